What follows belongs to an exercise in optimizing a design on an open flow for small area, a short achievable clock period and few clock cycles; a production flow would make more cautious choices.
RTL that was checked went through simulation tests only; none was proved equivalent to the original.
Order is by start time. A run may have started before the one above it ended, and the first run may already hold edits.
Some runs may be left out. An edit can pass the tests and still lose a function that they never use.
No functional check of the RTL was part of run 8.
Power figures rest on the tool's default switching activity, not on a simulated workload.

<file path="flow/design.v">
module LASER (
input CLK,
input RST,
input [3:0] X,
input [3:0] Y,
output reg [3:0] C1X,
output reg [3:0] C1Y,
output reg [3:0] C2X,
output reg [3:0] C2Y,
output reg DONE);
reg [3:0]current_state;
reg [3:0]next_state;
reg [2:0] interval;
parameter  INIT = 0;
parameter READ = 1;
parameter CAL_CIRCLE2_LOCATION = 2;
parameter CAL_COVER_RATE = 3;
parameter CAL_UP = 4;
parameter CAL_DOWN = 5;
parameter CAL_LEFT = 6;
parameter CAL_RIGHT = 7;
parameter OPTIMIZE = 8;
parameter OUTPUT = 9;
reg change;
reg circle;
reg [5:0] tmp_max_cover;
reg [5:0] max_cover;
reg [5:0] counter;
reg [3:0] bufferX [39:0];
reg [3:0] bufferY [39:0];
wire [10:0] add_1;
wire [10:0] add_2;
reg [10:0] temp_1;
reg [10:0] temp_2;
reg [10:0] temp_3;
reg [10:0] temp_4;
reg [3:0] dir1, dir2;
assign add_1 = (temp_1 + temp_2);
assign add_2 = (temp_3 + temp_4);
integer i;
reg [3:0] tmpx1, tmpx2, tmpy1, tmpy2;
wire [8:0] mul1, mul2;
assign mul1 =(tmpx1 - bufferX[counter])*(tmpx1 - bufferX[counter]) + (tmpy1 - bufferY[counter])*(tmpy1 - bufferY[counter]);
assign mul2 =(tmpx2 - bufferX[counter])*(tmpx2 - bufferX[counter]) + (tmpy2 - bufferY[counter])*(tmpy2 - bufferY[counter]);
always @(posedge CLK or posedge RST) begin
    if(RST)
        current_state <= INIT;
    else 
        current_state <= next_state;
end
always @(*) begin
case (current_state)
    INIT:
        next_state =(RST)?INIT:READ;
    READ:
        next_state =  (counter == 6'd39)?CAL_CIRCLE2_LOCATION:READ;
    CAL_CIRCLE2_LOCATION:
        next_state = CAL_COVER_RATE;
    CAL_COVER_RATE:
        next_state = (counter == 6'd40)?CAL_DOWN:CAL_COVER_RATE;
    CAL_DOWN:
        next_state =(counter == 6'd40)?CAL_UP:CAL_DOWN;
    CAL_UP:
        next_state =(counter == 6'd40)?CAL_RIGHT:CAL_UP;
    CAL_RIGHT:
        next_state =(counter == 6'd40)?CAL_LEFT:CAL_RIGHT;
    CAL_LEFT:
        next_state =(counter == 6'd40)?OPTIMIZE:CAL_LEFT;
    OPTIMIZE:
        next_state =(dir1 == 0 && dir2 == 0 && change ==0 && interval == 3'd7)?OUTPUT:CAL_DOWN;
    OUTPUT:
        next_state = READ;
    default: 
        next_state = INIT;
endcase
end
always @(posedge CLK)
begin
    if(RST)
    begin
        for(i=0;i<40;i=i+1)
        begin
            bufferX[i] <= 4'b0;
            bufferY[i] <= 4'b0;
        end
        temp_1 <= 0;
        temp_2 <= 0;
        temp_3 <= 0;
        temp_4 <= 0;
    end
    else if(next_state == READ || current_state == READ)
    begin
        if(counter == 0)
        begin
            bufferX[counter] <= X;
            bufferY[counter] <= Y;
            temp_1 <= X;
            temp_3 <= Y;
        end
        else if(counter == 1)
        begin
            bufferX[counter] <= X;
            bufferY[counter] <= Y;
            temp_2 <= X;
            temp_4 <= Y;
        end
        else
        begin
            bufferX[counter] <= X;
            bufferY[counter] <= Y;
            temp_1 <= add_1;
            temp_3 <= add_2;
            temp_2 <= X;
            temp_4 <= Y;
        end
    end
end
always @(posedge CLK) begin
if(RST)
    tmp_max_cover <= 6'd0;
else if(current_state == CAL_COVER_RATE)
begin
    if(counter >0)
    begin
        if(mul1 <=16)
            tmp_max_cover <= tmp_max_cover + 1;
    end
end
else if(current_state == CAL_UP || current_state == CAL_DOWN || current_state == CAL_LEFT ||current_state == CAL_RIGHT)
begin
    if(counter >0)
    begin
        if(mul1 <=16 || mul2 <= 16)
            tmp_max_cover <= tmp_max_cover + 1;
    end
    else
        tmp_max_cover <= 0;
end
else if(current_state == OUTPUT)
    tmp_max_cover <= 0;
end
always @(posedge CLK) begin
if(RST)
    max_cover <= 6'd0;
else if(current_state == CAL_COVER_RATE || current_state == CAL_UP || current_state == CAL_DOWN || current_state == CAL_LEFT || current_state == CAL_RIGHT)
begin
    if(counter == 6'd40)
    begin
        if(tmp_max_cover >max_cover)
            max_cover <= tmp_max_cover;
    end
end
else if(current_state == OUTPUT)
    max_cover <= 0;
end
always @(posedge CLK)
begin
if(RST)
begin
    dir1 <= 0;
    dir2 <= 0;
    change <= 0;
end
else if(current_state == OPTIMIZE && next_state == CAL_DOWN)
begin
    if(!circle && dir2!=0)
        change <= 1;
    else if(circle && dir1!=0)
        change <= 1;
    else
        change <=0;
    dir1 <= 0;
    dir2 <= 0;
end
else if(counter == 6'd40 && tmp_max_cover >max_cover)
begin
    if(circle)
    begin
        change <= 1;
        case(current_state)
            CAL_UP:
                dir2 <= 1;
            CAL_DOWN:
                dir2 <= 2;
            CAL_LEFT:
                dir2 <= 3;
            CAL_RIGHT:
                dir2 <= 4;
        endcase
    end
    else
    begin
        change <= 1;
        case(current_state)
            CAL_UP:
                dir1 <= 1;
            CAL_DOWN:
                dir1 <= 2;
            CAL_LEFT:
                dir1 <= 3;
            CAL_RIGHT:
                dir1 <= 4;
        endcase
    end
end
else if(current_state == OUTPUT)
begin
    dir1 <= 0;
    dir2 <= 0;
end
end
always @(posedge CLK) begin
if(RST)
    circle <= 0;
else if(current_state == CAL_LEFT)
begin
    if(counter == 6'd40)
        if((!circle && dir2==0) || (circle && dir1 == 0))
            circle <= ~circle;
end
else if(current_state == OUTPUT)
    circle <= 0;
end
always @(posedge CLK) begin
if(RST)
begin
    tmpx1 <= 0;
    tmpx2 <= 0;
    tmpy1 <= 0;
    tmpy2 <= 0;
end
else if(next_state == CAL_COVER_RATE)
begin
    tmpx1 <= C1X;
    tmpy1 <= C1Y;
end
else if(current_state == CAL_UP)
begin
    if(circle) 
    begin
        tmpx1 <= C1X-interval;
        tmpy1 <= C1Y;
        tmpx2 <= C2X;
        tmpy2 <= C2Y;
    end
    else  
    begin
        tmpx1 <= C1X;
        tmpy1 <= C1Y;
        tmpx2 <= C2X-interval;
        tmpy2 <= C2Y;
    end
end
else if(current_state == CAL_DOWN)
begin
    if(circle) 
    begin
        tmpx1 <= C1X+interval;
        tmpy1 <= C1Y;
        tmpx2 <= C2X;
        tmpy2 <= C2Y;
    end
    else  
    begin
        tmpx1 <= C1X;
        tmpy1 <= C1Y;
        tmpx2 <= C2X+interval;
        tmpy2 <= C2Y;
    end
end
else if(current_state == CAL_RIGHT)
begin
    if(circle) 
    begin
        tmpx1 <= C1X;
        tmpy1 <= C1Y-interval;
        tmpx2 <= C2X;
        tmpy2 <= C2Y;
    end
    else  
    begin
        tmpx1 <= C1X;
        tmpy1 <= C1Y;
        tmpx2 <= C2X;
        tmpy2 <= C2Y+interval;
    end
end
else if(current_state == CAL_LEFT)
begin
    if(circle) 
    begin
        tmpx1 <= C1X;
        tmpy1 <= C1Y+interval;
        tmpx2 <= C2X;
        tmpy2 <= C2Y;
    end
    else  
    begin
        tmpx1 <= C1X;
        tmpy1 <= C1Y;
        tmpx2 <= C2X;
        tmpy2 <= C2Y-interval;
    end
end
end
always @(posedge CLK) begin
if(RST)
    counter <= 0;
else if(current_state == OUTPUT)
    counter <= 0;
else if(next_state == READ)
    counter <= counter + 1;
else if(current_state == CAL_CIRCLE2_LOCATION)
    counter <= 0;
else if(current_state == CAL_COVER_RATE)
begin
    if(counter == 40)
        counter <= 0;
    else
        counter <= counter + 1;
end
else if(current_state == CAL_UP || current_state == CAL_DOWN || current_state == CAL_LEFT|| current_state == CAL_RIGHT )
begin
    if(counter ==6'd40)
        counter <= 0;
    else 
        counter <= counter +1;
end
else 
    counter <= 0;
end
always @(posedge CLK) begin
if(RST)
begin
    C1X <= 0;
    C1Y <= 0;
    C2X <= 0;
    C2Y <= 0;
    DONE <= 0;
end
else if(current_state == CAL_CIRCLE2_LOCATION)
begin
    C1X <= add_1/40;
    C1Y <= add_2/40;
    C2X <= add_1/40;
    C2Y <= add_2/40;
end
else if(current_state == CAL_UP || current_state == CAL_DOWN || current_state == CAL_LEFT || current_state == CAL_RIGHT)
begin
    if(counter == 6'd40)
    begin
        if(tmp_max_cover > max_cover)
        begin
            C1X <= tmpx1;
            C1Y <= tmpy1;
            C2X <= tmpx2;
            C2Y <= tmpy2;
        end
    end
end
if(next_state == OUTPUT)
begin
    DONE <= 1;
end
else 
    DONE <= 0;
end
always @(posedge CLK) begin
if(RST)
    interval <=1;
else if(change)
    interval <= 1;
else if(current_state == OPTIMIZE && change == 0 && dir1 == 0 && dir2 ==0)
    interval <= interval +1;
else if(current_state == READ)
    interval <= 1;
end
endmodule
</file>
<file path="flow/run.sh">
#!/bin/bash
# synth_recipe.tcl (not shown) runs the flow's synth.tcl, then flattens the netlist and writes it again
# the make line also repeats each setting of config.mk as NAME=value (left out here)
make -C /OpenROAD-flow-scripts/flow DESIGN_CONFIG=/design/flow/config.mk WORK_HOME=/design/flow/orfs CLKGATE_MAP_FILE= SYNTH_SCRIPT=/design/flow/synth_recipe.tcl finish
</file>
<file path="flow/config.mk">
export PLATFORM = sky130hd
export DESIGN_NAME = LASER
export DESIGN_NICKNAME = LASER
export VERILOG_FILES = /design/flow/design.v
export SDC_FILE = /design/flow/constraint.sdc
export NUM_CORES = 4
export LEC_CHECK = 0
export CAP_MARGIN = 20
export CORE_MARGIN = 2
export CORE_UTILIZATION = 40
export SLEW_MARGIN = 20
</file>
<file path="flow/constraint.sdc">
create_clock -name core_clock -period 12.0 [get_ports {CLK}]
set_input_delay 2.4000 -clock core_clock [delete_from_list [all_inputs] [get_ports {CLK}]]
set_output_delay 2.4000 -clock core_clock [all_outputs]
set_load 0.01 [all_outputs]
</file>
==> flow_summary.ini, run 1 <==
[status]
outcome = timing/DRC/antenna clean

[layout]
utilization = 0.4461
nets = 2952
stdcell_count = 3880
layout-drive-gt1-share = 0.08121
fillerInstances = 7409
multi_input_area_um2 = 13740
seq_area_um2 = 17320
antenna_cells = 0
syn_to_final_growth_pct = 10.74

[floorplan]
fp-row-count = 104
die_h_um = 288.1
core-area_um2 = 80160
die_x_um = 288.1
io_pins = 27
die_area_um2 = 83010
start_util = 0.4028

[logic_synthesis]
synthMostInstantiatedCell = edfxtp_1
yosys-top-cells-area = edfxtp_1 (48%), and2_1 (6.5%), dfxtp_1 (5.7%)
synthCells = 2801
yosys_most_used_dff = edfxtp_1
syn_area_um2 = 32290
yosys.area.top_type_share = 0.4762
ys_seq_area_frac = 0.5363
yosysTopAreaCell = edfxtp_1
syn_area_per_cell_um2 = 11.53
yosys_warnings = 1
synth_nets = 2989
ys_top_cells_by_count = edfxtp_1 (512), and2_1 (335), a22oi_1 (221)
synthArstFlopShare = 0.006579
synth.distinct_cells = 112
ys_ff_latch = 608
synth_edf_count = 512

[critical_path]
path_max_fanout = 34
worstPathRequired_ps = 12490
setup.reg_to_reg.worst_slack_ps = 2220
critPathCaptureType = flop
start_kind = flop
crit_arrival_ps = 10270
critPathSlowestCell = and3_2
critPathMostFrequentCell = fa_1
critical_path_class = reg2reg
cp_slowest_stage_delay_ps = 950

[clock_tree]
cts_resized = 0
cts_tree = built
cts_max_path_buffers = 3
numCtsBuffers = 70
cts_root_buffer = clkbuf_16
clk_pin_slew_ps = 70
clkLatencyLatePin_ps = 620
ctsHoldBuffers = 0
cts_setup_buffers = 0
h-tree-depth = 3
cts.sinks = 608

[sta]
finalSetupTns_ps = 0
fmaxAchievable_ghz = 0.1022
hold_violations = 0
rsz0062_at_grt = false
relSlewSlack = 0.2900
worst_slew_pin_slew_ps = 1054
worst_slack_ps = 2216
fin_crit_ps = 9784
clock_skew_ps = 38.89
period_share = 0.8154
setup_viol = 0
slew_violations = 0

[drt]
viasPerCell = 5.866
ant_nets = 0
wl_per_cell_um = 23.32
drt-initial-drc-count = 2581
drt-pass1-iter-count = 6
vias = 22760
drc = 0
totalWireLength_mm = 90.49

[pwr]
p_leak_nw = 12.79
worst_ir_drop_vdd_v = 0.0005135
power.total_mw = 8.534
power.density_nw_per_um2 = 238.7

[placed_design]
place.port_buffers = 26
preCtsSetupSlack_ps = 2355
placed_cells = 3751
gp_congestion = 0.8808
hpwl_mm = 58.84

[grt]
use_met1 = 0.2973
busiest_layer = met2
grt_pass1_wl_mm = 139.4
grt_use_met2 = 0.3611
use_met3 = 0.03835
grt-ovfl-total = 0
grt_pass1_vias = 22630
grt.total_usage = 0.2194
antenna_found_initial = 0
grt_max_degree = 67

[min_path]
hold_class = reg2reg

[flow_run]
maxCapViolCount = 0
-- final timing paths --
path	depth (start not counted)	endpoint	startpoint
setup / recovery	33	tmp_max_cover[4]	counter[2]
hold / removal	2	tmpy2[0]	tmpy2[0]
setup reg to reg	33	tmp_max_cover[4]	counter[2]
hold reg to reg	2	tmpy2[0]	tmpy2[0]
max in group asynchronous	2	current_state[3]	RST
min in group asynchronous	2	current_state[0]	RST
-- final cells by class --
cell class,instances,share of cell area
Clock buffer,89,0.05536
Inverter,127,0.01333
Timing Repair Buffer,71,0.01596
Clock inverter,39,0.009798
Tap cell,1060,0.03709
Multi-Input combinational cell,1886,0.3841
Sequential cell,608,0.4843
-- layout by cell type, fill, tap and decap left out, types with 75 or more instances in the layout --
master and n:
a22oi_1 221, nor2_1 211, edfxtp_1 512, ha_1 100, dfxtp_1 91, and2_1 335, clkbuf_16 75, nand2_1 135
fa_1 78, inv_1 124
-- kinds of logic after synthesis --
family,share of synthesized area
XOR/XNOR,0.02224
buffers and inverters,0.03960
AO/OA/AOI/OAI,0.1483
adder cells (fa/ha/maj),0.08773
AND/OR/NAND/NOR,0.1578
flip-flops,0.5363
multiplexers,0.008021
-- power breakdown --
part           switching, mW  internal (mW)  total (mW)
Clock                  0.882           1.26        2.14
Combinational           2.18           1.85        4.03
Sequential            0.0260           2.34        2.36
-- per-stage QoR --
step	hold WS [ps]	instance area, um2
after floorplan	431.9	32290
after global placement	442.4	33410
after detailed placement	447.0	33420
after CTS	459.2	35750
after global routing	483.5	35760
final	455.6	35760
-- critical path: cells and delay by family (launching register included) --
kind,cells,cell delay (ps)
adders and majority gates,8,3410
buffers and inverters,5,730
and+or+nand+nor,7,1640
DFF,1,760
xor gates and xnor gates,3,440
AOI/OAI and AO/OA,10,2650
-- flip-flops by register name, summed over array words and instances (netlist names), 6 cells and up --
signal,count
tmp_max_cover,6
max_cover,6
bufferY,256
temp_1,11
bufferX,256
temp_3,11
counter,6
-- routing by layer --
metal / up-vias / part of all wire / wire, um
met5: - / 0 / 0
met4: 0 / 0.027 / 2412
met3: 149 / 0.069 / 6254
met1: 11400 / 0.42 / 38270
li1: 10290 / - / -
met2: 929 / 0.48 / 43560
Testbench counts, summed over its fixed seeds: cycles 992,140.
==> inputs of run 2 (changes only) <==
==> flow/design.v (replaced) <==
module LASER (
input CLK,
input RST,
input [3:0] X,
input [3:0] Y,
output reg [3:0] C1X,
output reg [3:0] C1Y,
output reg [3:0] C2X,
output reg [3:0] C2Y,
output reg DONE);
localparam NR = 38;            
localparam OP_NONE = 2'd0, OP_CAND = 2'd1, OP_REF = 2'd2, OP_INIT = 2'd3;
function cov;
    input [3:0] cx, cy, px, py;
    reg [4:0] dx, dy;
    reg [3:0] ax, ay;
    begin
        dx = {1'b0, cx} - {1'b0, px};
        dy = {1'b0, cy} - {1'b0, py};
        ax = dx[4] ? (~dx[3:0] + 4'd1) : dx[3:0];
        ay = dy[4] ? (~dy[3:0] + 4'd1) : dy[3:0];
        cov = (ax == 4'd0 && ay <= 4'd4) ||
              (ax >= 4'd1 && ax <= 4'd2 && ay <= 4'd3) ||
              (ax == 4'd3 && ay <= 4'd2) ||
              (ax == 4'd4 && ay == 4'd0);
    end
endfunction
function [7:0] mv;
    input [3:0] x, y;
    input circ;
    input [1:0] d;
    input [2:0] s;
    begin
        case (d)
            2'd0: mv = {x + {1'b0, s}, y};
            2'd1: mv = {x - {1'b0, s}, y};
            2'd2: mv = {x, circ ? y - {1'b0, s} : y + {1'b0, s}};
            default: mv = {x, circ ? y + {1'b0, s} : y - {1'b0, s}};
        endcase
    end
endfunction
reg inph;
reg [5:0] cnt;
reg [3:0] xr, yr;
reg ldr, p0r, p1r, lastr, cent;
reg [9:0] sumx, sumy;
reg [3:0] p1x, p1y;
reg [7:0] ring [0:NR-1];
integer j;
always @(posedge CLK or posedge RST) begin
    if (RST) begin
        inph <= 1'b1; cnt <= 6'd0;
        ldr <= 1'b0; p0r <= 1'b0; p1r <= 1'b0; lastr <= 1'b0; cent <= 1'b0;
    end else begin
        if (DONE) begin
            inph <= 1'b1; cnt <= 6'd0;
        end else if (inph) begin
            cnt <= cnt + 6'd1;
            if (cnt == 6'd39) inph <= 1'b0;
        end
        ldr <= inph;
        p0r <= inph && cnt == 6'd0;
        p1r <= inph && cnt == 6'd1;
        lastr <= inph && cnt == 6'd39;
        cent <= lastr;
    end
end
always @(posedge CLK) begin
    xr <= X; yr <= Y;
    if (ldr) begin
        sumx <= (p0r ? 10'd0 : sumx) + {6'd0, xr};
        sumy <= (p0r ? 10'd0 : sumy) + {6'd0, yr};
    end
    if (p1r) begin p1x <= xr; p1y <= yr; end
    ring[0] <= ldr ? {xr, yr} : ring[NR-1];
    for (j = 1; j < NR; j = j + 1) ring[j] <= ring[j-1];
end
wire [9:0] qx10 = sumx / 10'd40;
wire [9:0] qy10 = sumy / 10'd40;
wire [3:0] qx = qx10[3:0];
wire [3:0] qy = qy10[3:0];
reg srch, stopped;
reg circle, ch, acc;
reg [1:0] d;
reg [2:0] I;
reg [5:0] maxc;
reg [1:0] op0, op1, op2;
reg [3:0] cx0, cy0, qx0, qy0;
reg [6:0] mt0, mt1, mt2;      
reg [NR-1:0] cov1;
reg covp1;
reg [3:0] pa2, pb2, pc2;
reg [NR-1:0] m1, m2;          
reg m1p, m2p;                 
wire [2:0] s_main = ch ? 3'd1 : I;
wire [3:0] movx = circle ? C1X : C2X;
wire [3:0] movy = circle ? C1Y : C2Y;
wire [7:0] ic = mv(movx, movy, circle, d, s_main);
wire [7:0] ip = mv(movx, movy, circle, d, I);
wire [5:0] count = {2'b0, pa2} + {2'b0, pb2} + {2'b0, pc2};
wire gt = count > maxc;
wire accept = (op2 == OP_CAND) && gt;
wire kc = mt2[6];
wire [1:0] kd = mt2[5:4];
wire [2:0] kI = mt2[3:1];
wire kch = mt2[0];
wire [3:0] kmx = kc ? C1X : C2X;
wire [3:0] kmy = kc ? C1Y : C2Y;
wire [7:0] kcand = mv(kmx, kmy, kc, kd, kch ? 3'd1 : kI);
wire done_n = srch && stopped && op0 == OP_NONE && op1 == OP_NONE && op2 == OP_NONE;
always @(posedge CLK or posedge RST) begin
    if (RST) begin
        srch <= 1'b0; op0 <= OP_NONE; op1 <= OP_NONE; op2 <= OP_NONE; DONE <= 1'b0;
    end else begin
        DONE <= done_n;
        if (done_n) srch <= 1'b0;
        else if (cent) srch <= 1'b1;
        op2 <= accept ? OP_NONE : op1;
        op1 <= accept ? OP_NONE : op0;
        if (accept) op0 <= OP_REF;
        else if (cent) op0 <= OP_INIT;
        else if (srch && !stopped) op0 <= OP_CAND;
        else op0 <= OP_NONE;
    end
end
always @(posedge CLK) begin
    if (accept) begin
        cx0 <= kcand[7:4]; cy0 <= kcand[3:0];
        qx0 <= kcand[7:4]; qy0 <= kcand[3:0];
        mt0 <= {kc, 6'd0};
        if (kc) begin C1X <= kcand[7:4]; C1Y <= kcand[3:0]; end
        else    begin C2X <= kcand[7:4]; C2Y <= kcand[3:0]; end
        maxc <= count;
        stopped <= 1'b0;
        ch <= 1'b1;
        if (kd == 2'd3) begin
            circle <= ~kc; d <= 2'd0; I <= 3'd1; acc <= 1'b0;
        end else begin
            circle <= kc; d <= kd + 2'd1; I <= kch ? 3'd1 : kI; acc <= 1'b1;
        end
    end else if (cent) begin
        C1X <= qx; C1Y <= qy; C2X <= qx; C2Y <= qy;
        cx0 <= qx; cy0 <= qy; qx0 <= qx; qy0 <= qy;
        mt0 <= 7'd0;
        stopped <= 1'b0; circle <= 1'b0; d <= 2'd0; I <= 3'd1; ch <= 1'b0; acc <= 1'b0;
    end else begin
        if (op2 == OP_INIT) begin
            maxc <= count;
            ch <= count != 6'd0;
        end
        if (srch && !stopped) begin
            cx0 <= ic[7:4]; cy0 <= ic[3:0];
            qx0 <= ip[7:4]; qy0 <= ip[3:0];
            mt0 <= {circle, d, I, ch};
            if (d == 2'd3) begin
                circle <= ~circle; d <= 2'd0;
                if (!ch && I == 3'd7) stopped <= 1'b1;
                I <= ch ? 3'd1 : I + 3'd1;
                ch <= acc; acc <= 1'b0;
            end else begin
                d <= d + 2'd1;
                if (ch) I <= 3'd1;
            end
        end
    end
    for (j = 0; j < NR; j = j + 1)
        cov1[j] <= cov(cx0, cy0, ring[j][7:4], ring[j][3:0]);
    covp1 <= cov(qx0, qy0, p1x, p1y);
    mt1 <= mt0;
    pa2 <= cnt13(uall[12:0]);
    pb2 <= cnt13(uall[25:13]);
    pc2 <= cnt13(uall[38:26]);
    mt2 <= mt1;
    for (j = 0; j < NR; j = j + 1) begin
        m1[j] <= ((op1 == OP_REF && mt1[6]) || op1 == OP_INIT) ? cov1[(j+NR-2)%NR] : m1[(j+NR-1)%NR];
        m2[j] <= ((op1 == OP_REF && !mt1[6]) || op1 == OP_INIT) ? cov1[(j+NR-2)%NR] : m2[(j+NR-1)%NR];
    end
    if ((op1 == OP_REF && mt1[6]) || op1 == OP_INIT) m1p <= covp1;
    if ((op1 == OP_REF && !mt1[6]) || op1 == OP_INIT) m2p <= covp1;
end
wire [NR-1:0] fm = mt1[6] ? m2 : m1;
wire fmp = mt1[6] ? m2p : m1p;
wire nofix = (op1 == OP_INIT);
wire [NR:0] uall;
genvar g;
generate
    for (g = 0; g < NR; g = g + 1) begin : U
        assign uall[g] = cov1[g] | (fm[(g+1)%NR] & ~nofix);
    end
endgenerate
assign uall[NR] = covp1 | (fmp & ~nofix);
function [3:0] cnt13;
    input [12:0] b;
    integer k;
    begin
        cnt13 = 4'd0;
        for (k = 0; k < 13; k = k + 1) cnt13 = cnt13 + {3'd0, b[k]};
    end
endfunction
endmodule
==> flow_summary.ini, run 2 <==
[floorplan]
fp-row-count = 108
io_pins = 27
die_area_um2 = 90140
start_util = 0.4040
core-area_um2 = 86890
die_h_um = 300.2
die_x_um = 300.2

[layout]
utilization = 0.4477
final_common_cell = inv_1
fin_area_um2 = 38900
layout-drive-gt1-share = 0.07224
antenna_cells = 0
syn_to_final_growth_pct = 10.80
top_register = ring
nets = 4152
layout_common_cells = inv_1 (494), dfxtp_1 (460), ha_1 (459)
largest_reg_flops = 304

[clock_tree]
cts_setup_buffers = 0
clkLatencyLatePin_ps = 590
h-tree-depth = 3
cts_resized = 0
cts_max_path_buffers = 3
ctsHoldBuffers = 0
cts.sinks = 557
numCtsBuffers = 66
cts_tree = built
cts_root_buffer = clkbuf_16
clk_pin_slew_ps = 60

[logic_synthesis]
yosys.area.top_type_share = 0.2629
syn_area_per_cell_um2 = 10.00
synthCells = 3510
yosys_most_used_dff = dfxtp_1
synthArstFlopShare = 0.03591
yosys-top-cells-area = dfxtp_1 (26%), ha_1 (16%), fa_1 (6.7%)
yosys_warnings = 2
synth_edf_count = 76
ys_top_cells_by_count = inv_1 (496), dfxtp_1 (461), ha_1 (459)
synthMostInstantiatedCell = inv_1
syn_area_um2 = 35100
yosysTopAreaCell = dfxtp_1
synth_nets = 4097
ys_seq_area_frac = 0.3422
ys_ff_latch = 557
synth.distinct_cells = 78

[sta]
fin_crit_ps = 4697
slew_violations = 0
period_share = 0.3914
setup_viol = 0
fmaxAchievable_ghz = 0.2129
worst_slew_pin_slew_ps = 935.3
clock_skew_ps = 27.29
rsz0062_at_grt = false
relSlewSlack = 0.3750
hold_violations = 0
holdWs_ps = 324.7
finalSetupTns_ps = 0

[placed_design]
place.port_buffers = 26
place_area_um2 = 36730
hpwl_mm = 52.27
gp_congestion = 0.8381

[drt]
vias = 23290
viasPerCell = 4.885
ant_nets = 0
drt-initial-drc-count = 1043
wl_per_cell_um = 14.93
drt-pass1-iter-count = 5
totalWireLength_mm = 71.21
drc = 0

[grt]
grt-ovfl-total = 0
antenna_found_initial = 0
grt.total_usage = 0.1617
grt_pass1_vias = 23400
grt_pass1_wl_mm = 119.2
grt_max_degree = 40

[status]
outcome = timing/DRC/antenna clean

[critical_path]
crit_arrival_ps = 5180
worstPathRequired_ps = 12480
critical_path_class = reg2reg
critPathCaptureType = flop
path_max_fanout = 33
cp_slowest_stage_delay_ps = 550
crit_family = adder cells
start_kind = flop
crit_chain = buf_4 > mux2i_1 > o21bai_1 > fa_1 > fa_1 > fa_1 > fa_1 > fa_1 > fa_1 > xor2_1
crit_buf_inv = 1
critPathMostFrequentCell = fa_1
critPathSlowestCell = fa_1

[flow_run]
maxCapViolCount = 0

[min_path]
hold_class = reg2reg
run 2: path summary, 6_finish.rpt:
check	slack, ps	start	to	cells past startpoint
max	7300	mt1[6]	pb2[2]	10
min	320	mt1[5]	mt2[5]	0
max reg2reg	7300	mt1[6]	pb2[2]	10
min reg2reg	320	mt1[5]	mt2[5]	0
max in group asynchronous	9120	RST	ldr	2
min in group asynchronous	2390	RST	op2[1]	2
run 2: cell type report:
| class | instances | area, um2 |
|---|---|---|
| timing repair buffer | 46 | 410.4 |
| clock buffer | 94 | 1929 |
| multi-input combinational | 2398 | 21000 |
| fill | 8188 | 47990 |
| sequential | 557 | 12010 |
| inverter | 496 | 1862 |
| clock inverter | 22 | 235.2 |
| tap | 1155 | 1445 |
run 2: logic make-up (layout without fill, tap and decap cells):
family	after synthesis	in the layout	synth area share
compound gates	725	725	0.1443
flops	557	557	0.3422
fa+ha+maj	596	596	0.2363
mux	144	144	0.04299
buf+inv	555	658	0.06020
simple gates	596	596	0.08169
xor+xnor	337	337	0.09232
run 2: worst register-to-register path: stages, from the launching register on:
cell,delay [ps]
dfxtp_2,520
buf_4,530
mux2i_1,300
o21bai_1,100
fa_1,550
fa_1,520
fa_1,510
fa_1,520
fa_1,470
fa_1,390
xor2_1,160
run 2: metal layers:
| metal | part of all wire | global-route usage | vias up | wire length, um |
|---|---|---|---|---|
| met5 | 0 | 0 | - | 0 |
| met3 | 0.028 | 0.01973 | 90 | 2013 |
| met4 | 0.018 | 0.04214 | 0 | 1315 |
| li1 | - | - | 12130 | - |
| met1 | 0.49 | 0.2158 | 10860 | 34600 |
| met2 | 0.47 | 0.2763 | 213 | 33280 |
run 2: through the flow:
step	instances	setup WS, ps
after floorplan	3510	7383
after global placement	4652	7313
after detailed placement	4652	7286
after CTS	4768	7267
after global routing	4768	7112
final	4768	7303
Testbench counts for the RTL of run 2, summed over its fixed seeds: cycles 45,102.
Power of run 2 is not shown: the default activity estimate is doubtful for this run.
==> inputs of run 3 (changes only) <==
--- a/flow/config.mk
+++ b/flow/config.mk
@@ -6,6 +6,8 @@
 export NUM_CORES = 4
 export LEC_CHECK = 0
+export ABC_CLOCK_PERIOD_IN_PS = 3000
 export CAP_MARGIN = 20
 export CORE_MARGIN = 2
 export CORE_UTILIZATION = 40
+export SETUP_SLACK_MARGIN = 5
 export SLEW_MARGIN = 20
==> flow_summary.ini, run 3 <==
[sta]
worst_slew_pin_slew_ps = 935.3
relSlewSlack = 0.3750
finalSetupTns_ps = 0
slew_violations = 0
worst_slack_ps = 7303
holdWs_ps = 324.7
hold_violations = 0
rsz0062_at_grt = false
fin_crit_ps = 4697
period_share = 0.3914
clock_skew_ps = 27.29
setup_viol = 0
fmaxAchievable_ghz = 0.2129

[placed_design]
place.port_buffers = 26
hpwl_mm = 52.27
preCtsSetupSlack_ps = 7286
gp_congestion = 0.8381

[grt]
grt_max_degree = 40
antenna_found_initial = 0
grt-ovfl-total = 0
grt.total_usage = 0.1617
grt_pass1_wl_mm = 119.2
grt_pass1_vias = 23400

[drt]
drc = 0
totalWireLength_mm = 71.21
wl_met3_mm = 2.013
viasPerCell = 4.885
vias = 23290
drt-initial-drc-count = 1043
wl_met1_mm = 34.60
drt-pass1-iter-count = 5
dr.max_layer_used = met4
wl_per_cell_um = 14.93
wl_met2_mm = 33.28
ant_nets = 0

[clock_tree]
cts_root_buffer = clkbuf_16
clk_pin_slew_ps = 60
numCtsBuffers = 66
cts_resized = 0
cts_setup_buffers = 0
cts.sinks = 557
h-tree-depth = 3
clkLatencyLatePin_ps = 590
cts_max_path_buffers = 3
ctsHoldBuffers = 0
cts_tree = built

[critical_path]
worstPathRequired_ps = 12480
critPathCaptureType = flop
crit_arrival_ps = 5180
r2r_start = mt1[6]
critPathMostFrequentCell = fa_1
crit_cells = 10
critPathSlowestCell = fa_1
path_max_fanout = 33
reg2reg_depth = 10
critical_path_class = reg2reg
crit-reg2reg-capture = pb2[2]
endpoint = pb2[2]
crit_buf_inv = 1
start_kind = flop
setup.reg_to_reg.worst_slack_ps = 7300
startpoint = mt1[6]
crit_chain = buf_4 > mux2i_1 > o21bai_1 > fa_1 > fa_1 > fa_1 > fa_1 > fa_1 > fa_1 > xor2_1
cp_slowest_stage_delay_ps = 550
crit_family = adder cells

[layout]
antenna_cells = 0
nets = 4152
final_common_cell = inv_1
top_register = ring
layout-drive-gt1-share = 0.07224
layout_common_cells = inv_1 (494), dfxtp_1 (460), ha_1 (459)
largest_reg_flops = 304
syn_to_final_growth_pct = 10.80

[logic_synthesis]
synth.distinct_cells = 78
ys_seq_area_frac = 0.3422
syn_area_um2 = 35100
synthCells = 3510
ys_top_cells_by_count = inv_1 (496), dfxtp_1 (461), ha_1 (459)
yosys.area.top_type_share = 0.2629
syn_area_per_cell_um2 = 10.00
synth_edf_count = 76
yosys_most_used_dff = dfxtp_1
yosys_warnings = 2
ys_ff_latch = 557
synthMostInstantiatedCell = inv_1
yosysTopAreaCell = dfxtp_1
synth_nets = 4097
yosys-top-cells-area = dfxtp_1 (26%), ha_1 (16%), fa_1 (6.7%)
synthArstFlopShare = 0.03591

[min_path]
hp-start = mt1[5]
hold_class = reg2reg

[flow_run]
maxCapViolCount = 0

[status]
outcome = timing/DRC/antenna clean

[floorplan]
fp-row-count = 108
die_h_um = 300.2
core-area_um2 = 86890
start_util = 0.4040
io_pins = 27
die_area_um2 = 90140
die_x_um = 300.2
[run 3: cell counts in the layout (fill, tap and decap cells not counted)]
No cell type changed its count.
[run 3: metal layers]
metal | vias up | track usage
li1 | 12130 | -
met1 | 10860 | 0.2158
met2 | 213 | 0.2763
met3 | 90 | 0.01973
met4 | 0 | 0.04214
met5 | - | 0
[run 3: worst min path at each step]
stage	depth (start not counted)	end
after floorplan	0	mt2[0]
after global placement	0	mt2[2]
after detailed placement	0	mt2[5]
after CTS	0	mt2[5]
after global routing	0	mt2[4]
final	0	mt2[5]
[run 3: cell type report]
cell class | count | area [um2]
tap | 1155 | 1445
multi-input combinational | 2398 | 21000
fill | 8188 | 47990
sequential | 557 | 12010
clock inverter | 22 | 235.2
clock buffer | 94 | 1929
timing repair buffer | 46 | 410.4
inverter | 496 | 1862
[run 3: cell families (layout without fill, tap and decap cells)]
group / Yosys count / in the layout / share of synthesized area
XOR/XNOR: 337 / 337 / 0.09232
buffers and inverters: 555 / 658 / 0.06020
flip-flops: 557 / 557 / 0.3422
adder cells (fa/ha/maj): 596 / 596 / 0.2363
AO/OA/AOI/OAI: 725 / 725 / 0.1443
multiplexers: 144 / 144 / 0.04299
AND/OR/NAND/NOR: 596 / 596 / 0.08169
[run 3: per-stage QoR]
stage	std cells	utilization	area, um2
after floorplan	3510	-	35100
after detailed placement	4652	0.4227	36730
after global routing	4768	0.4477	38900
final	4768	0.4477	38900
after CTS	4768	0.4477	38900
after global placement	4652	0.4227	36730
Power of run 3 is not shown: the default activity estimate is doubtful for this run.
==> inputs of run 4 (changes only) <==
--- a/flow/design.v
+++ b/flow/design.v
@@ -11,17 +11,45 @@
 localparam NR = 38;            
 localparam OP_NONE = 2'd0, OP_CAND = 2'd1, OP_REF = 2'd2, OP_INIT = 2'd3;
+function [3:0] dm;
+    input [3:0] a;
+    input [3:0] q;
+    reg k1, k2, k3;
+    begin
+        dm[0] = a[0] ^ q[0];
+        k1 = a[0] & q[0];
+        dm[1] = a[1] ^ q[1] ^ k1;
+        k2 = (a[1] & q[1]) | (k1 & (a[1] ^ q[1]));
+        dm[2] = a[2] ^ q[2] ^ k2;
+        k3 = (a[2] & q[2]) | (k2 & (a[2] ^ q[2]));
+        dm[3] = a[3] ^ q[3] ^ k3;
+    end
+endfunction
+function [5:0] cside;
+    input [3:0] c;
+    cside = {c + 4'd1, c[3] & c[2], ~c[3] & ~c[2]};
+endfunction
 function cov;
-    input [3:0] cx, cy, px, py;
-    reg [4:0] dx, dy;
-    reg [3:0] ax, ay;
-    begin
-        dx = {1'b0, cx} - {1'b0, px};
-        dy = {1'b0, cy} - {1'b0, py};
-        ax = dx[4] ? (~dx[3:0] + 4'd1) : dx[3:0];
-        ay = dy[4] ? (~dy[3:0] + 4'd1) : dy[3:0];
-        cov = (ax == 4'd0 && ay <= 4'd4) ||
-              (ax >= 4'd1 && ax <= 4'd2 && ay <= 4'd3) ||
-              (ax == 4'd3 && ay <= 4'd2) ||
-              (ax == 4'd4 && ay == 4'd0);
+    input [5:0] sx, sy;
+    input [7:0] q;
+    reg [3:0] dx, dy;
+    reg fx, fy, t;
+    begin
+        fx = (sx[1] & q[7] & q[6]) | (sx[0] & ~q[7] & ~q[6]);
+        fy = (sy[1] & q[3] & q[2]) | (sy[0] & ~q[3] & ~q[2]);
+        dx = dm(sx[5:2], q[7:4]);
+        dy = dm(sy[5:2], q[3:0]);
+        case ({dx, dy})
+            8'h00, 8'h01, 8'h02, 8'h03, 8'h04, 8'h0c, 8'h0d, 8'h0e, 8'h0f,
+            8'h10, 8'h11, 8'h12, 8'h13, 8'h1d, 8'h1e, 8'h1f,
+            8'h20, 8'h21, 8'h22, 8'h23, 8'h2d, 8'h2e, 8'h2f,
+            8'h30, 8'h31, 8'h32, 8'h3e, 8'h3f,
+            8'h40,
+            8'hc0,
+            8'hd0, 8'hd1, 8'hd2, 8'hde, 8'hdf,
+            8'he0, 8'he1, 8'he2, 8'he3, 8'hed, 8'hee, 8'hef,
+            8'hf0, 8'hf1, 8'hf2, 8'hf3, 8'hfd, 8'hfe, 8'hff: t = 1'b1;
+            default: t = 1'b0;
+        endcase
+        cov = t & ~fx & ~fy;
     end
 endfunction
@@ -40,4 +68,19 @@
     end
 endfunction
+function [1:0] fa;
+    input a, b, c;
+    fa = {(a & b) | (a & c) | (b & c), a ^ b ^ c};
+endfunction
+function [2:0] pc7;
+    input [6:0] b;
+    reg [1:0] s1, s2, s3, s4;
+    begin
+        s1 = fa(b[0], b[1], b[2]);
+        s2 = fa(b[3], b[4], b[5]);
+        s3 = fa(s1[0], s2[0], b[6]);
+        s4 = fa(s1[1], s2[1], s3[1]);
+        pc7 = {s4[1], s4[0], s3[0]};
+    end
+endfunction
 reg inph;
 reg [5:0] cnt;
@@ -45,5 +88,5 @@
 reg ldr, p0r, p1r, lastr, cent;
 reg [9:0] sumx, sumy;
-reg [3:0] p1x, p1y;
+reg [7:0] p1q;
 reg [7:0] ring [0:NR-1];
 integer j;
@@ -72,6 +115,6 @@
         sumy <= (p0r ? 10'd0 : sumy) + {6'd0, yr};
     end
-    if (p1r) begin p1x <= xr; p1y <= yr; end
-    ring[0] <= ldr ? {xr, yr} : ring[NR-1];
+    if (p1r) p1q <= ~{xr, yr};
+    ring[0] <= ldr ? ~{xr, yr} : ring[NR-1];
     for (j = 1; j < NR; j = j + 1) ring[j] <= ring[j-1];
 end
@@ -86,11 +129,10 @@
 reg [5:0] maxc;
 reg [1:0] op0, op1, op2;
-reg [3:0] cx0, cy0, qx0, qy0;
-reg [6:0] mt0, mt1, mt2;      
-reg [NR-1:0] cov1;
-reg covp1;
-reg [3:0] pa2, pb2, pc2;
-reg [NR-1:0] m1, m2;          
-reg m1p, m2p;                 
+reg [5:0] sx0, sy0, tx0, ty0;    
+reg [6:0] mt0, mt1, mt2;         
+reg [NR:0] u1;                   
+reg [2:0] g2 [0:5];              
+reg [NR-1:0] m1, m2;             
+reg m1p, m2p;                    
 wire [2:0] s_main = ch ? 3'd1 : I;
 wire [3:0] movx = circle ? C1X : C2X;
@@ -98,7 +140,10 @@
 wire [7:0] ic = mv(movx, movy, circle, d, s_main);
 wire [7:0] ip = mv(movx, movy, circle, d, I);
-wire [5:0] count = {2'b0, pa2} + {2'b0, pb2} + {2'b0, pc2};
-wire gt = count > maxc;
-wire accept = (op2 == OP_CAND) && gt;
+wire [5:0] nmax = ~maxc;
+wire [6:0] tot = {4'd0, g2[0]} + {4'd0, g2[1]} + {4'd0, g2[2]} + {4'd0, g2[3]} +
+                 {4'd0, g2[4]} + {4'd0, g2[5]} + {1'b0, nmax};
+wire [5:0] count = {3'd0, g2[0]} + {3'd0, g2[1]} + {3'd0, g2[2]} + {3'd0, g2[3]} +
+                   {3'd0, g2[4]} + {3'd0, g2[5]};
+wire accept = (op2 == OP_CAND) && tot[6];
 wire kc = mt2[6];
 wire [1:0] kd = mt2[5:4];
@@ -117,5 +162,5 @@
         else if (cent) srch <= 1'b1;
         op2 <= accept ? OP_NONE : op1;
-        op1 <= accept ? OP_NONE : op0;
+        op1 <= (accept || op0 == OP_REF) ? OP_NONE : op0;
         if (accept) op0 <= OP_REF;
         else if (cent) op0 <= OP_INIT;
@@ -124,8 +169,21 @@
     end
 end
+wire [NR-1:0] fm = mt0[6] ? m2 : m1;
+wire fmp = mt0[6] ? m2p : m1p;
+wire init0 = (op0 == OP_INIT);
+wire wr1 = (op0 == OP_REF && mt0[6]) || init0;
+wire wr2 = (op0 == OP_REF && !mt0[6]) || init0;
+wire [NR-1:0] chk;
+wire chkp = cov(tx0, ty0, p1q);
+genvar g;
+generate
+    for (g = 0; g < NR; g = g + 1) begin : CK
+        assign chk[g] = cov(sx0, sy0, ring[g]);
+    end
+endgenerate
 always @(posedge CLK) begin
     if (accept) begin
-        cx0 <= kcand[7:4]; cy0 <= kcand[3:0];
-        qx0 <= kcand[7:4]; qy0 <= kcand[3:0];
+        sx0 <= cside(kcand[7:4]); sy0 <= cside(kcand[3:0]);
+        tx0 <= cside(kcand[7:4]); ty0 <= cside(kcand[3:0]);
         mt0 <= {kc, 6'd0};
         if (kc) begin C1X <= kcand[7:4]; C1Y <= kcand[3:0]; end
@@ -141,5 +199,5 @@
     end else if (cent) begin
         C1X <= qx; C1Y <= qy; C2X <= qx; C2Y <= qy;
-        cx0 <= qx; cy0 <= qy; qx0 <= qx; qy0 <= qy;
+        sx0 <= cside(qx); sy0 <= cside(qy); tx0 <= cside(qx); ty0 <= cside(qy);
         mt0 <= 7'd0;
         stopped <= 1'b0; circle <= 1'b0; d <= 2'd0; I <= 3'd1; ch <= 1'b0; acc <= 1'b0;
@@ -150,6 +208,6 @@
         end
         if (srch && !stopped) begin
-            cx0 <= ic[7:4]; cy0 <= ic[3:0];
-            qx0 <= ip[7:4]; qy0 <= ip[3:0];
+            sx0 <= cside(ic[7:4]); sy0 <= cside(ic[3:0]);
+            tx0 <= cside(ip[7:4]); ty0 <= cside(ip[3:0]);
             mt0 <= {circle, d, I, ch};
             if (d == 2'd3) begin
@@ -165,36 +223,20 @@
     end
     for (j = 0; j < NR; j = j + 1)
-        cov1[j] <= cov(cx0, cy0, ring[j][7:4], ring[j][3:0]);
-    covp1 <= cov(qx0, qy0, p1x, p1y);
+        u1[j] <= chk[j] | (fm[j] & ~init0);
+    u1[NR] <= chkp | (fmp & ~init0);
     mt1 <= mt0;
-    pa2 <= cnt13(uall[12:0]);
-    pb2 <= cnt13(uall[25:13]);
-    pc2 <= cnt13(uall[38:26]);
+    for (j = 0; j < NR; j = j + 1) begin
+        m1[j] <= wr1 ? chk[(j+NR-1)%NR] : m1[(j+NR-1)%NR];
+        m2[j] <= wr2 ? chk[(j+NR-1)%NR] : m2[(j+NR-1)%NR];
+    end
+    if (wr1) m1p <= chkp;
+    if (wr2) m2p <= chkp;
+    g2[0] <= pc7(u1[6:0]);
+    g2[1] <= pc7(u1[13:7]);
+    g2[2] <= pc7(u1[20:14]);
+    g2[3] <= pc7(u1[27:21]);
+    g2[4] <= pc7(u1[34:28]);
+    g2[5] <= pc7({3'b000, u1[38:35]});
     mt2 <= mt1;
-    for (j = 0; j < NR; j = j + 1) begin
-        m1[j] <= ((op1 == OP_REF && mt1[6]) || op1 == OP_INIT) ? cov1[(j+NR-2)%NR] : m1[(j+NR-1)%NR];
-        m2[j] <= ((op1 == OP_REF && !mt1[6]) || op1 == OP_INIT) ? cov1[(j+NR-2)%NR] : m2[(j+NR-1)%NR];
-    end
-    if ((op1 == OP_REF && mt1[6]) || op1 == OP_INIT) m1p <= covp1;
-    if ((op1 == OP_REF && !mt1[6]) || op1 == OP_INIT) m2p <= covp1;
-end
-wire [NR-1:0] fm = mt1[6] ? m2 : m1;
-wire fmp = mt1[6] ? m2p : m1p;
-wire nofix = (op1 == OP_INIT);
-wire [NR:0] uall;
-genvar g;
-generate
-    for (g = 0; g < NR; g = g + 1) begin : U
-        assign uall[g] = cov1[g] | (fm[(g+1)%NR] & ~nofix);
-    end
-endgenerate
-assign uall[NR] = covp1 | (fmp & ~nofix);
-function [3:0] cnt13;
-    input [12:0] b;
-    integer k;
-    begin
-        cnt13 = 4'd0;
-        for (k = 0; k < 13; k = k + 1) cnt13 = cnt13 + {3'd0, b[k]};
-    end
-endfunction
+end
 endmodule
--- a/flow/config.mk
+++ b/flow/config.mk
@@ -6,8 +6,6 @@
 export NUM_CORES = 4
 export LEC_CHECK = 0
-export ABC_CLOCK_PERIOD_IN_PS = 3000
 export CAP_MARGIN = 20
 export CORE_MARGIN = 2
 export CORE_UTILIZATION = 40
-export SETUP_SLACK_MARGIN = 5
 export SLEW_MARGIN = 20
==> flow_summary.ini, run 4 <==
[layout]
antenna_cells = 0
largest_reg_flops = 304
nets = 3473
fillerInstances = 7395
top_register = ring
layout-drive-gt1-share = 0.06254
multi_input_area_um2 = 17360
largestRegisters = ring (304), u1 (39)
layout_common_cells = dfxtp_1 (467), inv_1 (308), o21ai_0 (237)
syn_to_final_growth_pct = 11.96
final_common_cell = dfxtp_1
seq_area_um2 = 12370

[flow_run]
maxCapViolCount = 0

[drt]
viasPerCell = 5.370
wl_met2_mm = 35.70
drt-initial-drc-count = 1340
dr.max_layer_used = met4
drc = 0
totalWireLength_mm = 76.08
vias = 22500
ant_nets = 0
drt-pass1-iter-count = 5
wl_per_cell_um = 18.16
wl_met3_mm = 3.328
wl_met1_mm = 35.55

[logic_synthesis]
synth_nets = 3449
synth_top_family_by_area = adder cells
synth_mux_area_frac = 0.03390
yosysTopAreaCell = dfxtp_1
synth_xor_area_frac = 0.06267
ys_ff_latch = 571
ys_seq_area_frac = 0.3958
yosys.area.top_type_share = 0.2990
syn_area_per_cell_um2 = 10.17
yosys_most_used_dff = dfxtp_1
synth_edf_count = 84
synth.distinct_cells = 89
synthMostInstantiatedCell = dfxtp_1
syn_area_um2 = 31260
yosys_warnings = 3
synth-simple-area-share = 0.1188
yosys-top-cells-area = dfxtp_1 (30%), fa_1 (14%), edfxtp_1 (8.1%)
synthArstFlopShare = 0.03503
synthAdderAreaFrac = 0.1976
synth_compound_area_frac = 0.1412
ys_top_cells_by_count = dfxtp_1 (467), inv_1 (310), o21ai_0 (241)
synthCells = 3074

[critical_path]
startpoint = maxc[2]
crit-reg2reg-capture = C1Y[1]
critical_path_class = reg2reg
start_kind = flop
r2r_start = maxc[2]
endpoint = C1Y[1]
setup.reg_to_reg.worst_slack_ps = 6750
crit_arrival_ps = 5510
worstPathRequired_ps = 12260
critPathCaptureType = flop
path_max_fanout = 41
reg2reg_depth = 13

[floorplan]
die_area_um2 = 80410
io_pins = 27
fp-row-count = 102
start_util = 0.4036
die_x_um = 283.6
die_h_um = 283.6
core-area_um2 = 77470

[grt]
grt_pass1_vias = 21970
antenna_found_initial = 0
grt.total_usage = 0.1886
grt_max_degree = 58
grt_pass1_wl_mm = 122.1
grt-ovfl-total = 0

[status]
outcome = timing/DRC/antenna clean

[clock_tree]
cts_setup_buffers = 0
clkLatencyLatePin_ps = 630
cts_max_path_buffers = 3
ctsHoldBuffers = 0
cts_root_buffer = clkbuf_16
cts.sinks = 571
cts_tree = built
numCtsBuffers = 61
clk_pin_slew_ps = 60
h-tree-depth = 2
cts_resized = 0

[placed_design]
hpwl_mm = 51.96
place.port_buffers = 26
gp_congestion = 0.8416

[sta]
fin_crit_ps = 5255
fmaxAchievable_ghz = 0.1903
worst_slew_pin_slew_ps = 1087
rsz0062_at_grt = false
finalSetupTns_ps = 0
clock_skew_ps = 28.17
slew_violations = 0
hold_violations = 0
period_share = 0.4379
setup_viol = 0
relSlewSlack = 0.2753

[min_path]
hold_class = reg2reg
## run 4: worst min-delay path by stage
stage	from	end	slack [ps]	depth (start not counted)
2_1_floorplan	mt1[0]	mt2[0]	310	0
3_3_place_gp	mt1[1]	mt2[1]	310	0
3_5_place_dp	mt1[1]	mt2[1]	310	0
4_1_cts	mt1[1]	mt2[1]	330	0
5_1_grt	mt1[5]	mt2[5]	340	0
6_report	mt1[1]	mt2[1]	330	0
## run 4: critical path: stages (launching register included)
cell and delay [ps]:
edfxtp_1 390, fa_1 540, inv_1 50, fa_1 500
fa_1 570, fa_1 420, ha_1 300, nand4_1 90
a21oi_1 60, a211oi_1 620, mux2i_4 330, buf_4 400
nand2_1 150, o21ai_1 430
## run 4: logic make-up (layout without fill, tap and decap cells)
family | Yosys count | count (layout)
compound gates | 676 | 676
flops | 571 | 571
xor+xnor | 194 | 194
fa+ha+maj | 367 | 367
mux | 101 | 101
simple gates | 763 | 763
buf+inv | 402 | 478
## run 4: stage by stage
step                      hold WS [ps]  utilization  cell area [um2]  setup slack, ps  cells
final                            328.5       0.4519            35000             6745   4190
after global routing             343.7       0.4519            35000             6405   4190
after CTS                        327.7       0.4519            35000             6653   4190
after detailed placement         313.5       0.4216            32660             6665   4075
after global placement           310.3       0.4216            32660             6710   4075
after floorplan                  309.6            -            31260             7196   3074
## run 4: final cells by class
type,instances,share of cell area
multi-input combinational,2101,0.4960
sequential,571,0.3535
clock buffer,80,0.05119
tap,1040,0.03717
inverter,311,0.03342
clock inverter,35,0.01573
timing repair buffer,52,0.01301
## run 4: layer usage
layer | vias up | global-route usage
met2 | 484 | 0.3114
li1 | 10860 | -
met4 | 0 | 0.04590
met5 | - | 0
met1 | 11050 | 0.2627
met3 | 108 | 0.02387
Testbench counts for the RTL of run 4, summed over its fixed seeds: cycles 45,102.
Power of run 4 is not shown: the default activity estimate is doubtful for this run.
==> inputs of run 5 (changes only) <==
--- a/flow/design.v
+++ b/flow/design.v
@@ -9,4 +9,6 @@
 output reg [3:0] C2Y,
 output reg DONE);
+reg [3:0] c1x, c1y, c2x, c2y;
+reg done_i;
 localparam NR = 38;            
 localparam OP_NONE = 2'd0, OP_CAND = 2'd1, OP_REF = 2'd2, OP_INIT = 2'd3;
@@ -72,4 +74,21 @@
     fa = {(a & b) | (a & c) | (b & c), a ^ b ^ c};
 endfunction
+function [3:0] pc13;
+    input [12:0] b;
+    reg [1:0] a1, a2, a3, a4, b1, b2, c1, c2, d1, e1;
+    begin
+        a1 = fa(b[0], b[1], b[2]);
+        a2 = fa(b[3], b[4], b[5]);
+        a3 = fa(b[6], b[7], b[8]);
+        a4 = fa(b[9], b[10], b[11]);
+        b1 = fa(a1[0], a2[0], a3[0]);
+        b2 = fa(a4[0], b[12], b1[0]);           
+        c1 = fa(a1[1], a2[1], a3[1]);
+        c2 = fa(a4[1], b1[1], b2[1]);
+        d1 = fa(c1[0], c2[0], 1'b0);             
+        e1 = fa(c1[1], c2[1], d1[1]);            
+        pc13 = {e1[1], e1[0], d1[0], b2[0]};
+    end
+endfunction
 function [2:0] pc7;
     input [6:0] b;
@@ -86,6 +105,7 @@
 reg [5:0] cnt;
 reg [3:0] xr, yr;
-reg ldr, p0r, p1r, lastr, cent;
-reg [9:0] sumx, sumy;
+reg ldr, p0r, p1r, lastr;
+reg [3:0] qxr, qyr;           
+reg [5:0] rxr, ryr;           
 reg [7:0] p1q;
 reg [7:0] ring [0:NR-1];
@@ -94,7 +114,7 @@
     if (RST) begin
         inph <= 1'b1; cnt <= 6'd0;
-        ldr <= 1'b0; p0r <= 1'b0; p1r <= 1'b0; lastr <= 1'b0; cent <= 1'b0;
+        ldr <= 1'b0; p0r <= 1'b0; p1r <= 1'b0; lastr <= 1'b0;
     end else begin
-        if (DONE) begin
+        if (done_i) begin
             inph <= 1'b1; cnt <= 6'd0;
         end else if (inph) begin
@@ -106,12 +126,12 @@
         p1r <= inph && cnt == 6'd1;
         lastr <= inph && cnt == 6'd39;
-        cent <= lastr;
     end
 end
 always @(posedge CLK) begin
+    C1X <= c1x; C1Y <= c1y; C2X <= c2x; C2Y <= c2y;
     xr <= X; yr <= Y;
     if (ldr) begin
-        sumx <= (p0r ? 10'd0 : sumx) + {6'd0, xr};
-        sumy <= (p0r ? 10'd0 : sumy) + {6'd0, yr};
+        qxr <= qxn; rxr <= rxn;
+        qyr <= qyn; ryr <= ryn;
     end
     if (p1r) p1q <= ~{xr, yr};
@@ -119,8 +139,14 @@
     for (j = 1; j < NR; j = j + 1) ring[j] <= ring[j-1];
 end
-wire [9:0] qx10 = sumx / 10'd40;
-wire [9:0] qy10 = sumy / 10'd40;
-wire [3:0] qx = qx10[3:0];
-wire [3:0] qy = qy10[3:0];
+wire [5:0] tx_ = (p0r ? 6'd0 : rxr) + {2'd0, xr};
+wire [5:0] ty_ = (p0r ? 6'd0 : ryr) + {2'd0, yr};
+wire ovx = tx_ >= 6'd40;
+wire ovy = ty_ >= 6'd40;
+wire [3:0] qxn = (p0r ? 4'd0 : qxr) + {3'd0, ovx};
+wire [3:0] qyn = (p0r ? 4'd0 : qyr) + {3'd0, ovy};
+wire [5:0] rxn = ovx ? tx_ - 6'd40 : tx_;
+wire [5:0] ryn = ovy ? ty_ - 6'd40 : ty_;
+wire [3:0] qx = qxn;
+wire [3:0] qy = qyn;
 reg srch, stopped;
 reg circle, ch, acc;
@@ -132,31 +158,52 @@
 reg [6:0] mt0, mt1, mt2;         
 reg [NR:0] u1;                   
-reg [2:0] g2 [0:5];              
+reg [3:0] g2 [0:2];              
 reg [NR-1:0] m1, m2;             
 reg m1p, m2p;                    
 wire [2:0] s_main = ch ? 3'd1 : I;
-wire [3:0] movx = circle ? C1X : C2X;
-wire [3:0] movy = circle ? C1Y : C2Y;
+wire [3:0] movx = circle ? c1x : c2x;
+wire [3:0] movy = circle ? c1y : c2y;
 wire [7:0] ic = mv(movx, movy, circle, d, s_main);
 wire [7:0] ip = mv(movx, movy, circle, d, I);
 wire [5:0] nmax = ~maxc;
-wire [6:0] tot = {4'd0, g2[0]} + {4'd0, g2[1]} + {4'd0, g2[2]} + {4'd0, g2[3]} +
-                 {4'd0, g2[4]} + {4'd0, g2[5]} + {1'b0, nmax};
-wire [5:0] count = {3'd0, g2[0]} + {3'd0, g2[1]} + {3'd0, g2[2]} + {3'd0, g2[3]} +
-                   {3'd0, g2[4]} + {3'd0, g2[5]};
-wire accept = (op2 == OP_CAND) && tot[6];
+wire [5:0] count = {2'd0, g2[0]} + {2'd0, g2[1]} + {2'd0, g2[2]};
+wire [3:0] cs_s, cs_c;
+wire [5:0] ct_s, ct_c;
+genvar h;
+generate
+    for (h = 0; h < 4; h = h + 1) begin : CSA1
+        assign {cs_c[h], cs_s[h]} = fa(g2[0][h], g2[1][h], g2[2][h]);
+    end
+    for (h = 0; h < 6; h = h + 1) begin : CSA2
+        wire a_ = (h < 4) ? cs_s[h] : 1'b0;
+        wire b_ = (h >= 1 && h <= 4) ? cs_c[h-1] : 1'b0;
+        assign {ct_c[h], ct_s[h]} = fa(a_, b_, nmax[h]);
+    end
+endgenerate
+wire [6:0] cg, cp;
+assign cg[0] = 1'b0; assign cp[0] = ct_s[0];
+generate
+    for (h = 1; h < 6; h = h + 1) begin : GP
+        assign cg[h] = ct_s[h] & ct_c[h-1];
+        assign cp[h] = ct_s[h] | ct_c[h-1];
+    end
+endgenerate
+wire c6 = cg[5] | (cp[5] & (cg[4] | (cp[4] & (cg[3] | (cp[3] & (cg[2] | (cp[2] & cg[1])))))));
+wire accept = (op2 == OP_CAND) && (ct_c[5] ^ c6);
 wire kc = mt2[6];
 wire [1:0] kd = mt2[5:4];
 wire [2:0] kI = mt2[3:1];
 wire kch = mt2[0];
-wire [3:0] kmx = kc ? C1X : C2X;
-wire [3:0] kmy = kc ? C1Y : C2Y;
+wire [3:0] kmx = kc ? c1x : c2x;
+wire [3:0] kmy = kc ? c1y : c2y;
 wire [7:0] kcand = mv(kmx, kmy, kc, kd, kch ? 3'd1 : kI);
+wire cent = lastr;
 wire done_n = srch && stopped && op0 == OP_NONE && op1 == OP_NONE && op2 == OP_NONE;
 always @(posedge CLK or posedge RST) begin
     if (RST) begin
-        srch <= 1'b0; op0 <= OP_NONE; op1 <= OP_NONE; op2 <= OP_NONE; DONE <= 1'b0;
+        srch <= 1'b0; op0 <= OP_NONE; op1 <= OP_NONE; op2 <= OP_NONE; DONE <= 1'b0; done_i <= 1'b0;
     end else begin
         DONE <= done_n;
+        done_i <= done_n;
         if (done_n) srch <= 1'b0;
         else if (cent) srch <= 1'b1;
@@ -187,6 +234,6 @@
         tx0 <= cside(kcand[7:4]); ty0 <= cside(kcand[3:0]);
         mt0 <= {kc, 6'd0};
-        if (kc) begin C1X <= kcand[7:4]; C1Y <= kcand[3:0]; end
-        else    begin C2X <= kcand[7:4]; C2Y <= kcand[3:0]; end
+        if (kc) begin c1x <= kcand[7:4]; c1y <= kcand[3:0]; end
+        else    begin c2x <= kcand[7:4]; c2y <= kcand[3:0]; end
         maxc <= count;
         stopped <= 1'b0;
@@ -198,5 +245,5 @@
         end
     end else if (cent) begin
-        C1X <= qx; C1Y <= qy; C2X <= qx; C2Y <= qy;
+        c1x <= qx; c1y <= qy; c2x <= qx; c2y <= qy;
         sx0 <= cside(qx); sy0 <= cside(qy); tx0 <= cside(qx); ty0 <= cside(qy);
         mt0 <= 7'd0;
@@ -232,10 +279,7 @@
     if (wr1) m1p <= chkp;
     if (wr2) m2p <= chkp;
-    g2[0] <= pc7(u1[6:0]);
-    g2[1] <= pc7(u1[13:7]);
-    g2[2] <= pc7(u1[20:14]);
-    g2[3] <= pc7(u1[27:21]);
-    g2[4] <= pc7(u1[34:28]);
-    g2[5] <= pc7({3'b000, u1[38:35]});
+    g2[0] <= pc13(u1[12:0]);
+    g2[1] <= pc13(u1[25:13]);
+    g2[2] <= pc13(u1[38:26]);
     mt2 <= mt1;
 end
==> flow_summary.ini, run 5 <==
[floorplan]
die_area_um2 = 81340
fp-row-count = 103
core-area_um2 = 78610
die_h_um = 285.2
start_util = 0.4023
die_x_um = 285.2
io_pins = 27

[drt]
drt-initial-drc-count = 1303
viasPerCell = 5.167
vias = 21940
totalWireLength_mm = 72.29
ant_nets = 0
drt-pass1-iter-count = 5
drc = 0
wl_per_cell_um = 17.03

[placed_design]
gp_congestion = 0.8416
hpwl_mm = 49.38
place.port_buffers = 26

[logic_synthesis]
yosys_most_used_dff = dfxtp_1
synthArstFlopShare = 0.03276
synthMostInstantiatedCell = dfxtp_1
yosys-top-cells-area = dfxtp_1 (30%), fa_1 (13%), edfxtp_1 (8.0%)
synth_nets = 3465
synth.distinct_cells = 91
yosys.area.top_type_share = 0.3019
yosysTopAreaCell = dfxtp_1
syn_area_um2 = 31630
yosys_warnings = 3
synth_edf_count = 84
ys_top_cells_by_count = dfxtp_1 (477), inv_1 (407), fa_1 (202)
ys_seq_area_frac = 0.3967
syn_area_per_cell_um2 = 10.19
ys_ff_latch = 580
synthCells = 3103

[layout]
fillerInstances = 7452
syn_to_final_growth_pct = 11.63
layout-drive-gt1-share = 0.06008
largest_reg_flops = 304
final_common_cell = dfxtp_1
nets = 3510
layout_common_cells = dfxtp_1 (477), inv_1 (403), fa_1 (202)
antenna_cells = 0
top_register = ring
largestRegisters = ring (304), u1 (39)

[critical_path]
path_max_fanout = 20
critPathCaptureType = flop
critPathMostFrequentCell = ha_1
start_kind = flop
cp_slowest_stage_delay_ps = 750
crit_family = adder cells
critPathSlowestCell = dfrtp_1
crit_chain = nor2b_1 > ha_1 > fa_1 > a21o_1 > a21oi_1 > xor2_1 > nor2_1 > nor2b_1 > ha_1 > ha_1 > ha_1 > a21oi_1 > a21oi_1
crit_arrival_ps = 4440
worstPathRequired_ps = 12310
crit_buf_inv = 0
critical_path_class = reg2reg
setup.reg_to_reg.worst_slack_ps = 7870

[grt]
use_met3 = 0.02728
use_met1 = 0.2457
antenna_found_initial = 1
grt_pass1_vias = 21530
grt-ovfl-total = 0
busiest_layer = met2
grt_max_degree = 74
grt_pass1_wl_mm = 117.0
grt.total_usage = 0.1789
grt_use_met2 = 0.2904

[sta]
setup_viol = 0
rsz0062_at_grt = false
hold_violations = 0
period_share = 0.3445
finalSetupTns_ps = 0
clock_skew_ps = 40.68
worst_slew_pin_slew_ps = 1020
fin_crit_ps = 4134
relSlewSlack = 0.3139
slew_violations = 0
fmaxAchievable_ghz = 0.2419

[clock_tree]
cts_root_buffer = clkbuf_16
h-tree-depth = 3
cts.sinks = 580
ctsHoldBuffers = 0
clk_pin_slew_ps = 60
cts_resized = 0
numCtsBuffers = 68
cts_setup_buffers = 0
clkLatencyLatePin_ps = 620
cts_tree = built
cts_max_path_buffers = 3

[status]
outcome = timing/DRC/antenna clean

[min_path]
hold_class = reg2reg

[flow_run]
maxCapViolCount = 0
run 5: changes by cell type in the layout (fill, tap and decap cells not counted), moves of 13 or more:
cell,change
nor2_1,-22
a221oi_1,-20
mux2i_1,+24
nand3_1,-57
o32ai_1,-48
xor3_1,+13
o22ai_1,+14
nand2b_1,+54
o21ai_1,-14
inv_1,+95
o21ai_0,-46
nor3_1,+13
xor2_1,-22
nor3b_1,+21
run 5: cells by family (layout without fill, tap and decap cells):
kind of cell,Yosys count,count (layout),synth area share
simple gates,779,779,0.1266
compound gates,618,618,0.1291
flops,580,580,0.3967
buf+inv,482,575,0.05894
fa+ha+maj,357,357,0.1888
xor+xnor,177,177,0.06416
mux,110,110,0.03572
run 5: layer usage:
layer	part of all wire	wire (um)
met5	0	0
met3	0.038	2733
met1	0.47	34190
met2	0.46	33240
met4	0.029	2124
run 5: through the flow:
step,hold slack (ps),utilization,instances,setup WS [ps],instance area [um2]
6_report,295.7,0.4491,4246,7866,35310
5_1_grt,313.2,0.4491,4246,7563,35310
4_1_cts,293.4,0.4491,4246,7797,35310
3_5_place_dp,314.3,0.4209,4128,7834,33080
3_3_place_gp,311.5,0.4209,4128,7882,33080
2_1_floorplan,309.6,-,3103,7987,31630
run 5: path summary, 6_finish.rpt:
path                       startpoint      to  cells past startpoint
setup / recovery                  p0r  sx0[3]                     13
hold / removal                 mt1[6]  mt2[6]                      0
setup reg to reg                  p0r  sx0[3]                     13
hold reg to reg                mt1[6]  mt2[6]                      0
max in group asynchronous         RST  op1[0]                      2
min in group asynchronous         RST  cnt[3]                      2
run 5: cell type report:
cell class / instances / area, um2 / area share
clock buffers: 85 / 1847 / 0.05231
flip-flops and latches: 580 / 12550 / 0.3554
multi-input cells: 2041 / 17250 / 0.4885
well taps: 1050 / 1314 / 0.03721
repair buffers: 50 / 440.4 / 0.01247
clock inverters: 33 / 376.6 / 0.01067
inverters: 407 / 1533 / 0.04341
Testbench counts for the RTL of run 5, summed over its fixed seeds: cycles 44,782.
Power of run 5 is not shown: the default activity estimate is doubtful for this run.
==> inputs of run 6 (changes only) <==
==> flow/flow/run.sh (new file) <==
#!/bin/bash
set -euo pipefail
bash standard.sh finish "BUFFER_PORTS_ARGS=-buffer_cell sky130_fd_sc_hd__buf_4" > standard_flow.log 2>&1
==> flow/standard.sh (new file) <==
#!/bin/bash
# synth_recipe.tcl (not shown) runs the flow's synth.tcl, then flattens the netlist and writes it again
# the make line also repeats each setting of config.mk as NAME=value (left out here)
make -C /OpenROAD-flow-scripts/flow DESIGN_CONFIG=/design/flow/config.mk WORK_HOME=/design/flow/orfs CLKGATE_MAP_FILE= SYNTH_SCRIPT=/design/flow/synth_recipe.tcl "${@:-finish}"
removed: flow/run.sh
==> flow_summary.ini, run 6 <==
[placed_design]
hpwl_mm = 49.42
placed_cells = 4128
preCtsSetupSlack_ps = 7981
place.port_buffers = 26
gp_congestion = 0.8376

[layout]
seq_area_um2 = 12550
layout-drive-gt1-share = 0.06996
largestRegisters = ring (304), u1 (39)
top_register = ring
largest_reg_flops = 304
antenna_cells = 0
syn_to_final_growth_pct = 12.13
nets = 3509
fillerInstances = 7453
stdcell_count = 4252
final_common_cell = dfxtp_1
layout_common_cells = dfxtp_1 (477), inv_1 (403), fa_1 (202)
multi_input_area_um2 = 17250

[min_path]
hold_depth = 0
whs_endpoint = mt2[3]
hp-start = mt1[3]
hold_class = reg2reg

[floorplan]
die_x_um = 285.2
io_pins = 27
fp-row-count = 103
die_h_um = 285.2
die_area_um2 = 81340
start_util = 0.4023
core-area_um2 = 78610

[logic_synthesis]
synthArstFlopShare = 0.03276
synth_nets = 3465
yosys_warnings = 3
ys_top_cells_by_count = dfxtp_1 (477), inv_1 (407), fa_1 (202)
yosys-top-cells-area = dfxtp_1 (30%), fa_1 (13%), edfxtp_1 (8.0%)
ys_seq_area_frac = 0.3967
yosys.area.top_type_share = 0.3019
syn_area_per_cell_um2 = 10.19
synth.distinct_cells = 91
yosysTopAreaCell = dfxtp_1
yosys_most_used_dff = dfxtp_1
ys_ff_latch = 580
synthCells = 3103
synthMostInstantiatedCell = dfxtp_1
syn_area_um2 = 31630
synth_edf_count = 84

[clock_tree]
cts.sinks = 580
numCtsBuffers = 67
cts_setup_buffers = 0
cts_max_path_buffers = 3
clkLatencyLatePin_ps = 610
h-tree-depth = 3
clk_pin_slew_ps = 60
ctsHoldBuffers = 0
cts_resized = 0
cts_tree = built
cts_root_buffer = clkbuf_16

[grt]
use_met1 = 0.2494
busiest_layer = met2
grt-ovfl-total = 0
use_met3 = 0.02904
grt_use_met2 = 0.2998
antenna_found_initial = 2
grt.total_usage = 0.1826
grt_pass1_wl_mm = 119.2
grt_max_degree = 74
grt_pass1_vias = 22180

[sta]
period_share = 0.3327
fmaxAchievable_ghz = 0.2505
fin_crit_ps = 3993
worst_slew_pin_slew_ps = 983.5
worst_slack_ps = 8007
finalSetupTns_ps = 0
relSlewSlack = 0.3435
rsz0062_at_grt = false
hold_violations = 0
clock_skew_ps = 27.00
setup_viol = 0
slew_violations = 0

[drt]
drt-initial-drc-count = 1400
drc = 0
wl_per_cell_um = 17.16
ant_nets = 0
drt-pass1-iter-count = 5
viasPerCell = 5.169
vias = 21980
totalWireLength_mm = 72.96

[critical_path]
cp_slowest_stage_delay_ps = 720
crit_buf_inv = 0
crit_arrival_ps = 4310
crit_family = adder cells
crit-reg2reg-capture = ty0[5]
start_kind = flop
critPathCaptureType = flop
reg2reg_depth = 15
setup.reg_to_reg.worst_slack_ps = 8010
r2r_start = p0r
critPathMostFrequentCell = ha_1
critPathSlowestCell = dfrtp_1
path_max_fanout = 20
critical_path_class = reg2reg
worstPathRequired_ps = 12310
crit_chain = nor2b_1 > ha_1 > fa_1 > a21o_1 > a21oi_1 > xor2_1 > nor2_1 > nor2b_1 > ha_1 > ha_1 > xnor2_1 > nand3_1 > xnor2_1 > nand3_1 > o221ai_1

[status]
outcome = timing/DRC/antenna clean

[flow_run]
maxCapViolCount = 0
run 6: per-stage QoR:
stage / hold WS [ps] / utilization / cell area [um2]
6_report: 331.2 / 0.4512 / 35470
5_1_grt: 338.0 / 0.4512 / 35470
4_1_cts: 332.8 / 0.4512 / 35470
3_5_place_dp: 314.3 / 0.4200 / 33020
3_3_place_gp: 311.0 / 0.4200 / 33020
2_1_floorplan: 309.6 / - / 31630
run 6: worst max path at each step:
stage / startpoint / endpoint / slack [ps] / depth (start not counted)
after floorplan: sy0[3] / m1[1] / 7990 / 9
after global routing: p0r / sx0[5] / 7580 / 16
after CTS: p0r / ty0[5] / 7980 / 15
after detailed placement: p0r / ty0[5] / 7980 / 15
final: p0r / ty0[5] / 8010 / 15
after global placement: p0r / ty0[5] / 8040 / 15
run 6: cells by family (layout without fill, tap and decap cells):
kind of cell	Yosys count	after routing	synth area share
adder cells (fa/ha/maj)	357	357	0.1888
multiplexers	110	110	0.03572
XOR/XNOR	177	177	0.06416
buffers and inverters	482	581	0.05894
AO/OA/AOI/OAI	618	618	0.1291
flip-flops	580	580	0.3967
AND/OR/NAND/NOR	779	779	0.1266
run 6: area by class of cell:
type                    count  share of cell area
clock buffers              97             0.05867
clock inverters            27             0.01034
inverters                 407             0.04322
multi-input cells        2041              0.4863
flip-flops and latches    580              0.3538
well taps                1050             0.03704
repair buffers             50             0.01058
run 6: per-layer routing:
layer | part of all wire | wire, um
met4 | 0.026 | 1885
met5 | 0 | 0
met1 | 0.46 | 33800
met2 | 0.46 | 33820
met3 | 0.047 | 3454
Power of run 6 is not shown: the default activity estimate is doubtful for this run.
==> inputs of run 7 (changes only) <==
==> flow/flow/run.sh (replaced) <==
#!/bin/bash
set -euo pipefail
bash standard.sh finish "BUFFER_PORTS_ARGS=-buffer_cell sky130_fd_sc_hd__buf_4" SETUP_SLACK_MARGIN=8.4 > standard_flow.log 2>&1
==> flow_summary.ini, run 7 <==
[drt]
wl_per_cell_um = 17.43
vias = 22070
wl_met1_mm = 35.04
drt-pass1-iter-count = 5
wl_met3_mm = 3.181
ant_nets = 0
dr.max_layer_used = met5
viasPerCell = 5.158
totalWireLength_mm = 74.57
drc = 0
wl_met2_mm = 34.32
drt-initial-drc-count = 1665

[critical_path]
critPathCaptureType = output port
crit_arrival_ps = 1130
worstPathRequired_ps = 9600
critPathSlowestCell = dfrtp_2
path_max_fanout = 2
crit_family = flip-flops
crit_chain = buf_4
critical_path_class = reg2out
crit_buf_inv = 1
reg2reg_depth = 14
cp_slowest_stage_delay_ps = 390
crit_cells = 1
start_kind = flop

[logic_synthesis]
syn_area_per_cell_um2 = 10.19
yosys_warnings = 3
synthArstFlopShare = 0.03276
ys_top_cells_by_count = dfxtp_1 (477), inv_1 (407), fa_1 (202)
yosys-top-cells-area = dfxtp_1 (30%), fa_1 (13%), edfxtp_1 (8.0%)
synth.distinct_cells = 91
ys_seq_area_frac = 0.3967
synthCells = 3103
synth_edf_count = 84
synthMostInstantiatedCell = dfxtp_1
synth_nets = 3465
syn_area_um2 = 31630
yosysTopAreaCell = dfxtp_1
ys_ff_latch = 580
yosys_most_used_dff = dfxtp_1
yosys.area.top_type_share = 0.3019

[min_path]
hold_depth = 0
hold_class = reg2reg

[grt]
grt_pass1_vias = 21920
grt-ovfl-total = 0
grt_max_degree = 74
antenna_found_initial = 3
grt_pass1_wl_mm = 119.6
grt.total_usage = 0.1838

[sta]
finalSetupTns_ps = 0
period_share = 0.2945
hold_violations = 0
worst_slew_pin_slew_ps = 897.1
fmaxAchievable_ghz = 0.2830
slew_violations = 0
setup_viol = 0
fin_crit_ps = 3534
clock_skew_ps = 30.34
rsz0062_at_grt = true
relSlewSlack = 0.4013

[clock_tree]
cts_max_path_buffers = 3
h-tree-depth = 3
cts_tree = built
cts_root_buffer = clkbuf_16
ctsHoldBuffers = 0
cts.sinks = 580
clkLatencyLatePin_ps = 610
clk_pin_slew_ps = 50
numCtsBuffers = 69

[layout]
largestRegisters = ring (304), u1 (39)
layout-drive-gt1-share = 0.1025
fin_area_um2 = 35940
top_register = ring
final_common_cell = dfxtp_1
antenna_cells = 0
layout_common_cells = dfxtp_1 (476), inv_1 (402), nand2_1 (200)
nets = 3541
largest_reg_flops = 304
syn_to_final_growth_pct = 13.62

[status]
outcome = timing/DRC/antenna clean

[floorplan]
fp-row-count = 103
core-area_um2 = 78610
io_pins = 27
die_area_um2 = 81340
start_util = 0.4023
die_h_um = 285.2
die_x_um = 285.2

[flow_run]
maxCapViolCount = 0

[placed_design]
hpwl_mm = 49.06
place_area_um2 = 33190
place.port_buffers = 26
gp_congestion = 0.8325
-- run 7: cell counts after synthesis --
Identical to the previous run, type by type.
-- run 7: logic make-up (layout without fill, tap and decap cells) --
logic type / Yosys count / after routing / synth area share
simple gates: 779 / 779 / 0.1266
compound gates: 618 / 618 / 0.1291
flops: 580 / 580 / 0.3967
buf+inv: 482 / 608 / 0.05894
fa+ha+maj: 357 / 357 / 0.1888
xor+xnor: 177 / 177 / 0.06416
mux: 110 / 110 / 0.03572
-- run 7: final cells by class --
type	instances	area, um2
sequential	580	12560
tap	1050	1314
clock inverter	31	330.3
multi-input combinational	2041	17600
inverter	407	1546
timing repair inverter	1	7.507
timing repair buffer	79	669.4
fill	7374	42670
clock buffer	90	1917
-- run 7: path summary, 6_finish.rpt --
check                       start     end  slack, ps
min in group asynchronous     RST  cnt[3]       2000
hold reg to reg            mt1[1]  mt2[1]        320
hold / removal             mt1[1]  mt2[1]        320
setup / recovery             DONE    DONE       8470
max in group asynchronous     RST     p0r       9350
setup reg to reg              p0r  sy0[4]       8520
-- run 7: repair_timing --
| action | in CTS | in global routing |
|---|---|---|
| setup buffers | 12 | 15 |
| pin swaps | 1 | 12 |
| cloned | 1 | 2 |
| setup endpoints to repair | 158 | 82 |
| gates resized for setup | 20 | 45 |
-- run 7: through the flow --
stage	std cells	utilization	setup WS, ps	hold WS [ps]
floorplan	3103	-	8234	309.6
CTS	4262	0.4528	8368	324.7
global route	4279	0.4572	8354	324.2
finish	4279	0.4572	8466	324.1
detailed placement	4128	0.4222	7768	313.8
global placement	4128	0.4222	7796	309.7
-- run 7: layer usage --
| layer | vias to the layer above | global-route usage |
|---|---|---|
| met2 | 489 | 0.2976 |
| met4 | 2 | 0.05432 |
| met1 | 10620 | 0.2541 |
| li1 | 10840 | - |
| met3 | 126 | 0.02848 |
| met5 | - | 0 |
Power of run 7 is not shown: the default activity estimate is doubtful for this run.
==> inputs of run 8 (changes only) <==
--- a/flow/design.v
+++ b/flow/design.v
@@ -107,4 +107,5 @@
 reg ldr, p0r, p1r, lastr;
 reg [3:0] qxr, qyr;           
+reg [3:0] qx1r, qy1r;         
 reg [5:0] rxr, ryr;           
 reg [7:0] p1q;
@@ -132,6 +133,9 @@
     xr <= X; yr <= Y;
     if (ldr) begin
-        qxr <= qxn; rxr <= rxn;
-        qyr <= qyn; ryr <= ryn;
+        qxr <= qxn; rxr <= rxn; qx1r <= qx1n;
+        qyr <= qyn; ryr <= ryn; qy1r <= qy1n;
+    end else begin
+        qxr <= 4'd0; rxr <= 6'd0; qx1r <= 4'd1;
+        qyr <= 4'd0; ryr <= 6'd0; qy1r <= 4'd1;
     end
     if (p1r) p1q <= ~{xr, yr};
@@ -139,10 +143,12 @@
     for (j = 1; j < NR; j = j + 1) ring[j] <= ring[j-1];
 end
-wire [5:0] tx_ = (p0r ? 6'd0 : rxr) + {2'd0, xr};
-wire [5:0] ty_ = (p0r ? 6'd0 : ryr) + {2'd0, yr};
+wire [5:0] tx_ = rxr + {2'd0, xr};
+wire [5:0] ty_ = ryr + {2'd0, yr};
 wire ovx = tx_ >= 6'd40;
 wire ovy = ty_ >= 6'd40;
-wire [3:0] qxn = (p0r ? 4'd0 : qxr) + {3'd0, ovx};
-wire [3:0] qyn = (p0r ? 4'd0 : qyr) + {3'd0, ovy};
+wire [3:0] qxn = ovx ? qx1r : qxr;
+wire [3:0] qyn = ovy ? qy1r : qyr;
+wire [3:0] qx1n = ovx ? qx1r + 4'd1 : qx1r;
+wire [3:0] qy1n = ovy ? qy1r + 4'd1 : qy1r;
 wire [5:0] rxn = ovx ? tx_ - 6'd40 : tx_;
 wire [5:0] ryn = ovy ? ty_ - 6'd40 : ty_;
@@ -216,6 +222,15 @@
     end
 end
-wire [NR-1:0] fm = mt0[6] ? m2 : m1;
-wire fmp = mt0[6] ? m2p : m1p;
+genvar g;
+wire [NR-1:0] fm = mt1[6] ? m2 : m1;
+wire fmp = mt1[6] ? m2p : m1p;
+wire nofix = (op1 == OP_INIT);
+wire [NR:0] uu;
+generate
+    for (g = 0; g < NR; g = g + 1) begin : UU
+        assign uu[g] = u1[g] | (fm[(g+1)%NR] & ~nofix);
+    end
+endgenerate
+assign uu[NR] = u1[NR] | (fmp & ~nofix);
 wire init0 = (op0 == OP_INIT);
 wire wr1 = (op0 == OP_REF && mt0[6]) || init0;
@@ -223,5 +238,4 @@
 wire [NR-1:0] chk;
 wire chkp = cov(tx0, ty0, p1q);
-genvar g;
 generate
     for (g = 0; g < NR; g = g + 1) begin : CK
@@ -246,5 +260,8 @@
     end else if (cent) begin
         c1x <= qx; c1y <= qy; c2x <= qx; c2y <= qy;
-        sx0 <= cside(qx); sy0 <= cside(qy); tx0 <= cside(qx); ty0 <= cside(qy);
+        sx0 <= {qx1n, qx[3] & qx[2], ~qx[3] & ~qx[2]};
+        sy0 <= {qy1n, qy[3] & qy[2], ~qy[3] & ~qy[2]};
+        tx0 <= {qx1n, qx[3] & qx[2], ~qx[3] & ~qx[2]};
+        ty0 <= {qy1n, qy[3] & qy[2], ~qy[3] & ~qy[2]};
         mt0 <= 7'd0;
         stopped <= 1'b0; circle <= 1'b0; d <= 2'd0; I <= 3'd1; ch <= 1'b0; acc <= 1'b0;
@@ -269,7 +286,5 @@
         end
     end
-    for (j = 0; j < NR; j = j + 1)
-        u1[j] <= chk[j] | (fm[j] & ~init0);
-    u1[NR] <= chkp | (fmp & ~init0);
+    u1 <= {chkp, chk};
     mt1 <= mt0;
     for (j = 0; j < NR; j = j + 1) begin
@@ -279,7 +294,7 @@
     if (wr1) m1p <= chkp;
     if (wr2) m2p <= chkp;
-    g2[0] <= pc13(u1[12:0]);
-    g2[1] <= pc13(u1[25:13]);
-    g2[2] <= pc13(u1[38:26]);
+    g2[0] <= pc13(uu[12:0]);
+    g2[1] <= pc13(uu[25:13]);
+    g2[2] <= pc13(uu[38:26]);
     mt2 <= mt1;
 end
==> flow/flow/run.sh (replaced) <==
#!/bin/bash
# The standard layout, with two changes to how it is made:
#  - port buffers of a regular buffer cell (buf_4) instead of the delay cell
#    that buffer_ports picks by default;
#  - repair_timing asked for more setup margin than the 12 ns clock needs,
#    so that it also works on paths that already meet 12 ns.
set -euo pipefail
bash standard.sh finish "BUFFER_PORTS_ARGS=-buffer_cell sky130_fd_sc_hd__buf_4" SETUP_SLACK_MARGIN=8.6 > standard_flow.log 2>&1
==> flow_summary.ini, run 8 <==
[clock_tree]
cts_max_path_buffers = 3
cts_root_buffer = clkbuf_16
numCtsBuffers = 68
cts_tree = built
cts.sinks = 587
ctsHoldBuffers = 0
clk_pin_slew_ps = 70
h-tree-depth = 3
clkLatencyLatePin_ps = 620

[layout]
nets = 3640
layout_common_cells = dfxtp_1 (487), inv_1 (370), nor2_1 (224)
top_register = ring
layout-drive-gt1-share = 0.1742
largest_reg_flops = 304
syn_to_final_growth_pct = 18.48
final_common_cell = dfxtp_1
antenna_cells = 0
fillerInstances = 7326
largestRegisters = ring (304), u1 (39)

[logic_synthesis]
synth_xor_area_frac = 0.06026
synthArstFlopShare = 0.03066
synthMostInstantiatedCell = dfxtp_1
synth-simple-area-share = 0.1219
yosys_warnings = 3
synthCells = 3159
synth_edf_count = 64
yosys.area.top_type_share = 0.3157
synthAdderAreaFrac = 0.1833
yosys_most_used_dff = dfxtp_1
synth_mux_area_frac = 0.05854
ys_ff_latch = 587
ys_seq_area_frac = 0.3899
ys_top_cells_by_count = dfxtp_1 (505), inv_1 (382), nor2_1 (226)
yosys-top-cells-area = dfxtp_1 (32%), fa_1 (13%), edfxtp_1 (6.0%)
syn_area_per_cell_um2 = 10.14
yosysTopAreaCell = dfxtp_1
synth_nets = 3516
synth.distinct_cells = 91
syn_area_um2 = 32020
synth_compound_area_frac = 0.1294
synth_top_family_by_area = adder cells

[floorplan]
die_h_um = 286.9
die_x_um = 286.9
io_pins = 27
start_util = 0.4047
core-area_um2 = 79130
fp-row-count = 103
die_area_um2 = 82330

[critical_path]
crit_arrival_ps = 4260
start_kind = flop
critPathCaptureType = flop
critical_path_class = reg2reg
crit-reg2reg-capture = g2[2][2]
setup.reg_to_reg.worst_slack_ps = 8300
r2r_start = mt1[6]
worstPathRequired_ps = 12550
path_max_fanout = 5
reg2reg_depth = 12

[grt]
grt_pass1_vias = 22600
grt_pass1_wl_mm = 125.7
grt-ovfl-total = 0
antenna_found_initial = 1
grt.total_usage = 0.1933
grt_max_degree = 39

[sta]
fin_crit_ps = 3704
rsz0062_at_grt = true
setup_viol = 0
relSlewSlack = 0.2693
slew_violations = 0
hold_violations = 0
finalSetupTns_ps = 0
clock_skew_ps = 29.61
fmaxAchievable_ghz = 0.2700
worst_slew_pin_slew_ps = 1096
period_share = 0.3086

[drt]
vias = 23280
wl_per_cell_um = 18.41
drt-pass1-iter-count = 6
ant_nets = 0
drc = 0
viasPerCell = 5.309
drt-initial-drc-count = 1574
totalWireLength_mm = 80.71

[status]
outcome = timing/DRC/antenna clean

[min_path]
hold_depth = 0
whs_endpoint = mt2[5]
hold_class = reg2reg
hp-start = mt1[5]

[placed_design]
hpwl_mm = 51.31
place.port_buffers = 26
gp_congestion = 0.8330

[flow_run]
maxCapViolCount = 0
## run 8: changes by cell type in the layout (fill, tap and decap cells not counted), sizes merged, moves of 21 or more
cell / previous run / this run
dfxtp: 477 / 505
nand3: 81 / 50
mux2: 23 / 82
xnor2: 99 / 120
a21oi: 94 / 124
buf: 76 / 120
nand2b: 86 / 61
nor2: 167 / 226
o21ai: 202 / 104
## run 8: cell type report
| cell class | count | area, um2 | area share |
|---|---|---|---|
| clock inverters | 27 | 312.8 | 0.008245 |
| well taps | 1050 | 1314 | 0.03463 |
| flip-flops and latches | 587 | 12510 | 0.3297 |
| inverters | 386 | 1468 | 0.03869 |
| clock buffers | 95 | 1987 | 0.05237 |
| repair buffers | 128 | 1535 | 0.04047 |
| multi-input cells | 2111 | 18800 | 0.4957 |
| repair inverters | 1 | 7.507 | 0.0001979 |
## run 8: worst max-delay path by stage
| stage | cells past startpoint | slack, ps | end | start |
|---|---|---|---|---|
| floorplan | 10 | 8210 | m1[15] | sy0[3] |
| detailed placement | 12 | 7850 | m1[15] | sy0[2] |
| global route | 12 | 8180 | g2[2][2] | mt1[6] |
| finish | 12 | 8300 | g2[2][2] | mt1[6] |
| global placement | 10 | 7920 | g2[1][2] | mt1[6] |
| CTS | 12 | 8300 | g2[1][2] | mt1[6] |
## run 8: cells by family after synthesis
| logic type | count (synthesis) |
|---|---|
| multiplexers | 177 |
| AO/OA/AOI/OAI | 597 |
| flip-flops | 587 |
| buffers and inverters | 462 |
| adder cells (fa/ha/maj) | 348 |
| AND/OR/NAND/NOR | 794 |
| XOR/XNOR | 194 |
## run 8: critical path, cell delays in order, from the launching register on
cell	delay, ps
dfxtp_4	370
buf_12	140
buf_16	150
mux2i_2	230
o21bai_2	90
fa_1	570
inv_2	50
fa_1	490
fa_2	350
inv_2	60
fa_1	420
ha_2	190
fa_2	510
## run 8: layer usage
layer / global-route usage / wire length (um)
met2: 0.3165 / 37920
met1: 0.2665 / 37330
met3: 0.03016 / 3972
met5: 0 / 0
met4: 0.05013 / 1485
## run 8: metrics by stage
stage / hold WS, ps / util / setup slack [ps] / instance area (um2) / instances
2_1_floorplan: 309.6 / - / 8214 / 32450 / 3159
3_3_place_gp: 311.1 / 0.4261 / 7920 / 33710 / 4181
3_5_place_dp: 317.5 / 0.4261 / 7854 / 33710 / 4181
5_1_grt: 346.7 / 0.4794 / 8182 / 37940 / 4385
6_report: 326.0 / 0.4794 / 8296 / 37940 / 4385
4_1_cts: 328.2 / 0.4656 / 8303 / 36840 / 4338
## run 8: timing repair
item,in CTS,in global routing
resized for setup,92,128
setup endpoints to repair,240,171
gates cloned,9,4
buffers inserted,26,43
pin swaps,6,39
Power of run 8 is not shown: the default activity estimate is doubtful for this run.
==> inputs of run 9 (changes only) <==
--- a/flow/design.v
+++ b/flow/design.v
@@ -105,5 +105,5 @@
 reg [5:0] cnt;
 reg [3:0] xr, yr;
-reg ldr, p0r, p1r, lastr;
+reg ldr, p1r, lastr;
 reg [3:0] qxr, qyr;           
 reg [3:0] qx1r, qy1r;         
@@ -115,5 +115,5 @@
     if (RST) begin
         inph <= 1'b1; cnt <= 6'd0;
-        ldr <= 1'b0; p0r <= 1'b0; p1r <= 1'b0; lastr <= 1'b0;
+        ldr <= 1'b0; p1r <= 1'b0; lastr <= 1'b0;
     end else begin
         if (done_i) begin
@@ -124,5 +124,4 @@
         end
         ldr <= inph;
-        p0r <= inph && cnt == 6'd0;
         p1r <= inph && cnt == 6'd1;
         lastr <= inph && cnt == 6'd39;
@@ -205,5 +204,6 @@
 wire [7:0] kcand = mv(kmx, kmy, kc, kd, kch ? 3'd1 : kI);
 wire cent = lastr;
-wire done_n = srch && stopped && op0 == OP_NONE && op1 == OP_NONE && op2 == OP_NONE;
+wire done_n = srch && stopped && op0 == OP_NONE && op1 == OP_NONE &&
+              (op2 == OP_NONE || (op2 == OP_CAND && !accept));
 always @(posedge CLK or posedge RST) begin
     if (RST) begin
@@ -222,15 +222,6 @@
     end
 end
-genvar g;
-wire [NR-1:0] fm = mt1[6] ? m2 : m1;
-wire fmp = mt1[6] ? m2p : m1p;
-wire nofix = (op1 == OP_INIT);
-wire [NR:0] uu;
-generate
-    for (g = 0; g < NR; g = g + 1) begin : UU
-        assign uu[g] = u1[g] | (fm[(g+1)%NR] & ~nofix);
-    end
-endgenerate
-assign uu[NR] = u1[NR] | (fmp & ~nofix);
+wire [NR-1:0] fm = mt0[6] ? m2 : m1;
+wire fmp = mt0[6] ? m2p : m1p;
 wire init0 = (op0 == OP_INIT);
 wire wr1 = (op0 == OP_REF && mt0[6]) || init0;
@@ -238,4 +229,5 @@
 wire [NR-1:0] chk;
 wire chkp = cov(tx0, ty0, p1q);
+genvar g;
 generate
     for (g = 0; g < NR; g = g + 1) begin : CK
@@ -286,5 +278,7 @@
         end
     end
-    u1 <= {chkp, chk};
+    for (j = 0; j < NR; j = j + 1)
+        u1[j] <= chk[j] | (fm[j] & ~init0);
+    u1[NR] <= chkp | (fmp & ~init0);
     mt1 <= mt0;
     for (j = 0; j < NR; j = j + 1) begin
@@ -294,7 +288,7 @@
     if (wr1) m1p <= chkp;
     if (wr2) m2p <= chkp;
-    g2[0] <= pc13(uu[12:0]);
-    g2[1] <= pc13(uu[25:13]);
-    g2[2] <= pc13(uu[38:26]);
+    g2[0] <= pc13(u1[12:0]);
+    g2[1] <= pc13(u1[25:13]);
+    g2[2] <= pc13(u1[38:26]);
     mt2 <= mt1;
 end
--- a/flow/flow/run.sh
+++ b/flow/flow/run.sh
@@ -6,3 +6,3 @@
 #    so that it also works on paths that already meet 12 ns.
 set -euo pipefail
-bash standard.sh finish "BUFFER_PORTS_ARGS=-buffer_cell sky130_fd_sc_hd__buf_4" SETUP_SLACK_MARGIN=8.6 > standard_flow.log 2>&1
+bash standard.sh finish "BUFFER_PORTS_ARGS=-buffer_cell sky130_fd_sc_hd__buf_4" SETUP_SLACK_MARGIN=8.5 > standard_flow.log 2>&1
==> flow_summary.ini, run 9 <==
[critical_path]
crit_buf_inv = 1
crit_chain = buf_6
crit_family = flip-flops
critical_path_class = reg2out
critPathSlowestCell = dfrtp_2
reg2reg_depth = 12
critPathCaptureType = output port
r2r_start = sx0[2]
worstPathRequired_ps = 9600
cp_slowest_stage_delay_ps = 410
path_max_fanout = 2
start_kind = flop
startpoint = DONE
crit_cells = 1
crit_arrival_ps = 1140

[drt]
ant_nets = 0
drt-initial-drc-count = 1623
drc = 0
viasPerCell = 5.241
drt-pass1-iter-count = 6
vias = 23230
wl_per_cell_um = 17.85
totalWireLength_mm = 79.12

[sta]
slew_violations = 0
finalSetupTns_ps = 0
hold_violations = 0
fin_crit_ps = 3538
relSlewSlack = 0.3672
rsz0062_at_grt = true
setup_viol = 0
worst_slew_pin_slew_ps = 949.1
clock_skew_ps = 21.89
period_share = 0.2948
fmaxAchievable_ghz = 0.2827

[logic_synthesis]
synth_nets = 3609
ys_ff_latch = 587
ys_top_cells_by_count = dfxtp_1 (505), inv_1 (403), nand2_1 (253)
yosys_most_used_dff = dfxtp_1
synth_edf_count = 64
yosys.area.top_type_share = 0.3129
yosysTopAreaCell = dfxtp_1
synthCells = 3252
ys_seq_area_frac = 0.3864
syn_area_um2 = 32310
synthArstFlopShare = 0.03066
yosys-top-cells-area = dfxtp_1 (31%), fa_1 (13%), edfxtp_1 (5.9%)
synth.distinct_cells = 89
synthMostInstantiatedCell = dfxtp_1
syn_area_per_cell_um2 = 9.935
yosys_warnings = 3

[floorplan]
io_pins = 27
start_util = 0.4024
core-area_um2 = 80290
die_x_um = 288.2
die_area_um2 = 83070
die_h_um = 288.2
fp-row-count = 104

[min_path]
hp-start = mt1[0]
hold_class = reg2reg
hold_depth = 0

[layout]
syn_to_final_growth_pct = 14.41
nets = 3671
final_common_cell = dfxtp_1
largest_reg_flops = 304
top_register = ring
layout-drive-gt1-share = 0.1166
largestRegisters = ring (304), u1 (39)
layout_common_cells = dfxtp_1 (502), inv_1 (398), nand2_1 (251)
fillerInstances = 7395
utilization = 0.4604

[clock_tree]
numCtsBuffers = 69
cts_tree = built
cts_root_buffer = clkbuf_16
cts_max_path_buffers = 3
cts.sinks = 587
h-tree-depth = 3
clk_pin_slew_ps = 60
clkLatencyLatePin_ps = 610
ctsHoldBuffers = 0

[grt]
grt_max_degree = 62
grt_pass1_wl_mm = 123.9
grt-ovfl-total = 0
grt.total_usage = 0.1879
grt_pass1_vias = 22810
antenna_found_initial = 2

[placed_design]
place.port_buffers = 26
gp_congestion = 0.8656
hpwl_mm = 52.18

[status]
outcome = timing/DRC/antenna clean

[flow_run]
maxCapViolCount = 0
[run 9: changes by cell type in the layout (fill, tap and decap cells not counted), sizes merged, moves of 25 or more]
cell and change:
o21ai +69, nor2 -60, buf -48, mux2 -40, nand3 +39, nand2 +32
a31oi +28, a21oi -26, a32oi -25
[run 9: cell type report]
class	instances	area [um2]	area share
Sequential cell	587	12490	0.3378
Inverter	405	1539	0.04163
Antenna cell	1	2.502	0.00006770
Timing Repair Buffer	76	755.7	0.02044
Clock inverter	33	354.1	0.009579
Multi-Input combinational cell	2175	18470	0.4996
Clock buffer	95	2031	0.05494
Tap cell	1060	1326	0.03588
[run 9: timing repair]
| item | in CTS | in global routing |
|---|---|---|
| cloned | 0 | 6 |
| pin swaps | 2 | 5 |
| setup buffers | 10 | 7 |
| resized for setup | 27 | 64 |
| endpoints found under the setup margin | 191 | 87 |
[run 9: worst paths after layout]
path                          end  slack (ps)
setup / recovery             DONE        8460
hold / removal             mt2[0]         320
setup reg to reg           m2[26]        8570
hold reg to reg            mt2[0]         320
max in group asynchronous    DONE        9520
min in group asynchronous    DONE        1940
[run 9: through the flow]
step                      cells  worst slack [ps]  area [um2]  hold WS (ps)
after CTS                  4418              8418       36500         326.1
after global routing       4431              8431       36960         329.4
after global placement     4280              7662       33950         310.9
after floorplan            3252              8224       32580         309.6
final                      4432              8462       36960         323.7
after detailed placement   4280              7696       33950         315.7
[run 9: kinds of logic (layout without fill, tap and decap cells)]
logic type	after synthesis	count (layout)	synth area share
adder cells (fa/ha/maj)	348	348	0.1816
XOR/XNOR	182	182	0.06115
AO/OA/AOI/OAI	617	617	0.1258
buffers and inverters	490	609	0.05882
other	0	1	0
AND/OR/NAND/NOR	889	889	0.1415
flip-flops	587	587	0.3864
multiplexers	139	139	0.04469
[run 9: metal layers]
metal	part of all wire	routed length (um)	vias up	GRT usage
met4	0.030	2407	0	0.06075
met1	0.47	37110	11230	0.2609
met2	0.45	35740	536	0.3018
li1	-	-	11310	-
met3	0.049	3869	156	0.02765
met5	0	0	-	0
Testbench counts for the RTL of run 9, summed over its fixed seeds: cycles 44,462.
Power of run 9 is not shown: the default activity estimate is doubtful for this run.
==> inputs of run 10 (changes only) <==
--- a/flow/design.v
+++ b/flow/design.v
@@ -105,7 +105,6 @@
 reg [5:0] cnt;
 reg [3:0] xr, yr;
-reg ldr, p1r, lastr;
+reg ldr, p0r, p1r, lastr;
 reg [3:0] qxr, qyr;           
-reg [3:0] qx1r, qy1r;         
 reg [5:0] rxr, ryr;           
 reg [7:0] p1q;
@@ -115,5 +114,5 @@
     if (RST) begin
         inph <= 1'b1; cnt <= 6'd0;
-        ldr <= 1'b0; p1r <= 1'b0; lastr <= 1'b0;
+        ldr <= 1'b0; p0r <= 1'b0; p1r <= 1'b0; lastr <= 1'b0;
     end else begin
         if (done_i) begin
@@ -124,4 +123,5 @@
         end
         ldr <= inph;
+        p0r <= inph && cnt == 6'd0;
         p1r <= inph && cnt == 6'd1;
         lastr <= inph && cnt == 6'd39;
@@ -132,9 +132,6 @@
     xr <= X; yr <= Y;
     if (ldr) begin
-        qxr <= qxn; rxr <= rxn; qx1r <= qx1n;
-        qyr <= qyn; ryr <= ryn; qy1r <= qy1n;
-    end else begin
-        qxr <= 4'd0; rxr <= 6'd0; qx1r <= 4'd1;
-        qyr <= 4'd0; ryr <= 6'd0; qy1r <= 4'd1;
+        qxr <= qxn; rxr <= rxn;
+        qyr <= qyn; ryr <= ryn;
     end
     if (p1r) p1q <= ~{xr, yr};
@@ -142,12 +139,10 @@
     for (j = 1; j < NR; j = j + 1) ring[j] <= ring[j-1];
 end
-wire [5:0] tx_ = rxr + {2'd0, xr};
-wire [5:0] ty_ = ryr + {2'd0, yr};
+wire [5:0] tx_ = (p0r ? 6'd0 : rxr) + {2'd0, xr};
+wire [5:0] ty_ = (p0r ? 6'd0 : ryr) + {2'd0, yr};
 wire ovx = tx_ >= 6'd40;
 wire ovy = ty_ >= 6'd40;
-wire [3:0] qxn = ovx ? qx1r : qxr;
-wire [3:0] qyn = ovy ? qy1r : qyr;
-wire [3:0] qx1n = ovx ? qx1r + 4'd1 : qx1r;
-wire [3:0] qy1n = ovy ? qy1r + 4'd1 : qy1r;
+wire [3:0] qxn = (p0r ? 4'd0 : qxr) + {3'd0, ovx};
+wire [3:0] qyn = (p0r ? 4'd0 : qyr) + {3'd0, ovy};
 wire [5:0] rxn = ovx ? tx_ - 6'd40 : tx_;
 wire [5:0] ryn = ovy ? ty_ - 6'd40 : ty_;
@@ -252,8 +247,5 @@
     end else if (cent) begin
         c1x <= qx; c1y <= qy; c2x <= qx; c2y <= qy;
-        sx0 <= {qx1n, qx[3] & qx[2], ~qx[3] & ~qx[2]};
-        sy0 <= {qy1n, qy[3] & qy[2], ~qy[3] & ~qy[2]};
-        tx0 <= {qx1n, qx[3] & qx[2], ~qx[3] & ~qx[2]};
-        ty0 <= {qy1n, qy[3] & qy[2], ~qy[3] & ~qy[2]};
+        sx0 <= cside(qx); sy0 <= cside(qy); tx0 <= cside(qx); ty0 <= cside(qy);
         mt0 <= 7'd0;
         stopped <= 1'b0; circle <= 1'b0; d <= 2'd0; I <= 3'd1; ch <= 1'b0; acc <= 1'b0;
==> flow_summary.ini, run 10 <==
[floorplan]
die_area_um2 = 80730
io_pins = 27
fp-row-count = 102
die_h_um = 284.1
start_util = 0.4045
die_x_um = 284.1
core-area_um2 = 77590

[critical_path]
setup.reg_to_reg.worst_slack_ps = 8590
critical_path_class = reg2out
path_max_fanout = 2
critPathCaptureType = output port
crit_arrival_ps = 1160
reg2reg_depth = 13
crit_family = flip-flops
worstPathRequired_ps = 9600
crit-reg2reg-capture = sy0[4]
r2r_start = circle
crit_chain = buf_6
cp_slowest_stage_delay_ps = 420
start_kind = flop
critPathSlowestCell = dfrtp_2
crit_buf_inv = 1

[clock_tree]
ctsHoldBuffers = 0
cts.sinks = 580
cts_tree = built
clk_pin_slew_ps = 60
h-tree-depth = 3
clkLatencyLatePin_ps = 620
numCtsBuffers = 67
cts_max_path_buffers = 3
cts_root_buffer = clkbuf_16

[drt]
totalWireLength_mm = 75.69
vias = 22090
viasPerCell = 5.128
drc = 0
wl_per_cell_um = 17.57
drt-initial-drc-count = 1564
ant_nets = 0
drt-pass1-iter-count = 6

[min_path]
hp-start = mt1[2]
hold_depth = 0
hold_class = reg2reg
whs_endpoint = mt2[2]

[logic_synthesis]
yosys_warnings = 3
syn_area_per_cell_um2 = 10.08
yosysTopAreaCell = dfxtp_1
synth_edf_count = 84
yosys_most_used_dff = dfxtp_1
synth.distinct_cells = 82
synthArstFlopShare = 0.03276
ys_seq_area_frac = 0.3998
yosys-top-cells-area = dfxtp_1 (30%), fa_1 (13%), edfxtp_1 (8.0%)
synth_nets = 3476
syn_area_um2 = 31390
synthCells = 3114
ys_top_cells_by_count = dfxtp_1 (477), inv_1 (415), nand2_1 (220)
yosys.area.top_type_share = 0.3042
synthMostInstantiatedCell = dfxtp_1
ys_ff_latch = 580

[sta]
rsz0062_at_grt = true
finalSetupTns_ps = 0
holdWs_ps = 325.4
relSlewSlack = 0.3682
fmaxAchievable_ghz = 0.2810
fin_crit_ps = 3559
clock_skew_ps = 18.50
hold_violations = 0
period_share = 0.2966
slew_violations = 0
worst_slew_pin_slew_ps = 947.7
setup_viol = 0
worst_slack_ps = 8441

[layout]
fin_area_um2 = 36190
layout_common_cells = dfxtp_1 (475), inv_1 (409), nand2_1 (218)
largestRegisters = ring (304), u1 (39)
largest_reg_flops = 304
top_register = ring
layout-drive-gt1-share = 0.1141
syn_to_final_growth_pct = 15.30
final_common_cell = dfxtp_1
nets = 3577
antenna_cells = 0

[placed_design]
gp_congestion = 0.8208
hpwl_mm = 49.31
place.port_buffers = 26
preCtsSetupSlack_ps = 7980
place_area_um2 = 32960

[grt]
grt_max_degree = 76
busiest_layer = met2
grt_use_met2 = 0.2959
use_met3 = 0.02777
use_met1 = 0.2540
grt-ovfl-total = 0
grt_pass1_wl_mm = 118.2
grt_pass1_vias = 21630
antenna_found_initial = 1
grt.total_usage = 0.1831

[flow_run]
maxCapViolCount = 0

[status]
outcome = timing/DRC/antenna clean
==> run 10: cell type report <==
class | instances | area, um2
Tap cell | 1040 | 1301
Clock buffer | 95 | 1933
Sequential cell | 580 | 12560
Timing Repair inverter | 1 | 7.507
Multi-Input combinational cell | 2045 | 17460
Fill cell | 7310 | 41400
Clock inverter | 27 | 372.9
Timing Repair Buffer | 105 | 988.4
Inverter | 415 | 1577
==> run 10: layer usage <==
layer / vias up / part of all wire / wire length (um)
met5: - / 0 / 0
met4: 0 / 0.024 / 1826
met3: 107 / 0.046 / 3462
met2: 484 / 0.46 / 34650
met1: 10690 / 0.47 / 35750
li1: 10810 / - / -
==> run 10: cell families (layout without fill, tap and decap cells) <==
group,count (synthesis),after routing,synth area share
flip-flops,580,580,0.3998
adder cells (fa/ha/maj),360,360,0.1912
XOR/XNOR,188,188,0.06226
AO/OA/AOI/OAI,602,602,0.1242
multiplexers,114,114,0.03711
AND/OR/NAND/NOR,780,781,0.1248
buffers and inverters,490,643,0.06071
==> run 10: what timing repair did <==
item,4_1_cts,5_1_grt
setup endpoints to repair,161,108
pin swaps,4,26
gates resized for setup,29,79
gates cloned,1,6
setup buffers,10,41
==> run 10: through the flow <==
step,util,instances
floorplan,-,3114
global placement,0.4248,4128
detailed placement,0.4248,4128
CTS,0.4570,4261
global route,0.4664,4308
finish,0.4664,4308
==> run 10: worst max-delay path by stage <==
| stage | from | depth (start not counted) | end | slack (ps) |
|---|---|---|---|---|
| 6_report | DONE | 1 | DONE | 8440 |
| 3_3_place_gp | p0r | 16 | sx0[5] | 8100 |
| 2_1_floorplan | sy0[3] | 10 | m2[34] | 8230 |
| 3_5_place_dp | p0r | 16 | sx0[5] | 7980 |
| 5_1_grt | g2[1][2] | 12 | sy0[2] | 8400 |
| 4_1_cts | DONE | 1 | DONE | 8400 |
Testbench counts for the RTL of run 10, summed over its fixed seeds: cycles 44,462.
Power of run 10 is not shown: the default activity estimate is doubtful for this run.
==> inputs of run 11 (changes only) <==
--- a/flow/design.v
+++ b/flow/design.v
@@ -129,4 +129,6 @@
 end
 always @(posedge CLK) begin
+    DONE <= done_n;
+    done_i <= done_n;
     C1X <= c1x; C1Y <= c1y; C2X <= c2x; C2Y <= c2y;
     xr <= X; yr <= Y;
@@ -203,8 +205,6 @@
 always @(posedge CLK or posedge RST) begin
     if (RST) begin
-        srch <= 1'b0; op0 <= OP_NONE; op1 <= OP_NONE; op2 <= OP_NONE; DONE <= 1'b0; done_i <= 1'b0;
+        srch <= 1'b0; op0 <= OP_NONE; op1 <= OP_NONE; op2 <= OP_NONE;
     end else begin
-        DONE <= done_n;
-        done_i <= done_n;
         if (done_n) srch <= 1'b0;
         else if (cent) srch <= 1'b1;
--- a/flow/flow/run.sh
+++ b/flow/flow/run.sh
@@ -6,3 +6,3 @@
 #    so that it also works on paths that already meet 12 ns.
 set -euo pipefail
-bash standard.sh finish "BUFFER_PORTS_ARGS=-buffer_cell sky130_fd_sc_hd__buf_4" SETUP_SLACK_MARGIN=8.5 > standard_flow.log 2>&1
+bash standard.sh finish "BUFFER_PORTS_ARGS=-buffer_cell sky130_fd_sc_hd__buf_4" SETUP_SLACK_MARGIN=8.7 > standard_flow.log 2>&1
==> flow_summary.ini, run 11 <==
[layout]
nets = 3624
largestRegisters = ring (304), u1 (39)
final_common_cell = dfxtp_1
top_register = ring
layout-drive-gt1-share = 0.1685
largest_reg_flops = 304
layout_common_cells = dfxtp_1 (462), inv_1 (401), nand2_1 (218)
syn_to_final_growth_pct = 19.50

[drt]
wl_met3_mm = 3.053
drc = 0
wl_per_cell_um = 17.81
wl_met1_mm = 37.05
vias = 22340
wl_met2_mm = 35.79
ant_nets = 0
totalWireLength_mm = 77.54
dr.max_layer_used = met4
drt-pass1-iter-count = 5
drt-initial-drc-count = 1712
viasPerCell = 5.131

[status]
outcome = timing/DRC/antenna clean

[sta]
hold_violations = 0
fmaxAchievable_ghz = 0.2893
finalSetupTns_ps = 0
slew_violations = 0
setup_viol = 0
period_share = 0.2880
worst_slew_pin_slew_ps = 1110
rsz0062_at_grt = true
clock_skew_ps = 35.37
relSlewSlack = 0.2530
fin_crit_ps = 3456

[flow_run]
maxCapViolCount = 0

[logic_synthesis]
yosys_most_used_dff = dfxtp_1
synth_edf_count = 84
synthArstFlopShare = 0.03103
ys_ff_latch = 580
synthMostInstantiatedCell = dfxtp_1
yosys-top-cells-area = dfxtp_1 (30%), fa_1 (13%), edfxtp_1 (8.0%)
ys_top_cells_by_count = dfxtp_1 (478), inv_1 (415), nand2_1 (220)
synth.distinct_cells = 82
yosys_warnings = 3
synth_nets = 3476
yosysTopAreaCell = dfxtp_1
syn_area_per_cell_um2 = 10.08
synthCells = 3114
yosys.area.top_type_share = 0.3049
syn_area_um2 = 31380
ys_seq_area_frac = 0.3997

[floorplan]
fp-row-count = 102
io_pins = 27
start_util = 0.4045
die_x_um = 284.1
die_h_um = 284.1
die_area_um2 = 80720
core-area_um2 = 77590

[critical_path]
critPathSlowestCell = dfxtp_4
crit_arrival_ps = 1060
worstPathRequired_ps = 9600
path_max_fanout = 2
crit_chain = buf_6
crit_buf_inv = 1
critPathCaptureType = output port
crit_family = flip-flops
cp_slowest_stage_delay_ps = 360
start_kind = flop
critical_path_class = reg2out

[grt]
grt_max_degree = 76
antenna_found_initial = 1
grt_pass1_vias = 21600
grt_pass1_wl_mm = 119.5
grt.total_usage = 0.1855
grt-ovfl-total = 0

[clock_tree]
clkLatencyLatePin_ps = 610
numCtsBuffers = 66
clk_pin_slew_ps = 60
ctsHoldBuffers = 0
cts_max_path_buffers = 3
cts.sinks = 580
cts_root_buffer = clkbuf_16
cts_tree = built
h-tree-depth = 3

[placed_design]
hpwl_mm = 49.29
place.port_buffers = 26
gp_congestion = 0.8374

[min_path]
hold_class = reg2reg
## run 11: cell count changes in the layout (fill, tap and decap cells not counted), moves of 13 or more
cell,previous run,this run
dfxtp_1,475,462
xnor2_2,6,21
xnor2_1,98,82
buf_4,81,104
fa_1,157,126
dfxtp_2,1,15
o21ai_0,152,116
fa_2,45,76
o21ai_1,42,70
buf_6,10,27
## run 11: final timing paths
kind	startpoint	end	slack, ps	cells after the start
hold reg to reg	mt1[1]	mt2[1]	330	0
setup reg to reg	sy0[2]	u1[33]	8660	14
setup / recovery	DONE	DONE	8540	1
hold / removal	mt1[1]	mt2[1]	330	0
max in group asynchronous	RST	p0r	9450	2
min in group asynchronous	RST	p0r	1970	2
## run 11: area by class of cell
| class | instances | area, um2 |
|---|---|---|
| clock buffers | 87 | 1917 |
| clock inverters | 31 | 451.7 |
| well taps | 1040 | 1301 |
| multi-input cells | 2045 | 18130 |
| inverters | 415 | 1577 |
| repair buffers | 153 | 1549 |
| fillers | 7136 | 40090 |
| flip-flops and latches | 580 | 12570 |
| repair inverters | 1 | 7.507 |
| diodes | 1 | 2.502 |
## run 11: repair_timing
item	in CTS	in global routing
cloned	4	8
endpoints found under the setup margin	225	163
gates resized for setup	85	202
setup buffers	46	48
pin swaps	14	95
## run 11: layer usage
metal / global-route usage / vias to the layer above
met5: 0 / -
met3: 0.02496 / 115
met2: 0.2991 / 482
met4: 0.05276 / 0
li1: - / 10900
met1: 0.2606 / 10840
## run 11: cell families after synthesis
kind of cell / count (synthesis) / synth area share
compound gates: 602 / 0.1242
xor+xnor: 188 / 0.06227
fa+ha+maj: 360 / 0.1912
buf+inv: 490 / 0.06072
flops: 580 / 0.3997
mux: 114 / 0.03712
simple gates: 780 / 0.1248
## run 11: metrics by stage
stage | std cells | worst slack (ps) | hold WS, ps | area (um2) | utilization
6_report | 4353 | 8544 | 325.2 | 37500 | 0.4833
3_5_place_dp | 4128 | 7969 | 312.1 | 33030 | 0.4256
4_1_cts | 4296 | 8513 | 324.8 | 36130 | 0.4656
3_3_place_gp | 4128 | 7998 | 309.8 | 33030 | 0.4256
5_1_grt | 4352 | 8514 | 332.6 | 37500 | 0.4833
2_1_floorplan | 3114 | 8287 | 309.6 | 31700 | -
## run 11: worst reg2reg max path: cells and delay by family (launching register included)
| family | cells | cell delay [ps] |
|---|---|---|
| AOI/OAI and AO/OA | 4 | 530 |
| and+or+nand+nor | 2 | 460 |
| DFF | 1 | 470 |
| buffers and inverters | 4 | 490 |
| adders and majority gates | 4 | 1260 |
Testbench counts for the RTL of run 11, summed over its fixed seeds: cycles 44,462.
Power of run 11 is not shown: the default activity estimate is doubtful for this run.
==> inputs of run 12 (changes only) <==
--- a/flow/flow/run.sh
+++ b/flow/flow/run.sh
@@ -6,3 +6,3 @@
 #    so that it also works on paths that already meet 12 ns.
 set -euo pipefail
-bash standard.sh finish "BUFFER_PORTS_ARGS=-buffer_cell sky130_fd_sc_hd__buf_4" SETUP_SLACK_MARGIN=8.7 > standard_flow.log 2>&1
+bash standard.sh finish "BUFFER_PORTS_ARGS=-buffer_cell sky130_fd_sc_hd__buf_4" SETUP_SLACK_MARGIN=8.7 CTS_CLUSTER_SIZE=28 CTS_CLUSTER_DIAMETER=70 > standard_flow.log 2>&1
--- a/flow/config.mk
+++ b/flow/config.mk
@@ -8,4 +8,4 @@
 export CAP_MARGIN = 20
 export CORE_MARGIN = 2
-export CORE_UTILIZATION = 40
+export CORE_UTILIZATION = 65
 export SLEW_MARGIN = 20
==> flow_summary.ini, run 12 <==
[clock_tree]
cts_max_path_buffers = 3
cts.sinks = 580
clk_pin_slew_ps = 90
numCtsBuffers = 37
cts_tree = built
h-tree-depth = 2
cts_root_buffer = clkbuf_16
clkLatencyLatePin_ps = 590

[logic_synthesis]
yosysTopAreaCell = dfxtp_1
yosys.area.top_type_share = 0.3049
ys_top_cells_by_count = dfxtp_1 (478), inv_1 (415), nand2_1 (220)
yosys_warnings = 3
synthCells = 3114
ys_ff_latch = 580
synth_nets = 3476
synthMostInstantiatedCell = dfxtp_1
synth.distinct_cells = 82
yosys-top-cells-area = dfxtp_1 (30%), fa_1 (13%), edfxtp_1 (8.0%)
syn_area_um2 = 31380
syn_area_per_cell_um2 = 10.08
yosys_most_used_dff = dfxtp_1
ys_seq_area_frac = 0.3997
synth_edf_count = 84
synthArstFlopShare = 0.03103

[layout]
fin_area_um2 = 36160
stdcell_count = 3890
nets = 3612
layout-drive-gt1-share = 0.1643
largest_reg_flops = 304
largestRegisters = ring (304), u1 (39)
layout_common_cells = dfxtp_1 (458), inv_1 (401), nand2_1 (218)
final_common_cell = dfxtp_1
syn_to_final_growth_pct = 15.23
top_register = ring
fillerInstances = 3268
antenna_cells = 0

[drt]
drt-initial-drc-count = 1705
totalWireLength_mm = 79.86
ant_nets = 0
vias = 23380
wl_per_cell_um = 20.53
drc = 0
viasPerCell = 6.011
drt-pass1-iter-count = 5

[sta]
worst_slack_ps = 8483
finalSetupTns_ps = 0
clock_skew_ps = 27.74
fin_crit_ps = 3517
worst_slew_pin_slew_ps = 920.7
period_share = 0.2931
fmaxAchievable_ghz = 0.2844
rsz0062_at_grt = true
slew_violations = 0
setup_viol = 0
hold_violations = 0
relSlewSlack = 0.3805

[min_path]
hold_class = reg2reg
hp-start = mt1[6]

[critical_path]
r2r_start = p0r
path_max_fanout = 6
cp_slowest_stage_delay_ps = 510
worstPathRequired_ps = 12320
critPathSlowestCell = dfrtp_4
crit_family = adder cells
critical_path_class = reg2reg
critPathCaptureType = flop
startpoint = p0r
crit_chain = buf_12 > nor2b_4 > buf_4 > fa_2 > a21o_1 > a21oi_2 > xor2_2 > nor2_2 > nor2b_4 > ha_4 > ha_4 > ha_1 > xor2_1 > a21oi_1 > a21oi_1
start_kind = flop
crit_arrival_ps = 3830
setup.reg_to_reg.worst_slack_ps = 8480
crit_buf_inv = 2

[floorplan]
core-area_um2 = 47750
fp-row-count = 80
die_h_um = 223.7
io_pins = 27
start_util = 0.6573
die_x_um = 223.7
die_area_um2 = 50060

[grt]
grt_max_degree = 56
grt.total_usage = 0.3088
antenna_found_initial = 0
grt_pass1_vias = 23150
grt_pass1_wl_mm = 121.6
grt-ovfl-total = 0

[flow_run]
maxCapViolCount = 0

[placed_design]
placed_cells = 3704
place_area_um2 = 32500
preCtsSetupSlack_ps = 7828
gp_congestion = 0.8944
hpwl_mm = 51.05
place.port_buffers = 26

[status]
outcome = timing/DRC/antenna clean
[run 12: metal layers]
metal	global-route usage	up-vias	wire length, um
li1	-	10850	-
met1	0.4039	11460	32860
met2	0.5312	886	38990
met3	0.03673	188	5186
met4	0.1123	0	2836
met5	0	-	0
[run 12: path summary, 6_finish.rpt]
check,to,cells past startpoint
setup / recovery,sx0[4],15
hold / removal,mt2[6],0
setup reg to reg,sx0[4],15
hold reg to reg,mt2[6],0
max in group asynchronous,p0r,2
min in group asynchronous,cnt[3],2
[run 12: timing repair]
action                                  in CTS  in global routing
hold buffers                                 0                  0
setup buffers                               45                 64
resized for setup                          113                200
endpoints found under the setup margin     234                180
pin swaps                                   34                101
gates cloned                                 5                  8
[run 12: metrics by stage]
stage / util / hold slack (ps)
2_1_floorplan: - / 309.6
3_3_place_gp: 0.6807 / 311.1
3_5_place_dp: 0.6808 / 315.0
4_1_cts: 0.7259 / 317.3
5_1_grt: 0.7574 / 320.2
6_report: 0.7574 / 323.3
[run 12: cells by family (layout without fill, tap and decap cells)]
kind of cell | count (synthesis) | in the layout | share of synthesized area
AO/OA/AOI/OAI | 602 | 602 | 0.1242
XOR/XNOR | 188 | 188 | 0.06227
adder cells (fa/ha/maj) | 360 | 360 | 0.1912
buffers and inverters | 490 | 650 | 0.06072
flip-flops | 580 | 580 | 0.3997
multiplexers | 114 | 114 | 0.03712
AND/OR/NAND/NOR | 780 | 781 | 0.1248
[run 12: cell type report]
cell class	instances	area, um2	area share
flip-flops and latches	580	12580	0.3478
clock inverters	21	310.3	0.008580
repair inverters	3	20.02	0.0005536
clock buffers	43	968.4	0.02678
repair buffers	168	1717	0.04747
well taps	615	769.5	0.02128
inverters	415	1577	0.04359
multi-input cells	2045	18230	0.5040
[run 12: worst reg2reg max path, cell delays in order (launching register included)]
cell,delay (ps)
dfrtp_4,510
buf_12,130
nor2b_4,40
buf_4,130
fa_2,370
a21o_1,210
a21oi_2,180
xor2_2,290
nor2_2,100
nor2b_4,150
ha_4,180
ha_4,220
ha_1,190
xor2_1,150
a21oi_1,260
a21oi_1,140
Power of run 12 is not shown: the default activity estimate is doubtful for this run.
==> inputs of run 13 (changes only) <==
--- a/flow/flow/run.sh
+++ b/flow/flow/run.sh
@@ -6,3 +6,3 @@
 #    so that it also works on paths that already meet 12 ns.
 set -euo pipefail
-bash standard.sh finish "BUFFER_PORTS_ARGS=-buffer_cell sky130_fd_sc_hd__buf_4" SETUP_SLACK_MARGIN=8.7 CTS_CLUSTER_SIZE=28 CTS_CLUSTER_DIAMETER=70 > standard_flow.log 2>&1
+bash standard.sh finish "BUFFER_PORTS_ARGS=-buffer_cell sky130_fd_sc_hd__buf_4" SETUP_SLACK_MARGIN=8.7 ABC_AREA=1 CTS_CLUSTER_SIZE=28 CTS_CLUSTER_DIAMETER=70 > standard_flow.log 2>&1
--- a/flow/config.mk
+++ b/flow/config.mk
@@ -8,4 +8,4 @@
 export CAP_MARGIN = 20
 export CORE_MARGIN = 2
-export CORE_UTILIZATION = 65
+export CORE_UTILIZATION = 40
 export SLEW_MARGIN = 20
==> flow_summary.ini, run 13 <==
[layout]
layout-drive-gt1-share = 0.07263
syn_to_final_growth_pct = 10.87
stdcell_count = 5283
layout_common_cells = nand2_1 (957), inv_1 (698), dfxtp_1 (461)
fillerInstances = 8052
utilization = 0.4494
largest_reg_flops = 304
nets = 4543
largestRegisters = ring (304), u1 (39)
final_common_cell = nand2_1
antenna_cells = 0
top_register = ring

[status]
outcome = timing/DRC/antenna clean

[logic_synthesis]
yosys_warnings = 3
yosys.area.top_type_share = 0.2871
yosysTopAreaCell = dfxtp_1
ys_top_cells_by_count = nand2_1 (963), inv_1 (710), dfxtp_1 (478)
synth.distinct_cells = 54
syn_area_per_cell_um2 = 8.067
synth_edf_count = 84
yosys-top-cells-area = dfxtp_1 (29%), fa_1 (12%), nand2_1 (11%)
synthMostInstantiatedCell = nand2_1
ys_ff_latch = 580
yosys_most_used_dff = dfxtp_1
synthArstFlopShare = 0.03103
syn_area_um2 = 33330
synth_nets = 4494
synthCells = 4132
ys_seq_area_frac = 0.3763

[drt]
drc = 0
viasPerCell = 4.892
drt-pass1-iter-count = 7
totalWireLength_mm = 83.03
wl_per_cell_um = 15.72
drt-initial-drc-count = 1718
vias = 25850
ant_nets = 0

[sta]
fmaxAchievable_ghz = 0.2913
finalSetupTns_ps = 0
hold_violations = 0
slew_violations = 0
fin_crit_ps = 3433
holdWs_ps = 330.3
period_share = 0.2861
setup_viol = 0
clock_skew_ps = 53.79
rsz0062_at_grt = true
worst_slew_pin_slew_ps = 1146
relSlewSlack = 0.2362

[clock_tree]
clkLatencyLatePin_ps = 620
numCtsBuffers = 40
ctsHoldBuffers = 0
cts_root_buffer = clkbuf_16
cts_max_path_buffers = 3
cts_tree = built
clk_pin_slew_ps = 90
h-tree-depth = 2
cts.sinks = 580

[critical_path]
path_max_fanout = 2
crit_buf_inv = 1
cp_slowest_stage_delay_ps = 340
crit-reg2reg-capture = g2[2][2]
critical_path_class = reg2out
start_kind = flop
reg2reg_depth = 8
crit_chain = buf_6
worstPathRequired_ps = 9600
crit_family = flip-flops
r2r_start = u1[32]
critPathCaptureType = output port
setup.reg_to_reg.worst_slack_ps = 8830
crit_arrival_ps = 1030
critPathSlowestCell = dfxtp_2

[floorplan]
die_area_um2 = 85660
io_pins = 27
die_h_um = 292.7
start_util = 0.4053
die_x_um = 292.7
core-area_um2 = 82240
fp-row-count = 105

[placed_design]
gp_congestion = 0.8824
placed_cells = 5178
place.port_buffers = 26
hpwl_mm = 57.39

[min_path]
hold_class = reg2reg
whs_endpoint = mt2[3]
hp-start = mt1[3]
hold_depth = 0

[grt]
grt_max_degree = 46
antenna_found_initial = 1
grt_pass1_vias = 24830
grt-ovfl-total = 0
grt.total_usage = 0.1940
grt_pass1_wl_mm = 133.1

[flow_run]
maxCapViolCount = 0
[run 13: cell types whose count changed in the layout (fill, tap and decap cells not counted), sizes merged, moves of 80 or more]
cell | previous run | this run
inv | 420 | 722
nor2 | 174 | 309
nand3 | 75 | 355
mux2i | 95 | 0
nand2b | 83 | 1
buf | 160 | 80
nand2 | 220 | 965
[run 13: cell families after synthesis]
| logic type | Yosys count | share of synthesized area |
|---|---|---|
| buffers and inverters | 792 | 0.09316 |
| AO/OA/AOI/OAI | 442 | 0.07800 |
| XOR/XNOR | 159 | 0.04414 |
| flip-flops | 580 | 0.3763 |
| adder cells (fa/ha/maj) | 352 | 0.1776 |
| AND/OR/NAND/NOR | 1807 | 0.2308 |
[run 13: worst register-to-register path: cells and delay by family (launching register included)]
kind	cells	cell delay, ps
buffers and inverters	2	160
adders and majority gates	6	2530
DFF	1	340
[run 13: area by class of cell]
| cell class | instances | area [um2] | share of cell area |
|---|---|---|---|
| inverter | 714 | 2709 | 0.07329 |
| sequential | 580 | 12570 | 0.3400 |
| tap | 1070 | 1339 | 0.03622 |
| clock inverter | 28 | 414.1 | 0.01121 |
| clock buffer | 46 | 1086 | 0.02938 |
| multi-input combinational | 2760 | 17990 | 0.4867 |
| timing repair inverter | 1 | 7.507 | 0.0002031 |
| timing repair buffer | 84 | 849.6 | 0.02299 |
[run 13: repair_timing]
| action | 4_1_cts | 5_1_grt |
|---|---|---|
| setup buffers | 8 | 18 |
| endpoints found under the setup margin | 213 | 174 |
| pin swaps | 2 | 19 |
| gates cloned | 1 | 4 |
| resized for setup | 56 | 66 |
[run 13: how the worst max path moves through the flow]
stage / start / to / slack, ps / depth (start not counted)
2_1_floorplan: sx0[3] / u1[13] / 8660 / 10
3_3_place_gp: p0r / sx0[4] / 8220 / 16
3_5_place_dp: p0r / ty0[5] / 8160 / 18
4_1_cts: DONE / DONE / 8530 / 1
5_1_grt: DONE / DONE / 8530 / 1
6_report: DONE / DONE / 8570 / 1
[run 13: metrics by stage]
stage          instance area [um2]  setup slack [ps]
3_5_place_dp                 34740              8159
2_1_floorplan                33390              8663
5_1_grt                      36960              8526
4_1_cts                      36490              8532
3_3_place_gp                 34740              8218
6_report                     36960              8567
[run 13: metal layers]
metal	share of wire	up-vias	wire length, um	global-route usage
met4	0.022	0	1802	0.04828
li1	-	13190	-	-
met5	0	-	0	0
met2	0.46	470	37980	0.3189
met1	0.48	12080	40010	0.2735
met3	0.039	107	3238	0.02011
Power of run 13 is not shown: the default activity estimate is doubtful for this run.
==> inputs of run 14 (changes only) <==
--- a/flow/flow/run.sh
+++ b/flow/flow/run.sh
@@ -6,3 +6,3 @@
 #    so that it also works on paths that already meet 12 ns.
 set -euo pipefail
-bash standard.sh finish "BUFFER_PORTS_ARGS=-buffer_cell sky130_fd_sc_hd__buf_4" SETUP_SLACK_MARGIN=8.7 ABC_AREA=1 CTS_CLUSTER_SIZE=28 CTS_CLUSTER_DIAMETER=70 > standard_flow.log 2>&1
+bash standard.sh finish "BUFFER_PORTS_ARGS=-buffer_cell sky130_fd_sc_hd__buf_4" SETUP_SLACK_MARGIN=8.7 CTS_CLUSTER_SIZE=32 CTS_CLUSTER_DIAMETER=90 CTS_BUF_DISTANCE=300 > standard_flow.log 2>&1
==> flow_summary.ini, run 14 <==
[status]
outcome = timing/DRC/antenna clean

[flow_run]
maxCapViolCount = 0

[floorplan]
io_pins = 27
die_x_um = 284.1
fp-row-count = 102
start_util = 0.4045
die_area_um2 = 80720
core-area_um2 = 77590
die_h_um = 284.1

[placed_design]
hpwl_mm = 49.29
placed_cells = 4128
place.port_buffers = 26
gp_congestion = 0.8374

[clock_tree]
numCtsBuffers = 29
cts_root_buffer = clkbuf_16
cts.sinks = 580
cts_tree = built
clk_pin_slew_ps = 120
ctsHoldBuffers = 0
clkLatencyLatePin_ps = 630
cts_max_path_buffers = 3
h-tree-depth = 1

[sta]
rsz0062_at_grt = true
clock_skew_ps = 42.16
finalSetupTns_ps = 0
fmaxAchievable_ghz = 0.2830
setup_viol = 0
holdWs_ps = 337.0
fin_crit_ps = 3534
period_share = 0.2945
worst_slew_pin_slew_ps = 1053
relSlewSlack = 0.2914
slew_violations = 0
hold_violations = 0

[critical_path]
crit_buf_inv = 1
start_kind = flop
path_max_fanout = 2
critPathSlowestCell = dfxtp_4
critPathCaptureType = output port
critical_path_class = reg2out
crit_chain = buf_6
crit_arrival_ps = 1130
cp_slowest_stage_delay_ps = 380
crit_family = flip-flops
worstPathRequired_ps = 9600

[logic_synthesis]
synth_nets = 3476
yosys_warnings = 3
ys_seq_area_frac = 0.3997
synth.distinct_cells = 82
synthMostInstantiatedCell = dfxtp_1
yosys-top-cells-area = dfxtp_1 (30%), fa_1 (13%), edfxtp_1 (8.0%)
synth_compound_area_frac = 0.1242
synth_top_family_by_area = adder cells
syn_area_per_cell_um2 = 10.08
synth_xor_area_frac = 0.06227
synth_mux_area_frac = 0.03712
ys_top_cells_by_count = dfxtp_1 (478), inv_1 (415), nand2_1 (220)
synth-simple-area-share = 0.1248
ys_ff_latch = 580
synth_edf_count = 84
synthArstFlopShare = 0.03103
synthAdderAreaFrac = 0.1912
syn_area_um2 = 31380
yosys_most_used_dff = dfxtp_1
synthCells = 3114
yosys.area.top_type_share = 0.3049
yosysTopAreaCell = dfxtp_1

[layout]
final_common_cell = dfxtp_1
top_register = ring
layout_common_cells = dfxtp_1 (461), inv_1 (394), nand2_1 (218)
syn_to_final_growth_pct = 18.12
stdcell_count = 4334
largest_reg_flops = 304
nets = 3634
layout-drive-gt1-share = 0.1870
utilization = 0.4777
largestRegisters = ring (304), u1 (39)
antenna_cells = 0

[drt]
drt-pass1-iter-count = 5
vias = 22270
totalWireLength_mm = 77.34
drc = 0
ant_nets = 0
wl_per_cell_um = 17.84
drt-initial-drc-count = 1564
viasPerCell = 5.139

[grt]
grt_max_degree = 76
grt.total_usage = 0.1799
grt_pass1_wl_mm = 116.7
antenna_found_initial = 1
grt-ovfl-total = 0
grt_pass1_vias = 21070

[min_path]
hold_class = reg2reg
run 14: changes by cell type after synthesis, moves of 30 or more:
cell,before,now
nor3b_1,2,32
nor2_1,306,172
mux2i_1,0,95
nand3_1,343,75
a21oi_1,68,99
inv_1,710,415
nand2b_1,1,83
nor3_1,77,23
nor2b_1,0,53
nand2_1,963,220
a32oi_1,0,55
run 14: worst paths after layout:
kind | start | endpoint | slack, ps | cells past startpoint
worst min register to register | mt1[2] | mt2[2] | 340 | 0
worst max register to register | sy0[2] | m1[7] | 8560 | 14
max in group asynchronous | RST | p0r | 9500 | 2
min in group asynchronous | RST | srch | 1910 | 2
worst max-delay path | DONE | DONE | 8470 | 1
worst min-delay path | mt1[2] | mt2[2] | 340 | 0
run 14: logic make-up (layout without fill, tap and decap cells):
family / count (synthesis) / count (layout)
adder cells (fa/ha/maj): 360 / 360
XOR/XNOR: 188 / 188
multiplexers: 114 / 114
flip-flops: 580 / 580
AND/OR/NAND/NOR: 780 / 781
buffers and inverters: 490 / 669
AO/OA/AOI/OAI: 602 / 602
run 14: layout make-up:
| type | count | area (um2) |
|---|---|---|
| inverter | 415 | 1577 |
| tap | 1040 | 1301 |
| timing repair buffer | 198 | 2042 |
| clock buffer | 33 | 793.3 |
| fill | 7195 | 40520 |
| sequential | 580 | 12570 |
| clock inverter | 20 | 305.3 |
| timing repair inverter | 3 | 22.52 |
| multi-input combinational | 2045 | 18460 |
run 14: metrics by stage:
stage | area [um2] | setup WS [ps]
2_1_floorplan | 31700 | 8287
3_3_place_gp | 33030 | 7998
3_5_place_dp | 33030 | 7969
4_1_cts | 34870 | 8422
5_1_grt | 37070 | 8420
6_report | 37070 | 8466
run 14: layer usage:
layer,vias to the layer above,routed length (um),track usage
li1,10890,-,-
met1,10820,36060,0.2567
met2,492,36150,0.2894
met3,77,3639,0.02247
met4,0,1489,0.04500
met5,-,0,0
run 14: what timing repair did:
item / in CTS / in global routing
pin swaps: 26 / 142
buffers inserted: 41 / 96
cloned: 4 / 12
endpoints found under the setup margin: 226 / 171
resized for setup: 92 / 317
Power of run 14 is not shown: the default activity estimate is doubtful for this run.
==> inputs of run 15 (changes only) <==
--- a/flow/flow/run.sh
+++ b/flow/flow/run.sh
@@ -6,3 +6,3 @@
 #    so that it also works on paths that already meet 12 ns.
 set -euo pipefail
-bash standard.sh finish "BUFFER_PORTS_ARGS=-buffer_cell sky130_fd_sc_hd__buf_4" SETUP_SLACK_MARGIN=8.7 CTS_CLUSTER_SIZE=32 CTS_CLUSTER_DIAMETER=90 CTS_BUF_DISTANCE=300 > standard_flow.log 2>&1
+bash standard.sh finish "BUFFER_PORTS_ARGS=-buffer_cell sky130_fd_sc_hd__buf_4" SETUP_SLACK_MARGIN=8.7 CTS_CLUSTER_SIZE=22 CTS_CLUSTER_DIAMETER=60 > standard_flow.log 2>&1
==> flow_summary.ini, run 15 <==
[logic_synthesis]
ys_ff_latch = 580
yosys-top-cells-area = dfxtp_1 (30%), fa_1 (13%), edfxtp_1 (8.0%)
synth.distinct_cells = 82
syn_area_per_cell_um2 = 10.08
synthCells = 3114
ys_seq_area_frac = 0.3997
synth_edf_count = 84
syn_area_um2 = 31380
yosys_most_used_dff = dfxtp_1
yosys_warnings = 3
yosys.area.top_type_share = 0.3049
synthMostInstantiatedCell = dfxtp_1
ys_top_cells_by_count = dfxtp_1 (478), inv_1 (415), nand2_1 (220)
synthArstFlopShare = 0.03103
yosysTopAreaCell = dfxtp_1
synth_nets = 3476

[floorplan]
start_util = 0.4045
fp-row-count = 102
die_x_um = 284.1
io_pins = 27
die_area_um2 = 80720
core-area_um2 = 77590
die_h_um = 284.1

[clock_tree]
clk_pin_slew_ps = 80
cts_tree = built
h-tree-depth = 2
cts.sinks = 580
cts_root_buffer = clkbuf_16
ctsHoldBuffers = 0
clkLatencyLatePin_ps = 630
cts_max_path_buffers = 3
numCtsBuffers = 49

[critical_path]
r2r_start = p0r
crit_buf_inv = 1
crit-reg2reg-capture = tx0[5]
cp_slowest_stage_delay_ps = 370
critPathCaptureType = output port
setup.reg_to_reg.worst_slack_ps = 8670
critical_path_class = reg2out
crit_arrival_ps = 1110
crit_chain = buf_6
reg2reg_depth = 17
crit_family = flip-flops
worstPathRequired_ps = 9600
path_max_fanout = 2
critPathSlowestCell = dfxtp_4
start_kind = flop

[layout]
syn_to_final_growth_pct = 18.71
top_register = ring
layout_common_cells = dfxtp_1 (462), inv_1 (399), nand2_1 (218)
largestRegisters = ring (304), u1 (39)
nets = 3629
antenna_cells = 0
fillerInstances = 7178
final_common_cell = dfxtp_1
largest_reg_flops = 304
layout-drive-gt1-share = 0.1733

[grt]
use_met3 = 0.02496
use_met1 = 0.2587
grt_pass1_wl_mm = 118.5
antenna_found_initial = 1
busiest_layer = met2
grt_max_degree = 76
grt.total_usage = 0.1837
grt_use_met2 = 0.2937
grt-ovfl-total = 0
grt_pass1_vias = 21450

[sta]
clock_skew_ps = 38.61
holdWs_ps = 330.2
setup_viol = 0
slew_violations = 0
rsz0062_at_grt = true
fmaxAchievable_ghz = 0.2848
finalSetupTns_ps = 0
relSlewSlack = 0.2749
fin_crit_ps = 3511
period_share = 0.2926
worst_slew_pin_slew_ps = 1078
hold_violations = 0

[min_path]
whs_endpoint = mt2[2]
hp-start = mt1[2]
hold_class = reg2reg
hold_depth = 0

[drt]
viasPerCell = 5.137
drt-pass1-iter-count = 5
vias = 22330
drt-initial-drc-count = 1578
wl_per_cell_um = 17.79
drc = 0
ant_nets = 0
totalWireLength_mm = 77.30

[placed_design]
gp_congestion = 0.8374
place.port_buffers = 26
hpwl_mm = 49.29

[flow_run]
maxCapViolCount = 0

[status]
outcome = timing/DRC/antenna clean
-- run 15: cell counts after synthesis --
No cell type changed its count.
-- run 15: metal layers --
| layer | up-vias | wire [um] |
|---|---|---|
| li1 | 10920 | - |
| met1 | 10810 | 36320 |
| met2 | 496 | 35520 |
| met3 | 103 | 3663 |
| met4 | 0 | 1795 |
| met5 | - | 0 |
-- run 15: worst max path at each step --
stage               cells past startpoint  startpoint      to  slack, ps
CTS                                     1        DONE    DONE       8450
detailed placement                     16         p0r  sx0[5]       7970
global placement                       16         p0r  tx0[5]       8000
floorplan                              10      sy0[3]  m2[34]       8290
finish                                  1        DONE    DONE       8490
global route                            1        DONE    DONE       8450
-- run 15: area by class of cell --
class / count / area [um2] / area share
clock inverter: 35 / 554.3 / 0.01488
sequential: 580 / 12570 / 0.3375
timing repair inverter: 2 / 15.01 / 0.0004030
multi-input combinational: 2045 / 18180 / 0.4880
clock buffer: 55 / 1301 / 0.03493
timing repair buffer: 174 / 1754 / 0.04709
tap: 1040 / 1301 / 0.03493
inverter: 415 / 1577 / 0.04232
-- run 15: timing repair --
action,4_1_cts,5_1_grt
gates cloned,3,7
gates resized for setup,89,230
pin swaps,13,125
endpoints found under the hold margin,0,0
endpoints found under the setup margin,225,173
buffers inserted,47,71
-- run 15: stage by stage --
step / instance area [um2] / utilization / instances / worst slack, ps
6_report: 37250 / 0.4801 / 4346 / 8489
5_1_grt: 37250 / 0.4801 / 4346 / 8455
4_1_cts: 35650 / 0.4594 / 4268 / 8449
3_5_place_dp: 33030 / 0.4256 / 4128 / 7969
3_3_place_gp: 33030 / 0.4256 / 4128 / 7998
2_1_floorplan: 31700 / - / 3114 / 8287
-- run 15: logic make-up after synthesis --
family	after synthesis	share of synthesized area
AO/OA/AOI/OAI	602	0.1242
AND/OR/NAND/NOR	780	0.1248
multiplexers	114	0.03712
XOR/XNOR	188	0.06227
buffers and inverters	490	0.06072
flip-flops	580	0.3997
adder cells (fa/ha/maj)	360	0.1912
Power of run 15 is not shown: the default activity estimate is doubtful for this run.
==> inputs of run 16 (changes only) <==
--- a/flow/flow/run.sh
+++ b/flow/flow/run.sh
@@ -6,3 +6,3 @@
 #    so that it also works on paths that already meet 12 ns.
 set -euo pipefail
-bash standard.sh finish "BUFFER_PORTS_ARGS=-buffer_cell sky130_fd_sc_hd__buf_4" SETUP_SLACK_MARGIN=8.7 CTS_CLUSTER_SIZE=22 CTS_CLUSTER_DIAMETER=60 > standard_flow.log 2>&1
+bash standard.sh finish "BUFFER_PORTS_ARGS=-buffer_cell sky130_fd_sc_hd__buf_4" SETUP_SLACK_MARGIN=8.7 CTS_CLUSTER_SIZE=28 CTS_CLUSTER_DIAMETER=70 > standard_flow.log 2>&1
==> flow_summary.ini, run 16 <==
[drt]
drt-initial-drc-count = 1643
drt-pass1-iter-count = 6
vias = 22290
drc = 0
viasPerCell = 5.150
wl_per_cell_um = 17.73
ant_nets = 0
totalWireLength_mm = 76.75

[grt]
grt_max_degree = 76
grt-ovfl-total = 0
grt_pass1_vias = 21180
grt_pass1_wl_mm = 117.3
antenna_found_initial = 1
grt.total_usage = 0.1819

[floorplan]
die_area_um2 = 80720
die_h_um = 284.1
io_pins = 27
fp-row-count = 102
core-area_um2 = 77590
start_util = 0.4045
die_x_um = 284.1

[clock_tree]
cts_max_path_buffers = 3
clk_pin_slew_ps = 80
h-tree-depth = 2
cts_root_buffer = clkbuf_16
cts_tree = built
clkLatencyLatePin_ps = 600
cts.sinks = 580
numCtsBuffers = 38

[logic_synthesis]
ys_seq_area_frac = 0.3997
synthMostInstantiatedCell = dfxtp_1
synth_xor_area_frac = 0.06227
synth-simple-area-share = 0.1248
synthArstFlopShare = 0.03103
synth_mux_area_frac = 0.03712
synth_compound_area_frac = 0.1242
synthAdderAreaFrac = 0.1912
yosys_most_used_dff = dfxtp_1
yosys-top-cells-area = dfxtp_1 (30%), fa_1 (13%), edfxtp_1 (8.0%)
syn_area_um2 = 31380
synth_nets = 3476
synth_edf_count = 84
synth_top_family_by_area = adder cells
yosys_warnings = 3
yosysTopAreaCell = dfxtp_1
yosys.area.top_type_share = 0.3049
synthCells = 3114
syn_area_per_cell_um2 = 10.08
ys_top_cells_by_count = dfxtp_1 (478), inv_1 (415), nand2_1 (220)
ys_ff_latch = 580
synth.distinct_cells = 82

[flow_run]
maxCapViolCount = 0

[sta]
finalSetupTns_ps = 0
fin_crit_ps = 3476
period_share = 0.2897
setup_viol = 0
rsz0062_at_grt = true
worst_slack_ps = 8524
worst_slew_pin_slew_ps = 1085
fmaxAchievable_ghz = 0.2877
slew_violations = 0
clock_skew_ps = 23.21
relSlewSlack = 0.2698
hold_violations = 0

[critical_path]
r2r_start = sy0[2]
critical_path_class = reg2out
reg2reg_depth = 14
worstPathRequired_ps = 9600
start_kind = flop
critPathCaptureType = output port
crit_family = flip-flops
cp_slowest_stage_delay_ps = 370
crit-reg2reg-capture = m1[24]
critPathSlowestCell = dfxtp_4
crit_arrival_ps = 1080
setup.reg_to_reg.worst_slack_ps = 8630
crit_chain = buf_6
path_max_fanout = 2
crit_buf_inv = 1

[layout]
final_common_cell = dfxtp_1
layout-drive-gt1-share = 0.1630
top_register = ring
antenna_cells = 0
nets = 3621
seq_area_um2 = 12570
fillerInstances = 7220
utilization = 0.4729
syn_to_final_growth_pct = 16.92
largestRegisters = ring (304), u1 (39)
layout_common_cells = dfxtp_1 (461), inv_1 (404), nand2_1 (217)
largest_reg_flops = 304
multi_input_area_um2 = 18080

[status]
outcome = timing/DRC/antenna clean

[placed_design]
gp_congestion = 0.8374
preCtsSetupSlack_ps = 7969
place.port_buffers = 26
hpwl_mm = 49.29

[min_path]
whs_endpoint = mt2[2]
hold_depth = 0
hold_class = reg2reg
hp-start = mt1[2]
-- run 16: per-stage QoR --
stage | area [um2] | hold slack, ps | cells
finish | 36690 | 331.6 | 4328
CTS | 35080 | 331.9 | 4243
detailed placement | 33030 | 312.1 | 4128
global route | 36690 | 340.9 | 4328
global placement | 33030 | 309.8 | 4128
floorplan | 31700 | 309.6 | 3114
-- run 16: kinds of logic after synthesis --
family / Yosys count
compound gates: 602
xor+xnor: 188
fa+ha+maj: 360
buf+inv: 490
flops: 580
mux: 114
simple gates: 780
-- run 16: worst max-delay path by stage --
stage / startpoint / to / slack [ps] / cells past startpoint
3_3_place_gp: p0r / tx0[5] / 8000 / 16
3_5_place_dp: p0r / sx0[5] / 7970 / 16
5_1_grt: sy0[2] / m2[24] / 8460 / 14
4_1_cts: DONE / DONE / 8490 / 1
6_report: DONE / DONE / 8520 / 1
2_1_floorplan: sy0[3] / m2[34] / 8290 / 10
-- run 16: final cells by class --
class,count,share of cell area
multi-input combinational,2045,0.4927
sequential,580,0.3427
timing repair buffer,178,0.04866
inverter,415,0.04296
tap,1040,0.03546
clock buffer,43,0.02755
clock inverter,26,0.009820
timing repair inverter,1,0.0002046
-- run 16: metal layers --
metal | vias to the layer above | wire length, um | global-route usage
met2 | 523 | 35450 | 0.2902
met4 | 0 | 1420 | 0.05237
met1 | 10790 | 36090 | 0.2559
met5 | - | 0 | 0
met3 | 86 | 3794 | 0.02753
li1 | 10890 | - | -
-- run 16: repair_timing --
item                       4_1_cts  5_1_grt
pin swaps                       11       97
setup endpoints to repair      226      169
setup buffers                   42       82
cloned                           4        3
gates resized for setup         79      213
hold buffers                     0        0
Power of run 16 is not shown: the default activity estimate is doubtful for this run.
==> inputs of run 17 (changes only) <==
--- a/flow/design.v
+++ b/flow/design.v
@@ -255,8 +255,8 @@
             ch <= count != 6'd0;
         end
+        sx0 <= cside(ic[7:4]); sy0 <= cside(ic[3:0]);
+        tx0 <= cside(ip[7:4]); ty0 <= cside(ip[3:0]);
+        mt0 <= {circle, d, I, ch};
         if (srch && !stopped) begin
-            sx0 <= cside(ic[7:4]); sy0 <= cside(ic[3:0]);
-            tx0 <= cside(ip[7:4]); ty0 <= cside(ip[3:0]);
-            mt0 <= {circle, d, I, ch};
             if (d == 2'd3) begin
                 circle <= ~circle; d <= 2'd0;
==> flow_summary.ini, run 17 <==
[status]
outcome = timing/DRC/antenna clean

[logic_synthesis]
synthCells = 3077
ys_top_cells_by_count = dfxtp_1 (503), inv_1 (407), nand2_1 (211)
yosysTopAreaCell = dfxtp_1
ys_ff_latch = 580
yosys.area.top_type_share = 0.3258
ys_seq_area_frac = 0.3977
synthMostInstantiatedCell = dfxtp_1
synth_nets = 3439
syn_area_um2 = 30910
yosys_most_used_dff = dfxtp_1
yosys-top-cells-area = dfxtp_1 (33%), fa_1 (13%), ha_1 (6.1%)
yosys_warnings = 3
synth.distinct_cells = 79
syn_area_per_cell_um2 = 10.04
synth_edf_count = 59
synthArstFlopShare = 0.03103

[placed_design]
place.port_buffers = 26
hpwl_mm = 47.30
gp_congestion = 0.8373

[grt]
grt_use_met2 = 0.2914
antenna_found_initial = 0
grt_max_degree = 74
grt_pass1_vias = 20820
busiest_layer = met2
grt_pass1_wl_mm = 112.6
use_met3 = 0.02130
grt.total_usage = 0.1776
use_met1 = 0.2522
grt-ovfl-total = 0

[sta]
hold_violations = 0
slew_violations = 0
clock_skew_ps = 31.52
setup_viol = 0
worst_slew_pin_slew_ps = 981.5
rsz0062_at_grt = true
fmaxAchievable_ghz = 0.2890
relSlewSlack = 0.3457
period_share = 0.2883
fin_crit_ps = 3460
finalSetupTns_ps = 0

[clock_tree]
cts_root_buffer = clkbuf_16
cts_max_path_buffers = 3
ctsHoldBuffers = 0
cts_tree = built
cts.sinks = 580
clk_pin_slew_ps = 80
h-tree-depth = 2
clkLatencyLatePin_ps = 590
numCtsBuffers = 38

[critical_path]
r2r_start = sx0[2]
path_max_fanout = 2
worstPathRequired_ps = 9600
crit-reg2reg-capture = m1[23]
cp_slowest_stage_delay_ps = 360
start_kind = flop
crit_arrival_ps = 1060
reg2reg_depth = 13
critical_path_class = reg2out
setup.reg_to_reg.worst_slack_ps = 8770
critPathCaptureType = output port
crit_chain = buf_6
critPathSlowestCell = dfxtp_4
crit_buf_inv = 1
crit_family = flip-flops

[drt]
vias = 21630
drc = 0
drt-initial-drc-count = 1378
ant_nets = 0
totalWireLength_mm = 71.99
drt-pass1-iter-count = 5
wl_per_cell_um = 17.05
viasPerCell = 5.125

[layout]
nets = 3523
syn_to_final_growth_pct = 13.20
final_common_cell = dfxtp_1
layout-drive-gt1-share = 0.1254
layout_common_cells = dfxtp_1 (476), inv_1 (399), nand2_1 (211)
largest_reg_flops = 304
fillerInstances = 7144
top_register = ring
largestRegisters = ring (304), u1 (39)

[floorplan]
start_util = 0.4056
core-area_um2 = 76200
die_x_um = 282.0
die_h_um = 282.0
io_pins = 27
fp-row-count = 101
die_area_um2 = 79510

[min_path]
whs_endpoint = mt2[4]
hp-start = mt1[4]
hold_depth = 0
hold_class = reg2reg

[flow_run]
maxCapViolCount = 0
-- run 17: logic make-up after synthesis --
| group | after synthesis | synth area share |
|---|---|---|
| simple gates | 782 | 0.1273 |
| compound gates | 588 | 0.1214 |
| flops | 580 | 0.3977 |
| buf+inv | 481 | 0.06036 |
| fa+ha+maj | 357 | 0.1932 |
| xor+xnor | 178 | 0.06295 |
| mux | 111 | 0.03708 |
-- run 17: how the worst max path moves through the flow --
stage                       from  slack, ps      to  depth (start not counted)
after floorplan           sy0[3]       8330  m2[27]                         10
after global placement    sy0[2]       8120  m2[27]                         12
after detailed placement  sy0[2]       8120  m2[27]                         12
after CTS                   DONE       8500    DONE                          1
after global routing        DONE       8510    DONE                          1
final                       DONE       8540    DONE                          1
-- run 17: metrics by stage --
stage                     cells  hold slack, ps  cell area, um2    util  setup slack [ps]
final                      4221           327.8           34990  0.4592              8540
after global routing       4220           336.0           34990  0.4591              8511
after CTS                  4170           334.0           34190  0.4487              8504
after detailed placement   4080           314.4           32510  0.4267              8119
after global placement     4080           311.0           32510  0.4267              8116
after floorplan            3077           309.6           31180       -              8332
-- run 17: per-layer routing --
layer	vias up	wire length, um
li1	10630	-
met1	10500	34810
met2	409	32650
met3	91	2921
met4	0	1602
met5	-	0
-- run 17: area by class of cell --
cell class	count	area (um2)	share of cell area
clock inverter	24	244.0	0.006973
inverter	408	1550	0.04431
tap	1030	1289	0.03683
timing repair buffer	114	1131	0.03233
sequential	580	12340	0.3526
antenna	1	2.502	0.00007152
timing repair inverter	2	12.51	0.0003576
multi-input combinational	2017	17390	0.4971
clock buffer	45	1028	0.02940
-- run 17: timing repair --
item                                    in CTS  in global routing
gates cloned                                 2                  8
endpoints found under the setup margin     206                 92
gates resized for setup                     75                 73
pin swaps                                   10                 32
endpoints found under the hold margin        0                  0
buffers inserted                            19                 42
Testbench counts for the RTL of run 17, summed over its fixed seeds: cycles 44,462.
Power of run 17 is not shown: the default activity estimate is doubtful for this run.
==> inputs of run 18 (changes only) <==
--- a/flow/design.v
+++ b/flow/design.v
@@ -10,5 +10,4 @@
 output reg DONE);
 reg [3:0] c1x, c1y, c2x, c2y;
-reg done_i;
 localparam NR = 38;            
 localparam OP_NONE = 2'd0, OP_CAND = 2'd1, OP_REF = 2'd2, OP_INIT = 2'd3;
@@ -116,5 +115,5 @@
         ldr <= 1'b0; p0r <= 1'b0; p1r <= 1'b0; lastr <= 1'b0;
     end else begin
-        if (done_i) begin
+        if (!inph && !srch && !lastr) begin    
             inph <= 1'b1; cnt <= 6'd0;
         end else if (inph) begin
@@ -130,5 +129,4 @@
 always @(posedge CLK) begin
     DONE <= done_n;
-    done_i <= done_n;
     C1X <= c1x; C1Y <= c1y; C2X <= c2x; C2Y <= c2y;
     xr <= X; yr <= Y;
==> flow_summary.ini, run 18 <==
[logic_synthesis]
synth_nets = 3508
yosys.area.top_type_share = 0.3190
synth_edf_count = 59
ys_seq_area_frac = 0.3894
yosys-top-cells-area = dfxtp_1 (32%), fa_1 (13%), ha_1 (5.9%)
yosys_most_used_dff = dfxtp_1
synthArstFlopShare = 0.03103
synthMostInstantiatedCell = dfxtp_1
yosysTopAreaCell = dfxtp_1
synth.distinct_cells = 94
syn_area_um2 = 31570
syn_area_per_cell_um2 = 10.03
ys_top_cells_by_count = dfxtp_1 (503), inv_1 (425), fa_1 (202)
yosys_warnings = 3
synthCells = 3146
ys_ff_latch = 580

[critical_path]
crit_buf_inv = 1
critPathCaptureType = output port
start_kind = flop
critical_path_class = reg2out
worstPathRequired_ps = 9600
critPathSlowestCell = dfxtp_2
crit_family = flip-flops
crit_chain = buf_6
crit_arrival_ps = 1020
path_max_fanout = 1
cp_slowest_stage_delay_ps = 330

[clock_tree]
cts_max_path_buffers = 3
clk_pin_slew_ps = 90
h-tree-depth = 2
clkLatencyLatePin_ps = 610
numCtsBuffers = 36
cts.sinks = 580
cts_root_buffer = clkbuf_16
ctsHoldBuffers = 0
cts_tree = built

[sta]
setup_viol = 0
relSlewSlack = 0.4149
clock_skew_ps = 41.39
finalSetupTns_ps = 0
period_share = 0.2846
rsz0062_at_grt = true
worst_slew_pin_slew_ps = 874.3
fin_crit_ps = 3416
slew_violations = 0
hold_violations = 0
fmaxAchievable_ghz = 0.2928

[layout]
layout-drive-gt1-share = 0.1501
largest_reg_flops = 304
final_common_cell = dfxtp_1
top_register = ring
stdcell_count = 4323
seq_area_um2 = 12340
nets = 3606
syn_to_final_growth_pct = 14.61
fillerInstances = 7409
multi_input_area_um2 = 18250
layout_common_cells = dfxtp_1 (474), inv_1 (413), nand2_1 (189)
largestRegisters = ring (304), u1 (39)

[placed_design]
placed_cells = 4169
hpwl_mm = 50.34
gp_congestion = 0.8447
place.port_buffers = 26

[drt]
drt-initial-drc-count = 1353
drc = 0
vias = 22420
viasPerCell = 5.186
totalWireLength_mm = 76.47
ant_nets = 0
drt-pass1-iter-count = 6
wl_per_cell_um = 17.69

[floorplan]
io_pins = 27
fp-row-count = 103
die_area_um2 = 81190
die_h_um = 284.9
start_util = 0.4016
die_x_um = 284.9
core-area_um2 = 78610

[grt]
grt-ovfl-total = 0
grt_pass1_wl_mm = 118.6
antenna_found_initial = 1
grt_pass1_vias = 21940
grt_max_degree = 50
grt.total_usage = 0.1816

[flow_run]
maxCapViolCount = 0

[min_path]
hold_class = reg2reg

[status]
outcome = timing/DRC/antenna clean
-- run 18: changes by cell type after synthesis, moves of 12 or more --
cell      change
nor2_1       +27
a21oi_1      -24
a32oi_1      +24
o21ai_1      +19
inv_1        +18
nand2_1      -18
xor2_1       -18
a31oi_1      -14
nand3_1      -13
a211oi_1     +12
-- run 18: area by class of cell --
type                    instances  share of cell area
clock inverters                25            0.008991
repair inverters                2           0.0004150
multi-input cells            2067              0.5043
flip-flops and latches        580              0.3411
well taps                    1050             0.03631
inverters                     426             0.04471
repair buffers                131             0.03721
clock buffers                  41             0.02687
diodes                          1          0.00006916
-- run 18: worst register-to-register path, cell delays in order, from the launching register on --
cell and delay, ps:
dfxtp_2 330, inv_2 40, fa_1 540, inv_2 50, fa_1 450, nor2b_4 140
maj3_2 320, o311ai_4 380, nor2_4 70, buf_12 150, nor2_4 160, clkinvlp_4 160
buf_6 150, buf_16 140, nand2b_4 80, o21ai_4 80
-- run 18: what timing repair did --
| action | 4_1_cts | 5_1_grt |
|---|---|---|
| gates cloned | 4 | 6 |
| setup buffers | 40 | 37 |
| endpoints found under the setup margin | 212 | 138 |
| pin swaps | 14 | 62 |
| gates resized for setup | 85 | 118 |
-- run 18: final timing paths --
kind,startpoint,endpoint,slack [ps],depth (start not counted)
max,C2X[1],C2X[1],8580,1
min,mt0[5],mt1[5],330,0
max reg2reg,g2[0][3],sy0[2],8660,15
min reg2reg,mt0[5],mt1[5],330,0
max in group asynchronous,RST,p0r,9420,2
min in group asynchronous,RST,op1[0],1950,2
-- run 18: metal layers --
| metal | track usage | vias up | routed length [um] |
|---|---|---|---|
| met5 | 0 | - | 0 |
| met4 | 0.04437 | 0 | 1922 |
| met3 | 0.02008 | 106 | 2567 |
| met2 | 0.3096 | 399 | 36540 |
| met1 | 0.2469 | 10960 | 35440 |
| li1 | - | 10960 | - |
-- run 18: cell families (layout without fill, tap and decap cells) --
group / after synthesis / after routing / share of synthesized area
other cells: 0 / 1 / 0
xor+xnor: 177 / 177 / 0.06480
compound gates: 618 / 618 / 0.1296
flops: 580 / 580 / 0.3894
buf+inv: 499 / 625 / 0.06115
simple gates: 801 / 801 / 0.1289
fa+ha+maj: 363 / 363 / 0.1910
mux: 108 / 108 / 0.03512
-- run 18: metrics by stage --
| stage | hold slack [ps] | cell area [um2] | util | worst slack (ps) |
|---|---|---|---|---|
| 3_3_place_gp | 310.1 | 33290 | 0.4235 | 8036 |
| 5_1_grt | 335.8 | 36180 | 0.4602 | 8544 |
| 3_5_place_dp | 313.2 | 33290 | 0.4235 | 8018 |
| 2_1_floorplan | 309.6 | 31930 | - | 8340 |
| 4_1_cts | 333.4 | 35290 | 0.4489 | 8556 |
| 6_report | 331.0 | 36180 | 0.4602 | 8584 |
Testbench counts for the RTL of run 18, summed over its fixed seeds: cycles 44,462.
Power of run 18 is not shown: the default activity estimate is doubtful for this run.
==> inputs of run 19 (changes only) <==
--- a/flow/design.v
+++ b/flow/design.v
@@ -10,4 +10,5 @@
 output reg DONE);
 reg [3:0] c1x, c1y, c2x, c2y;
+reg done_i;
 localparam NR = 38;            
 localparam OP_NONE = 2'd0, OP_CAND = 2'd1, OP_REF = 2'd2, OP_INIT = 2'd3;
@@ -115,5 +116,5 @@
         ldr <= 1'b0; p0r <= 1'b0; p1r <= 1'b0; lastr <= 1'b0;
     end else begin
-        if (!inph && !srch && !lastr) begin    
+        if (done_i) begin
             inph <= 1'b1; cnt <= 6'd0;
         end else if (inph) begin
@@ -129,4 +130,5 @@
 always @(posedge CLK) begin
     DONE <= done_n;
+    done_i <= done_n;
     C1X <= c1x; C1Y <= c1y; C2X <= c2x; C2Y <= c2y;
     xr <= X; yr <= Y;
--- a/flow/flow/run.sh
+++ b/flow/flow/run.sh
@@ -6,3 +6,3 @@
 #    so that it also works on paths that already meet 12 ns.
 set -euo pipefail
-bash standard.sh finish "BUFFER_PORTS_ARGS=-buffer_cell sky130_fd_sc_hd__buf_4" SETUP_SLACK_MARGIN=8.7 CTS_CLUSTER_SIZE=28 CTS_CLUSTER_DIAMETER=70 > standard_flow.log 2>&1
+bash standard.sh finish "BUFFER_PORTS_ARGS=-buffer_cell sky130_fd_sc_hd__buf_4" SETUP_SLACK_MARGIN=8.55 CTS_CLUSTER_SIZE=28 CTS_CLUSTER_DIAMETER=70 > standard_flow.log 2>&1
==> flow_summary.ini, run 19 <==
[status]
outcome = timing/DRC/antenna clean

[placed_design]
hpwl_mm = 47.66
place.port_buffers = 26
preCtsSetupSlack_ps = 8197
gp_congestion = 0.8386

[critical_path]
endpoint = DONE
worstPathRequired_ps = 9600
setup.reg_to_reg.worst_slack_ps = 8710
crit-reg2reg-capture = tx0[2]
crit_arrival_ps = 1080
critPathCaptureType = output port
critical_path_class = reg2out
r2r_start = g2[0][2]
critPathSlowestCell = dfxtp_4
crit_buf_inv = 1
crit_family = flip-flops
path_max_fanout = 2
crit_cells = 1
reg2reg_depth = 12
startpoint = DONE
cp_slowest_stage_delay_ps = 360
start_kind = flop
crit_chain = buf_6

[clock_tree]
clkLatencyLatePin_ps = 600
cts.sinks = 580
clk_pin_slew_ps = 90
numCtsBuffers = 39
cts_root_buffer = clkbuf_16
h-tree-depth = 2
cts_max_path_buffers = 3
cts_tree = built
ctsHoldBuffers = 0

[grt]
grt_pass1_vias = 20710
grt-ovfl-total = 0
antenna_found_initial = 1
grt_pass1_wl_mm = 113.2
grt_max_degree = 74
grt.total_usage = 0.1800

[floorplan]
io_pins = 27
die_h_um = 282.0
core-area_um2 = 76200
fp-row-count = 101
die_x_um = 282.0
die_area_um2 = 79510
start_util = 0.4056

[sta]
fin_crit_ps = 3477
clock_skew_ps = 24.33
relSlewSlack = 0.4132
fmaxAchievable_ghz = 0.2876
hold_violations = 0
slew_violations = 0
worst_slew_pin_slew_ps = 880.2
worst_slack_ps = 8523
finalSetupTns_ps = 0
period_share = 0.2898
setup_viol = 0
rsz0062_at_grt = true

[flow_run]
maxCapViolCount = 0

[drt]
drt-pass1-iter-count = 5
wl_per_cell_um = 16.91
vias = 21300
drt-initial-drc-count = 1359
drc = 0
viasPerCell = 5.103
totalWireLength_mm = 70.58
ant_nets = 0

[logic_synthesis]
synth.distinct_cells = 79
yosys_warnings = 3
yosys.area.top_type_share = 0.3258
synthArstFlopShare = 0.03103
ys_seq_area_frac = 0.3977
yosys_most_used_dff = dfxtp_1
syn_area_um2 = 30910
synthMostInstantiatedCell = dfxtp_1
ys_ff_latch = 580
yosysTopAreaCell = dfxtp_1
synthCells = 3077
yosys-top-cells-area = dfxtp_1 (33%), fa_1 (13%), ha_1 (6.1%)
ys_top_cells_by_count = dfxtp_1 (503), inv_1 (407), nand2_1 (211)
syn_area_per_cell_um2 = 10.04
synth_edf_count = 59
synth_nets = 3439

[layout]
layout-drive-gt1-share = 0.09351
syn_to_final_growth_pct = 11.12
largestRegisters = ring (304), u1 (39)
layout_common_cells = dfxtp_1 (475), inv_1 (402), nand2_1 (210)
final_common_cell = dfxtp_1
fillerInstances = 7137
antenna_cells = 0
largest_reg_flops = 304
utilization = 0.4507
top_register = ring
nets = 3476

[min_path]
hold_class = reg2reg
-- run 19: changes by cell type after synthesis, moves of 18 or more --
cell     delta
nand2_1    +18
a32oi_1    -24
nor2_1     -27
o21ai_1    -19
a21oi_1    +24
inv_1      -18
xor2_1     +18
-- run 19: worst min-delay path by stage --
stage                start      to  slack, ps  cells after the start
detailed placement  mt0[0]  mt1[0]        310                      0
finish              mt1[1]  mt2[1]        330                      0
global route        mt1[4]  mt2[4]        340                      0
floorplan           mt0[0]  mt1[0]        310                      0
global placement    mt0[5]  mt1[5]        310                      0
CTS                 mt0[0]  mt1[0]        330                      0
-- run 19: area by class of cell --
class	instances	area, um2	share of cell area
inverter	408	1550	0.04514
tap	1030	1289	0.03752
multi-input combinational	2016	17100	0.4979
clock inverter	29	422.9	0.01231
timing repair inverter	1	7.507	0.0002186
timing repair buffer	68	629.4	0.01832
clock buffer	42	1008	0.02936
sequential	580	12340	0.3593
-- run 19: metal layers --
layer,GRT usage,share of wire,vias up
met4,0.04555,0.019,0
met5,0,0,-
met2,0.2918,0.46,380
li1,-,-,10550
met3,0.02105,0.041,82
met1,0.2553,0.48,10290
-- run 19: repair_timing --
item | CTS | global route
setup buffers | 5 | 13
setup endpoints to repair | 143 | 153
pin swaps | 1 | 9
gates cloned | 1 | 2
gates resized for setup | 44 | 48
-- run 19: kinds of logic after synthesis --
| kind of cell | synth area share |
|---|---|
| simple gates | 0.1273 |
| compound gates | 0.1214 |
| flops | 0.3977 |
| buf+inv | 0.06036 |
| fa+ha+maj | 0.1932 |
| xor+xnor | 0.06295 |
| mux | 0.03708 |
-- run 19: per-stage QoR --
step | std cells | area (um2) | hold WS (ps)
final | 4174 | 34350 | 331.8
after global routing | 4174 | 34350 | 338.8
after CTS | 4159 | 34050 | 333.7
after detailed placement | 4082 | 32450 | 312.1
after global placement | 4082 | 32450 | 309.9
after floorplan | 3077 | 31090 | 309.6
Testbench counts for the RTL of run 19, summed over its fixed seeds: cycles 44,462.
Power of run 19 is not shown: the default activity estimate is doubtful for this run.
==> inputs of run 20 (changes only) <==
--- a/flow/flow/run.sh
+++ b/flow/flow/run.sh
@@ -6,3 +6,3 @@
 #    so that it also works on paths that already meet 12 ns.
 set -euo pipefail
-bash standard.sh finish "BUFFER_PORTS_ARGS=-buffer_cell sky130_fd_sc_hd__buf_4" SETUP_SLACK_MARGIN=8.55 CTS_CLUSTER_SIZE=28 CTS_CLUSTER_DIAMETER=70 > standard_flow.log 2>&1
+bash standard.sh finish "BUFFER_PORTS_ARGS=-buffer_cell sky130_fd_sc_hd__buf_4" SETUP_SLACK_MARGIN=8.9 CTS_CLUSTER_SIZE=28 CTS_CLUSTER_DIAMETER=70 > standard_flow.log 2>&1
==> flow_summary.ini, run 20 <==
[status]
outcome = timing/DRC/antenna clean

[floorplan]
io_pins = 27
core-area_um2 = 76200
die_x_um = 282.0
die_area_um2 = 79510
start_util = 0.4056
fp-row-count = 101
die_h_um = 282.0

[logic_synthesis]
synth_edf_count = 59
yosys_most_used_dff = dfxtp_1
synth_nets = 3439
syn_area_um2 = 30910
yosys_warnings = 3
ys_ff_latch = 580
syn_area_per_cell_um2 = 10.04
synth.distinct_cells = 79
ys_seq_area_frac = 0.3977
synthArstFlopShare = 0.03103
synthCells = 3077
yosys-top-cells-area = dfxtp_1 (33%), fa_1 (13%), ha_1 (6.1%)
yosys.area.top_type_share = 0.3258
yosysTopAreaCell = dfxtp_1
ys_top_cells_by_count = dfxtp_1 (503), inv_1 (407), nand2_1 (211)
synthMostInstantiatedCell = dfxtp_1

[critical_path]
crit_buf_inv = 1
cp_slowest_stage_delay_ps = 360
crit_chain = buf_6
crit_arrival_ps = 1100
critical_path_class = reg2out
critPathSlowestCell = dfxtp_4
worstPathRequired_ps = 9600
critPathCaptureType = output port
path_max_fanout = 2
start_kind = flop
crit_family = flip-flops

[layout]
layout_common_cells = dfxtp_1 (470), inv_1 (362), nand2_1 (193)
top_register = ring
largest_reg_flops = 304
nets = 3637
syn_to_final_growth_pct = 23.32
utilization = 0.5002
final_common_cell = dfxtp_1
largestRegisters = ring (304), u1 (39)
antenna_cells = 0
layout-drive-gt1-share = 0.2514

[grt]
grt-ovfl-total = 0
grt_pass1_wl_mm = 119.1
grt_max_degree = 74
antenna_found_initial = 1
grt_pass1_vias = 21470
grt.total_usage = 0.1911

[drt]
drt-initial-drc-count = 1339
drc = 0
ant_nets = 0
vias = 22430
viasPerCell = 5.173
wl_per_cell_um = 18.09
totalWireLength_mm = 78.43
drt-pass1-iter-count = 5

[sta]
period_share = 0.2915
worst_slack_ps = 8502
relSlewSlack = 0.2961
slew_violations = 0
hold_violations = 0
finalSetupTns_ps = 0
worst_slew_pin_slew_ps = 1056
rsz0062_at_grt = true
clock_skew_ps = 47.12
fin_crit_ps = 3498
holdWs_ps = 324.6
setup_viol = 0
fmaxAchievable_ghz = 0.2859

[clock_tree]
cts.sinks = 580
cts_max_path_buffers = 3
ctsHoldBuffers = 0
cts_tree = built
h-tree-depth = 2
numCtsBuffers = 40
cts_root_buffer = clkbuf_16
clk_pin_slew_ps = 100
clkLatencyLatePin_ps = 630

[flow_run]
maxCapViolCount = 0

[placed_design]
place.port_buffers = 26
hpwl_mm = 47.77
preCtsSetupSlack_ps = 8087
gp_congestion = 0.8350

[min_path]
hold_class = reg2reg
-- run 20: worst paths after layout --
kind                       startpoint      to  slack, ps  cells after the start
max                              DONE    DONE       8500                      1
min reg2reg                    mt0[5]  mt1[5]        320                      0
min                            mt0[5]  mt1[5]        320                      0
min in group asynchronous         RST  cnt[0]       1920                      2
max reg2reg                    sx0[2]  m1[34]       8730                     15
max in group asynchronous         RST     p0r       9480                      2
-- run 20: stage by stage --
stage | std cells | instance area (um2)
global placement | 4079 | 32620
floorplan | 3077 | 31330
detailed placement | 4079 | 32620
finish | 4336 | 38120
CTS | 4243 | 35780
global route | 4336 | 38120
-- run 20: worst register-to-register path, stage by stage (launching register included) --
cell	delay, ps
dfxtp_4	390
buf_12	120
buf_12	110
buf_16	140
buf_12	130
buf_6	100
ha_4	120
inv_2	40
fa_2	380
fa_2	340
xor3_1	250
or3_4	450
nor4_2	160
o31ai_1	110
a31o_2	240
o21ai_1	130
-- run 20: kinds of logic (layout without fill, tap and decap cells) --
kind of cell / count (synthesis) / in the layout / synth area share
flops: 580 / 580 / 0.3977
mux: 111 / 111 / 0.03708
buf+inv: 481 / 708 / 0.06036
compound gates: 588 / 588 / 0.1214
simple gates: 782 / 784 / 0.1273
xor+xnor: 178 / 178 / 0.06295
fa+ha+maj: 357 / 357 / 0.1932
-- run 20: area by class of cell --
cell class | instances | area (um2)
Tap cell | 1030 | 1289
Multi-Input combinational cell | 2018 | 19070
Clock buffer | 42 | 1018
Timing Repair inverter | 1 | 7.507
Clock inverter | 31 | 455.4
Timing Repair Buffer | 226 | 2372
Fill cell | 6792 | 38090
Sequential cell | 580 | 12350
Inverter | 408 | 1553
-- run 20: what timing repair did --
item	in CTS	in global routing
endpoints found under the setup margin	231	199
gates resized for setup	228	383
buffers inserted	84	89
pin swaps	104	261
gates cloned	7	4
-- run 20: routing by layer --
layer / vias up / wire length, um / track usage
li1: 10880 / - / -
met5: - / 0 / 0
met4: 0 / 2023 / 0.05715
met2: 512 / 37030 / 0.3119
met3: 133 / 3534 / 0.02776
met1: 10900 / 35840 / 0.2624
Power of run 20 is not shown: the default activity estimate is doubtful for this run.
==> inputs of run 21 (changes only) <==
--- a/flow/design.v
+++ b/flow/design.v
@@ -10,5 +10,4 @@
 output reg DONE);
 reg [3:0] c1x, c1y, c2x, c2y;
-reg done_i;
 localparam NR = 38;            
 localparam OP_NONE = 2'd0, OP_CAND = 2'd1, OP_REF = 2'd2, OP_INIT = 2'd3;
@@ -104,5 +103,4 @@
 reg inph;
 reg [5:0] cnt;
-reg [3:0] xr, yr;
 reg ldr, p0r, p1r, lastr;
 reg [3:0] qxr, qyr;           
@@ -116,5 +114,5 @@
         ldr <= 1'b0; p0r <= 1'b0; p1r <= 1'b0; lastr <= 1'b0;
     end else begin
-        if (done_i) begin
+        if (!inph && !srch && !lastr) begin    
             inph <= 1'b1; cnt <= 6'd0;
         end else if (inph) begin
@@ -130,15 +128,15 @@
 always @(posedge CLK) begin
     DONE <= done_n;
-    done_i <= done_n;
     C1X <= c1x; C1Y <= c1y; C2X <= c2x; C2Y <= c2y;
-    xr <= X; yr <= Y;
     if (ldr) begin
         qxr <= qxn; rxr <= rxn;
         qyr <= qyn; ryr <= ryn;
     end
-    if (p1r) p1q <= ~{xr, yr};
-    ring[0] <= ldr ? ~{xr, yr} : ring[NR-1];
+    if (p1r) p1q <= ring[0];
+    ring[0] <= inph ? ~{X, Y} : ring[NR-1];
     for (j = 1; j < NR; j = j + 1) ring[j] <= ring[j-1];
 end
+wire [3:0] xr = ~ring[0][7:4];
+wire [3:0] yr = ~ring[0][3:0];
 wire [5:0] tx_ = (p0r ? 6'd0 : rxr) + {2'd0, xr};
 wire [5:0] ty_ = (p0r ? 6'd0 : ryr) + {2'd0, yr};
--- a/flow/flow/run.sh
+++ b/flow/flow/run.sh
@@ -6,3 +6,3 @@
 #    so that it also works on paths that already meet 12 ns.
 set -euo pipefail
-bash standard.sh finish "BUFFER_PORTS_ARGS=-buffer_cell sky130_fd_sc_hd__buf_4" SETUP_SLACK_MARGIN=8.9 CTS_CLUSTER_SIZE=28 CTS_CLUSTER_DIAMETER=70 > standard_flow.log 2>&1
+bash standard.sh finish "BUFFER_PORTS_ARGS=-buffer_cell sky130_fd_sc_hd__buf_4" SETUP_SLACK_MARGIN=8.55 CTS_CLUSTER_SIZE=28 CTS_CLUSTER_DIAMETER=70 > standard_flow.log 2>&1
==> flow_summary.ini, run 21 <==
[status]
outcome = timing/DRC/antenna clean

[logic_synthesis]
synth_top_family_by_area = adder cells
synth_edf_count = 59
synth_compound_area_frac = 0.1268
yosys-top-cells-area = dfxtp_1 (32%), fa_1 (13%), ha_1 (6.1%)
ys_seq_area_frac = 0.3917
synthCells = 3058
synth_mux_area_frac = 0.03805
synthMostInstantiatedCell = dfxtp_1
ys_ff_latch = 572
syn_area_um2 = 30980
synthArstFlopShare = 0.03147
synth_xor_area_frac = 0.06390
yosysTopAreaCell = dfxtp_1
syn_area_per_cell_um2 = 10.13
synthAdderAreaFrac = 0.1937
yosys_warnings = 3
synth-simple-area-share = 0.1249
yosys.area.top_type_share = 0.3199
ys_top_cells_by_count = dfxtp_1 (495), inv_1 (411), fa_1 (202)
synth_nets = 3420
synth.distinct_cells = 88
yosys_most_used_dff = dfxtp_1

[layout]
final_common_cell = dfxtp_1
largestRegisters = ring (304), u1 (39)
largest_reg_flops = 304
fin_area_um2 = 34550
antenna_cells = 0
layout_common_cells = dfxtp_1 (467), inv_1 (406), fa_1 (192)
fillerInstances = 7359
layout-drive-gt1-share = 0.09524
top_register = ring
syn_to_final_growth_pct = 11.53
nets = 3482

[grt]
grt.total_usage = 0.1844
grt_pass1_vias = 21050
grt_max_degree = 69
antenna_found_initial = 0
grt-ovfl-total = 0
grt_pass1_wl_mm = 116.2

[drt]
totalWireLength_mm = 73.74
wl_per_cell_um = 17.60
drt-initial-drc-count = 1479
drt-pass1-iter-count = 7
vias = 21540
viasPerCell = 5.140
drc = 0
ant_nets = 0

[critical_path]
critPathCaptureType = output port
path_max_fanout = 1
start_kind = flop
critPathSlowestCell = dfxtp_2
crit_buf_inv = 1
crit_chain = buf_6
cp_slowest_stage_delay_ps = 330
crit_arrival_ps = 1050
critical_path_class = reg2out
worstPathRequired_ps = 9600
crit_family = flip-flops

[sta]
rsz0062_at_grt = true
setup_viol = 0
finalSetupTns_ps = 0
fin_crit_ps = 3451
holdWs_ps = 330.8
slew_violations = 0
period_share = 0.2876
relSlewSlack = 0.3887
fmaxAchievable_ghz = 0.2898
worst_slew_pin_slew_ps = 916.9
clock_skew_ps = 42.23
hold_violations = 0

[placed_design]
place.port_buffers = 26
gp_congestion = 0.8574
hpwl_mm = 49.31
place_area_um2 = 32420

[clock_tree]
cts_tree = built
cts_max_path_buffers = 3
cts.sinks = 572
clk_pin_slew_ps = 90
h-tree-depth = 2
numCtsBuffers = 38
cts_root_buffer = clkbuf_16
clkLatencyLatePin_ps = 610

[floorplan]
die_h_um = 282.3
core-area_um2 = 77080
start_util = 0.4018
die_x_um = 282.3
die_area_um2 = 79680
fp-row-count = 102
io_pins = 27

[min_path]
hold_class = reg2reg

[flow_run]
maxCapViolCount = 0
## run 21: cell type report
cell class,instances,area [um2],share of cell area
sequential,572,12180,0.3525
inverter,413,1573,0.04553
timing repair buffer,91,848.3,0.02456
clock inverter,27,390.4,0.01130
clock buffer,43,979.7,0.02836
tap,1040,1301,0.03767
multi-input combinational,2004,17280,0.5001
## run 21: kinds of logic after synthesis
family,Yosys count
AND/OR/NAND/NOR,752
AO/OA/AOI/OAI,595
flip-flops,572
buffers and inverters,483
adder cells (fa/ha/maj),360
XOR/XNOR,181
multiplexers,115
## run 21: worst paths after layout
path | from | end | slack (ps) | depth (start not counted)
min in group asynchronous | RST | srch | 1960 | 2
hold / removal | mt1[4] | mt2[4] | 330 | 0
setup / recovery | C1X[0] | C1X[0] | 8550 | 1
setup reg to reg | circle | sy0[5] | 8660 | 11
max in group asynchronous | RST | p0r | 9420 | 2
hold reg to reg | mt1[4] | mt2[4] | 330 | 0
## run 21: per-stage QoR
| step | cells | utilization | worst slack (ps) |
|---|---|---|---|
| finish | 4190 | 0.4482 | 8549 |
| global route | 4190 | 0.4482 | 8469 |
| CTS | 4157 | 0.4422 | 8511 |
| detailed placement | 4075 | 0.4206 | 8031 |
| global placement | 4075 | 0.4206 | 8068 |
| floorplan | 3058 | - | 8201 |
## run 21: per-layer routing
metal  vias up  global-route usage  part of all wire
met1     10440              0.2592              0.47
met5         -                   0                 0
met2       406              0.3040              0.47
met4         0             0.04301             0.023
li1      10590                   -                 -
met3        99             0.02090             0.039
## run 21: worst register-to-register path: stages (launching register included)
cell	delay [ps]
edfxtp_1	350
buf_6	250
mux2i_4	380
inv_1	220
ha_1	360
nor2_1	50
a221oi_2	310
mux2i_1	170
a2111oi_2	410
a21oi_1	200
xnor2_1	230
a221o_1	300
## run 21: repair_timing
| action | in CTS | in global routing |
|---|---|---|
| endpoints found under the hold margin | 0 | 0 |
| gates resized for setup | 58 | 45 |
| cloned | 0 | 3 |
| setup endpoints to repair | 190 | 90 |
| hold buffers | 0 | 0 |
| setup buffers | 12 | 30 |
| pin swaps | 4 | 10 |
Testbench counts for the RTL of run 21, summed over its fixed seeds: cycles 44,462.
Power of run 21 is not shown: the default activity estimate is doubtful for this run.
==> inputs of run 22 (changes only) <==
--- a/flow/flow/run.sh
+++ b/flow/flow/run.sh
@@ -6,3 +6,3 @@
 #    so that it also works on paths that already meet 12 ns.
 set -euo pipefail
-bash standard.sh finish "BUFFER_PORTS_ARGS=-buffer_cell sky130_fd_sc_hd__buf_4" SETUP_SLACK_MARGIN=8.55 CTS_CLUSTER_SIZE=28 CTS_CLUSTER_DIAMETER=70 > standard_flow.log 2>&1
+bash standard.sh finish "BUFFER_PORTS_ARGS=-buffer_cell sky130_fd_sc_hd__buf_4" SETUP_SLACK_MARGIN=8.4 CTS_CLUSTER_SIZE=28 CTS_CLUSTER_DIAMETER=70 > standard_flow.log 2>&1
==> flow_summary.ini, run 22 <==
[clock_tree]
numCtsBuffers = 39
cts_root_buffer = clkbuf_16
cts_max_path_buffers = 3
h-tree-depth = 2
cts_tree = built
clkLatencyLatePin_ps = 610
ctsHoldBuffers = 0
cts.sinks = 572
clk_pin_slew_ps = 90

[logic_synthesis]
yosys_most_used_dff = dfxtp_1
synthCells = 3058
syn_area_per_cell_um2 = 10.13
yosysTopAreaCell = dfxtp_1
ys_ff_latch = 572
syn_area_um2 = 30980
yosys_warnings = 3
synthArstFlopShare = 0.03147
synth.distinct_cells = 88
synthMostInstantiatedCell = dfxtp_1
synth_edf_count = 59
ys_seq_area_frac = 0.3917
synth_nets = 3420
ys_top_cells_by_count = dfxtp_1 (495), inv_1 (411), fa_1 (202)
yosys-top-cells-area = dfxtp_1 (32%), fa_1 (13%), ha_1 (6.1%)
yosys.area.top_type_share = 0.3199

[layout]
layout_common_cells = dfxtp_1 (484), inv_1 (406), fa_1 (195)
largest_reg_flops = 304
multi_input_area_um2 = 17150
antenna_cells = 0
layout-drive-gt1-share = 0.07374
top_register = ring
seq_area_um2 = 12150
nets = 3450
fillerInstances = 7333
final_common_cell = dfxtp_1
syn_to_final_growth_pct = 10.21
largestRegisters = ring (304), u1 (39)

[grt]
grt-ovfl-total = 0
grt_pass1_wl_mm = 114.7
busiest_layer = met2
grt.total_usage = 0.1824
antenna_found_initial = 0
use_met3 = 0.02197
grt_pass1_vias = 20780
grt_max_degree = 70
grt_use_met2 = 0.3017
use_met1 = 0.2551

[drt]
drc = 0
wl_per_cell_um = 17.25
vias = 21290
totalWireLength_mm = 71.74
drt-initial-drc-count = 1205
drt-pass1-iter-count = 5
ant_nets = 0
viasPerCell = 5.119

[placed_design]
hpwl_mm = 48.97
gp_congestion = 0.8607
place.port_buffers = 26

[sta]
rsz0062_at_grt = true
hold_violations = 0
finalSetupTns_ps = 0
clock_skew_ps = 32.40
slew_violations = 0
fmaxAchievable_ghz = 0.2898
relSlewSlack = 0.2962
fin_crit_ps = 3451
setup_viol = 0
worst_slew_pin_slew_ps = 1052
period_share = 0.2876

[floorplan]
core-area_um2 = 77080
start_util = 0.4018
die_area_um2 = 79680
fp-row-count = 102
die_x_um = 282.3
die_h_um = 282.3
io_pins = 27

[critical_path]
critPathSlowestCell = dfxtp_1
worstPathRequired_ps = 9600
start_kind = flop
cp_slowest_stage_delay_ps = 310
crit_chain = buf_4
critical_path_class = reg2out
crit_arrival_ps = 1050
critPathCaptureType = output port
crit_buf_inv = 1
path_max_fanout = 1
crit_family = flip-flops

[flow_run]
maxCapViolCount = 0

[min_path]
hold_class = reg2reg

[status]
outcome = timing/DRC/antenna clean
==> run 22: cell counts after synthesis <==
No cell type changed its count.
==> run 22: final cells by class <==
| cell class | count | area share |
|---|---|---|
| Clock buffer | 41 | 0.03005 |
| Clock inverter | 31 | 0.01345 |
| Inverter | 413 | 0.04614 |
| Multi-Input combinational cell | 2003 | 0.5024 |
| Sequential cell | 572 | 0.3558 |
| Tap cell | 1040 | 0.03812 |
| Timing Repair Buffer | 58 | 0.01374 |
| Timing Repair inverter | 1 | 0.0002199 |
==> run 22: layer usage <==
| metal | part of all wire | up-vias |
|---|---|---|
| li1 | - | 10530 |
| met1 | 0.48 | 10310 |
| met2 | 0.46 | 371 |
| met3 | 0.038 | 84 |
| met4 | 0.020 | 0 |
| met5 | 0 | - |
==> run 22: logic make-up (layout without fill, tap and decap cells) <==
group,Yosys count,count (layout),share of synthesized area
compound gates,595,595,0.1268
xor+xnor,181,181,0.06390
fa+ha+maj,360,360,0.1937
buf+inv,483,544,0.06091
flops,572,572,0.3917
mux,115,115,0.03805
simple gates,752,752,0.1249
==> run 22: timing repair <==
item | 4_1_cts | 5_1_grt
gates cloned | 0 | 1
setup buffers | 4 | 7
pin swaps | 0 | 2
resized for setup | 16 | 30
endpoints found under the setup margin | 159 | 98
==> run 22: path summary, 6_finish.rpt <==
kind                              from     end  slack, ps  depth (start not counted)
min in group asynchronous          RST   lastr       1990                          2
worst max register to register     p0r  sy0[5]       8550                         16
max in group asynchronous          RST     p0r       9410                          2
worst max-delay path            C2Y[0]  C2Y[0]       8550                          1
worst min-delay path            mt0[0]  mt1[0]        330                          0
worst min register to register  mt0[0]  mt1[0]        330                          0
==> run 22: through the flow <==
stage          hold WS, ps  cell area (um2)  setup WS, ps    util  std cells
2_1_floorplan        309.6            31010          8201       -       3058
3_3_place_gp         309.9            32370          8009  0.4199       4075
3_5_place_dp         312.1            32370          7921  0.4199       4075
4_1_cts              331.2            33950          8386  0.4404       4151
5_1_grt              338.3            34140          8341  0.4429       4159
6_report             330.1            34140          8549  0.4429       4159
Power of run 22 is not shown: the default activity estimate is doubtful for this run.
==> inputs of run 23 (changes only) <==
==> flow/run.sh (new file) <==
#!/bin/bash
# synth_recipe.tcl (not shown) runs the flow's synth.tcl, then flattens the netlist and writes it again
# the make line also repeats each setting of config.mk as NAME=value (left out here)
make -C /OpenROAD-flow-scripts/flow DESIGN_CONFIG=/design/flow/config.mk WORK_HOME=/design/flow/orfs CLKGATE_MAP_FILE= SYNTH_SCRIPT=/design/flow/synth_recipe.tcl finish
--- a/flow/config.mk
+++ b/flow/config.mk
@@ -9,3 +9,5 @@
 export CORE_MARGIN = 2
 export CORE_UTILIZATION = 40
+export CTS_CLUSTER_DIAMETER = 70
+export CTS_CLUSTER_SIZE = 28
 export SLEW_MARGIN = 20
removed: flow/flow/run.sh
removed: flow/standard.sh
==> flow_summary.ini, run 23 <==
[status]
outcome = timing/DRC/antenna clean

[min_path]
hold_class = reg2reg
hold_depth = 0

[layout]
syn_to_final_growth_pct = 9.201
largestRegisters = ring (304), u1 (39)
antenna_cells = 0
layout-drive-gt1-share = 0.05151
final_common_cell = dfxtp_1
top_register = ring
layout_common_cells = dfxtp_1 (486), inv_1 (407), fa_1 (202)
largest_reg_flops = 304
nets = 3438

[clock_tree]
numCtsBuffers = 39
cts_setup_buffers = 0
cts_max_path_buffers = 3
cts_resized = 0
clkLatencyLatePin_ps = 610
cts_tree = built
cts_root_buffer = clkbuf_16
ctsHoldBuffers = 0
clk_pin_slew_ps = 80
h-tree-depth = 2
cts.sinks = 572

[logic_synthesis]
synthMostInstantiatedCell = dfxtp_1
ys_ff_latch = 572
yosys-top-cells-area = dfxtp_1 (32%), fa_1 (13%), ha_1 (6.1%)
ys_top_cells_by_count = dfxtp_1 (495), inv_1 (411), fa_1 (202)
yosys_warnings = 3
syn_area_um2 = 30980
yosys.area.top_type_share = 0.3199
yosys_most_used_dff = dfxtp_1
synth_edf_count = 59
synthArstFlopShare = 0.03147
synthCells = 3058
synth_nets = 3420
yosysTopAreaCell = dfxtp_1
synth.distinct_cells = 88
ys_seq_area_frac = 0.3917
syn_area_per_cell_um2 = 10.13

[drt]
totalWireLength_mm = 70.74
vias = 21190
drt-pass1-iter-count = 5
viasPerCell = 5.111
drt-initial-drc-count = 1306
drc = 0
wl_per_cell_um = 17.06
ant_nets = 0

[placed_design]
hpwl_mm = 48.75
preCtsSetupSlack_ps = 8064
place.port_buffers = 26
gp_congestion = 0.8490

[sta]
hold_violations = 0
period_share = 0.3297
slew_violations = 0
clock_skew_ps = 43.41
finalSetupTns_ps = 0
fin_crit_ps = 3956
fmaxAchievable_ghz = 0.2528
relSlewSlack = 0.3351
worst_slew_pin_slew_ps = 997.3
rsz0062_at_grt = false
worst_slack_ps = 8044
setup_viol = 0
holdWs_ps = 327.7

[grt]
grt_max_degree = 69
grt.total_usage = 0.1815
grt-ovfl-total = 0
grt_pass1_wl_mm = 114.0
antenna_found_initial = 1
grt_pass1_vias = 20850

[floorplan]
io_pins = 27
fp-row-count = 102
core-area_um2 = 77080
die_h_um = 282.3
die_x_um = 282.3
start_util = 0.4018
die_area_um2 = 79680

[critical_path]
crit_arrival_ps = 4450
worstPathRequired_ps = 12490
critPathCaptureType = flop
path_max_fanout = 20
start_kind = flop
critical_path_class = reg2reg
reg2reg_depth = 16
setup.reg_to_reg.worst_slack_ps = 8040

[flow_run]
maxCapViolCount = 0
[run 23: cell counts after synthesis]
No cell type changed its count.
[run 23: final cells by class]
class / count / area [um2]
clock buffer: 42 / 1030
clock inverter: 29 / 396.6
fill: 7480 / 43260
inverter: 413 / 1555
multi-input combinational: 2003 / 16980
sequential: 572 / 12140
tap: 1040 / 1301
timing repair buffer: 47 / 417.9
[run 23: metal layers]
metal  up-vias  global-route usage  part of all wire
li1      10490                   -                 -
met5         -                   0                 0
met4         0             0.03853             0.018
met3        82             0.02032             0.038
met2       330              0.3052              0.47
met1     10280              0.2522              0.48
[run 23: kinds of logic after synthesis]
logic type                 after synthesis  synth area share
and+or+nand+nor                        752            0.1249
AOI/OAI and AO/OA                      595            0.1268
DFF                                    572            0.3917
buffers and inverters                  483           0.06091
adders and majority gates              360            0.1937
xor gates and xnor gates               181           0.06390
muxes                                  115           0.03805
[run 23: through the flow]
stage	instances	instance area (um2)	utilization
after floorplan	3058	30980	-
after global placement	4075	32400	0.4203
after detailed placement	4075	32400	0.4203
after CTS	4146	33830	0.4388
after global routing	4146	33830	0.4388
final	4146	33830	0.4388
[run 23: final timing paths]
path	to	from
worst max-delay path	ty0[5]	p0r
worst min-delay path	mt1[2]	mt0[2]
worst max register to register	ty0[5]	p0r
worst min register to register	mt1[2]	mt0[2]
max in group asynchronous	cnt[1]	RST
min in group asynchronous	srch	RST
[run 23: worst max-delay path, cell delays in order (launching register included)]
cell and delay (ps):
dfrtp_1 770, nand2b_1 230, inv_1 60, ha_1 270, a21o_1 180, a21o_1 200, a21oi_1 170, or3_1 120
a21oi_1 120, a21boi_0 190, ha_1 220, ha_1 210, xnor2_1 470, nand3_1 160, xor2_1 160, nor2_1 70
a221o_1 250
Power of run 23 is not shown: the default activity estimate is doubtful for this run.
==> inputs of run 24 (changes only) <==
==> flow/flow/run.sh (new file) <==
#!/bin/bash
# The standard layout, with two changes to how it is made:
#  - port buffers of a regular buffer cell (buf_4) instead of the delay cell
#    that buffer_ports picks by default;
#  - repair_timing asked for more setup margin than the 12 ns clock needs,
#    so that it also works on paths that already meet 12 ns.
set -euo pipefail
bash standard.sh finish "BUFFER_PORTS_ARGS=-buffer_cell sky130_fd_sc_hd__buf_4" SETUP_SLACK_MARGIN=8.55 ABC_AREA=1 CTS_CLUSTER_SIZE=28 CTS_CLUSTER_DIAMETER=70 > standard_flow.log 2>&1
==> flow/standard.sh (new file) <==
#!/bin/bash
# synth_recipe.tcl (not shown) runs the flow's synth.tcl, then flattens the netlist and writes it again
# the make line also repeats each setting of config.mk as NAME=value (left out here)
make -C /OpenROAD-flow-scripts/flow DESIGN_CONFIG=/design/flow/config.mk WORK_HOME=/design/flow/orfs CLKGATE_MAP_FILE= SYNTH_SCRIPT=/design/flow/synth_recipe.tcl "${@:-finish}"
--- a/flow/config.mk
+++ b/flow/config.mk
@@ -9,5 +9,3 @@
 export CORE_MARGIN = 2
 export CORE_UTILIZATION = 40
-export CTS_CLUSTER_DIAMETER = 70
-export CTS_CLUSTER_SIZE = 28
 export SLEW_MARGIN = 20
removed: flow/run.sh
==> flow_summary.ini, run 24 <==
[drt]
totalWireLength_mm = 79.10
vias = 25400
drt-pass1-iter-count = 5
viasPerCell = 4.858
drc = 0
ant_nets = 0
wl_per_cell_um = 15.13
drt-initial-drc-count = 1391

[grt]
grt_use_met2 = 0.3133
grt-ovfl-total = 0
use_met1 = 0.2688
use_met3 = 0.01924
busiest_layer = met2
grt.total_usage = 0.1900
grt_max_degree = 42
antenna_found_initial = 1
grt_pass1_vias = 24540
grt_pass1_wl_mm = 130.0

[clock_tree]
cts_root_buffer = clkbuf_16
numCtsBuffers = 41
cts_tree = built
cts.sinks = 572
clkLatencyLatePin_ps = 620
ctsHoldBuffers = 0
h-tree-depth = 2
clk_pin_slew_ps = 80
cts_max_path_buffers = 3

[logic_synthesis]
synth_mux_area_frac = 0
ys_top_cells_by_count = nand2_1 (925), inv_1 (698), dfxtp_1 (495)
synth_nets = 4461
syn_area_per_cell_um2 = 8.051
ys_ff_latch = 572
synth_edf_count = 59
ys_seq_area_frac = 0.3677
synthAdderAreaFrac = 0.1794
yosys-top-cells-area = dfxtp_1 (30%), fa_1 (12%), nand2_1 (11%)
synthCells = 4099
synth_top_family_by_area = simple AND/OR/NAND/NOR gates
synth.distinct_cells = 58
yosysTopAreaCell = dfxtp_1
yosys_warnings = 3
yosys_most_used_dff = dfxtp_1
yosys.area.top_type_share = 0.3003
synth_xor_area_frac = 0.04717
synth_compound_area_frac = 0.07739
synth-simple-area-share = 0.2345
synthArstFlopShare = 0.03147
syn_area_um2 = 33000
synthMostInstantiatedCell = nand2_1

[layout]
layout-drive-gt1-share = 0.06784
fin_area_um2 = 36190
final_common_cell = nand2_1
largest_reg_flops = 304
syn_to_final_growth_pct = 9.673
top_register = ring
largestRegisters = ring (304), u1 (39)
antenna_cells = 0
nets = 4487
layout_common_cells = nand2_1 (923), inv_1 (690), dfxtp_1 (471)
fillerInstances = 8087

[placed_design]
gp_congestion = 0.8658
place.port_buffers = 26
preCtsSetupSlack_ps = 8090
hpwl_mm = 55.66
place_area_um2 = 34320

[floorplan]
die_h_um = 291.2
fp-row-count = 105
die_area_um2 = 84810
die_x_um = 291.2
start_util = 0.4032
core-area_um2 = 81850
io_pins = 27

[critical_path]
crit_buf_inv = 1
crit_arrival_ps = 1070
critPathSlowestCell = dfxtp_2
start_kind = flop
crit_chain = buf_6
critical_path_class = reg2out
critPathCaptureType = output port
worstPathRequired_ps = 9600
cp_slowest_stage_delay_ps = 370
crit_family = flip-flops
path_max_fanout = 1

[sta]
worst_slack_ps = 8532
hold_violations = 0
holdWs_ps = 329.4
finalSetupTns_ps = 0
worst_slew_pin_slew_ps = 917.7
rsz0062_at_grt = true
fin_crit_ps = 3468
period_share = 0.2890
relSlewSlack = 0.3875
clock_skew_ps = 37.67
fmaxAchievable_ghz = 0.2884
slew_violations = 0
setup_viol = 0

[status]
outcome = timing/DRC/antenna clean

[flow_run]
maxCapViolCount = 0

[min_path]
hold_class = reg2reg
run 24: cell type report:
type / instances / area (um2) / area share
Clock inverter: 32 / 475.5 / 0.01314
Clock buffer: 43 / 1044 / 0.02883
Sequential cell: 572 / 12170 / 0.3362
Multi-Input combinational cell: 2739 / 17930 / 0.4953
Timing Repair Buffer: 61 / 556.8 / 0.01538
Tap cell: 1070 / 1339 / 0.03699
Inverter: 710 / 2683 / 0.07412
run 24: cell families (layout without fill, tap and decap cells):
logic type / count (synthesis) / after routing
buf+inv: 788 / 846
compound gates: 427 / 427
xor+xnor: 167 / 167
simple gates: 1793 / 1793
flops: 572 / 572
fa+ha+maj: 352 / 352
run 24: path summary, 6_finish.rpt:
path | start | to | slack, ps | depth (start not counted)
setup reg to reg | g2[0][2] | c1x[0] | 8760 | 13
hold / removal | mt0[1] | mt1[1] | 330 | 0
min in group asynchronous | RST | p0r | 2000 | 2
setup / recovery | C1X[1] | C1X[1] | 8530 | 1
hold reg to reg | mt0[1] | mt1[1] | 330 | 0
max in group asynchronous | RST | p0r | 9390 | 2
run 24: stage by stage:
step / cells / utilization
after floorplan: 4099 / -
after global routing: 5227 / 0.4422
final: 5227 / 0.4422
after global placement: 5139 / 0.4192
after detailed placement: 5140 / 0.4193
after CTS: 5219 / 0.4397
run 24: timing repair:
item | in CTS | in global routing
setup buffers | 4 | 8
endpoints found under the setup margin | 114 | 136
pin swaps | 3 | 10
gates resized for setup | 43 | 38
run 24: routing by layer:
metal  routed length (um)  part of all wire  vias to the layer above
met2                36260              0.46                      416
li1                     -                 -                    13040
met5                    0                 0                        -
met1                38360              0.48                    11860
met4                 1349             0.017                        0
met3                 3128             0.040                       86
Power of run 24 is not shown: the default activity estimate is doubtful for this run.
==> inputs of run 25 (changes only) <==
==> flow/flow/run.sh (replaced) <==
#!/bin/bash
set -euo pipefail
bash standard.sh finish "BUFFER_PORTS_ARGS=-buffer_cell sky130_fd_sc_hd__buf_4" SETUP_SLACK_MARGIN=8.55 "CTS_ARGS=-sink_clustering_enable -repair_clock_nets -sink_clustering_size 28 -sink_clustering_max_diameter 70 -sink_clustering_levels 1" > standard_flow.log 2>&1
==> flow_summary.ini, run 25 <==
[status]
outcome = timing/DRC/antenna clean

[placed_design]
place.port_buffers = 26
hpwl_mm = 49.31
gp_congestion = 0.8574

[logic_synthesis]
synth_mux_area_frac = 0.03805
synth_compound_area_frac = 0.1268
synth-simple-area-share = 0.1249
yosys.area.top_type_share = 0.3199
yosysTopAreaCell = dfxtp_1
synth_xor_area_frac = 0.06390
ys_ff_latch = 572
syn_area_um2 = 30980
yosys_warnings = 3
synthMostInstantiatedCell = dfxtp_1
yosys_most_used_dff = dfxtp_1
syn_area_per_cell_um2 = 10.13
ys_top_cells_by_count = dfxtp_1 (495), inv_1 (411), fa_1 (202)
synth_nets = 3420
synth.distinct_cells = 88
synth_edf_count = 59
synthAdderAreaFrac = 0.1937
ys_seq_area_frac = 0.3917
synthCells = 3058
yosys-top-cells-area = dfxtp_1 (32%), fa_1 (13%), ha_1 (6.1%)
synthArstFlopShare = 0.03147
synth_top_family_by_area = adder cells

[layout]
final_common_cell = dfxtp_1
nets = 3482
layout-drive-gt1-share = 0.09524
largestRegisters = ring (304), u1 (39)
fillerInstances = 7359
antenna_cells = 0
syn_to_final_growth_pct = 11.53
top_register = ring
largest_reg_flops = 304
layout_common_cells = dfxtp_1 (467), inv_1 (406), fa_1 (192)

[clock_tree]
clk_pin_slew_ps = 90
cts.sinks = 572
cts_root_buffer = clkbuf_16
cts_max_path_buffers = 3
numCtsBuffers = 38
clkLatencyLatePin_ps = 610
cts_tree = built
h-tree-depth = 2
ctsHoldBuffers = 0

[sta]
setup_viol = 0
clock_skew_ps = 42.23
finalSetupTns_ps = 0
slew_violations = 0
fmaxAchievable_ghz = 0.2898
fin_crit_ps = 3451
relSlewSlack = 0.3887
period_share = 0.2876
rsz0062_at_grt = true
worst_slew_pin_slew_ps = 916.9
hold_violations = 0

[drt]
totalWireLength_mm = 73.74
drt-pass1-iter-count = 7
vias = 21540
ant_nets = 0
viasPerCell = 5.140
drt-initial-drc-count = 1479
wl_per_cell_um = 17.60
drc = 0

[floorplan]
start_util = 0.4018
die_h_um = 282.3
die_x_um = 282.3
io_pins = 27
fp-row-count = 102
die_area_um2 = 79680
core-area_um2 = 77080

[grt]
grt.total_usage = 0.1844
grt_pass1_vias = 21050
grt_max_degree = 69
antenna_found_initial = 0
grt_pass1_wl_mm = 116.2
grt-ovfl-total = 0

[critical_path]
crit_arrival_ps = 1050
crit_chain = buf_6
endpoint = C1X[0]
start_kind = flop
crit_buf_inv = 1
cp_slowest_stage_delay_ps = 330
crit_family = flip-flops
critPathCaptureType = output port
path_max_fanout = 1
reg2reg_depth = 11
startpoint = C1X[0]
critical_path_class = reg2out
r2r_start = circle
critPathSlowestCell = dfxtp_2
crit_cells = 1
worstPathRequired_ps = 9600
crit-reg2reg-capture = sy0[5]
setup.reg_to_reg.worst_slack_ps = 8660

[flow_run]
maxCapViolCount = 0

[min_path]
hold_class = reg2reg
[run 25: changes by cell type in the layout (fill, tap and decap cells not counted), moves of 64 or more]
cell | previous run | this run
nand2b_1 | 1 | 88
nand2_1 | 923 | 182
mux2i_1 | 0 | 91
a32oi_1 | 0 | 64
nor2_1 | 304 | 164
nand3_1 | 336 | 77
inv_1 | 690 | 406
[run 25: routing by layer]
| metal | vias up | track usage | wire (um) |
|---|---|---|---|
| li1 | 10590 | - | - |
| met5 | - | 0 | 0 |
| met2 | 406 | 0.3040 | 34410 |
| met1 | 10440 | 0.2592 | 34800 |
| met4 | 0 | 0.04301 | 1674 |
| met3 | 99 | 0.02090 | 2854 |
[run 25: what timing repair did]
item | in CTS | in global routing
pin swaps | 4 | 10
cloned | 0 | 3
endpoints found under the setup margin | 190 | 90
setup buffers | 12 | 30
resized for setup | 58 | 45
[run 25: area by class of cell]
class / instances / area [um2] / share of cell area
well taps: 1040 / 1301 / 0.03767
multi-input cells: 2004 / 17280 / 0.5001
repair buffers: 91 / 848.3 / 0.02456
clock buffers: 43 / 979.7 / 0.02836
clock inverters: 27 / 390.4 / 0.01130
inverters: 413 / 1573 / 0.04553
flip-flops and latches: 572 / 12180 / 0.3525
[run 25: cells by family after synthesis]
kind of cell	after synthesis
AO/OA/AOI/OAI	595
XOR/XNOR	181
adder cells (fa/ha/maj)	360
buffers and inverters	483
flip-flops	572
multiplexers	115
AND/OR/NAND/NOR	752
[run 25: how the worst min path moves through the flow]
stage                       from  depth (start not counted)  slack (ps)     end
after floorplan           mt0[0]                          0         310  mt1[0]
after global placement    mt1[4]                          0         310  mt2[4]
after detailed placement  mt0[2]                          0         310  mt1[2]
after CTS                 mt1[2]                          0         330  mt2[2]
after global routing      mt1[5]                          0         340  mt2[5]
final                     mt1[4]                          0         330  mt2[4]
[run 25: stage by stage]
| stage | area [um2] | std cells | hold WS (ps) | utilization | setup WS (ps) |
|---|---|---|---|---|---|
| final | 34550 | 4190 | 330.8 | 0.4482 | 8549 |
| after CTS | 34080 | 4157 | 333.8 | 0.4422 | 8511 |
| after detailed placement | 32420 | 4075 | 312.1 | 0.4206 | 8031 |
| after global routing | 34550 | 4190 | 335.9 | 0.4482 | 8469 |
| after global placement | 32420 | 4075 | 310.1 | 0.4206 | 8068 |
| after floorplan | 31070 | 3058 | 309.6 | - | 8201 |
Power of run 25 is not shown: the default activity estimate is doubtful for this run.
==> inputs of run 26 (changes only) <==
==> flow/flow/run.sh (replaced) <==
#!/bin/bash
set -euo pipefail
bash standard.sh finish "BUFFER_PORTS_ARGS=-buffer_cell sky130_fd_sc_hd__buf_4" SETUP_SLACK_MARGIN=8.55 "CTS_ARGS=-sink_clustering_enable -repair_clock_nets -sink_clustering_size 28 -sink_clustering_max_diameter 70 -sink_clustering_levels 1 -distance_between_buffers 500 -branching_point_buffers_distance 500" > standard_flow.log 2>&1
==> flow_summary.ini, run 26 <==
[status]
outcome = timing/DRC/antenna clean

[clock_tree]
clkLatencyLatePin_ps = 610
cts_tree = built
numCtsBuffers = 38
cts.sinks = 572
clk_pin_slew_ps = 90
cts_root_buffer = clkbuf_16
cts_max_path_buffers = 3
h-tree-depth = 2

[logic_synthesis]
ys_top_cells_by_count = dfxtp_1 (495), inv_1 (411), fa_1 (202)
yosysTopAreaCell = dfxtp_1
synthArstFlopShare = 0.03147
synthCells = 3058
synth_nets = 3420
synth.distinct_cells = 88
ys_seq_area_frac = 0.3917
ys_ff_latch = 572
synth_edf_count = 59
syn_area_um2 = 30980
yosys_most_used_dff = dfxtp_1
yosys.area.top_type_share = 0.3199
synthMostInstantiatedCell = dfxtp_1
yosys-top-cells-area = dfxtp_1 (32%), fa_1 (13%), ha_1 (6.1%)
yosys_warnings = 3
syn_area_per_cell_um2 = 10.13

[sta]
hold_violations = 0
fmaxAchievable_ghz = 0.2898
fin_crit_ps = 3451
period_share = 0.2876
worst_slew_pin_slew_ps = 916.9
setup_viol = 0
clock_skew_ps = 42.23
slew_violations = 0
finalSetupTns_ps = 0
rsz0062_at_grt = true
relSlewSlack = 0.3887

[drt]
wl_per_cell_um = 17.60
totalWireLength_mm = 73.74
viasPerCell = 5.140
vias = 21540
drt-pass1-iter-count = 7
ant_nets = 0
drt-initial-drc-count = 1479
drc = 0

[placed_design]
hpwl_mm = 49.31
place.port_buffers = 26
gp_congestion = 0.8574

[floorplan]
die_x_um = 282.3
die_h_um = 282.3
die_area_um2 = 79680
fp-row-count = 102
core-area_um2 = 77080
io_pins = 27
start_util = 0.4018

[layout]
largest_reg_flops = 304
largestRegisters = ring (304), u1 (39)
layout_common_cells = dfxtp_1 (467), inv_1 (406), fa_1 (192)
syn_to_final_growth_pct = 11.53
nets = 3482
multi_input_area_um2 = 17280
antenna_cells = 0
final_common_cell = dfxtp_1
fillerInstances = 7359
layout-drive-gt1-share = 0.09524
top_register = ring
seq_area_um2 = 12180

[grt]
grt.total_usage = 0.1844
grt_pass1_wl_mm = 116.2
grt_max_degree = 69
antenna_found_initial = 0
grt-ovfl-total = 0
grt_pass1_vias = 21050

[critical_path]
critPathSlowestCell = dfxtp_2
crit_arrival_ps = 1050
worstPathRequired_ps = 9600
path_max_fanout = 1
critPathCaptureType = output port
start_kind = flop
crit_family = flip-flops
cp_slowest_stage_delay_ps = 330
crit_chain = buf_6
critical_path_class = reg2out
crit_buf_inv = 1

[flow_run]
maxCapViolCount = 0

[min_path]
hold_class = reg2reg
run 26: cell counts after synthesis:
No cell type changed its count.
run 26: timing repair:
action                                  4_1_cts  5_1_grt
endpoints found under the hold margin         0        0
endpoints found under the setup margin      190       90
pin swaps                                     4       10
hold buffers                                  0        0
buffers inserted                             12       30
resized for setup                            58       45
cloned                                        0        3
run 26: worst reg2reg max path: cells and delay by family (launching register included):
family / cells / cell delay [ps]
flops: 1 / 350
buf+inv: 2 / 470
fa+ha+maj: 1 / 360
compound gates: 4 / 1220
simple gates: 1 / 50
xor+xnor: 1 / 230
mux: 2 / 550
run 26: final timing paths:
check | slack [ps] | startpoint | end | cells past startpoint
setup / recovery | 8550 | C1X[0] | C1X[0] | 1
hold / removal | 330 | mt1[4] | mt2[4] | 0
setup reg to reg | 8660 | circle | sy0[5] | 11
hold reg to reg | 330 | mt1[4] | mt2[4] | 0
max in group asynchronous | 9420 | RST | p0r | 2
min in group asynchronous | 1960 | RST | srch | 2
run 26: kinds of logic after synthesis:
family | after synthesis | synth area share
adder cells (fa/ha/maj) | 360 | 0.1937
buffers and inverters | 483 | 0.06091
flip-flops | 572 | 0.3917
XOR/XNOR | 181 | 0.06390
AO/OA/AOI/OAI | 595 | 0.1268
AND/OR/NAND/NOR | 752 | 0.1249
multiplexers | 115 | 0.03805
run 26: cell type report:
cell class | count | area share
well taps | 1040 | 0.03767
repair buffers | 91 | 0.02456
flip-flops and latches | 572 | 0.3525
clock buffers | 43 | 0.02836
clock inverters | 27 | 0.01130
multi-input cells | 2004 | 0.5001
inverters | 413 | 0.04553
run 26: per-stage QoR:
| stage | hold WS (ps) | utilization | worst slack, ps | cell area (um2) | std cells |
|---|---|---|---|---|---|
| 2_1_floorplan | 309.6 | - | 8201 | 31070 | 3058 |
| 3_3_place_gp | 310.1 | 0.4206 | 8068 | 32420 | 4075 |
| 3_5_place_dp | 312.1 | 0.4206 | 8031 | 32420 | 4075 |
| 4_1_cts | 333.8 | 0.4422 | 8511 | 34080 | 4157 |
| 5_1_grt | 335.9 | 0.4482 | 8469 | 34550 | 4190 |
| 6_report | 330.8 | 0.4482 | 8549 | 34550 | 4190 |
run 26: routing by layer:
metal  wire length, um  up-vias  global-route usage
li1                  -    10590                   -
met1             34800    10440              0.2592
met2             34410      406              0.3040
met3              2854       99             0.02090
met4              1674        0             0.04301
met5                 0        -                   0
Power of run 26 is not shown: the default activity estimate is doubtful for this run.

afterwards: timing with drivers on the ports:
The flow's constraints put no driver on any port. The routed layouts listed below were extracted and timed again, unchanged, in two steps.
Step 1, drivers: a clkbuf_16 drives CLK and a buf_2 each remaining input, both assumed.
Step 2 also shifts input and output timing later by t, the mid clock arrival at the registers, as if the neighbouring blocks saw the same clock.
Slacks: ideal / step 1 / step 2; pairs: ideal / step 1.
run	shift t [ns]	setup slack, ns	hold slack, ns	worst setup path after step 2	worst slew at a driven data input, ns
run 1	0.666	2.216 / 2.216 / 2.216	0.456 / 0.456 / 0.456	register to register	0.03
run 2	0.633	7.303 / 7.303 / 7.303	0.325 / 0.325 / 0.325	register to register	0.03
run 3	0.633	7.303 / 7.303 / 7.303	0.325 / 0.325 / 0.325	register to register	0.03
run 4	0.679	6.745 / 6.745 / 6.745	0.328 / 0.328 / 0.328	register to register	0.03
run 5	0.665	7.866 / 7.852 / 7.866	0.296 / 0.296 / 0.296	register to register	0.03
run 6	0.665	8.007 / 8.007 / 8.007	0.331 / 0.331 / 0.331	register to register	0.03
run 7	0.657	8.466 / 8.404 / 8.520	0.324 / 0.324 / 0.324	register to register	0.03
run 8	0.667	8.296 / 8.296 / 8.296	0.326 / 0.326 / 0.326	register to register	0.04
run 9	0.663	8.462 / 8.400 / 8.571	0.324 / 0.324 / 0.324	register to register	0.03
run 10	0.669	8.441 / 8.378 / 8.593	0.325 / 0.325 / 0.325	register to register	0.04
run 11	0.652	8.544 / 8.481 / 8.660	0.325 / 0.325 / 0.325	register to register	0.03
run 12	0.631	8.483 / 8.480 / 8.483	0.323 / 0.323 / 0.323	register to register	0.03
run 13	0.662	8.567 / 8.497 / 8.831	0.330 / 0.330 / 0.330	register to register	0.07
run 14	0.674	8.466 / 8.403 / 8.560	0.337 / 0.337 / 0.337	register to register	0.03
run 15	0.670	8.489 / 8.427 / 8.667	0.330 / 0.330 / 0.330	register to register	0.03
run 16	0.651	8.524 / 8.462 / 8.628	0.332 / 0.332 / 0.332	register to register	0.03
run 17	0.641	8.540 / 8.474 / 8.768	0.328 / 0.328 / 0.328	register to register	0.03
run 18	0.649	8.584 / 8.524 / 8.658	0.331 / 0.331 / 0.331	register to register	0.03
run 19	0.654	8.523 / 8.458 / 8.709	0.332 / 0.332 / 0.332	register to register	0.03
run 20	0.667	8.502 / 8.441 / 8.727	0.325 / 0.325 / 0.325	register to register	0.03
run 21	0.651	8.549 / 8.485 / 8.659	0.331 / 0.331 / 0.331	register to register	0.03
run 22	0.651	8.549 / 8.488 / 8.552	0.330 / 0.330 / 0.330	register to register	0.03
run 23	0.651	8.044 / 8.044 / 8.044	0.328 / 0.328 / 0.328	register to register	0.04
run 24	0.656	8.532 / 8.472 / 8.757	0.329 / 0.329 / 0.329	register to register	0.06
run 25	0.651	8.549 / 8.485 / 8.659	0.331 / 0.331 / 0.331	register to register	0.03
run 26	0.651	8.549 / 8.485 / 8.659	0.331 / 0.331 / 0.331	register to register	0.03
After both steps every run listed still meets setup and hold.
